Context: an optimization exercise on an open-source flow, tuned for small area. The choices shown serve that exercise and are no tape-out recipe.
RTL that was checked went through simulation tests only; none was proved equivalent to the original.
The runs stand in the order in which they began. Some may have run side by side, so a run need not build on the results above it, and the first need not be the original design.
The series may have gaps, and a smaller design here may also do less where the tests do not look.
For runs 1, 4 and 6, only the layout was checked, not whether the RTL still works.
Power and IR drop assume default switching activity.

`flow/config.mk`:
```
export PLATFORM = sky130hd
export DESIGN_NAME = armreduced
export DESIGN_NICKNAME = armreduced
export VERILOG_FILES = /design/flow/design.v
export SDC_FILE = /design/flow/constraint.sdc
export NUM_CORES = 4
export LEC_CHECK = 0
export CAP_MARGIN = 20
export CORE_MARGIN = 2
export CORE_UTILIZATION = 45
export SLEW_MARGIN = 20
```
`flow/constraint.sdc`:
```
create_clock -name core_clock -period 10.0 [get_ports {clk}]
set_input_delay 2.0000 -clock core_clock [delete_from_list [all_inputs] [get_ports {clk}]]
set_output_delay 2.0000 -clock core_clock [all_outputs]
set_load 0.01 [all_outputs]
```
`flow/design.v`:
```
 module signextmux(
	 input [23:0] in,
	 input [1:0] select,
	 output reg[31:0] extVal);
	integer i;
	always @ (*) begin
	case(select)
	0 : begin
		extVal[7:0]=in[7:0];
		for(i=8;i<32;i=i+1) extVal[i]=in[7];
		end
	1 : begin
		extVal[11:0]=in[11:0];
		for(i=12;i<32;i=i+1) extVal[i]='b0;
		end
	2 : begin
		extVal[1:0]=2'b00;
		extVal[25:2]=in[23:0];
		for(i=26;i<32;i=i+1) extVal[i]=in[23];
		end
	default : extVal='h00000000;
	endcase
	end
endmodule
module register_1bit(
	input regin,
	input clk,
	input write,
	input reset,
	output reg regout);
	always @ (posedge clk,posedge reset)
	if(reset) begin
		regout<=0;
	end
	else if(write) begin
		regout<=regin;
	end
endmodule
module register(
	input[31:0] regin,
	input clk,
	input write,
	input reset,
	output reg[31:0] regout);
	always @ (posedge clk)
	if(reset)
		regout<='h0000;
	else if(write)
		regout<=regin;
endmodule
module decoder_4to16(
	input[3:0] in,
	output reg[15:0] out);
	always @ (*)
	case(in)
	0 : out='h0001;
	1 : out='h0002;
	2 : out='h0004;
	3 : out='h0008;
	4 : out='h0010;
	5 : out='h0020;
	6 : out='h0040;
	7 : out='h0080;
	8 : out='h0100;
	9 : out='h0200;
   10 : out='h0400;
   11 : out='h0800;
   12 : out='h1000;
   13 : out='h2000;
   14 : out='h4000;
   15 : out='h8000;
    endcase
endmodule
module registerfile(
	input[3:0] reg1,
	input[3:0] reg2,
	input[3:0] regdst,
	input[31:0] regsrc,
	input[31:0] newPc,
	input PCsv,
	input clk,
	input reset,
	input we,
	output[31:0] out1,
	output[31:0] out2,
	output[31:0] pc);
	wire[15:0] write;
	wire[31:0] registers [15:0];
	decoder_4to16 selecter(.in (regdst), .out (write));
	register register0 (.regin (regsrc), .write (write[0]&we), .clk (clk), .reset (reset), .regout (registers[0]));
	register register1 (.regin (regsrc), .write (write[1]&we), .clk (clk), .reset (reset), .regout (registers[1]));
	register register2 (.regin (regsrc), .write (write[2]&we), .clk (clk), .reset (reset), .regout (registers[2]));
	register register3 (.regin (regsrc), .write (write[3]&we), .clk (clk), .reset (reset), .regout (registers[3]));
	register register4 (.regin (regsrc), .write (write[4]&we), .clk (clk), .reset (reset), .regout (registers[4]));
	register register5 (.regin (regsrc), .write (write[5]&we), .clk (clk), .reset (reset), .regout (registers[5]));
	register register6 (.regin (regsrc), .write (write[6]&we), .clk (clk), .reset (reset), .regout (registers[6]));
	register register7 (.regin (regsrc), .write (write[7]&we), .clk (clk), .reset (reset), .regout (registers[7]));
	register register8 (.regin (regsrc), .write (write[8]&we), .clk (clk), .reset (reset), .regout (registers[8]));
	register register9 (.regin (regsrc), .write (write[9]&we), .clk (clk), .reset (reset), .regout (registers[9]));
	register register10 (.regin (regsrc), .write (write[10]&we), .clk (clk), .reset (reset), .regout (registers[10]));
	register register11 (.regin (regsrc), .write (write[11]&we), .clk (clk), .reset (reset), .regout (registers[11]));
	register register12 (.regin (regsrc), .write (write[12]&we), .clk (clk), .reset (reset), .regout (registers[12]));
	register register13 (.regin (regsrc), .write (write[13]&we), .clk (clk), .reset (reset), .regout (registers[13]));
	register register14 (.regin (registers[15]), .write (PCsv), .clk (clk), .reset (reset), .regout (registers[14]));
	register register15 (.regin (newPc), .write ('b1), .clk (clk), .reset (reset), .regout (registers[15]));
	assign out1=registers[reg1];
	assign out2=registers[reg2];
	assign pc=registers[15];
endmodule
module armreduced(
	input clk,
	input reset,
	output[31:0] pc,
	input[31:0] inst,
	input nIRQ,
	output [3:0] be,
	output[31:0] memaddr,
	output memwrite,
	output memread,
	output[31:0] writedata,
	input[31:0] readdata);
	wire [31:0] pc_reg, pc_next, pc_plus4, pc_branch;
	wire IRwrite,PCsave,regwrite,NZCVwrite;
	wire [1:0] regdst,regsrc,ALUsrcA,immsrc,ALUsrcB;
	wire [2:0] ALUop;
	wire [3:0] instop;
	wire regBdst;
	wire[31:0] imm;
	wire [3:0] ALUflags;
	wire [31:0] ALUresult,readA,readB;
	wire [3:0] RFdst [2:0];
	wire [31:0] RFsrc [3:0];
	wire [31:0] ALUnum1 [2:0];
	wire [31:0] ALUnum2 [3:0];
	wire [3:0] regBread [1:0];
	assign be = 4'b1111;
	wire[31:0] instructions;  
	wire[31:0] A,B;  
	wire[31:0] ALUout, B_MEM;  
	wire[31:0] ALUout_WB, B_WB, mdr;  
	reg n,v;
	wire z,c;
	reg setbubble;
	assign instructions = (setbubble == 1'b0) ? inst : 32'b00000000000000000000000000000000;
	register A_Register(.regin (readA), .write ('b1), .clk (clk), .reset (reset), .regout (A));
	register B_Register(.regin (readB), .write ('b1), .clk (clk), .reset (reset), .regout (B));
	register ALUoutRegister(.regin (ALUresult), .write ('b1), .clk (clk), .reset (reset), .regout (ALUout));
	register B_MEM_Register(.regin (B), .write ('b1), .clk (clk), .reset (reset), .regout (B_MEM));
	register MDR(.regin (readdata), .write ('b1), .clk (clk), .reset (reset), .regout (mdr));
	register B_WB_Register(.regin (B_MEM), .write ('b1), .clk (clk), .reset (reset), .regout (B_WB));
	register ALUout_WB_Register(.regin (ALUout), .write ('b1), .clk (clk), .reset (reset), .regout (ALUout_WB));
	register_1bit Z(.regin (ALUflags[2]), .reset (reset), .clk (clk), .write (NZCVwrite), .regout (z));
	register_1bit C(.regin (ALUflags[1]), .reset (reset), .clk (clk), .write (NZCVwrite), .regout (c));
	assign RFdst[0]=instructions[15:12];
	assign RFdst[1]=4'b1111;
	assign RFdst[2]=4'b1110;
	assign RFsrc[0]=mdr;
	assign RFsrc[1]=ALUout_WB;
	assign RFsrc[2]=ALUout;
	assign RFsrc[3]=B_WB;
	assign regBread[0]=instructions[3:0];
	assign regBread[1]=instructions[15:12];
	assign ALUnum1[0]=pc;
	assign ALUnum1[1]=A;
	assign ALUnum1[2]='h00000000;
	assign ALUnum2[0]='h00000004;
	assign ALUnum2[1]='h00000008;
	assign ALUnum2[2]=imm;
	assign ALUnum2[3]=B<<instructions[11:7];
	assign writedata=B_MEM;
	assign memaddr=ALUout;
	signalunit SignalControl(
		.clk (clk),
		.reset (reset),
		.flags (instructions[31:20]),
		.zero (z),
		.Mwrite (memwrite),
		.IRwrite (IRwrite),
		.PCsave (PCsave),
		.Mread (memread),
		.regwrite (regwrite),
		.regdst (regdst),
		.regsrc (regsrc),
		.ALUsrcA (ALUsrcA),
		.ALUsrcB (ALUsrcB),
		.ALUop (instop),
		.NZCVwrite (NZCVwrite),
		.immsrc (immsrc),
		.regbdst (regBdst));  
	registerfile RegisterFile(
		.reg1 (instructions[19:16]),
		.reg2 (regBread[regBdst]),
		.regdst (RFdst[regdst]),
		.regsrc (RFsrc[regsrc]),
		.newPc (pc_next),
		.PCsv (PCsave),
		.clk (clk),
		.reset (reset),
		.we (regwrite),
		.out1 (readA),
		.out2 (readB),
		.pc (pc_reg));
	signextmux Immidiate(instructions[23:0],immsrc,imm);
	ALUopdecoder ALUopDecoder(
		.instop (instop),
		.aluop (ALUop));
	ALU32bit ALU(
		.inpa (ALUnum1[ALUsrcA]),
		.inpb (ALUnum2[ALUsrcB]),
		.cin (c),
		.aluop (ALUop),
		.result (ALUresult),
		.negative (ALUflags[3]),
		.zero (ALUflags[2]),
		.cout (ALUflags[1]),
		.overflow (ALUflags[0]));
	assign pc = pc_reg;
	assign pc_plus4 = pc_reg + 32'd4;
    assign pc_branch = ALUresult;
    assign pc_next = (setbubble == 1'b0) ? pc_plus4 : pc_branch;
	always @(posedge clk or posedge reset) begin
		if (reset) begin
			setbubble <= 0;
		end else begin
			if (IRwrite == 0) begin
				setbubble <= 1;
			end else if (setbubble > 0) begin
				setbubble <= setbubble - 1;
			end
		end
	end
endmodule
module ArithUnit
(input[31:0] inpa,	input[31:0] inpb, input cin, input addsub, input carryop,	output[31:0] outp, output cout, output overflow);
	wire [32:0] temp;
  assign temp = addsub ? inpa+inpb+(carryop ? cin : 0) : inpa-inpb-(carryop? (cin ? 0 : 1) : 0);
  assign cout = temp[32];
  assign outp = temp[31:0];
  assign overflow = (inpa[31]^outp[31])&(inpb[31]^outp[31]);
endmodule
module ALUopdecoder(
 input[3:0] instop,
 output reg[2:0] aluop);
	always @ (*)
		case(instop)
		0 : aluop='b011;
		1 : aluop='b111;
		2 : aluop='b000;
		4 : aluop='b001;
		5 : aluop='b101;
		6 : aluop='b100;
		10 : aluop='b000;
		12 : aluop='b010;
		13 : aluop='b001;
		default : aluop='b000;
		endcase
endmodule 
module LogicUnit
(input[31:0] inpa, input[31:0] inpb, input andor, input xorop, output[31:0] outp);
  assign outp = xorop ? inpa^inpb : andor ? inpa&inpb : inpa|inpb;
endmodule
module ALU32bit
(input[31:0] inpa,	input[31:0] inpb,	input cin, input[2:0] aluop,	output[31:0] result, output negative, output zero, output cout, output overflow);
  wire[31:0] resultl;
  wire[31:0] resulta;
  wire carrya, overflowa;
  wire carryl = cin;
  wire overflowl = overflow; 
  wire al = aluop[1];  
  LogicUnit logicop(inpa,	inpb,	aluop[0], aluop[2],	resultl);
  ArithUnit arithop(inpa,	inpb,	cin, aluop[0], aluop[2],	resulta, carrya, overflowa);
  assign result = al ? resultl : resulta;
  assign negative = result[31];
  assign zero = (result=='h00000000) ? 'b1 : 'b0; 
  assign cout = al ? carryl : carrya;
  assign overflow = al ? overflowl : overflowa;
endmodule
module signalcontrol(
	input[11:0] flags,
	input zero,
  output reg [4:0] s1,  
	output reg [8:0] s2,  
	output reg [1:0] s3,  
	output reg [4:0] s4);  
 always @ (*) begin
  if(flags==12'b000000000000) begin  
    s1=5'b10000;
    s2=9'b000000000;
    s3=2'b00;
    s4=5'b00000;
  end
  else if((flags[11]&flags[10]&flags[9])||(flags[8]^zero)) begin
    if(flags[7]) begin  
      if(~flags[4]) begin  
        s1=5'b00100;
      end
      else begin  
        s1=5'b01100;
      end
      s2=9'b001001000;
      s3=2'b00;
      s4=5'b00000;
    end
    else if(flags[6]) begin  
      s1={4'b1001, (flags[0]==1 ? 1'b0 : 1'b1)};
      s2={2'b01,(flags[5]==1 ? 2'b11 : 2'b10),(flags[3]==1 ? 4'b0100 : 4'b0010),1'b0};
      if(~flags[0]) begin  
        s3=2'b10;
        s4=5'b00000;
      end
      else begin  
        s3=2'b01;
        s4=5'b10000;
      end 
    end
    else  
    case(flags[4:1])
      10 : begin  
        s1=5'b10000;
        s2={2'b01, (flags[5]==1 ? 2'b10 : 2'b11), 5'b00101};
        s3=2'b00;
        s4=5'b00000;
      end
      13 : begin  
        s1=5'b10000;
        s2={2'b10, (flags[5]==1 ? 2'b10 : 2'b11), 4'b0100 ,flags[0]};
        s3=2'b00;
        s4=5'b10001;
      end
      default : begin  
        s1=5'b10000;
        s2={2'b01, (flags[5]==1 ? 2'b10 : 2'b11), flags[4:0]};
        s3=2'b00;
        s4=5'b10001;
      end
    endcase
  end
  else begin  
    s1=5'b10000;
    s2=9'b000000000;
    s3=2'b00;
    s4=5'b00000;
  end
 end
endmodule 
module oneStep(
	input clk,
	input reset,
	input [11:0] new_flag,
	output reg[11:0] step1,
  output reg[11:0] step2,
  output reg[11:0] step3,
  output reg[11:0] step4);
  wire [11:0] stepB[3:0];
  assign stepB[3] = step3;
  assign stepB[2] = step2;
  assign stepB[1] = step1;
  assign stepB[0] = new_flag;
	always @ (posedge clk, posedge reset) begin
    if(reset) begin
      step1<=12'b000000000000;
      step2<=12'b000000000000;
      step3<=12'b000000000000;
      step4<=12'b000000000000;
    end
    else begin
      step4=stepB[3];
      step3=stepB[2];
      step2=stepB[1];
      step1=stepB[0];
    end
  end
endmodule
module signalunit
	(input clk,
	 input reset,
	 input[11:0] flags,
	 input zero,
	 output Mwrite,
	 output IRwrite,
   output PCsave,
	 output Mread,
	 output regwrite,
	 output[1:0] regdst,
	 output[1:0] regsrc,
	 output[1:0] ALUsrcA,
	 output[1:0] ALUsrcB,
	 output[3:0] ALUop,
	 output NZCVwrite,
	 output [1:0] immsrc,
	 output regbdst);
  wire [4:0] s_if;
  wire [8:0] s_alu;
  wire [1:0] s_mem;
  wire [4:0] s_wb;
  wire [11:0] stage1,stage2,stage3,stage4;
  oneStep Next_step(.clk (clk), .reset (reset), .new_flag (flags), .step1 (stage1), .step2(stage2), .step3(stage3), .step4(stage4));
  signalcontrol bring_if(.flags (stage1), .zero (zero), .s1 (s_if), .s2 (), .s3 (),.s4 ());
  signalcontrol bring_alu(.flags (stage2), .zero (zero), .s1 (), .s2 (s_alu), .s3 (),.s4 ()); 
  signalcontrol bring_mem(.flags (stage3), .zero (zero), .s1 (), .s2 (), .s3 (s_mem),.s4 ()); 
  signalcontrol bring_wb(.flags (stage4), .zero (zero), .s1 (), .s2 (), .s3 (),.s4 (s_wb)); 
  assign IRwrite=s_if[4];
  assign PCsave=s_if[3];
  assign immsrc=s_if[2:1];
  assign regbdst=s_if[0];
  assign ALUsrcA=s_alu[8:7];
  assign ALUsrcB=s_alu[6:5];
  assign ALUop=s_alu[4:1];
  assign NZCVwrite=s_alu[0];
  assign Mwrite=s_mem[1];
  assign Mread=s_mem[0];
  assign regwrite=s_wb[4];
  assign regdst=s_wb[3:2];
  assign regsrc=s_wb[1:0];
endmodule
```
`flow/run.sh`:
```
#!/bin/bash
# synth_recipe.tcl (not shown) runs the flow's synth.tcl, then flattens the netlist and writes it again
# the make line also repeats each setting of config.mk as NAME=value (left out here)
make -C /OpenROAD-flow-scripts/flow DESIGN_CONFIG=/design/flow/config.mk WORK_HOME=/design/flow/orfs CLKGATE_MAP_FILE= SYNTH_SCRIPT=/design/flow/synth_recipe.tcl finish
```
==> metrics.md, run 1 <==
| Metric | Value |
|---|---|
| Peak VDD IR | `0.123 mV` |
| Setup TNS Final | `0 ps` |
| Clock buffer depth | `3` |
| Synth cell types | `95` |
| WS Path Type | `input port to register` |
| CP startpoint kind | `input port` |
| Remaining Overflow, GRT | `0` |
| Global-route wire length before repair | `approximately 240000 um` |
| Post-synthesis adder-cell area fraction | `under 10%` |
| Gpl congestion | `0.991` |
| CTS sink count | `755` |
| Hold crit path type | `register to register` |
| DP Area | `between 40000 and 50000 um^2` |
| Average size of a mapped cell | `~8.5 um^2` |
| Fin nets | `between 4000 and 5000` |
| Share of layout cells above drive strength 1 | `8.07%` |
| DR iter-0 viols | `5557` |
| Die area | `89300 um^2` |
| Post-layout instance area | `~44000 um^2` |
| Routed met2 length | `71300 um` |
| Pre-CTS setup slack | `roughly 1100 ps` |
| Mapped Cells | `around 4600` |
| Synthesized cell area | `~40000 um^2` |
| Hold Vio Cnt, Final | `0` |
| Die Y | `between 200 and 300 um` |
| Leakage | `between 15 and 20 nW` |
| Post-CTS Setup Repair Bufs | `0` |
| Synth Area in XOR/XNOR | `1.59%` |
| CTS tree | `done` |
| RSZ-0062 raised after global routing | `false` |
| Worst EP required | `around 11000 ps` |
| P&R area growth vs syn | `13.8%` |
| Cts bufs inserted | `just over 80` |
| WL final | `approximately 170000 um` |
| Met1 WL | `between 60000 and 70000 um` |
| Post-synth EDFFs | `0` |
| Resized cells post-CTS | `0` |
| Met3 Wirelength | `about 20000 um` |
| Worst slew margin | `17.7%` |
| Status | `no timing/DRC/antenna violations` |
| Worst setup margin | `roughly 1700 ps` |
| Number of port buffers | `roughly 160` |
| Worst Skew | `about 26 ps` |
| Max Slew Vio Count | `0` |
| Fin Hold WS | `~350 ps` |
| Clk latency of the worst-skew pair | `approximately 660 ps` |
| Dominant synthesized flop cell | `dfxtp_1` |
| Warnings from Yosys | `9` |
| Slew @ Worst Pin | `roughly 1200 ps` |
| Initial antenna violation count | `6` |
| Row Count | `about 110` |
| Sequential element share of the synthesized area | `between 30% and 40%` |
| Residual DRC | `0` |
| Die X | `299 um` |
| Remaining antenna violation count after routing | `0` |
| Initial Utilization | `45.2%` |
| DR WL/cell | `approximately 29 um` |
| Largest family of logic cells by synthesized area | `compound AO/OA/AOI/OAI gates` |
| Worst setup EP type | `register` |
| Clock-pin transition on the worst setup and hold timing paths | `60 ps` |
| Post-CTS Hold Buffers | `0` |
| Compound-Gate Fraction of Synth Area | `between 20% and 30%` |
| Ports | `about 170` |
| Core box area | `between 80000 and 90000 um^2` |
| Max-cap violations | `0` |
| Final period util | `83.3%` |
| Clock H-tree levels | `3` |
| CP Data Arrival Time | `roughly 8900 ps` |
| Final period demand of the worst path | `around 8300 ps` |
| Achievable Freq | `approximately 120 MHz` |
| CP Max Fanout | `19` |
| Post-DP HPWL | `between 100000 and 150000 um` |
| Final-report setup violation count | `0` |
| Total track usage | `a little over a third` |
| Asr flop ratio synth | `roughly 6.8%` |
| Number of global-route vias before repair | `34900` |
| Total vias in the final route | `about 38000` |
| Pre-antenna DRT Iters | `7` |
| Clk root buf | `clkbuf_16` |
| Vias per inst | `6.56` |
| Highest routed layer | `met4` |
| P per Cell Area | `between 150 and 200 nW/um^2` |
| Post-synthesis mux area share | `4.19%` |
| Post-synthesis simple-gate area fraction | `between 10% and 20%` |
| Seq cells post-synth | `about 760` |
| Maximum number of pins on one net before global-route repair | `about 200` |
stage by stage:
stage,instances,total power [W],util [%]
after floorplan,4595,0.00444,-
after detailed placement,5597,0.00513,48.3
after CTS,5741,0.00822,51.4
after global placement,5596,0.00513,48.3
after global routing,5741,0.00852,51.4
final,5742,0.00826,51.5
final timing paths:
path | slack [ps] | depth (start not counted) | start | endpoint
worst max-delay path | 1670 | 23 | inst[8] | Z.regout
worst min-delay path | 350 | 0 | SignalControl.Next_step.step1[2] | SignalControl.Next_step.step2[2]
worst max register to register | 2260 | 23 | SignalControl.Next_step.step2[2] | Z.regout
worst min register to register | 350 | 0 | SignalControl.Next_step.step1[2] | SignalControl.Next_step.step2[2]
max in group asynchronous | 6820 | 3 | reset | SignalControl.Next_step.step1[3]
min in group asynchronous | 1890 | 2 | reset | SignalControl.Next_step.step1[0]
synth_stat cells, types with 9 or more instances:
library cell | count | area, um^2
a211oi_1 | 503 | 3780
a21o_1 | 25 | 188
a21oi_1 | 181 | 906
a221o_1 | 23 | 230
a221oi_1 | 96 | 841
a222oi_1 | 42 | 420
a22o_1 | 75 | 657
a22oi_1 | 207 | 1550
a31oi_1 | 37 | 231
and2_1 | 21 | 131
and3_1 | 45 | 282
buf_1 | 24 | 90.1
buf_2 | 17 | 85.1
clkbuf_1 | 382 | 1430
dfrtp_1 | 51 | 1280
dfxtp_1 | 704 | 14100
ha_1 | 128 | 1600
inv_1 | 130 | 488
mux2i_1 | 159 | 1590
nand2_1 | 234 | 878
nand2b_1 | 19 | 119
nand3_1 | 83 | 415
nand3b_1 | 11 | 82.6
nand4_1 | 57 | 357
nor2_1 | 694 | 2610
nor2b_1 | 129 | 807
nor3_1 | 43 | 215
nor4_1 | 9 | 56.3
o211ai_1 | 28 | 210
o21a_1 | 19 | 143
o21ai_0 | 108 | 541
o221a_2 | 31 | 349
o22a_1 | 12 | 105
o22ai_1 | 13 | 81.3
or3_1 | 12 | 75.1
xnor2_1 | 42 | 368
xor2_1 | 29 | 254
where the power goes:
part	total (W)	switching, W	internal (W)
clock	0.00311	0.00127	0.00184
sequential	0.00328	0.000146	0.00314
combinational	0.00186	0.00120	0.000657
total	0.00826	0.00262	0.00563
layer usage:
metal,vias to the layer above,GRT usage [%]
li1,16800,-
met1,17900,48.8
met2,2415,54.4
met3,545,10.2
met4,0,16.8
met5,-,0
worst max-delay path: stages:
cell             delay [ps]
clkdlybuf4s50_1         570
nor2b_4                 620
buf_4                   420
nor2b_1                  80
nor2_1                   90
a21oi_1                 100
mux2i_1                 300
nor2_1                   60
o21ai_0                 430
inv_1                   130
ha_1                    490
ha_1                    390
a211oi_1                310
o21bai_1                150
a22o_1                  290
or3_1                   530
a31oi_1                 240
xnor2_1                 120
a2111oi_2               660
and4bb_1                280
nand4_1                 110
nor4_1                  400
a21o_1                  120
layout by cell type (no fill, tap or decap), types with 39 or more instances in the layout:
| master | synthesis | final |
|---|---|---|
| nand3_1 | 83 | 81 |
| nand2_1 | 234 | 233 |
| clkdlybuf4s50_1 | 0 | 161 |
| a22o_1 | 75 | 75 |
| clkbuf_16 | 0 | 85 |
| a22oi_1 | 207 | 207 |
| dfxtp_1 | 704 | 704 |
| a211oi_1 | 503 | 503 |
| xnor2_1 | 42 | 42 |
| ha_1 | 128 | 128 |
| inv_1 | 130 | 129 |
| a21oi_1 | 181 | 180 |
| a222oi_1 | 42 | 42 |
| buf_4 | 7 | 120 |
| a221oi_1 | 96 | 96 |
| o21ai_0 | 108 | 108 |
| nor2b_1 | 129 | 127 |
| and3_1 | 45 | 44 |
| nor3_1 | 43 | 39 |
| dfrtp_1 | 51 | 50 |
| nor2_1 | 694 | 658 |
| mux2i_1 | 159 | 151 |
| nand4_1 | 57 | 57 |
logic make-up (layout without fill, tap and decap cells):
| group | Yosys count | count (layout) |
|---|---|---|
| AO/OA/AOI/OAI | 1502 | 1502 |
| other | 1 | 5 |
| multiplexers | 163 | 163 |
| buffers and inverters | 569 | 560 |
| flip-flops | 755 | 755 |
| adder cells (fa/ha/maj) | 132 | 132 |
| XOR/XNOR | 71 | 71 |
| AND/OR/NAND/NOR | 1399 | 1399 |
layout make-up:
cell class | instances | area, um^2
Antenna cell | 1 | 2.50
Clock buffer | 121 | 2440
Clock inverter | 23 | 282
Fill cell | 8266 | 42000
Inverter | 132 | 498
Multi-Input combinational cell | 3271 | 21900
Sequential cell | 755 | 15400
Tap cell | 1155 | 1450
Timing Repair Buffer | 284 | 2560
==> run 2, diff against run 1 <==
==> flow/design.v (replaced) <==
module armreduced(
	input clk,
	input reset,
	output[31:0] pc,
	input[31:0] inst,
	input nIRQ,
	output [3:0] be,
	output[31:0] memaddr,
	output memwrite,
	output memread,
	output[31:0] writedata,
	input[31:0] readdata);
	assign be = 4'b1111;
	reg [31:0] r15;             
	reg [31:0] r14;             
	reg [32*14-1:0] rf;         
	reg [31:0] A, B;            
	reg [31:0] ALUout;          
	reg [31:0] B_MEM;           
	reg [31:0] WBdata;          
	reg z, c, setbubble;
	reg [9:0] st1, st2;         
	reg [3:0] st3;              
	reg [2:0] st4;              
	assign pc = r15;
	assign memaddr = ALUout;
	assign writedata = B_MEM;
	wire [31:0] ins = setbubble ? 32'd0 : inst;
	wire [11:0] F = ins[31:20];
	wire [1:0] cF = (F == 12'd0) ? 2'b00 : (&F[11:9]) ? 2'b11 : (F[8] ? 2'b10 : 2'b01);
	function pass_of(input [1:0] cc, input zz);
		pass_of = (cc[1] & cc[0]) | (cc[0] & zz) | (cc[1] & ~zz);
	endfunction
	wire p1 = pass_of(st1[9:8], z);
	wire s1_br = p1 & st1[7];
	wire s1_ls = p1 & ~st1[7] & st1[6];
	wire IRwrite = ~s1_br;
	wire PCsave = s1_br & st1[4];
	wire regbdst = s1_ls & ~st1[0];
	reg [31:0] imm;
	always @(*) begin
		if (s1_br)
			imm = {{6{ins[23]}}, ins[23:0], 2'b00};
		else if (s1_ls)
			imm = {20'd0, ins[11:0]};
		else
			imm = {{24{ins[7]}}, ins[7:0]};
	end
	wire [3:0] ra = ins[19:16];
	wire [3:0] rb = regbdst ? ins[15:12] : ins[3:0];
	function [31:0] rd(input [3:0] idx, input [32*14-1:0] f, input [31:0] x14, input [31:0] x15);
		integer k;
		begin
			rd = 32'd0;
			for (k = 0; k < 14; k = k + 1)
				rd = rd | ({32{idx == k}} & f[32*k +: 32]);
			rd = rd | ({32{idx == 4'd14}} & x14) | ({32{idx == 4'd15}} & x15);
		end
	endfunction
	wire [31:0] readA = rd(ra, rf, r14, r15);
	wire [31:0] readB = rd(rb, rf, r14, r15);
	wire p2 = pass_of(st2[9:8], z);
	wire [3:0] op = st2[4:1];
	wire isB = st2[7];
	wire isLS = ~st2[7] & st2[6];
	wire isDP = ~st2[7] & ~st2[6];
	wire isMOV = isDP & (op == 4'd13);
	wire useImm = isB | (isLS & ~st2[5]) | (isDP & st2[5]);
	wire [31:0] shifted = B << ins[11:7];
	wire [31:0] opA = isB ? r15 : isMOV ? 32'd0 : A;
	wire [31:0] opB = useImm ? imm : shifted;
	reg lg, sub, usec;       
	reg [1:0] lop;           
	always @(*) begin
		lg = 1'b0; sub = 1'b1; usec = 1'b0; lop = 2'd0;
		if (isB) begin
			sub = 1'b0;
		end else if (isLS) begin
			sub = ~st2[3];
		end else begin
			case (op)
			4'd0: begin lg = 1'b1; lop = 2'd0; end
			4'd1: begin lg = 1'b1; lop = 2'd1; end
			4'd12: begin lg = 1'b1; lop = 2'd2; end
			4'd4, 4'd13: sub = 1'b0;
			4'd5: begin sub = 1'b0; usec = 1'b1; end
			4'd6: begin sub = 1'b1; usec = 1'b1; end
			default: sub = 1'b1;
			endcase
		end
	end
	wire [31:0] bx = sub ? ~opB : opB;
	wire cin = usec ? c : sub;
	wire [32:0] sum = {1'b0, opA} + {1'b0, bx} + {32'd0, cin};
	wire [31:0] lres = (lop == 2'd0) ? (opA & opB) : (lop == 2'd1) ? (opA ^ opB) : (opA | opB);
	wire [31:0] res = lg ? lres : sum[31:0];
	wire [31:0] ALUresult = p2 ? res : {29'd0, r15[2], 2'b00};
	wire nzcv = p2 & isDP & ((op == 4'd10) | st2[0]);
	wire cnew = lg ? c : (sum[32] ^ sub);
	wire p3 = pass_of(st3[3:2], z);
	assign memwrite = p3 & (st3[1:0] == 2'b01);
	assign memread = p3 & (st3[1:0] == 2'b10);
	wire p4 = pass_of(st4[2:1], z);
	wire regwrite = p4 & st4[0];
	wire [3:0] rdst = ins[15:12];
	wire [31:0] wd = WBdata;    
	wire [1:0] tnext = isB ? 2'b00 : isLS ? (st2[0] ? 2'b10 : 2'b01) : ((op == 4'd10) ? 2'b00 : 2'b11);
	always @(posedge clk or posedge reset) begin
		if (reset) begin
			r15 <= 32'd0;
			B <= 32'd0;
			WBdata <= 32'd0;
			z <= 1'b0;
			c <= 1'b0;
			setbubble <= 1'b0;
			st1 <= 10'd0;
			st2 <= 10'd0;
			st3 <= 4'd0;
			st4 <= 3'd0;
		end else begin
			r15 <= setbubble ? ALUresult : r15 + 32'd4;
			B <= readB;
			WBdata <= (st3[1:0] == 2'b10) ? readdata : ALUout;
			if (nzcv) begin
				z <= (res == 32'd0);
				c <= cnew;
			end
			setbubble <= ~IRwrite;
			st1 <= {cF, F[7:0]};
			st2 <= st1;
			st3 <= {st2[9:8], tnext};
			st4 <= {st3[3:2], st3[1]};
		end
	end
	always @(posedge clk) begin
		A <= readA;
		ALUout <= ALUresult;
		B_MEM <= B;
		if (reset | PCsave)
			r14 <= r15;
	end
	genvar g;
	generate
		for (g = 0; g < 14; g = g + 1) begin : regs
			always @(posedge clk)
				if (reset | (regwrite & (rdst == g)))
					rf[32*g +: 32] <= wd;
		end
	endgenerate
endmodule
==> run 2 against run 1 <==
Still clean on timing, DRC and antenna. Synthesized cell count fell by 40%. Synthesized area fell by 14%. Non-clock buffer count fell by 35. Maximum frequency increased by 5.0%. Worst hold slack got worse by 0.90 ps. Clock power is 3% lower. Clock skew shrank 1.2 ps. Sequential share of layout area up 15 points. Worst setup slack gained 400 ps. Final cell count fell by 31%. Final area shrank 11%. Register-to-register slack improved by 1100 ps.
==> metrics.md, run 2 <==
| Metric | Value |
|---|---|
| Status | `no timing/DRC/antenna violations` |
| Total vias in the final route | `27900 (-26%)` |
| Peak VDD IR | `0.168 mV (+36%)` |
| Post-synth EDFFs | `480 (+480)` |
| Initial antenna violation count | `8 (+2)` |
| Seq cells post-synth | `702 (-7.0%)` |
| Slew @ Worst Pin | `1350 ps (+136 ps)` |
| Hold Vio Cnt, Final | `0 (unchanged)` |
| DR iter-0 viols | `4898 (-12%)` |
| Post-synthesis simple-gate area fraction | `8.47% (-7.9 points)` |
| Commonest cells after routing, fill and taps aside | `480 x edfxtp_1, 210 x a22o_1, 210 x a221oi_1, 175 x nand2_1, 163 x clkdlybuf4s50_1` |
| Post-layout instance area | `39600 um^2 (-11%)` |
| Commonest non-fill, non-tap cell in the layout | `edfxtp_1` |
| Fin Hold WS | `346 ps (-0.896 ps)` |
| Achievable Freq | `126 MHz (+5.0%)` |
| Clk root buf | `clkbuf_16` |
| Remaining Overflow, GRT | `0 (unchanged)` |
| Synth Area in XOR/XNOR | `2.05% (+0.46 points)` |
| Clock H-tree levels | `3 (unchanged)` |
| Post-DP HPWL | `86200 um (-17%)` |
| Vias per inst | `7.08 (+7.9%)` |
| Remaining antenna violation count after routing | `0 (unchanged)` |
| RSZ-0062 raised after global routing | `false` |
| Compound-Gate Fraction of Synth Area | `20.2% (-8.4 points)` |
| Warnings from Yosys | `1 (-8)` |
| Synthesized cell area | `33800 um^2 (-14%)` |
| Maximum number of pins on one net before global-route repair | `94 (-53%)` |
| Main area contributors after synthesis | `edfxtp_1 43%, dfrtp_1 9.3%, dfxtp_1 5.7%` |
| Row Count | `100 (-7.4%)` |
| Synth top area share | `42.7% (+6.7 points)` |
| CP startpoint kind | `input port` |
| Cts bufs inserted | `77 (-7.2%)` |
| Core box area | `74300 um^2 (-14%)` |
| Synth cell types | `80 (-16%)` |
| Ports | `169 (unchanged)` |
| P per Cell Area | `303 nW/um^2 (+63%)` |
| Number of global-route vias before repair | `26800 (-23%)` |
| Die X | `278 um (-7.0%)` |
| Hold crit path type | `register to register` |
| Setup TNS Final | `0 ps (unchanged)` |
| Pre-antenna DRT Iters | `7 (unchanged)` |
| Worst Skew | `24.9 ps (-1.15 ps)` |
| Max-cap violations | `0 (unchanged)` |
| Fin nets | `3070 (-35%)` |
| Count leader, synth | `edfxtp_1` |
| Mapped Cells | `2765 (-40%)` |
| CP Max Fanout | `32 (+13)` |
| Post-CTS Hold Buffers | `0 (unchanged)` |
| Asr flop ratio synth | `17.9% (+11 points)` |
| Total Power | `0.0120 W (+45%)` |
| Top post-synthesis cells by count | `480 x edfxtp_1, 210 x a221oi_1, 210 x a22o_1` |
| Average size of a mapped cell | `12.2 um^2 (+43%)` |
| Dominant synthesized flop cell | `edfxtp_1` |
| Worst setup EP type | `register` |
| Gpl congestion | `0.952 (-3.9%)` |
| Post-synthesis adder-cell area fraction | `3.68% (-0.62 points)` |
| Pre-CTS setup slack | `1630 ps (+506 ps)` |
| Clk latency of the worst-skew pair | `640 ps (-20 ps)` |
| Post-synth top area cell | `edfxtp_1` |
| P&R area growth vs syn | `17.3%` |
| Clock-pin transition on the worst setup and hold timing paths | `60 ps (about the same)` |
| Largest family of logic cells by synthesized area | `compound AO/OA/AOI/OAI gates` |
| WL final | `139000 um (-18%)` |
| Worst setup margin | `2060 ps (+396 ps)` |
| FF-to-FF path depth | `19 (-17%)` |
| Most flop-heavy register | `rf` |
| Number of flip-flops in the largest register | `between 400 and 500` |
| Worst slew margin | `9.26% (-8.4 points)` |
| Share of layout cells above drive strength 1 | `11.1% (+3.0 points)` |
| Die Y | `278 um (-7.0%)` |
| Global-route wire length before repair | `194000 um (-20%)` |
| Resized cells post-CTS | `0 (unchanged)` |
| Initial Utilization | `45.4% (+0.21 points)` |
| Residual DRC | `0 (unchanged)` |
| Worst EP required | `10560 ps (-30 ps)` |
| CTS sink count | `702 (-7.0%)` |
| WHS Path Cells | `0 (unchanged)` |
| Post-CTS Setup Repair Bufs | `0 (unchanged)` |
| CTS tree | `done` |
| DR WL/cell | `35.2 um (+20%)` |
| CP Data Arrival Time | `8500 ps (-420 ps)` |
| Sequential element share of the synthesized area | `57.7% (+18 points)` |
| Post-synthesis mux area share | `4.59% (+0.40 points)` |
| Total track usage | `35.2% (-1.3 points)` |
| Max Slew Vio Count | `0 (unchanged)` |
| WS Path Type | `input port to register` |
| Final-report setup violation count | `0 (unchanged)` |
| Number of port buffers | `163 (unchanged)` |
| Final period demand of the worst path | `7940 ps (-396 ps)` |
| DP Area | `36900 um^2 (-12%)` |
| Final period util | `79.4% (-4.0 points)` |
| Clock buffer depth | `3 (unchanged)` |
| Die area | `77200 um^2 (-13%)` |
| Leakage | `14.9 nW (-6.3%)` |
run 2: changes by cell type after synthesis, sizes merged, moves of 49 or more:
cell and delta:
dfxtp -608, nor2 -568, edfxtp +480, a211oi -461, clkbuf -249, a22o +135, a221oi +115, a22oi -115
nor2b -107, a21oi -94, dfrtp +75, nand2 -58, mux2i -56, nand3 -49
run 2: power by group:
group / switching [W] / internal (W)
Sequential: 0.000894 / 0.00418
Combinational: 0.00240 / 0.00148
Clock: 0.00122 / 0.00181
run 2: through the flow:
stage          cells  utilization [%]
4_1_cts         3937             53.2
5_1_grt         3938             53.3
3_5_place_dp    3794             49.6
3_3_place_gp    3794             49.6
2_1_floorplan   2768                -
6_report        3939             53.3
run 2: cell families after synthesis:
group	Yosys count
DFF	702
AOI/OAI and AO/OA	884
adders and majority gates	98
other	1
muxes	149
buffers and inverters	275
xor gates and xnor gates	79
and+or+nand+nor	577
run 2: final timing paths:
check | start | to | slack (ps)
worst max register to register | setbubble | z | 3310
worst max-delay path | inst[8] | z | 2060
min in group asynchronous | reset | B[11] | 1770
max in group asynchronous | reset | r15[4] | 6590
worst min-delay path | st1[3] | st2[3] | 350
worst min register to register | st1[3] | st2[3] | 350
run 2: critical path, stage by stage:
cell and delay, ps:
clkdlybuf4s50_1 490, nor2b_4 880, mux2i_1 260, mux2i_1 310, mux2i_1 190, nand2_1 100, a31oi_1 150, o21ai_0 830
xor2_1 150, ha_1 470, nand4_1 230, a2111oi_2 480, nand2b_1 130, o22ai_1 340, nor3_1 90, or4_1 570
o21ai_0 240, o2111a_1 210, nand4_1 220, nand2_1 130
run 2: layer usage:
layer  GRT usage, %  routed length (um)  vias up
met5              0                   7        -
met1           46.2               51400    13800
met3           9.88               18300      499
met4           20.9                9550        2
met2           52.0               59600     2322
li1               -                   -    11300
run 2: area by class of cell:
type | instances | area, um^2
diodes | 1 | 2.50
clock buffers | 104 | 2150
clock inverters | 39 | 561
fillers | 6368 | 34700
inverters | 84 | 320
multi-input cells | 1791 | 13600
flip-flops and latches | 702 | 19500
well taps | 969 | 1210
repair buffers | 249 | 2300
==> run 3, diff against run 2 <==
==> flow/flow/run.sh (new file) <==
#!/bin/bash
# Standard layout (standard.sh, unchanged synthesis) with smaller port
# buffers and a clock tree without dummy loads.
export BUFFER_PORTS_ARGS="-buffer_cell sky130_fd_sc_hd__buf_1"
export CTS_ARGS="-sink_clustering_enable -repair_clock_nets -dont_use_dummy_load"
bash standard.sh > standard.log 2>&1
==> flow/standard.sh (new file) <==
#!/bin/bash
# synth_recipe.tcl (not shown) runs the flow's synth.tcl, then flattens the netlist and writes it again
# the make line also repeats each setting of config.mk as NAME=value (left out here)
make -C /OpenROAD-flow-scripts/flow DESIGN_CONFIG=/design/flow/config.mk WORK_HOME=/design/flow/orfs CLKGATE_MAP_FILE= SYNTH_SCRIPT=/design/flow/synth_recipe.tcl "${@:-finish}"
--- a/flow/config.mk
+++ b/flow/config.mk
@@ -7,5 +7,5 @@
 export LEC_CHECK = 0
 export CAP_MARGIN = 20
 export CORE_MARGIN = 2
-export CORE_UTILIZATION = 45
+export CORE_UTILIZATION = 65
 export SLEW_MARGIN = 20
removed: flow/run.sh
==> run 3 against run 2 <==
Still clean. Worst setup slack improved by 490 ps. Final cell count decreased by 9.0%. Via count increased by 1.3%.
==> metrics.md, run 3 <==
| Metric | Value |
|---|---|
| Cts bufs inserted | `71 (-7.8%)` |
| Fin Hold WS | `351 ps (+4.50 ps)` |
| Post-synth EDFFs | `480 (unchanged)` |
| Count leader, synth | `edfxtp_1` |
| Share of layout cells above drive strength 1 | `9.33% (-1.7 points)` |
| CP startpoint kind | `input port` |
| CP endpoint | `z` |
| Die area | `53800 um^2 (-30%)` |
| WL final | `130000 um (-6.1%)` |
| Commonest cells after routing, fill and taps aside | `480 x edfxtp_1, 210 x a22o_1, 210 x a221oi_1, 175 x nand2_1, 162 x buf_1` |
| RSZ-0062 raised after global routing | `false` |
| Synthesized cell area | `33800 um^2 (unchanged)` |
| Clock H-tree levels | `3 (unchanged)` |
| Remaining Overflow, GRT | `0 (unchanged)` |
| Core box area | `51300 um^2 (-31%)` |
| Post-DP HPWL | `80300 um (-6.8%)` |
| Highest routed layer | `met5` |
| Post-synth top area cell | `edfxtp_1` |
| CP Max Fanout | `13 (-59%)` |
| CP Data Arrival Time | `7950 ps (-550 ps)` |
| WS Path Type | `input port to register` |
| Clk latency of the worst-skew pair | `630 ps (about the same)` |
| Met1 WL | `42600 um (-17%)` |
| Maximum number of pins on one net before global-route repair | `86 (-8.5%)` |
| Routed met2 length | `54600 um (-8.3%)` |
| Status | `no timing/DRC/antenna violations` |
| Synth cell types | `80 (unchanged)` |
| Sequential element share of the synthesized area | `57.7% (unchanged)` |
| Resized cells post-CTS | `0 (unchanged)` |
| Clock-pin transition on the worst setup and hold timing paths | `60 ps (about the same)` |
| Max Slew Vio Count | `0 (unchanged)` |
| Hold Vio Cnt, Final | `0 (unchanged)` |
| Top post-synthesis cells by count | `480 x edfxtp_1, 210 x a221oi_1, 210 x a22o_1` |
| Worst Skew | `66.3 ps (+41.4 ps)` |
| Residual DRC | `0 (unchanged)` |
| Met3 Wirelength | `21900 um (+20%)` |
| Remaining antenna violation count after routing | `0 (unchanged)` |
| Number of flip-flops in the largest register | `448 (unchanged)` |
| Setup TNS Final | `0 ps (unchanged)` |
| Peak VDD IR | `0.285 mV (+70%)` |
| R2R Setup Slk | `3300 ps (about the same)` |
| Worst slew margin | `18.8% (+9.5 points)` |
| Worst setup EP type | `register` |
| Pre-antenna DRT Iters | `10 (+3)` |
| Global-route wire length before repair | `183000 um (-5.6%)` |
| Total track usage | `48.0% (+13 points)` |
| Total vias in the final route | `28200 (+1.3%)` |
| CTS tree | `done` |
| Number of port buffers | `163 (unchanged)` |
| Synth top area share | `42.7% (unchanged)` |
| Die Y | `232 um (-17%)` |
| Initial antenna violation count | `18 (+10)` |
| Most flop-heavy register | `rf` |
| Total Power | `0.0111 W (-7.4%)` |
| Mapped Cells | `2765 (unchanged)` |
| Asr flop ratio synth | `17.9% (unchanged)` |
| Achievable Freq | `134 MHz (+6.6%)` |
| Warnings from Yosys | `1 (unchanged)` |
| Main area contributors after synthesis | `edfxtp_1 43%, dfrtp_1 9.3%, dfxtp_1 5.7%` |
| Final period util | `74.4% (-4.9 points)` |
| P per Cell Area | `298 nW/um^2 (-1.4%)` |
| Fin nets | `3060 (-0.33%)` |
| Crit path launch | `inst[7]` |
| CTS sink count | `702 (unchanged)` |
| Row Count | `83 (-17%)` |
| FF-to-FF path depth | `19 (unchanged)` |
| Post-CTS Setup Repair Bufs | `0 (unchanged)` |
| FILL cells | `3515 (-45%)` |
| Hold crit path type | `register to register` |
| Slew @ Worst Pin | `1220 ps (-132 ps)` |
| Max-cap violations | `0 (unchanged)` |
| Worst r2r src | `setbubble` |
| Post-CTS Hold Buffers | `0 (unchanged)` |
| P&R area growth vs syn | `10.2%` |
| Die X | `232 um (-17%)` |
| Clk root buf | `clkbuf_16` |
| Area occupied by multi-input gates | `13500 um^2 (-0.54%)` |
| Seq cells post-synth | `702 (unchanged)` |
| RR Endpoint | `z` |
| Storage element area | `19500 um^2 (about the same)` |
| Dominant synthesized flop cell | `edfxtp_1` |
| Initial Utilization | `65.8% (+20 points)` |
| Number of global-route vias before repair | `26700 (-0.66%)` |
| Gpl congestion | `0.990 (+4.0%)` |
| Final-report setup violation count | `0 (unchanged)` |
| Ports | `169 (unchanged)` |
| Worst EP required | `10510 ps (-50 ps)` |
| Vias per inst | `7.88 (+11%)` |
| Final period demand of the worst path | `7440 ps (-491 ps)` |
| Average size of a mapped cell | `12.2 um^2 (unchanged)` |
| DR iter-0 viols | `5293 (+8.1%)` |
| DR WL/cell | `36.4 um (+3.1%)` |
| Leakage | `13.9 nW (-6.1%)` |
| Clock buffer depth | `3 (unchanged)` |
| Commonest non-fill, non-tap cell in the layout | `edfxtp_1` |
-- run 3: cell counts after synthesis --
Identical to the previous run, type by type.
-- run 3: metrics by stage --
stage               cells  util, %  setup WS [ps]  cell area (um^2)
finish               3585     72.5           2560             37200
global route         3574     72.5           2160             37200
CTS                  3573     72.4           2730             37200
detailed placement   3502     69.0           2180             35400
global placement     3502     69.0           2200             35400
floorplan            2768        -           3130             33800
-- run 3: report_power, final --
part / internal [W] / leakage, nW / switching (W) / total, W
registers: 0.00419 / 7.25 / 0.000833 / 0.00502
logic: 0.00127 / 5.82 / 0.00256 / 0.00382
clock network: 0.00124 / 0.875 / 0.00102 / 0.00226
total: 0.00670 / 13.9 / 0.00440 / 0.0111
-- run 3: critical path, cell delays in order --
cell and delay [ps]:
buf_1 200, nor2b_1 960, mux2_2 480, nor2_1 100, a31oi_1 90, mux2i_1 290
mux2i_1 160, a22oi_1 580, xnor2_1 140, ha_1 480, nand4_1 240, a2111oi_2 450
nand2b_1 150, o22ai_1 300, nor3_1 90, or4_1 540, o21ai_0 170, o2111a_1 210
nand4_1 200, nand2_1 120
-- run 3: layout make-up --
cell class                 count  area share [%]
antenna                       12          0.0807
clock buffer                  71            4.78
inverter                      84           0.861
multi-input combinational   1791            36.3
sequential                   702            52.4
tap                          680            2.29
timing repair buffer         245            3.30
-- run 3: how the worst min path moves through the flow --
stage          cells past startpoint    from      to  slack [ps]
6_report                           0  st1[5]  st2[5]         350
5_1_grt                            0  st1[5]  st2[5]         360
4_1_cts                            0  st1[5]  st2[5]         350
3_5_place_dp                       0  st1[2]  st2[2]         340
3_3_place_gp                       0  st1[1]  st2[1]         340
2_1_floorplan                      0  st1[1]  st2[1]         330
-- run 3: kinds of logic after synthesis --
logic type | Yosys count | share of synthesized area, %
simple gates | 577 | 8.47
other cells | 1 | 0.0111
flops | 702 | 57.7
compound gates | 884 | 20.2
mux | 149 | 4.59
xor+xnor | 79 | 2.05
buf+inv | 275 | 3.31
fa+ha+maj | 98 | 3.68
-- run 3: metal layers --
layer  up-vias  global-route usage [%]
met5         -                    2.11
met1     13400                    59.1
met3       796                    20.8
met4        18                    30.6
met2      2828                    69.3
li1      11200                       -
==> run 4, diff against run 3 <==
--- a/flow/design.v
+++ b/flow/design.v
@@ -11,8 +11,8 @@
 	output[31:0] writedata,
 	input[31:0] readdata);
 	assign be = 4'b1111;
-	reg [31:0] r15;             
-	reg [31:0] r14;             
+	reg [31:2] r15;             
+	reg [31:2] r14;             
 	reg [32*14-1:0] rf;         
 	reg [31:0] A, B;            
 	reg [31:0] ALUout;          
@@ -22,7 +22,9 @@
 	reg [9:0] st1, st2;         
 	reg [3:0] st3;              
 	reg [2:0] st4;              
-	assign pc = r15;
+	assign pc = {r15, 2'b00};
+	wire [31:0] pcv = {r15, 2'b00};
+	wire [31:0] lrv = {r14, 2'b00};
 	assign memaddr = ALUout;
 	assign writedata = B_MEM;
 	wire [31:0] ins = setbubble ? 32'd0 : inst;
@@ -46,20 +48,25 @@
 		else
 			imm = {{24{ins[7]}}, ins[7:0]};
 	end
+	wire p2 = pass_of(st2[9:8], z);
+	genvar q;
+	wire [31:2] pc4;
+	wire [32:2] ic;
+	assign ic[2] = 1'b1;
+	generate
+		for (q = 2; q < 32; q = q + 1) begin : inc
+			assign pc4[q] = r15[q] ^ ic[q];
+			assign ic[q+1] = r15[q] & ic[q];
+		end
+	endgenerate
+	wire [31:2] pc_next = setbubble ? (p2 ? r15 : {29'd0, r15[2]}) : pc4;
 	wire [3:0] ra = ins[19:16];
 	wire [3:0] rb = regbdst ? ins[15:12] : ins[3:0];
-	function [31:0] rd(input [3:0] idx, input [32*14-1:0] f, input [31:0] x14, input [31:0] x15);
-		integer k;
-		begin
-			rd = 32'd0;
-			for (k = 0; k < 14; k = k + 1)
-				rd = rd | ({32{idx == k}} & f[32*k +: 32]);
-			rd = rd | ({32{idx == 4'd14}} & x14) | ({32{idx == 4'd15}} & x15);
-		end
-	endfunction
-	wire [31:0] readA = rd(ra, rf, r14, r15);
-	wire [31:0] readB = rd(rb, rf, r14, r15);
-	wire p2 = pass_of(st2[9:8], z);
+	wire [31:0] readA, readB;
+	wire st1_br = st1[7];
+	wire st1_mov = ~st1[7] & ~st1[6] & (st1[4:1] == 4'd13);
+	rfreadA_cells port_a (.idx(ra), .regs({pcv, lrv, rf}), .alt({pc_next, 2'b00}), .use_alt(st1_br), .kill(st1_mov), .out(readA));
+	rfread_cells port_b (.idx(rb), .regs({pcv, lrv, rf}), .out(readB));
 	wire [3:0] op = st2[4:1];
 	wire isB = st2[7];
 	wire isLS = ~st2[7] & st2[6];
@@ -67,7 +74,7 @@
 	wire isMOV = isDP & (op == 4'd13);
 	wire useImm = isB | (isLS & ~st2[5]) | (isDP & st2[5]);
 	wire [31:0] shifted = B << ins[11:7];
-	wire [31:0] opA = isB ? r15 : isMOV ? 32'd0 : A;
+	wire [31:0] opA = A;
 	wire [31:0] opB = useImm ? imm : shifted;
 	reg lg, sub, usec;       
 	reg [1:0] lop;           
@@ -79,9 +86,9 @@
 			sub = ~st2[3];
 		end else begin
 			case (op)
-			4'd0: begin lg = 1'b1; lop = 2'd0; end
-			4'd1: begin lg = 1'b1; lop = 2'd1; end
-			4'd12: begin lg = 1'b1; lop = 2'd2; end
+			4'd0: begin lg = 1'b1; sub = 1'b0; lop = 2'd0; end
+			4'd1: begin lg = 1'b1; sub = 1'b0; lop = 2'd1; end
+			4'd12: begin lg = 1'b1; sub = 1'b0; lop = 2'd2; end
 			4'd4, 4'd13: sub = 1'b0;
 			4'd5: begin sub = 1'b0; usec = 1'b1; end
 			4'd6: begin sub = 1'b1; usec = 1'b1; end
@@ -91,9 +98,21 @@
 	end
 	wire [31:0] bx = sub ? ~opB : opB;
 	wire cin = usec ? c : sub;
-	wire [32:0] sum = {1'b0, opA} + {1'b0, bx} + {32'd0, cin};
-	wire [31:0] lres = (lop == 2'd0) ? (opA & opB) : (lop == 2'd1) ? (opA ^ opB) : (opA | opB);
-	wire [31:0] res = lg ? lres : sum[31:0];
+	wire kp = ~(lg & (lop == 2'd0));
+	wire kg = lg & (lop != 2'd1);
+	wire kc = ~lg;
+	wire [32:0] cy;
+	wire [31:0] res;
+	assign cy[0] = cin;
+	generate
+		for (q = 0; q < 32; q = q + 1) begin : rca
+			wire pp = opA[q] ^ bx[q];
+			wire gg = opA[q] & bx[q];
+			assign res[q] = (pp & kp) ^ (gg & kg) ^ (cy[q] & kc);
+			assign cy[q+1] = gg | (cy[q] & pp);
+		end
+	endgenerate
+	wire [32:0] sum = {cy[32], 32'd0};
 	wire [31:0] ALUresult = p2 ? res : {29'd0, r15[2], 2'b00};
 	wire nzcv = p2 & isDP & ((op == 4'd10) | st2[0]);
 	wire cnew = lg ? c : (sum[32] ^ sub);
@@ -107,7 +126,7 @@
 	wire [1:0] tnext = isB ? 2'b00 : isLS ? (st2[0] ? 2'b10 : 2'b01) : ((op == 4'd10) ? 2'b00 : 2'b11);
 	always @(posedge clk or posedge reset) begin
 		if (reset) begin
-			r15 <= 32'd0;
+			r15 <= 30'd0;
 			B <= 32'd0;
 			WBdata <= 32'd0;
 			z <= 1'b0;
@@ -118,7 +137,7 @@
 			st3 <= 4'd0;
 			st4 <= 3'd0;
 		end else begin
-			r15 <= setbubble ? ALUresult : r15 + 32'd4;
+			r15 <= pc_next;
 			B <= readB;
 			WBdata <= (st3[1:0] == 2'b10) ? readdata : ALUout;
 			if (nzcv) begin
@@ -139,12 +158,115 @@
 		if (reset | PCsave)
 			r14 <= r15;
 	end
+	wire [13:0] en_lo, en_hi;
+	rfwen_cells wen (.dst(rdst), .we(regwrite), .rst(reset), .en_lo(en_lo), .en_hi(en_hi));
 	genvar g;
 	generate
 		for (g = 0; g < 14; g = g + 1) begin : regs
-			always @(posedge clk)
-				if (reset | (regwrite & (rdst == g)))
-					rf[32*g +: 32] <= wd;
-		end
-	endgenerate
-endmodule
+			always @(posedge clk) begin
+				if (en_lo[g])
+					rf[32*g +: 16] <= wd[15:0];
+				if (en_hi[g])
+					rf[32*g+16 +: 16] <= wd[31:16];
+			end
+		end
+	endgenerate
+endmodule
+module rfread(input [3:0] idx, input [32*16-1:0] regs, output [31:0] out);
+	reg [31:0] o;
+	integer k;
+	always @(*) begin
+		o = 32'd0;
+		for (k = 0; k < 16; k = k + 1)
+			o = o | ({32{idx == k}} & regs[32*k +: 32]);
+	end
+	assign out = o;
+endmodule
+module rfwen(input [3:0] dst, input we, input rst, output [13:0] en_lo, output [13:0] en_hi);
+	genvar g;
+	generate
+		for (g = 0; g < 14; g = g + 1) begin : e
+			assign en_lo[g] = rst | (we & (dst == g));
+		end
+	endgenerate
+	assign en_hi = en_lo;
+endmodule
+module rfreadA(input [3:0] idx, input [32*16-1:0] regs, input [31:0] alt, input use_alt, input kill, output [31:0] out);
+	reg [31:0] o;
+	integer k;
+	always @(*) begin
+		o = 32'd0;
+		for (k = 0; k < 16; k = k + 1)
+			o = o | ({32{idx == k}} & regs[32*k +: 32]);
+		if (use_alt)
+			o = alt;
+		else if (kill)
+			o = 32'd0;
+	end
+	assign out = o;
+endmodule
+// Hand-mapped 16:1 x 32 read port: one-hot selects, a222oi AND-OR tree.
+module rfread_cells(input [3:0] idx, input [32*16-1:0] regs, output [31:0] out);
+	wire [15:0] s;
+	wire [3:0] lo = 4'b0001 << idx[1:0];
+	wire [3:0] hi = 4'b0001 << idx[3:2];
+	genvar i, b;
+	generate
+		// each select drives 32 gates: use a strong and2 as its driver
+		for (i = 0; i < 16; i = i + 1) begin : dec
+			sky130_fd_sc_hd__and2_4 sd (.X(s[i]), .A(lo[i % 4]), .B(hi[i / 4]));
+		end
+		for (b = 0; b < 32; b = b + 1) begin : bit_
+			wire t0, t1, t2, t3, t4, t5, u0, u1;
+			sky130_fd_sc_hd__a222oi_1 g0 (.Y(t0), .A1(s[0]), .A2(regs[32*0+b]), .B1(s[1]), .B2(regs[32*1+b]), .C1(s[2]), .C2(regs[32*2+b]));
+			sky130_fd_sc_hd__a222oi_1 g1 (.Y(t1), .A1(s[3]), .A2(regs[32*3+b]), .B1(s[4]), .B2(regs[32*4+b]), .C1(s[5]), .C2(regs[32*5+b]));
+			sky130_fd_sc_hd__a222oi_1 g2 (.Y(t2), .A1(s[6]), .A2(regs[32*6+b]), .B1(s[7]), .B2(regs[32*7+b]), .C1(s[8]), .C2(regs[32*8+b]));
+			sky130_fd_sc_hd__a222oi_1 g3 (.Y(t3), .A1(s[9]), .A2(regs[32*9+b]), .B1(s[10]), .B2(regs[32*10+b]), .C1(s[11]), .C2(regs[32*11+b]));
+			sky130_fd_sc_hd__a222oi_1 g4 (.Y(t4), .A1(s[12]), .A2(regs[32*12+b]), .B1(s[13]), .B2(regs[32*13+b]), .C1(s[14]), .C2(regs[32*14+b]));
+			sky130_fd_sc_hd__nand2_1 g5 (.Y(t5), .A(s[15]), .B(regs[32*15+b]));
+			sky130_fd_sc_hd__nand3_1 g6 (.Y(u0), .A(t0), .B(t1), .C(t2));
+			sky130_fd_sc_hd__nand3_1 g7 (.Y(u1), .A(t3), .B(t4), .C(t5));
+			sky130_fd_sc_hd__or2_1 g8 (.X(out[b]), .A(u0), .B(u1));
+		end
+	endgenerate
+endmodule
+// Hand-mapped port A: 16 register slots plus an alternative input.
+// out = use_alt ? alt : kill ? 0 : regs[idx]   (one-hot a222oi AND-OR tree)
+module rfreadA_cells(input [3:0] idx, input [32*16-1:0] regs, input [31:0] alt, input use_alt, input kill, output [31:0] out);
+	wire [15:0] s;
+	wire sa;
+	wire [3:0] lo = 4'b0001 << idx[1:0];
+	wire [3:0] hi = {4{~use_alt & ~kill}} & (4'b0001 << idx[3:2]);
+	genvar i, b;
+	generate
+		// each select drives 32 gates: use a strong driver
+		for (i = 0; i < 16; i = i + 1) begin : dec
+			sky130_fd_sc_hd__and2_4 sd (.X(s[i]), .A(lo[i % 4]), .B(hi[i / 4]));
+		end
+		sky130_fd_sc_hd__buf_4 sad (.X(sa), .A(use_alt));
+		for (b = 0; b < 32; b = b + 1) begin : bit_
+			wire t0, t1, t2, t3, t4, t5, u0, u1;
+			sky130_fd_sc_hd__a222oi_1 g0 (.Y(t0), .A1(s[0]), .A2(regs[32*0+b]), .B1(s[1]), .B2(regs[32*1+b]), .C1(s[2]), .C2(regs[32*2+b]));
+			sky130_fd_sc_hd__a222oi_1 g1 (.Y(t1), .A1(s[3]), .A2(regs[32*3+b]), .B1(s[4]), .B2(regs[32*4+b]), .C1(s[5]), .C2(regs[32*5+b]));
+			sky130_fd_sc_hd__a222oi_1 g2 (.Y(t2), .A1(s[6]), .A2(regs[32*6+b]), .B1(s[7]), .B2(regs[32*7+b]), .C1(s[8]), .C2(regs[32*8+b]));
+			sky130_fd_sc_hd__a222oi_1 g3 (.Y(t3), .A1(s[9]), .A2(regs[32*9+b]), .B1(s[10]), .B2(regs[32*10+b]), .C1(s[11]), .C2(regs[32*11+b]));
+			sky130_fd_sc_hd__a222oi_1 g4 (.Y(t4), .A1(s[12]), .A2(regs[32*12+b]), .B1(s[13]), .B2(regs[32*13+b]), .C1(s[14]), .C2(regs[32*14+b]));
+			sky130_fd_sc_hd__a22oi_1 g5 (.Y(t5), .A1(s[15]), .A2(regs[32*15+b]), .B1(sa), .B2(alt[b]));
+			sky130_fd_sc_hd__nand3_1 g6 (.Y(u0), .A(t0), .B(t1), .C(t2));
+			sky130_fd_sc_hd__nand3_1 g7 (.Y(u1), .A(t3), .B(t4), .C(t5));
+			sky130_fd_sc_hd__or2_1 g8 (.X(out[b]), .A(u0), .B(u1));
+		end
+	endgenerate
+endmodule
+// Hand-mapped register-file write enables: one a21o_2 per register half.
+module rfwen_cells(input [3:0] dst, input we, input rst, output [13:0] en_lo, output [13:0] en_hi);
+	wire [3:0] lo = {4{we}} & (4'b0001 << dst[1:0]);
+	wire [3:0] hi = 4'b0001 << dst[3:2];
+	genvar g;
+	generate
+		for (g = 0; g < 14; g = g + 1) begin : e
+			sky130_fd_sc_hd__a21o_2 dl (.X(en_lo[g]), .A1(lo[g % 4]), .A2(hi[g / 4]), .B1(rst));
+			sky130_fd_sc_hd__a21o_2 dh (.X(en_hi[g]), .A1(lo[g % 4]), .A2(hi[g / 4]), .B1(rst));
+		end
+	endgenerate
+endmodule
==> flow/flow/run.sh (replaced) <==
#!/bin/bash
# Layout flow: the standard ORFS flow (standard.sh, standard synthesis
# script) with these changes:
#  - the instances of rfread and rfreadA (register-file read ports) and rfwen
#    (register-file write enables) are swapped for hand-mapped versions of
#    the same function (flow/*_cells.v) before synthesis; no register
#    changes;
#  - buf_1 port buffers;
#  - a clock tree of clkbuf_4/clkbuf_8 without dummy loads.
# Each tool's output goes to a log file in this folder.
set -euo pipefail
swap() {  # module, expected instance count
	local n
	n=$(grep -c "^[[:space:]]*$1 [a-z_]* (" design.v || true)
	if [[ "$n" != "$2" ]]; then echo "expected $2 $1 instances, found $n" >&2; exit 1; fi
	sed -i "s/^\([[:space:]]*\)$1 \([a-z_]*\) (/\1$1_cells \2 (/" design.v
	cat "flow/$1_cells.v" >> design.v
}
swap rfread 1
swap rfreadA 1
swap rfwen 1
export BUFFER_PORTS_ARGS="-buffer_cell sky130_fd_sc_hd__buf_1"
export CTS_ARGS="-sink_clustering_enable -repair_clock_nets -dont_use_dummy_load -buf_list {sky130_fd_sc_hd__clkbuf_4 sky130_fd_sc_hd__clkbuf_8} -sink_clustering_size 16 -sink_clustering_max_diameter 50"
bash standard.sh > standard.log 2>&1
==> flow/flow/rfreadA_cells.v (new file) <==
// Hand-mapped port A: 16 register slots plus an alternative input.
// out = use_alt ? alt : kill ? 0 : regs[idx]   (one-hot a222oi AND-OR tree)
module rfreadA_cells(input [3:0] idx, input [32*16-1:0] regs, input [31:0] alt, input use_alt, input kill, output [31:0] out);
	wire [15:0] s;
	wire sa;
	wire [3:0] lo = 4'b0001 << idx[1:0];
	wire [3:0] hi = {4{~use_alt & ~kill}} & (4'b0001 << idx[3:2]);
	genvar i, b;
	generate
		// each select drives 32 gates: use a strong driver
		for (i = 0; i < 16; i = i + 1) begin : dec
			sky130_fd_sc_hd__and2_4 sd (.X(s[i]), .A(lo[i % 4]), .B(hi[i / 4]));
		end
		sky130_fd_sc_hd__buf_4 sad (.X(sa), .A(use_alt));
		for (b = 0; b < 32; b = b + 1) begin : bit_
			wire t0, t1, t2, t3, t4, t5, u0, u1;
			sky130_fd_sc_hd__a222oi_1 g0 (.Y(t0), .A1(s[0]), .A2(regs[32*0+b]), .B1(s[1]), .B2(regs[32*1+b]), .C1(s[2]), .C2(regs[32*2+b]));
			sky130_fd_sc_hd__a222oi_1 g1 (.Y(t1), .A1(s[3]), .A2(regs[32*3+b]), .B1(s[4]), .B2(regs[32*4+b]), .C1(s[5]), .C2(regs[32*5+b]));
			sky130_fd_sc_hd__a222oi_1 g2 (.Y(t2), .A1(s[6]), .A2(regs[32*6+b]), .B1(s[7]), .B2(regs[32*7+b]), .C1(s[8]), .C2(regs[32*8+b]));
			sky130_fd_sc_hd__a222oi_1 g3 (.Y(t3), .A1(s[9]), .A2(regs[32*9+b]), .B1(s[10]), .B2(regs[32*10+b]), .C1(s[11]), .C2(regs[32*11+b]));
			sky130_fd_sc_hd__a222oi_1 g4 (.Y(t4), .A1(s[12]), .A2(regs[32*12+b]), .B1(s[13]), .B2(regs[32*13+b]), .C1(s[14]), .C2(regs[32*14+b]));
			sky130_fd_sc_hd__a22oi_1 g5 (.Y(t5), .A1(s[15]), .A2(regs[32*15+b]), .B1(sa), .B2(alt[b]));
			sky130_fd_sc_hd__nand3_1 g6 (.Y(u0), .A(t0), .B(t1), .C(t2));
			sky130_fd_sc_hd__nand3_1 g7 (.Y(u1), .A(t3), .B(t4), .C(t5));
			sky130_fd_sc_hd__or2_1 g8 (.X(out[b]), .A(u0), .B(u1));
		end
	endgenerate
endmodule
==> flow/flow/rfread_cells.v (new file) <==
// Hand-mapped 16:1 x 32 read port: one-hot selects, a222oi AND-OR tree.
module rfread_cells(input [3:0] idx, input [32*16-1:0] regs, output [31:0] out);
	wire [15:0] s;
	wire [3:0] lo = 4'b0001 << idx[1:0];
	wire [3:0] hi = 4'b0001 << idx[3:2];
	genvar i, b;
	generate
		// each select drives 32 gates: use a strong and2 as its driver
		for (i = 0; i < 16; i = i + 1) begin : dec
			sky130_fd_sc_hd__and2_4 sd (.X(s[i]), .A(lo[i % 4]), .B(hi[i / 4]));
		end
		for (b = 0; b < 32; b = b + 1) begin : bit_
			wire t0, t1, t2, t3, t4, t5, u0, u1;
			sky130_fd_sc_hd__a222oi_1 g0 (.Y(t0), .A1(s[0]), .A2(regs[32*0+b]), .B1(s[1]), .B2(regs[32*1+b]), .C1(s[2]), .C2(regs[32*2+b]));
			sky130_fd_sc_hd__a222oi_1 g1 (.Y(t1), .A1(s[3]), .A2(regs[32*3+b]), .B1(s[4]), .B2(regs[32*4+b]), .C1(s[5]), .C2(regs[32*5+b]));
			sky130_fd_sc_hd__a222oi_1 g2 (.Y(t2), .A1(s[6]), .A2(regs[32*6+b]), .B1(s[7]), .B2(regs[32*7+b]), .C1(s[8]), .C2(regs[32*8+b]));
			sky130_fd_sc_hd__a222oi_1 g3 (.Y(t3), .A1(s[9]), .A2(regs[32*9+b]), .B1(s[10]), .B2(regs[32*10+b]), .C1(s[11]), .C2(regs[32*11+b]));
			sky130_fd_sc_hd__a222oi_1 g4 (.Y(t4), .A1(s[12]), .A2(regs[32*12+b]), .B1(s[13]), .B2(regs[32*13+b]), .C1(s[14]), .C2(regs[32*14+b]));
			sky130_fd_sc_hd__nand2_1 g5 (.Y(t5), .A(s[15]), .B(regs[32*15+b]));
			sky130_fd_sc_hd__nand3_1 g6 (.Y(u0), .A(t0), .B(t1), .C(t2));
			sky130_fd_sc_hd__nand3_1 g7 (.Y(u1), .A(t3), .B(t4), .C(t5));
			sky130_fd_sc_hd__or2_1 g8 (.X(out[b]), .A(u0), .B(u1));
		end
	endgenerate
endmodule
==> flow/flow/rfwen_cells.v (new file) <==
// Hand-mapped register-file write enables: one a21o_2 per register half.
module rfwen_cells(input [3:0] dst, input we, input rst, output [13:0] en_lo, output [13:0] en_hi);
	wire [3:0] lo = {4{we}} & (4'b0001 << dst[1:0]);
	wire [3:0] hi = 4'b0001 << dst[3:2];
	genvar g;
	generate
		for (g = 0; g < 14; g = g + 1) begin : e
			sky130_fd_sc_hd__a21o_2 dl (.X(en_lo[g]), .A1(lo[g % 4]), .A2(hi[g / 4]), .B1(rst));
			sky130_fd_sc_hd__a21o_2 dh (.X(en_hi[g]), .A1(lo[g % 4]), .A2(hi[g / 4]), .B1(rst));
		end
	endgenerate
endmodule
--- a/flow/config.mk
+++ b/flow/config.mk
@@ -7,5 +7,6 @@
 export LEC_CHECK = 0
 export CAP_MARGIN = 20
 export CORE_MARGIN = 2
-export CORE_UTILIZATION = 65
+export CORE_UTILIZATION = 55
+export GPL_TIMING_DRIVEN = 0
 export SLEW_MARGIN = 20
==> run 4 against run 3 <==
Sequential share of layout area is 4.5 points higher. Combinational power fell by 28%. Via count down 15%. Largest cell class unchanged.
==> metrics.md, run 4 <==
| Metric | Value |
|---|---|
| P&R area growth vs syn | `8.32%` |
| Remaining Overflow, GRT | `0 (unchanged)` |
| Worst slew margin | `20.2% (+1.5 points)` |
| Post-synth EDFFs | `478 (-0.42%)` |
| Asr flop ratio synth | `17.8% (-0.18 points)` |
| Main area contributors after synthesis | `edfxtp_1 46%, a222oi_1 10%, dfrtp_1 9.9%` |
| Global-route wire length before repair | `158000 um (-14%)` |
| Worst setup EP type | `register` |
| Share of layout cells above drive strength 1 | `9.09% (-0.25 points)` |
| Die Y | `243 um (+4.8%)` |
| Worst EP required | `10550 ps (+40 ps)` |
| Number of global-route vias before repair | `22900 (-14%)` |
| Max Slew Vio Count | `0 (unchanged)` |
| Sequential element share of the synthesized area | `61.6% (+3.9 points)` |
| Post-CTS Setup Repair Bufs | `0 (unchanged)` |
| Worst Skew | `108 ps (+41.3 ps)` |
| Slew @ Worst Pin | `1170 ps (-49.1 ps)` |
| Clock-pin transition on the worst setup and hold timing paths | `70 ps (about the same)` |
| Met1 Use GR | `52.2% (-6.9 points)` |
| Fin Hold WS | `338 ps (-12.6 ps)` |
| Total vias in the final route | `23900 (-15%)` |
| CP Max Fanout | `10 (-3)` |
| Fin nets | `2704 (-12%)` |
| Post-Layout Cell Count | `3333 (-7.0%)` |
| Clock buffer depth | `3 (unchanged)` |
| Die X | `243 um (+4.8%)` |
| CTS tree | `done` |
| Resized cells post-CTS | `0 (unchanged)` |
| Final period util | `85.6% (+11 points)` |
| GR peak layer | `met2` |
| Number of port buffers | `161 (-1.2%)` |
| Initial antenna violation count | `16 (-2)` |
| Core box area | `56500 um^2 (+10%)` |
| Top post-synthesis cells by count | `478 x edfxtp_1, 320 x a222oi_1, 175 x nand2_1` |
| Final-report setup violation count | `0 (unchanged)` |
| Grt met3 use | `10.3% (-11 points)` |
| Final period demand of the worst path | `8560 ps (+1120 ps)` |
| Crit path launch | `inst[8]` |
| FF-to-FF path depth | `21 (+2)` |
| Maximum number of pins on one net before global-route repair | `77 (-10%)` |
| DR iter-0 viols | `4849 (-8.4%)` |
| Status | `no timing/DRC/antenna violations` |
| Mapped Cells | `2330 (-16%)` |
| Commonest non-fill, non-tap cell in the layout | `edfxtp_1` |
| Leakage | `12.9 nW (-7.2%)` |
| Number of flip-flops in the largest register | `448 (unchanged)` |
| Count leader, synth | `edfxtp_1` |
| RR Endpoint | `z` |
| RSZ-0062 raised after global routing | `false` |
| Worst setup margin | `1440 ps (-1120 ps)` |
| Cts bufs inserted | `68 (-4.2%)` |
| CP startpoint kind | `input port` |
| Hold Vio Cnt, Final | `0 (unchanged)` |
| Worst r2r src | `setbubble` |
| Post-synth top area cell | `edfxtp_1` |
| P per Cell Area | `264 nW/um^2 (-12%)` |
| CP endpoint | `z` |
| Post-CTS Hold Buffers | `0 (unchanged)` |
| Dominant synthesized flop cell | `edfxtp_1` |
| Clk root buf | `clkbuf_8` |
| Total Power | `0.00899 W (-19%)` |
| Synth cell types | `82 (+2.5%)` |
| Warnings from Yosys | `1 (unchanged)` |
| Pre-antenna DRT Iters | `14 (+4)` |
| Most flop-heavy register | `rf` |
| Seq cells post-synth | `698 (-0.57%)` |
| CP peak stage delay | `710 ps (-250 ps)` |
| Vias per inst | `7.18 (-8.9%)` |
| Synthesized cell area | `31400 um^2 (-6.9%)` |
| CTS sink count | `698 (-0.57%)` |
| Crit path cell chain | `buf_1 > nor2b_1 > clkbuf_1 > buf_1 > mux2i_1 > mux2i_1 > a21oi_1 > o22ai_1 > xor2_1 > ha_1 > and3_1 > nor4_1 > nand2_1 > o211ai_1 > a2111oi_0 > a311oi_1 > nand2_1 > or4_1 > nor4_1 > nand4bb_1 > o31ai_2` |
| Clk latency of the worst-skew pair | `690 ps (+60 ps)` |
| Synth top area share | `45.7% (+3.0 points)` |
| WS Path Type | `input port to register` |
| Post-DP HPWL | `72900 um (-9.2%)` |
| Ports | `169 (unchanged)` |
| Initial Utilization | `55.7% (-10 points)` |
| Average size of a mapped cell | `13.5 um^2 (+11%)` |
| DR WL/cell | `33.3 um (-8.4%)` |
| Achievable Freq | `117 MHz (-13%)` |
| Clock H-tree levels | `3 (unchanged)` |
| Setup TNS Final | `0 ps (unchanged)` |
| Pre-CTS setup slack | `941 ps (-1240 ps)` |
| Grt met2 use | `56.9% (-12 points)` |
| Remaining antenna violation count after routing | `0 (unchanged)` |
| Max-cap violations | `0 (unchanged)` |
| Worst path slowest cell | `a311oi_1` |
| Row Count | `87 (+4.8%)` |
| Gpl congestion | `0.974 (-1.7%)` |
| Peak VDD IR | `0.152 mV (-47%)` |
| WL final | `111000 um (-15%)` |
| CP Data Arrival Time | `9110 ps (+1160 ps)` |
| Total track usage | `37.0% (-11 points)` |
| Commonest cells after routing, fill and taps aside | `478 x edfxtp_1, 320 x a222oi_1, 174 x nand2_1, 170 x buf_1, 146 x nand3_1` |
| Placed cells | `3263 (-6.8%)` |
| Residual DRC | `0 (unchanged)` |
| Die area | `59100 um^2 (+9.9%)` |
| Hold crit path type | `register to register` |
| R2R Setup Slk | `2180 ps (-1120 ps)` |
==> run 4: cell count changes in the layout (fill, tap and decap cells not counted), sizes merged, moves of 69 or more <==
cell    before  now
inv         84   15
nand3       34  146
a222oi      15  320
nand4       75    2
a221oi     212    0
a22o       210    0
==> run 4: layout make-up <==
type                       count  area [um^2]
clock buffer                  68          936
tap                          756          946
multi-input combinational   1532        11500
timing repair buffer         163          647
fill                        4444        22400
buffer                        99          563
inverter                      15         63.8
antenna                        2         5.00
sequential                   698        19400
==> run 4: cells by family (layout without fill, tap and decap cells) <==
| kind of cell | count (synthesis) | in the layout | share of synthesized area [%] |
|---|---|---|---|
| flops | 698 | 698 | 61.6 |
| fa+ha+maj | 60 | 60 | 2.39 |
| buf+inv | 114 | 345 | 1.97 |
| xor+xnor | 101 | 101 | 2.81 |
| simple gates | 590 | 590 | 9.44 |
| mux | 133 | 133 | 4.39 |
| other cells | 2 | 18 | 0.0239 |
| compound gates | 632 | 632 | 17.4 |
==> run 4: worst min path at each step <==
stage | start | to | slack, ps | depth (start not counted)
6_report | st3[3] | st4[2] | 340 | 0
5_1_grt | st3[3] | st4[2] | 340 | 0
4_1_cts | st3[3] | st4[2] | 340 | 0
3_5_place_dp | st1[5] | st2[5] | 350 | 0
3_3_place_gp | st1[5] | st2[5] | 340 | 0
2_1_floorplan | st1[5] | st2[5] | 330 | 0
==> run 4: per-layer routing <==
metal | share of wire [%] | vias to the layer above
met5 | 0.044 | -
met4 | 2.8 | 8
met3 | 13 | 197
met2 | 45 | 1711
met1 | 39 | 11900
li1 | - | 10100
==> run 4: stage by stage <==
| stage | area, um^2 | utilization [%] |
|---|---|---|
| floorplan | 31500 | - |
| global placement | 33000 | 58.5 |
| detailed placement | 33100 | 58.6 |
| CTS | 34000 | 60.3 |
| global route | 34100 | 60.3 |
| finish | 34100 | 60.3 |
==> run 4: power breakdown <==
part / leakage, nW / total, W / internal (W) / switching (W)
registers: 7.25 / 0.00472 / 0.00404 / 0.000685
logic: 5.21 / 0.00275 / 0.000982 / 0.00177
clock network: 0.489 / 0.00151 / 0.000607 / 0.000908
total: 12.9 / 0.00899 / 0.00563 / 0.00336
==> run 4: critical path: cells and delay by family <==
kind,cells,cell delay [ps]
mux,2,500
xor+xnor,1,170
compound gates,6,2450
buf+inv,3,1020
simple gates,8,2530
fa+ha+maj,1,430
==> run 5, diff against run 4 <==
--- a/flow/design.v
+++ b/flow/design.v
@@ -48,25 +48,12 @@
 		else
 			imm = {{24{ins[7]}}, ins[7:0]};
 	end
-	wire p2 = pass_of(st2[9:8], z);
-	genvar q;
-	wire [31:2] pc4;
-	wire [32:2] ic;
-	assign ic[2] = 1'b1;
-	generate
-		for (q = 2; q < 32; q = q + 1) begin : inc
-			assign pc4[q] = r15[q] ^ ic[q];
-			assign ic[q+1] = r15[q] & ic[q];
-		end
-	endgenerate
-	wire [31:2] pc_next = setbubble ? (p2 ? r15 : {29'd0, r15[2]}) : pc4;
 	wire [3:0] ra = ins[19:16];
 	wire [3:0] rb = regbdst ? ins[15:12] : ins[3:0];
 	wire [31:0] readA, readB;
-	wire st1_br = st1[7];
-	wire st1_mov = ~st1[7] & ~st1[6] & (st1[4:1] == 4'd13);
-	rfreadA_cells port_a (.idx(ra), .regs({pcv, lrv, rf}), .alt({pc_next, 2'b00}), .use_alt(st1_br), .kill(st1_mov), .out(readA));
+	rfread_cells port_a (.idx(ra), .regs({pcv, lrv, rf}), .out(readA));
 	rfread_cells port_b (.idx(rb), .regs({pcv, lrv, rf}), .out(readB));
+	wire p2 = pass_of(st2[9:8], z);
 	wire [3:0] op = st2[4:1];
 	wire isB = st2[7];
 	wire isLS = ~st2[7] & st2[6];
@@ -74,7 +61,7 @@
 	wire isMOV = isDP & (op == 4'd13);
 	wire useImm = isB | (isLS & ~st2[5]) | (isDP & st2[5]);
 	wire [31:0] shifted = B << ins[11:7];
-	wire [31:0] opA = A;
+	wire [31:0] opA = isB ? pcv : isMOV ? 32'd0 : A;
 	wire [31:0] opB = useImm ? imm : shifted;
 	reg lg, sub, usec;       
 	reg [1:0] lop;           
@@ -104,6 +91,7 @@
 	wire [32:0] cy;
 	wire [31:0] res;
 	assign cy[0] = cin;
+	genvar q;
 	generate
 		for (q = 0; q < 32; q = q + 1) begin : rca
 			wire pp = opA[q] ^ bx[q];
@@ -116,6 +104,15 @@
 	wire [31:0] ALUresult = p2 ? res : {29'd0, r15[2], 2'b00};
 	wire nzcv = p2 & isDP & ((op == 4'd10) | st2[0]);
 	wire cnew = lg ? c : (sum[32] ^ sub);
+	wire [31:2] pc4;
+	wire [32:2] ic;
+	assign ic[2] = 1'b1;
+	generate
+		for (q = 2; q < 32; q = q + 1) begin : inc
+			assign pc4[q] = r15[q] ^ ic[q];
+			assign ic[q+1] = r15[q] & ic[q];
+		end
+	endgenerate
 	wire p3 = pass_of(st3[3:2], z);
 	assign memwrite = p3 & (st3[1:0] == 2'b01);
 	assign memread = p3 & (st3[1:0] == 2'b10);
@@ -137,7 +134,7 @@
 			st3 <= 4'd0;
 			st4 <= 3'd0;
 		end else begin
-			r15 <= pc_next;
+			r15 <= setbubble ? (p2 ? r15 : {29'd0, r15[2]}) : pc4;
 			B <= readB;
 			WBdata <= (st3[1:0] == 2'b10) ? readdata : ALUout;
 			if (nzcv) begin
@@ -191,20 +188,6 @@
 	endgenerate
 	assign en_hi = en_lo;
 endmodule
-module rfreadA(input [3:0] idx, input [32*16-1:0] regs, input [31:0] alt, input use_alt, input kill, output [31:0] out);
-	reg [31:0] o;
-	integer k;
-	always @(*) begin
-		o = 32'd0;
-		for (k = 0; k < 16; k = k + 1)
-			o = o | ({32{idx == k}} & regs[32*k +: 32]);
-		if (use_alt)
-			o = alt;
-		else if (kill)
-			o = 32'd0;
-	end
-	assign out = o;
-endmodule
 // Hand-mapped 16:1 x 32 read port: one-hot selects, a222oi AND-OR tree.
 module rfread_cells(input [3:0] idx, input [32*16-1:0] regs, output [31:0] out);
 	wire [15:0] s;
@@ -230,34 +213,6 @@
 		end
 	endgenerate
 endmodule
-// Hand-mapped port A: 16 register slots plus an alternative input.
-// out = use_alt ? alt : kill ? 0 : regs[idx]   (one-hot a222oi AND-OR tree)
-module rfreadA_cells(input [3:0] idx, input [32*16-1:0] regs, input [31:0] alt, input use_alt, input kill, output [31:0] out);
-	wire [15:0] s;
-	wire sa;
-	wire [3:0] lo = 4'b0001 << idx[1:0];
-	wire [3:0] hi = {4{~use_alt & ~kill}} & (4'b0001 << idx[3:2]);
-	genvar i, b;
-	generate
-		// each select drives 32 gates: use a strong driver
-		for (i = 0; i < 16; i = i + 1) begin : dec
-			sky130_fd_sc_hd__and2_4 sd (.X(s[i]), .A(lo[i % 4]), .B(hi[i / 4]));
-		end
-		sky130_fd_sc_hd__buf_4 sad (.X(sa), .A(use_alt));
-		for (b = 0; b < 32; b = b + 1) begin : bit_
-			wire t0, t1, t2, t3, t4, t5, u0, u1;
-			sky130_fd_sc_hd__a222oi_1 g0 (.Y(t0), .A1(s[0]), .A2(regs[32*0+b]), .B1(s[1]), .B2(regs[32*1+b]), .C1(s[2]), .C2(regs[32*2+b]));
-			sky130_fd_sc_hd__a222oi_1 g1 (.Y(t1), .A1(s[3]), .A2(regs[32*3+b]), .B1(s[4]), .B2(regs[32*4+b]), .C1(s[5]), .C2(regs[32*5+b]));
-			sky130_fd_sc_hd__a222oi_1 g2 (.Y(t2), .A1(s[6]), .A2(regs[32*6+b]), .B1(s[7]), .B2(regs[32*7+b]), .C1(s[8]), .C2(regs[32*8+b]));
-			sky130_fd_sc_hd__a222oi_1 g3 (.Y(t3), .A1(s[9]), .A2(regs[32*9+b]), .B1(s[10]), .B2(regs[32*10+b]), .C1(s[11]), .C2(regs[32*11+b]));
-			sky130_fd_sc_hd__a222oi_1 g4 (.Y(t4), .A1(s[12]), .A2(regs[32*12+b]), .B1(s[13]), .B2(regs[32*13+b]), .C1(s[14]), .C2(regs[32*14+b]));
-			sky130_fd_sc_hd__a22oi_1 g5 (.Y(t5), .A1(s[15]), .A2(regs[32*15+b]), .B1(sa), .B2(alt[b]));
-			sky130_fd_sc_hd__nand3_1 g6 (.Y(u0), .A(t0), .B(t1), .C(t2));
-			sky130_fd_sc_hd__nand3_1 g7 (.Y(u1), .A(t3), .B(t4), .C(t5));
-			sky130_fd_sc_hd__or2_1 g8 (.X(out[b]), .A(u0), .B(u1));
-		end
-	endgenerate
-endmodule
 // Hand-mapped register-file write enables: one a21o_2 per register half.
 module rfwen_cells(input [3:0] dst, input we, input rst, output [13:0] en_lo, output [13:0] en_hi);
 	wire [3:0] lo = {4{we}} & (4'b0001 << dst[1:0]);
--- a/flow/flow/run.sh
+++ b/flow/flow/run.sh
@@ -1,7 +1,7 @@
 #!/bin/bash
 # Layout flow: the standard ORFS flow (standard.sh, standard synthesis
 # script) with these changes:
-#  - the instances of rfread and rfreadA (register-file read ports) and rfwen
+#  - the instances of rfread (register-file read ports) and rfwen
 #    (register-file write enables) are swapped for hand-mapped versions of
 #    the same function (flow/*_cells.v) before synthesis; no register
 #    changes;
@@ -16,8 +16,7 @@
 	sed -i "s/^\([[:space:]]*\)$1 \([a-z_]*\) (/\1$1_cells \2 (/" design.v
 	cat "flow/$1_cells.v" >> design.v
 }
-swap rfread 1
-swap rfreadA 1
+swap rfread 2
 swap rfwen 1
 export BUFFER_PORTS_ARGS="-buffer_cell sky130_fd_sc_hd__buf_1"
 export CTS_ARGS="-sink_clustering_enable -repair_clock_nets -dont_use_dummy_load -buf_list {sky130_fd_sc_hd__clkbuf_4 sky130_fd_sc_hd__clkbuf_8} -sink_clustering_size 16 -sink_clustering_max_diameter 50"
--- a/flow/config.mk
+++ b/flow/config.mk
@@ -7,6 +7,6 @@
 export LEC_CHECK = 0
 export CAP_MARGIN = 20
 export CORE_MARGIN = 2
-export CORE_UTILIZATION = 55
+export CORE_UTILIZATION = 65
 export GPL_TIMING_DRIVEN = 0
 export SLEW_MARGIN = 20
removed: flow/flow/rfreadA_cells.v
==> run 5 against run 4 <==
Critical path depth increased by 3. Clock skew increased by 54 ps. Maximum frequency increased by 12%. Global-route usage increased by 6.8 points. Sequential power about the same. Final area increased by 2.0%. Routed wire length increased by 1.9%. Utilization increased by 11 points. Die area decreased by 13%. Synthesized area increased by 2.8%. First-iteration DRC count increased by 39%. Synthesized cell count increased by 8.6%.
==> metrics.md, run 5 <==
| Metric | Value |
|---|---|
| P&R area growth vs syn | `7.46%` |
| Clock-pin transition on the worst setup and hold timing paths | `70 ps (about the same)` |
| Hold_sp | `st1[1]` |
| RSZ-0062 raised after global routing | `false` |
| Pre-antenna DRT Iters | `13 (-1)` |
| Synth top area share | `44.4% (-1.2 points)` |
| Post-CTS Hold Buffers | `0 (unchanged)` |
| Total Power | `0.00907 W (+0.88%)` |
| Post-synth top area cell | `edfxtp_1` |
| Sequential element share of the synthesized area | `60.0% (-1.7 points)` |
| Worst r2r src | `r15[2]` |
| Post-synth EDFFs | `478 (unchanged)` |
| WS Path Type | `input port to register` |
| Leakage | `13.2 nW (+1.7%)` |
| Die Y | `227 um (-6.6%)` |
| Top post-synthesis cells by count | `478 x edfxtp_1, 320 x a222oi_1, 191 x nand2_1` |
| Resized cells post-CTS | `0 (unchanged)` |
| Crit path max-delay family | `compound AO/OA/AOI/OAI gates` |
| Vias per inst | `7.66 (+6.7%)` |
| Final period demand of the worst path | `7640 ps (-919 ps)` |
| Achievable Freq | `131 MHz (+12%)` |
| Remaining Overflow, GRT | `0 (unchanged)` |
| Fin nets | `2896 (+7.1%)` |
| Crit path cell chain | `buf_1 > nor2b_1 > clkbuf_1 > buf_2 > mux2i_1 > mux2i_1 > a21oi_1 > nand2_1 > nand2_1 > o22ai_1 > a21oi_1 > xnor2_1 > ha_1 > clkbuf_1 > a21o_1 > a21oi_1 > o21ai_0 > a41o_1 > a32oi_1 > a2111oi_0 > nor4b_1 > and4_1 > nand4_1 > o22ai_2` |
| Most flop-heavy register | `rf` |
| Number of global-route vias before repair | `24800 (+8.4%)` |
| Number of port buffers | `161 (unchanged)` |
| Total track usage | `43.8% (+6.8 points)` |
| Slew @ Worst Pin | `1090 ps (-71.8 ps)` |
| Mapped Cells | `2530 (+8.6%)` |
| CP Max Fanout | `10 (unchanged)` |
| CP peak stage delay | `550 ps (-160 ps)` |
| Maximum number of pins on one net before global-route repair | `72 (-6.5%)` |
| P_sw | `0.00350 W (+4.0%)` |
| Asr flop ratio synth | `17.8% (unchanged)` |
| Core box area | `49100 um^2 (-13%)` |
| Clock share of power | `15.5% (-1.3 points)` |
| Dominant synthesized flop cell | `edfxtp_1` |
| Post-Layout Cell Count | `3438 (+3.2%)` |
| Crit path launch | `inst[8]` |
| Fin util | `70.8% (+11 points)` |
| Gpl congestion | `1.01 (+3.7%)` |
| Commonest cells after routing, fill and taps aside | `478 x edfxtp_1, 320 x a222oi_1, 190 x nand2_1, 173 x nand3_1, 168 x buf_1` |
| Remaining antenna violation count after routing | `0 (unchanged)` |
| CP startpoint kind | `input port` |
| Cell mode on critical path | `a21oi_1` |
| Main area contributors after synthesis | `edfxtp_1 44%, a222oi_1 9.9%, dfrtp_1 9.6%` |
| Synthesized cell area | `32300 um^2 (+2.8%)` |
| Synth cell types | `97 (+18%)` |
| CTS sink count | `698 (unchanged)` |
| Initial antenna violation count | `11 (-5)` |
| Worst EP required | `10550 ps (about the same)` |
| Sequential share of power | `52.1% (-0.4 points)` |
| DP Area | `33900 um^2 (+2.3%)` |
| Number of flip-flops in the largest register | `448 (unchanged)` |
| Commonest non-fill, non-tap cell in the layout | `edfxtp_1` |
| Clock H-tree levels | `2 (-1)` |
| Global-route wire length before repair | `163000 um (+3.1%)` |
| Clk latency of the worst-skew pair | `770 ps (+80 ps)` |
| P per Cell Area | `261 nW/um^2 (-1.1%)` |
| Share of layout cells above drive strength 1 | `9.25% (+0.16 points)` |
| Post-DP HPWL | `77600 um (+6.4%)` |
| Row Count | `81 (-6.9%)` |
| Max Slew Vio Count | `0 (unchanged)` |
| Die area | `51500 um^2 (-13%)` |
| Cts bufs inserted | `60 (-12%)` |
| Peak VDD IR | `0.161 mV (+6.4%)` |
| Count leader, synth | `edfxtp_1` |
| Switching Share | `38.6% (+1.2 points)` |
| Hold Vio Cnt, Final | `0 (unchanged)` |
| Post-CTS Setup Repair Bufs | `0 (unchanged)` |
| Warnings from Yosys | `1 (unchanged)` |
| Final-report setup violation count | `0 (unchanged)` |
| Residual DRC | `0 (unchanged)` |
| Die X | `227 um (-6.6%)` |
| CP Data Arrival Time | `8190 ps (-920 ps)` |
| Clk root buf | `clkbuf_8` |
| Worst path slowest cell | `nor4b_1` |
| Initial Utilization | `65.9% (+10 points)` |
| Status | `no timing/DRC/antenna violations` |
| Critical path buffers and inverters | `4 (+1)` |
| CTS tree | `done` |
| DR WL/cell | `32.9 um (-1.2%)` |
| Ports | `169 (unchanged)` |
| Hold crit path type | `register to register` |
| Clock buffer depth | `3 (unchanged)` |
| Comb power frac | `32.3% (+1.7 points)` |
| Worst Skew | `161 ps (+53.6 ps)` |
| Worst slew margin | `26.5% (+6.2 points)` |
| WL final | `113000 um (+1.9%)` |
| DR iter-0 viols | `6762 (+39%)` |
| Worst setup EP type | `register` |
| Final period util | `76.4% (-9.2 points)` |
| Average size of a mapped cell | `12.8 um^2 (-5.3%)` |
| Internal | `0.00557 W (-0.99%)` |
| Max-cap violations | `0 (unchanged)` |
| Post-layout instance area | `34700 um^2 (+2.0%)` |
| Total vias in the final route | `26300 (+10%)` |
| Placed cells | `3371 (+3.3%)` |
| Seq cells post-synth | `698 (unchanged)` |
run 5: changes by cell type after synthesis, sizes merged, moves of 16 or more:
cell     previous run  this run
a21oi              58       114
a22o                0        30
a22oi              39         9
inv                15        48
nand2             175       191
nand3             146       173
o21ai              34        66
o22ai              19        44
o2bb2ai            28         1
xnor2              48        31
xor2               53        23
run 5: layer usage:
metal	track usage [%]	part of all wire, %	vias to the layer above
met5	0	0.031	-
met4	17.5	5.4	6
met3	13.2	15	469
met2	68.0	45	2461
met1	58.4	35	12600
li1	-	-	10800
run 5: logic make-up (layout without fill, tap and decap cells):
family	count (synthesis)	in the layout	synth area share, %
AOI/OAI and AO/OA	744	744	18.9
DFF	698	698	60.0
and+or+nand+nor	681	681	10.9
buffers and inverters	171	396	2.52
muxes	120	120	3.85
adders and majority gates	60	60	2.32
xor gates and xnor gates	54	54	1.49
other	2	21	0.0232
run 5: power groups by stage:
stage	Clock (W)	Combinational, W	Sequential [W]
floorplan	0	0.00185	0.00447
global placement	0	0.00275	0.00466
detailed placement	0	0.00280	0.00475
CTS	0.00140	0.00282	0.00469
global route	0.00150	0.00311	0.00479
finish	0.00141	0.00293	0.00473
run 5: final cells by class:
| class | instances | area, um^2 |
|---|---|---|
| diodes | 7 | 17.5 |
| plain buffers | 123 | 633 |
| clock buffers | 60 | 826 |
| fillers | 3418 | 14300 |
| inverters | 48 | 188 |
| multi-input cells | 1673 | 12200 |
| flip-flops and latches | 698 | 19400 |
| well taps | 664 | 831 |
| repair buffers | 165 | 672 |
run 5: metrics by stage:
stage               hold slack, ps  TNS, ps  worst slack [ps]
detailed placement             337        0              2020
global placement               334    -8770              -299
floorplan                      331        0              3150
global route                   366        0              2230
CTS                            357        0              2680
finish                         354        0              2360
run 5: path summary, 6_finish.rpt:
kind / slack [ps] / cells after the start / end
max: 2360 / 24 / z
min: 350 / 0 / st2[1]
max reg2reg: 3100 / 30 / r15[30]
min reg2reg: 350 / 0 / st2[1]
max in group asynchronous: 7620 / 3 / WBdata[3]
min in group asynchronous: 1500 / 2 / WBdata[16]
run 5: worst reg2reg max path: cells and delay by family (launching register included):
family / cells / cell delay, ps
compound gates: 1 / 60
flops: 1 / 580
fa+ha+maj: 28 / 6070
buf+inv: 1 / 50
==> run 6, diff against run 5 <==
--- a/flow/design.v
+++ b/flow/design.v
@@ -19,9 +19,14 @@
 	reg [31:0] B_MEM;           
 	reg [31:0] WBdata;          
 	reg z, c, setbubble;
-	reg [9:0] st1, st2;         
-	reg [3:0] st3;              
-	reg [2:0] st4;              
+	reg [1:0] c1, c2, c3, c4;   
+	reg [7:0] f1, f2;           
+	reg [1:0] t3;               
+	reg w4;                     
+	wire [9:0] st1 = {c1, f1};
+	wire [9:0] st2 = {c2, f2};
+	wire [3:0] st3 = {c3, t3};
+	wire [2:0] st4 = {c4, w4};
 	assign pc = {r15, 2'b00};
 	wire [31:0] pcv = {r15, 2'b00};
 	wire [31:0] lrv = {r14, 2'b00};
@@ -48,12 +53,25 @@
 		else
 			imm = {{24{ins[7]}}, ins[7:0]};
 	end
+	wire p2 = pass_of(st2[9:8], z);
+	genvar q;
+	wire [31:2] pc4;
+	wire [32:2] ic;
+	assign ic[2] = 1'b1;
+	generate
+		for (q = 2; q < 32; q = q + 1) begin : inc
+			assign pc4[q] = r15[q] ^ ic[q];
+			assign ic[q+1] = r15[q] & ic[q];
+		end
+	endgenerate
+	wire [31:2] pc_next = setbubble ? (p2 ? r15 : {29'd0, r15[2]}) : pc4;
 	wire [3:0] ra = ins[19:16];
 	wire [3:0] rb = regbdst ? ins[15:12] : ins[3:0];
 	wire [31:0] readA, readB;
-	rfread_cells port_a (.idx(ra), .regs({pcv, lrv, rf}), .out(readA));
+	wire st1_br = st1[7];
+	wire st1_mov = ~st1[7] & ~st1[6] & (st1[4:1] == 4'd13);
+	rfreadA_cells port_a (.idx(ra), .regs({pcv, lrv, rf}), .alt({pc_next, 2'b00}), .use_alt(st1_br), .kill(st1_mov), .out(readA));
 	rfread_cells port_b (.idx(rb), .regs({pcv, lrv, rf}), .out(readB));
-	wire p2 = pass_of(st2[9:8], z);
 	wire [3:0] op = st2[4:1];
 	wire isB = st2[7];
 	wire isLS = ~st2[7] & st2[6];
@@ -61,7 +79,7 @@
 	wire isMOV = isDP & (op == 4'd13);
 	wire useImm = isB | (isLS & ~st2[5]) | (isDP & st2[5]);
 	wire [31:0] shifted = B << ins[11:7];
-	wire [31:0] opA = isB ? pcv : isMOV ? 32'd0 : A;
+	wire [31:0] opA = A;
 	wire [31:0] opB = useImm ? imm : shifted;
 	reg lg, sub, usec;       
 	reg [1:0] lop;           
@@ -83,36 +101,17 @@
 			endcase
 		end
 	end
-	wire [31:0] bx = sub ? ~opB : opB;
 	wire cin = usec ? c : sub;
-	wire kp = ~(lg & (lop == 2'd0));
-	wire kg = lg & (lop != 2'd1);
+	wire kp = p2 & ~(lg & (lop == 2'd0));
+	wire kg = p2 & lg & (lop != 2'd1);
 	wire kc = ~lg;
-	wire [32:0] cy;
 	wire [31:0] res;
-	assign cy[0] = cin;
-	genvar q;
-	generate
-		for (q = 0; q < 32; q = q + 1) begin : rca
-			wire pp = opA[q] ^ bx[q];
-			wire gg = opA[q] & bx[q];
-			assign res[q] = (pp & kp) ^ (gg & kg) ^ (cy[q] & kc);
-			assign cy[q+1] = gg | (cy[q] & pp);
-		end
-	endgenerate
-	wire [32:0] sum = {cy[32], 32'd0};
-	wire [31:0] ALUresult = p2 ? res : {29'd0, r15[2], 2'b00};
+	wire cout, zero;
+	alu32_cells alu (.a(opA), .b(opB), .sub(sub), .cin(cin), .kc(kc), .kp(kp), .kg(kg), .pcb(~p2 & r15[2]),
+		.res(res), .cout(cout), .zero(zero));
+	wire [31:0] ALUresult = res;
 	wire nzcv = p2 & isDP & ((op == 4'd10) | st2[0]);
-	wire cnew = lg ? c : (sum[32] ^ sub);
-	wire [31:2] pc4;
-	wire [32:2] ic;
-	assign ic[2] = 1'b1;
-	generate
-		for (q = 2; q < 32; q = q + 1) begin : inc
-			assign pc4[q] = r15[q] ^ ic[q];
-			assign ic[q+1] = r15[q] & ic[q];
-		end
-	endgenerate
+	wire cnew = lg ? c : (cout ^ sub);
 	wire p3 = pass_of(st3[3:2], z);
 	assign memwrite = p3 & (st3[1:0] == 2'b01);
 	assign memread = p3 & (st3[1:0] == 2'b10);
@@ -129,26 +128,30 @@
 			z <= 1'b0;
 			c <= 1'b0;
 			setbubble <= 1'b0;
-			st1 <= 10'd0;
-			st2 <= 10'd0;
-			st3 <= 4'd0;
-			st4 <= 3'd0;
+			c1 <= 2'd0;
+			c2 <= 2'd0;
+			c3 <= 2'd0;
+			c4 <= 2'd0;
 		end else begin
-			r15 <= setbubble ? (p2 ? r15 : {29'd0, r15[2]}) : pc4;
+			r15 <= pc_next;
 			B <= readB;
 			WBdata <= (st3[1:0] == 2'b10) ? readdata : ALUout;
 			if (nzcv) begin
-				z <= (res == 32'd0);
+				z <= zero;
 				c <= cnew;
 			end
 			setbubble <= ~IRwrite;
-			st1 <= {cF, F[7:0]};
-			st2 <= st1;
-			st3 <= {st2[9:8], tnext};
-			st4 <= {st3[3:2], st3[1]};
+			c1 <= cF;
+			c2 <= c1;
+			c3 <= c2;
+			c4 <= c3;
 		end
 	end
 	always @(posedge clk) begin
+		f1 <= F[7:0];
+		f2 <= f1;
+		t3 <= tnext;
+		w4 <= t3[1];
 		A <= readA;
 		ALUout <= ALUresult;
 		B_MEM <= B;
@@ -188,6 +191,38 @@
 	endgenerate
 	assign en_hi = en_lo;
 endmodule
+module rfreadA(input [3:0] idx, input [32*16-1:0] regs, input [31:0] alt, input use_alt, input kill, output [31:0] out);
+	reg [31:0] o;
+	integer k;
+	always @(*) begin
+		o = 32'd0;
+		for (k = 0; k < 16; k = k + 1)
+			o = o | ({32{idx == k}} & regs[32*k +: 32]);
+		if (use_alt)
+			o = alt;
+		else if (kill)
+			o = 32'd0;
+	end
+	assign out = o;
+endmodule
+module alu32(input [31:0] a, input [31:0] b, input sub, input cin, input kc, input kp, input kg, input pcb,
+		output [31:0] res, output cout, output zero);
+	wire [31:0] bx = b ^ {32{sub}};
+	wire [31:0] p = a ^ bx;
+	wire [31:0] g = a & bx;
+	wire [32:0] cy;
+	assign cy[0] = cin;
+	genvar i;
+	generate
+		for (i = 0; i < 32; i = i + 1) begin : c
+			assign cy[i+1] = (g[i] & kc) | (p[i] & cy[i]);
+		end
+	endgenerate
+	wire [31:0] sum = p ^ cy[31:0];
+	assign res = (sum & {32{kp}}) | (g & {32{kg}}) | {29'd0, pcb, 2'b00};
+	assign cout = cy[32];
+	assign zero = (res == 32'd0);
+endmodule
 // Hand-mapped 16:1 x 32 read port: one-hot selects, a222oi AND-OR tree.
 module rfread_cells(input [3:0] idx, input [32*16-1:0] regs, output [31:0] out);
 	wire [15:0] s;
@@ -200,16 +235,42 @@
 			sky130_fd_sc_hd__and2_4 sd (.X(s[i]), .A(lo[i % 4]), .B(hi[i / 4]));
 		end
 		for (b = 0; b < 32; b = b + 1) begin : bit_
-			wire t0, t1, t2, t3, t4, t5, u0, u1;
+			wire t0, t1, t2, t3, t4, t5, u0;
 			sky130_fd_sc_hd__a222oi_1 g0 (.Y(t0), .A1(s[0]), .A2(regs[32*0+b]), .B1(s[1]), .B2(regs[32*1+b]), .C1(s[2]), .C2(regs[32*2+b]));
 			sky130_fd_sc_hd__a222oi_1 g1 (.Y(t1), .A1(s[3]), .A2(regs[32*3+b]), .B1(s[4]), .B2(regs[32*4+b]), .C1(s[5]), .C2(regs[32*5+b]));
 			sky130_fd_sc_hd__a222oi_1 g2 (.Y(t2), .A1(s[6]), .A2(regs[32*6+b]), .B1(s[7]), .B2(regs[32*7+b]), .C1(s[8]), .C2(regs[32*8+b]));
 			sky130_fd_sc_hd__a222oi_1 g3 (.Y(t3), .A1(s[9]), .A2(regs[32*9+b]), .B1(s[10]), .B2(regs[32*10+b]), .C1(s[11]), .C2(regs[32*11+b]));
 			sky130_fd_sc_hd__a222oi_1 g4 (.Y(t4), .A1(s[12]), .A2(regs[32*12+b]), .B1(s[13]), .B2(regs[32*13+b]), .C1(s[14]), .C2(regs[32*14+b]));
 			sky130_fd_sc_hd__nand2_1 g5 (.Y(t5), .A(s[15]), .B(regs[32*15+b]));
-			sky130_fd_sc_hd__nand3_1 g6 (.Y(u0), .A(t0), .B(t1), .C(t2));
-			sky130_fd_sc_hd__nand3_1 g7 (.Y(u1), .A(t3), .B(t4), .C(t5));
-			sky130_fd_sc_hd__or2_1 g8 (.X(out[b]), .A(u0), .B(u1));
+			sky130_fd_sc_hd__and3_1 g6 (.X(u0), .A(t0), .B(t1), .C(t2));
+			sky130_fd_sc_hd__nand4_1 g7 (.Y(out[b]), .A(u0), .B(t3), .C(t4), .D(t5));
+		end
+	endgenerate
+endmodule
+// Hand-mapped port A: 16 register slots plus an alternative input.
+// out = use_alt ? alt : kill ? 0 : regs[idx]   (one-hot a222oi AND-OR tree)
+module rfreadA_cells(input [3:0] idx, input [32*16-1:0] regs, input [31:0] alt, input use_alt, input kill, output [31:0] out);
+	wire [15:0] s;
+	wire sa;
+	wire [3:0] lo = 4'b0001 << idx[1:0];
+	wire [3:0] hi = {4{~use_alt & ~kill}} & (4'b0001 << idx[3:2]);
+	genvar i, b;
+	generate
+		// each select drives 32 gates: use a strong driver
+		for (i = 0; i < 16; i = i + 1) begin : dec
+			sky130_fd_sc_hd__and2_4 sd (.X(s[i]), .A(lo[i % 4]), .B(hi[i / 4]));
+		end
+		sky130_fd_sc_hd__buf_4 sad (.X(sa), .A(use_alt));
+		for (b = 0; b < 32; b = b + 1) begin : bit_
+			wire t0, t1, t2, t3, t4, t5, u0;
+			sky130_fd_sc_hd__a222oi_1 g0 (.Y(t0), .A1(s[0]), .A2(regs[32*0+b]), .B1(s[1]), .B2(regs[32*1+b]), .C1(s[2]), .C2(regs[32*2+b]));
+			sky130_fd_sc_hd__a222oi_1 g1 (.Y(t1), .A1(s[3]), .A2(regs[32*3+b]), .B1(s[4]), .B2(regs[32*4+b]), .C1(s[5]), .C2(regs[32*5+b]));
+			sky130_fd_sc_hd__a222oi_1 g2 (.Y(t2), .A1(s[6]), .A2(regs[32*6+b]), .B1(s[7]), .B2(regs[32*7+b]), .C1(s[8]), .C2(regs[32*8+b]));
+			sky130_fd_sc_hd__a222oi_1 g3 (.Y(t3), .A1(s[9]), .A2(regs[32*9+b]), .B1(s[10]), .B2(regs[32*10+b]), .C1(s[11]), .C2(regs[32*11+b]));
+			sky130_fd_sc_hd__a222oi_1 g4 (.Y(t4), .A1(s[12]), .A2(regs[32*12+b]), .B1(s[13]), .B2(regs[32*13+b]), .C1(s[14]), .C2(regs[32*14+b]));
+			sky130_fd_sc_hd__a22oi_1 g5 (.Y(t5), .A1(s[15]), .A2(regs[32*15+b]), .B1(sa), .B2(alt[b]));
+			sky130_fd_sc_hd__and3_1 g6 (.X(u0), .A(t0), .B(t1), .C(t2));
+			sky130_fd_sc_hd__nand4_1 g7 (.Y(out[b]), .A(u0), .B(t3), .C(t4), .D(t5));
 		end
 	endgenerate
 endmodule
@@ -225,3 +286,59 @@
 		end
 	endgenerate
 endmodule
+// Hand-mapped ALU datapath (same function as module alu32 in ARMCPU.v).
+// Ripple carry chain alternating a21oi (even bits, true carry in) and
+// o21ai (odd bits, inverted carry in).
+module alu32_cells(input [31:0] a, input [31:0] b, input sub, input cin, input kc, input kp, input kg, input pcb,
+		output [31:0] res, output cout, output zero);
+	wire subb, kpb, kgn, kcb, kcn;
+	sky130_fd_sc_hd__buf_4 d_sub (.X(subb), .A(sub));
+	sky130_fd_sc_hd__buf_4 d_kp (.X(kpb), .A(kp));
+	sky130_fd_sc_hd__inv_4 d_kg (.Y(kgn), .A(kg));
+	sky130_fd_sc_hd__buf_2 d_kc (.X(kcb), .A(kc));
+	sky130_fd_sc_hd__inv_2 d_kcn (.Y(kcn), .A(kc));
+	wire [32:0] cy;   // true carry at even positions, inverted at odd ones
+	wire [31:0] r;
+	assign cy[0] = cin;
+	genvar i;
+	generate
+		for (i = 0; i < 32; i = i + 1) begin : bit_
+			wire bx, gn, s;
+			sky130_fd_sc_hd__xor2_1 u_bx (.X(bx), .A(b[i]), .B(subb));
+			sky130_fd_sc_hd__nand2_1 u_gn (.Y(gn), .A(a[i]), .B(bx));
+			if (i % 2 == 0) begin : ev
+				wire p, gm;
+				sky130_fd_sc_hd__xor2_1 u_p (.X(p), .A(a[i]), .B(bx));
+				sky130_fd_sc_hd__nor2_1 u_gm (.Y(gm), .A(gn), .B(kcn));
+				sky130_fd_sc_hd__a21oi_1 u_c (.Y(cy[i+1]), .A1(p), .A2(cy[i]), .B1(gm));
+				sky130_fd_sc_hd__xor2_1 u_s (.X(s), .A(p), .B(cy[i]));
+			end else begin : od
+				wire pn, gmn;
+				sky130_fd_sc_hd__xnor2_1 u_p (.Y(pn), .A(a[i]), .B(bx));
+				sky130_fd_sc_hd__nand3_1 u_gm (.Y(gmn), .A(a[i]), .B(bx), .C(kcb));
+				sky130_fd_sc_hd__o21ai_1 u_c (.Y(cy[i+1]), .A1(pn), .A2(cy[i]), .B1(gmn));
+				sky130_fd_sc_hd__xor2_1 u_s (.X(s), .A(pn), .B(cy[i]));
+			end
+			if (i == 2) begin : b2
+				wire r0;
+				sky130_fd_sc_hd__a2bb2o_1 u_r (.X(r0), .A1_N(gn), .A2_N(kgn), .B1(s), .B2(kpb));
+				sky130_fd_sc_hd__or2_1 u_o (.X(r[i]), .A(r0), .B(pcb));
+			end else begin : bn
+				sky130_fd_sc_hd__a2bb2o_1 u_r (.X(r[i]), .A1_N(gn), .A2_N(kgn), .B1(s), .B2(kpb));
+			end
+		end
+	endgenerate
+	assign res = r;
+	assign cout = cy[32];
+	// zero = ~|r
+	wire [7:0] z4;
+	wire [1:0] z16;
+	generate
+		for (i = 0; i < 8; i = i + 1) begin : zq
+			sky130_fd_sc_hd__nor4_1 u_z (.Y(z4[i]), .A(r[4*i]), .B(r[4*i+1]), .C(r[4*i+2]), .D(r[4*i+3]));
+		end
+	endgenerate
+	sky130_fd_sc_hd__nand4_1 u_z0 (.Y(z16[0]), .A(z4[0]), .B(z4[1]), .C(z4[2]), .D(z4[3]));
+	sky130_fd_sc_hd__nand4_1 u_z1 (.Y(z16[1]), .A(z4[4]), .B(z4[5]), .C(z4[6]), .D(z4[7]));
+	sky130_fd_sc_hd__nor2_1 u_z2 (.Y(zero), .A(z16[0]), .B(z16[1]));
+endmodule
--- a/flow/flow/run.sh
+++ b/flow/flow/run.sh
@@ -1,8 +1,8 @@
 #!/bin/bash
 # Layout flow: the standard ORFS flow (standard.sh, standard synthesis
 # script) with these changes:
-#  - the instances of rfread (register-file read ports) and rfwen
-#    (register-file write enables) are swapped for hand-mapped versions of
+#  - the instances of rfread and rfreadA (register-file read ports), rfwen
+#    (register-file write enables) and alu32 (ALU datapath) are swapped for hand-mapped versions of
 #    the same function (flow/*_cells.v) before synthesis; no register
 #    changes;
 #  - buf_1 port buffers;
@@ -16,8 +16,10 @@
 	sed -i "s/^\([[:space:]]*\)$1 \([a-z_]*\) (/\1$1_cells \2 (/" design.v
 	cat "flow/$1_cells.v" >> design.v
 }
-swap rfread 2
+swap rfread 1
+swap rfreadA 1
 swap rfwen 1
+swap alu32 1
 export BUFFER_PORTS_ARGS="-buffer_cell sky130_fd_sc_hd__buf_1"
 export CTS_ARGS="-sink_clustering_enable -repair_clock_nets -dont_use_dummy_load -buf_list {sky130_fd_sc_hd__clkbuf_4 sky130_fd_sc_hd__clkbuf_8} -sink_clustering_size 16 -sink_clustering_max_diameter 50"
 bash standard.sh > standard.log 2>&1
==> flow/flow/alu32_cells.v (new file) <==
// Hand-mapped ALU datapath (same function as module alu32 in ARMCPU.v).
// Ripple carry chain alternating a21oi (even bits, true carry in) and
// o21ai (odd bits, inverted carry in).
module alu32_cells(input [31:0] a, input [31:0] b, input sub, input cin, input kc, input kp, input kg, input pcb,
		output [31:0] res, output cout, output zero);
	wire subb, kpb, kgn, kcb, kcn;
	sky130_fd_sc_hd__buf_4 d_sub (.X(subb), .A(sub));
	sky130_fd_sc_hd__buf_4 d_kp (.X(kpb), .A(kp));
	sky130_fd_sc_hd__inv_4 d_kg (.Y(kgn), .A(kg));
	sky130_fd_sc_hd__buf_2 d_kc (.X(kcb), .A(kc));
	sky130_fd_sc_hd__inv_2 d_kcn (.Y(kcn), .A(kc));
	wire [32:0] cy;   // true carry at even positions, inverted at odd ones
	wire [31:0] r;
	assign cy[0] = cin;
	genvar i;
	generate
		for (i = 0; i < 32; i = i + 1) begin : bit_
			wire bx, gn, s;
			sky130_fd_sc_hd__xor2_1 u_bx (.X(bx), .A(b[i]), .B(subb));
			sky130_fd_sc_hd__nand2_1 u_gn (.Y(gn), .A(a[i]), .B(bx));
			if (i % 2 == 0) begin : ev
				wire p, gm;
				sky130_fd_sc_hd__xor2_1 u_p (.X(p), .A(a[i]), .B(bx));
				sky130_fd_sc_hd__nor2_1 u_gm (.Y(gm), .A(gn), .B(kcn));
				sky130_fd_sc_hd__a21oi_1 u_c (.Y(cy[i+1]), .A1(p), .A2(cy[i]), .B1(gm));
				sky130_fd_sc_hd__xor2_1 u_s (.X(s), .A(p), .B(cy[i]));
			end else begin : od
				wire pn, gmn;
				sky130_fd_sc_hd__xnor2_1 u_p (.Y(pn), .A(a[i]), .B(bx));
				sky130_fd_sc_hd__nand3_1 u_gm (.Y(gmn), .A(a[i]), .B(bx), .C(kcb));
				sky130_fd_sc_hd__o21ai_1 u_c (.Y(cy[i+1]), .A1(pn), .A2(cy[i]), .B1(gmn));
				sky130_fd_sc_hd__xor2_1 u_s (.X(s), .A(pn), .B(cy[i]));
			end
			if (i == 2) begin : b2
				wire r0;
				sky130_fd_sc_hd__a2bb2o_1 u_r (.X(r0), .A1_N(gn), .A2_N(kgn), .B1(s), .B2(kpb));
				sky130_fd_sc_hd__or2_1 u_o (.X(r[i]), .A(r0), .B(pcb));
			end else begin : bn
				sky130_fd_sc_hd__a2bb2o_1 u_r (.X(r[i]), .A1_N(gn), .A2_N(kgn), .B1(s), .B2(kpb));
			end
		end
	endgenerate
	assign res = r;
	assign cout = cy[32];
	// zero = ~|r
	wire [7:0] z4;
	wire [1:0] z16;
	generate
		for (i = 0; i < 8; i = i + 1) begin : zq
			sky130_fd_sc_hd__nor4_1 u_z (.Y(z4[i]), .A(r[4*i]), .B(r[4*i+1]), .C(r[4*i+2]), .D(r[4*i+3]));
		end
	endgenerate
	sky130_fd_sc_hd__nand4_1 u_z0 (.Y(z16[0]), .A(z4[0]), .B(z4[1]), .C(z4[2]), .D(z4[3]));
	sky130_fd_sc_hd__nand4_1 u_z1 (.Y(z16[1]), .A(z4[4]), .B(z4[5]), .C(z4[6]), .D(z4[7]));
	sky130_fd_sc_hd__nor2_1 u_z2 (.Y(zero), .A(z16[0]), .B(z16[1]));
endmodule
==> flow/flow/rfreadA_cells.v (new file) <==
// Hand-mapped port A: 16 register slots plus an alternative input.
// out = use_alt ? alt : kill ? 0 : regs[idx]   (one-hot a222oi AND-OR tree)
module rfreadA_cells(input [3:0] idx, input [32*16-1:0] regs, input [31:0] alt, input use_alt, input kill, output [31:0] out);
	wire [15:0] s;
	wire sa;
	wire [3:0] lo = 4'b0001 << idx[1:0];
	wire [3:0] hi = {4{~use_alt & ~kill}} & (4'b0001 << idx[3:2]);
	genvar i, b;
	generate
		// each select drives 32 gates: use a strong driver
		for (i = 0; i < 16; i = i + 1) begin : dec
			sky130_fd_sc_hd__and2_4 sd (.X(s[i]), .A(lo[i % 4]), .B(hi[i / 4]));
		end
		sky130_fd_sc_hd__buf_4 sad (.X(sa), .A(use_alt));
		for (b = 0; b < 32; b = b + 1) begin : bit_
			wire t0, t1, t2, t3, t4, t5, u0;
			sky130_fd_sc_hd__a222oi_1 g0 (.Y(t0), .A1(s[0]), .A2(regs[32*0+b]), .B1(s[1]), .B2(regs[32*1+b]), .C1(s[2]), .C2(regs[32*2+b]));
			sky130_fd_sc_hd__a222oi_1 g1 (.Y(t1), .A1(s[3]), .A2(regs[32*3+b]), .B1(s[4]), .B2(regs[32*4+b]), .C1(s[5]), .C2(regs[32*5+b]));
			sky130_fd_sc_hd__a222oi_1 g2 (.Y(t2), .A1(s[6]), .A2(regs[32*6+b]), .B1(s[7]), .B2(regs[32*7+b]), .C1(s[8]), .C2(regs[32*8+b]));
			sky130_fd_sc_hd__a222oi_1 g3 (.Y(t3), .A1(s[9]), .A2(regs[32*9+b]), .B1(s[10]), .B2(regs[32*10+b]), .C1(s[11]), .C2(regs[32*11+b]));
			sky130_fd_sc_hd__a222oi_1 g4 (.Y(t4), .A1(s[12]), .A2(regs[32*12+b]), .B1(s[13]), .B2(regs[32*13+b]), .C1(s[14]), .C2(regs[32*14+b]));
			sky130_fd_sc_hd__a22oi_1 g5 (.Y(t5), .A1(s[15]), .A2(regs[32*15+b]), .B1(sa), .B2(alt[b]));
			sky130_fd_sc_hd__and3_1 g6 (.X(u0), .A(t0), .B(t1), .C(t2));
			sky130_fd_sc_hd__nand4_1 g7 (.Y(out[b]), .A(u0), .B(t3), .C(t4), .D(t5));
		end
	endgenerate
endmodule
--- a/flow/flow/rfread_cells.v
+++ b/flow/flow/rfread_cells.v
@@ -10,16 +10,15 @@
 			sky130_fd_sc_hd__and2_4 sd (.X(s[i]), .A(lo[i % 4]), .B(hi[i / 4]));
 		end
 		for (b = 0; b < 32; b = b + 1) begin : bit_
-			wire t0, t1, t2, t3, t4, t5, u0, u1;
+			wire t0, t1, t2, t3, t4, t5, u0;
 			sky130_fd_sc_hd__a222oi_1 g0 (.Y(t0), .A1(s[0]), .A2(regs[32*0+b]), .B1(s[1]), .B2(regs[32*1+b]), .C1(s[2]), .C2(regs[32*2+b]));
 			sky130_fd_sc_hd__a222oi_1 g1 (.Y(t1), .A1(s[3]), .A2(regs[32*3+b]), .B1(s[4]), .B2(regs[32*4+b]), .C1(s[5]), .C2(regs[32*5+b]));
 			sky130_fd_sc_hd__a222oi_1 g2 (.Y(t2), .A1(s[6]), .A2(regs[32*6+b]), .B1(s[7]), .B2(regs[32*7+b]), .C1(s[8]), .C2(regs[32*8+b]));
 			sky130_fd_sc_hd__a222oi_1 g3 (.Y(t3), .A1(s[9]), .A2(regs[32*9+b]), .B1(s[10]), .B2(regs[32*10+b]), .C1(s[11]), .C2(regs[32*11+b]));
 			sky130_fd_sc_hd__a222oi_1 g4 (.Y(t4), .A1(s[12]), .A2(regs[32*12+b]), .B1(s[13]), .B2(regs[32*13+b]), .C1(s[14]), .C2(regs[32*14+b]));
 			sky130_fd_sc_hd__nand2_1 g5 (.Y(t5), .A(s[15]), .B(regs[32*15+b]));
-			sky130_fd_sc_hd__nand3_1 g6 (.Y(u0), .A(t0), .B(t1), .C(t2));
-			sky130_fd_sc_hd__nand3_1 g7 (.Y(u1), .A(t3), .B(t4), .C(t5));
-			sky130_fd_sc_hd__or2_1 g8 (.X(out[b]), .A(u0), .B(u1));
+			sky130_fd_sc_hd__and3_1 g6 (.X(u0), .A(t0), .B(t1), .C(t2));
+			sky130_fd_sc_hd__nand4_1 g7 (.Y(out[b]), .A(u0), .B(t3), .C(t4), .D(t5));
 		end
 	endgenerate
 endmodule
--- a/flow/config.mk
+++ b/flow/config.mk
@@ -7,6 +7,6 @@
 export LEC_CHECK = 0
 export CAP_MARGIN = 20
 export CORE_MARGIN = 2
-export CORE_UTILIZATION = 65
+export CORE_UTILIZATION = 55
 export GPL_TIMING_DRIVEN = 0
 export SLEW_MARGIN = 20
==> run 6 against run 5 <==
Final area is 3.5% lower. Final cell count is 9.2% lower. Highest routed layer unchanged. Utilization is 10 points lower.
==> metrics.md, run 6 <==
| Metric | Value |
|---|---|
| Status | `no timing/DRC/antenna violations` |
| Max Slew Vio Count | `0 (unchanged)` |
| DR WL/cell | `36.0 um (+9.4%)` |
| Vias per inst | `7.52 (-1.8%)` |
| Remaining antenna violation count after routing | `0 (unchanged)` |
| Hold Vio Cnt, Final | `0 (unchanged)` |
| Main area contributors after synthesis | `edfxtp_1 47%, a222oi_1 10%, dfrtp_1 8.6%` |
| CP Data Arrival Time | `10290 ps (+2100 ps)` |
| WHS Path Cells | `0 (unchanged)` |
| Pre-CTS setup slack | `-1940 ps (-3960 ps)` |
| Final period util | `96.9% (+20 points)` |
| Hold_sp | `f1[5]` |
| RR Endpoint | `z` |
| CTS sink count | `698 (unchanged)` |
| Mapped Cells | `2125 (-16%)` |
| Count leader, synth | `edfxtp_1` |
| Total Power | `0.00866 W (-4.6%)` |
| Met1 Use GR | `53.3% (-5.1 points)` |
| Die Y | `240 um (+5.9%)` |
| Warnings from Yosys | `1 (unchanged)` |
| Clk root buf | `clkbuf_8` |
| Max-cap violations | `0 (unchanged)` |
| GR peak layer | `met2` |
| Global-route wire length before repair | `156000 um (-4.1%)` |
| WL final | `112000 um (-0.65%)` |
| Worst path slowest cell | `a221oi_1` |
| Fin Hold WS | `339 ps (-14.8 ps)` |
| Commonest non-fill, non-tap cell in the layout | `edfxtp_1` |
| Post-synthesis mux area share | `4.08% (+0.23 points)` |
| Worst setup margin | `315 ps (-2040 ps)` |
| Asr flop ratio synth | `15.0% (-2.7 points)` |
| Fin nets | `2469 (-15%)` |
| CP startpoint kind | `input port` |
| Post-synth EDFFs | `478 (unchanged)` |
| Average size of a mapped cell | `14.5 um^2 (+13%)` |
| Synth top area share | `46.7% (+2.3 points)` |
| FF-to-FF path depth | `46 (+53%)` |
| Final period demand of the worst path | `9690 ps (+2040 ps)` |
| Hold crit path type | `register to register` |
| Clock buffer depth | `3 (unchanged)` |
| Number of port buffers | `158 (-1.9%)` |
| Final-report setup violation count | `0 (unchanged)` |
| Crit path launch | `inst[7]` |
| Worst slew margin | `20.6% (-5.8 points)` |
| Cell mode on critical path | `a21oi_2` |
| Sequential element share of the synthesized area | `62.8% (+2.8 points)` |
| Largest family of logic cells by synthesized area | `compound AO/OA/AOI/OAI gates` |
| Peak VDD IR | `0.163 mV (+0.82%)` |
| DR iter-0 viols | `5231 (-23%)` |
| Synthesized cell area | `30700 um^2 (-5.0%)` |
| DP Area | `32400 um^2 (-4.5%)` |
| CP peak stage delay | `870 ps (+320 ps)` |
| Number of global-route vias before repair | `22100 (-11%)` |
| Clock H-tree levels | `3 (+1)` |
| Slew @ Worst Pin | `1190 ps (+96.0 ps)` |
| Cts bufs inserted | `70 (+17%)` |
| Number of flip-flops in the largest register | `448 (unchanged)` |
| Achievable Freq | `103 MHz (-21%)` |
| CTS tree | `done` |
| Worst EP required | `10610 ps (+60 ps)` |
| CP Max Fanout | `10 (unchanged)` |
| Residual DRC | `0 (unchanged)` |
| Initial antenna violation count | `8 (-3)` |
| Worst setup EP type | `register` |
| Gpl congestion | `1.04 (+2.8%)` |
| Dominant synthesized flop cell | `edfxtp_1` |
| Synth cell types | `91 (-6.2%)` |
| Crit path max-delay family | `compound AO/OA/AOI/OAI gates` |
| Seq cells post-synth | `698 (unchanged)` |
| Clk latency of the worst-skew pair | `690 ps (-80 ps)` |
| Initial Utilization | `55.6% (-10 points)` |
| Most flop-heavy register | `rf` |
| P&R area growth vs syn | `9.09%` |
| Share of layout cells above drive strength 1 | `13.7% (+4.4 points)` |
| Remaining Overflow, GRT | `0 (unchanged)` |
| Grt met2 use | `58.3% (-9.7 points)` |
| Post-synthesis simple-gate area fraction | `8.49% (-2.4 points)` |
| Hold EP | `f2[5]` |
| Compound-Gate Fraction of Synth Area | `18.2% (-0.73 points)` |
| Post-layout instance area | `33500 um^2 (-3.5%)` |
| Critical path buffers and inverters | `3 (-1)` |
| P per Cell Area | `258 nW/um^2 (-1.1%)` |
| Grt met3 use | `11.4% (-1.7 points)` |
| Synth Area in XOR/XNOR | `2.97% (+1.5 points)` |
| Die X | `240 um (+5.9%)` |
| Leakage | `12.1 nW (-8.3%)` |
| Commonest cells after routing, fill and taps aside | `478 x edfxtp_1, 322 x a222oi_1, 161 x buf_1, 131 x nand2_1, 115 x dfxtp_1` |
| Total track usage | `38.5% (-5.3 points)` |
| Post-DP HPWL | `73100 um (-5.8%)` |
| Total vias in the final route | `23500 (-11%)` |
| Clock-pin transition on the worst setup and hold timing paths | `80 ps (about the same)` |
| Top post-synthesis cells by count | `478 x edfxtp_1, 322 x a222oi_1, 132 x nand2_1` |
| Core box area | `55200 um^2 (+13%)` |
| Row Count | `86 (+6.2%)` |
| FILL cells | `4283 (+25%)` |
| Ports | `169 (unchanged)` |
| WS Path Type | `input port to register` |
| Post-synth top area cell | `edfxtp_1` |
| Post-Layout Cell Count | `3123 (-9.2%)` |
| Worst r2r src | `setbubble` |
| Worst Skew | `60.8 ps (-100 ps)` |
| Pre-antenna DRT Iters | `14 (+1)` |
| Placed cells | `3047 (-9.6%)` |
| Die area | `57800 um^2 (+12%)` |
| Post-synthesis adder-cell area fraction | `1.14% (-1.2 points)` |
| Maximum number of pins on one net before global-route repair | `61 (-15%)` |
| R2R Setup Slk | `940 ps (-2160 ps)` |
| Post-CTS Hold Buffers | `0 (unchanged)` |
run 6: cell types whose count changed after synthesis, moves of 56 or more:
cell	delta
xor2_1	+60
mux2i_1	-61
and3_1	+56
or2_1	-63
nand3_1	-143
a21oi_1	-68
nand2_1	-59
run 6: logic make-up after synthesis:
kind of cell,Yosys count
fa+ha+maj,28
compound gates,628
buf+inv,108
flops,698
mux,89
xor+xnor,102
other cells,2
simple gates,470
run 6: worst max path at each step:
stage,endpoint,cells after the start
floorplan,z,43
global placement,z,44
detailed placement,z,44
CTS,z,45
global route,z,45
finish,z,43
run 6: per-layer routing:
layer | part of all wire, % | vias up
met2 | 44 | 1898
met5 | 0.038 | -
met1 | 37 | 11700
li1 | - | 9592
met4 | 3.7 | 6
met3 | 15 | 273
run 6: repair_timing:
action                     in CTS  in global routing
pin swaps                       2                  2
setup buffers                   2                  1
gates resized for setup        20                 18
setup endpoints to repair       5                  4
run 6: through the flow:
step                setup TNS, ps  util (%)
finish                          0      60.7
floorplan                       0         -
detailed placement          -8000      58.6
global placement            -6750      58.5
global route                -57.1      60.7
CTS                             0      60.5
run 6: cell type report:
class                   instances  area [um^2]  share of cell area, %
repair buffers                163          666                   1.99
plain buffers                  91          651                   1.94
flip-flops and latches        698        19300                   57.5
well taps                     748          936                   2.79
inverters                      17         71.3                  0.213
multi-input cells            1333        10900                   32.6
diodes                          3         7.51                 0.0224
clock buffers                  70          963                   2.88
run 6: power breakdown:
part | leakage [nW] | internal (W) | switching, W
Clock | 0.503 | 0.000624 | 0.000918
Combinational | 4.38 | 0.000821 | 0.00146
Sequential | 7.18 | 0.00405 | 0.000775
run 6: worst register-to-register path, delay by kind of cell (launching register included):
kind,cells,cell delay (ps)
muxes,1,190
and+or+nand+nor,5,970
buffers and inverters,4,990
xor gates and xnor gates,3,650
DFF,1,440
AOI/OAI and AO/OA,33,5780
==> run 7, diff against run 6 <==
--- a/flow/design.v
+++ b/flow/design.v
@@ -18,7 +18,9 @@
 	reg [31:0] ALUout;          
 	reg [31:0] B_MEM;           
 	reg [31:0] WBdata;          
-	reg z, c, setbubble;
+	reg c, setbubble;
+	reg zlive, zs;
+	wire z = zlive ? (ALUout == 32'd0) : zs;
 	reg [1:0] c1, c2, c3, c4;   
 	reg [7:0] f1, f2;           
 	reg [1:0] t3;               
@@ -78,7 +80,8 @@
 	wire isDP = ~st2[7] & ~st2[6];
 	wire isMOV = isDP & (op == 4'd13);
 	wire useImm = isB | (isLS & ~st2[5]) | (isDP & st2[5]);
-	wire [31:0] shifted = B << ins[11:7];
+	wire [31:0] shifted;
+	shl_cells shifter (.d(B), .sh(ins[11:7]), .out(shifted));
 	wire [31:0] opA = A;
 	wire [31:0] opB = useImm ? imm : shifted;
 	reg lg, sub, usec;       
@@ -106,9 +109,9 @@
 	wire kg = p2 & lg & (lop != 2'd1);
 	wire kc = ~lg;
 	wire [31:0] res;
-	wire cout, zero;
+	wire cout;
 	alu32_cells alu (.a(opA), .b(opB), .sub(sub), .cin(cin), .kc(kc), .kp(kp), .kg(kg), .pcb(~p2 & r15[2]),
-		.res(res), .cout(cout), .zero(zero));
+		.res(res), .cout(cout));
 	wire [31:0] ALUresult = res;
 	wire nzcv = p2 & isDP & ((op == 4'd10) | st2[0]);
 	wire cnew = lg ? c : (cout ^ sub);
@@ -125,7 +128,8 @@
 			r15 <= 30'd0;
 			B <= 32'd0;
 			WBdata <= 32'd0;
-			z <= 1'b0;
+			zlive <= 1'b0;
+			zs <= 1'b0;
 			c <= 1'b0;
 			setbubble <= 1'b0;
 			c1 <= 2'd0;
@@ -136,10 +140,10 @@
 			r15 <= pc_next;
 			B <= readB;
 			WBdata <= (st3[1:0] == 2'b10) ? readdata : ALUout;
-			if (nzcv) begin
-				z <= zero;
+			zlive <= nzcv;
+			zs <= z;
+			if (nzcv)
 				c <= cnew;
-			end
 			setbubble <= ~IRwrite;
 			c1 <= cF;
 			c2 <= c1;
@@ -206,7 +210,7 @@
 	assign out = o;
 endmodule
 module alu32(input [31:0] a, input [31:0] b, input sub, input cin, input kc, input kp, input kg, input pcb,
-		output [31:0] res, output cout, output zero);
+		output [31:0] res, output cout);
 	wire [31:0] bx = b ^ {32{sub}};
 	wire [31:0] p = a ^ bx;
 	wire [31:0] g = a & bx;
@@ -221,7 +225,9 @@
 	wire [31:0] sum = p ^ cy[31:0];
 	assign res = (sum & {32{kp}}) | (g & {32{kg}}) | {29'd0, pcb, 2'b00};
 	assign cout = cy[32];
-	assign zero = (res == 32'd0);
+endmodule
+module shl(input [31:0] d, input [4:0] sh, output [31:0] out);
+	assign out = d << sh;
 endmodule
 // Hand-mapped 16:1 x 32 read port: one-hot selects, a222oi AND-OR tree.
 module rfread_cells(input [3:0] idx, input [32*16-1:0] regs, output [31:0] out);
@@ -287,19 +293,22 @@
 	endgenerate
 endmodule
 // Hand-mapped ALU datapath (same function as module alu32 in ARMCPU.v).
-// Ripple carry chain alternating a21oi (even bits, true carry in) and
-// o21ai (odd bits, inverted carry in).
+// Carries ripple inside 4-bit blocks, alternating a21oi (even bits, true
+// carry in) and o21ai (odd bits, inverted carry in); each block's carry in
+// comes from a block-level generate/propagate chain.
 module alu32_cells(input [31:0] a, input [31:0] b, input sub, input cin, input kc, input kp, input kg, input pcb,
-		output [31:0] res, output cout, output zero);
+		output [31:0] res, output cout);
 	wire subb, kpb, kgn, kcb, kcn;
 	sky130_fd_sc_hd__buf_4 d_sub (.X(subb), .A(sub));
 	sky130_fd_sc_hd__buf_4 d_kp (.X(kpb), .A(kp));
 	sky130_fd_sc_hd__inv_4 d_kg (.Y(kgn), .A(kg));
 	sky130_fd_sc_hd__buf_2 d_kc (.X(kcb), .A(kc));
 	sky130_fd_sc_hd__inv_2 d_kcn (.Y(kcn), .A(kc));
-	wire [32:0] cy;   // true carry at even positions, inverted at odd ones
+	wire [31:0] cy;   // true carry at even positions, inverted at odd ones
 	wire [31:0] r;
-	assign cy[0] = cin;
+	wire [31:0] P, GM; // propagate, masked generate (true polarity)
+	wire [8:0] C;      // block carries
+	assign C[0] = cin;
 	genvar i;
 	generate
 		for (i = 0; i < 32; i = i + 1) begin : bit_
@@ -310,13 +319,19 @@
 				wire p, gm;
 				sky130_fd_sc_hd__xor2_1 u_p (.X(p), .A(a[i]), .B(bx));
 				sky130_fd_sc_hd__nor2_1 u_gm (.Y(gm), .A(gn), .B(kcn));
+				assign P[i] = p;
+				assign GM[i] = gm;
 				sky130_fd_sc_hd__a21oi_1 u_c (.Y(cy[i+1]), .A1(p), .A2(cy[i]), .B1(gm));
 				sky130_fd_sc_hd__xor2_1 u_s (.X(s), .A(p), .B(cy[i]));
 			end else begin : od
 				wire pn, gmn;
 				sky130_fd_sc_hd__xnor2_1 u_p (.Y(pn), .A(a[i]), .B(bx));
 				sky130_fd_sc_hd__nand3_1 u_gm (.Y(gmn), .A(a[i]), .B(bx), .C(kcb));
-				sky130_fd_sc_hd__o21ai_1 u_c (.Y(cy[i+1]), .A1(pn), .A2(cy[i]), .B1(gmn));
+				assign P[i] = ~pn;
+				assign GM[i] = ~gmn;
+				if (i % 4 == 1) begin : rc
+					sky130_fd_sc_hd__o21ai_1 u_c (.Y(cy[i+1]), .A1(pn), .A2(cy[i]), .B1(gmn));
+				end
 				sky130_fd_sc_hd__xor2_1 u_s (.X(s), .A(pn), .B(cy[i]));
 			end
 			if (i == 2) begin : b2
@@ -328,17 +343,48 @@
 			end
 		end
 	endgenerate
+	generate
+		for (i = 0; i < 8; i = i + 1) begin : blk
+			wire G = GM[4*i+3] | (P[4*i+3] & (GM[4*i+2] | (P[4*i+2] & (GM[4*i+1] | (P[4*i+1] & GM[4*i])))));
+			wire PP = &P[4*i+3:4*i];
+			assign C[i+1] = G | (PP & C[i]);
+			assign cy[4*i] = C[i];
+		end
+	endgenerate
 	assign res = r;
-	assign cout = cy[32];
-	// zero = ~|r
-	wire [7:0] z4;
-	wire [1:0] z16;
+	assign cout = C[8];
+endmodule
+// Hand-mapped 32-bit left shifter (zero fill): five mux2i levels, each
+// inverting; the inverted result of level 5 is inverted back at the end.
+module shl_cells(input [31:0] d, input [4:0] sh, output [31:0] out);
+	wire [4:0] s;
+	genvar k;
+	generate
+		for (k = 0; k < 5; k = k + 1) begin : sd
+			sky130_fd_sc_hd__buf_2 u_s (.X(s[k]), .A(sh[k]));
+		end
+	endgenerate
+	wire [31:0] l0 = d;
+	wire [31:0] l1n, l2, l3n, l4, l5n;
+	genvar i;
 	generate
-		for (i = 0; i < 8; i = i + 1) begin : zq
-			sky130_fd_sc_hd__nor4_1 u_z (.Y(z4[i]), .A(r[4*i]), .B(r[4*i+1]), .C(r[4*i+2]), .D(r[4*i+3]));
+		for (i = 0; i < 32; i = i + 1) begin : b
+			// level 1: shift by 1, output inverted
+			if (i >= 1) sky130_fd_sc_hd__mux2i_1 m1 (.Y(l1n[i]), .A0(l0[i]), .A1(l0[i-1]), .S(s[0]));
+			else        sky130_fd_sc_hd__nand2b_1 m1 (.Y(l1n[i]), .A_N(s[0]), .B(l0[i]));
+			// level 2: shift by 2, inverted input -> true output
+			if (i >= 2) sky130_fd_sc_hd__mux2i_1 m2 (.Y(l2[i]), .A0(l1n[i]), .A1(l1n[i-2]), .S(s[1]));
+			else        sky130_fd_sc_hd__nor2_1 m2 (.Y(l2[i]), .A(l1n[i]), .B(s[1]));
+			// level 3: shift by 4, output inverted
+			if (i >= 4) sky130_fd_sc_hd__mux2i_1 m3 (.Y(l3n[i]), .A0(l2[i]), .A1(l2[i-4]), .S(s[2]));
+			else        sky130_fd_sc_hd__nand2b_1 m3 (.Y(l3n[i]), .A_N(s[2]), .B(l2[i]));
+			// level 4: shift by 8, true output
+			if (i >= 8) sky130_fd_sc_hd__mux2i_1 m4 (.Y(l4[i]), .A0(l3n[i]), .A1(l3n[i-8]), .S(s[3]));
+			else        sky130_fd_sc_hd__nor2_1 m4 (.Y(l4[i]), .A(l3n[i]), .B(s[3]));
+			// level 5: shift by 16, output inverted
+			if (i >= 16) sky130_fd_sc_hd__mux2i_1 m5 (.Y(l5n[i]), .A0(l4[i]), .A1(l4[i-16]), .S(s[4]));
+			else         sky130_fd_sc_hd__nand2b_1 m5 (.Y(l5n[i]), .A_N(s[4]), .B(l4[i]));
 		end
 	endgenerate
-	sky130_fd_sc_hd__nand4_1 u_z0 (.Y(z16[0]), .A(z4[0]), .B(z4[1]), .C(z4[2]), .D(z4[3]));
-	sky130_fd_sc_hd__nand4_1 u_z1 (.Y(z16[1]), .A(z4[4]), .B(z4[5]), .C(z4[6]), .D(z4[7]));
-	sky130_fd_sc_hd__nor2_1 u_z2 (.Y(zero), .A(z16[0]), .B(z16[1]));
+	assign out = ~l5n;
 endmodule
==> flow/flow/run.sh (replaced) <==
#!/bin/bash
# Layout flow: the standard ORFS flow (standard.sh, standard synthesis
# script) with these changes:
#  - the instances of rfread and rfreadA (register-file read ports), rfwen
#    (register-file write enables), alu32 (ALU datapath) and shl (shifter)
#    are swapped for hand-mapped versions of
#    the same function (flow/*_cells.v) before synthesis; no register
#    changes;
#  - buf_1 port buffers;
#  - a clock tree of clkbuf_16 with large clusters, without dummy loads.
# Each tool's output goes to a log file in this folder.
set -euo pipefail
swap() {  # module, expected instance count
	local n
	n=$(grep -c "^[[:space:]]*$1 [a-z_]* (" design.v || true)
	if [[ "$n" != "$2" ]]; then echo "expected $2 $1 instances, found $n" >&2; exit 1; fi
	sed -i "s/^\([[:space:]]*\)$1 \([a-z_]*\) (/\1$1_cells \2 (/" design.v
	cat "flow/$1_cells.v" >> design.v
}
swap rfread 1
swap rfreadA 1
swap rfwen 1
swap alu32 1
swap shl 1
export BUFFER_PORTS_ARGS="-buffer_cell sky130_fd_sc_hd__buf_1"
export CTS_ARGS="-sink_clustering_enable -repair_clock_nets -dont_use_dummy_load -buf_list {sky130_fd_sc_hd__clkbuf_16} -sink_clustering_size 32 -sink_clustering_max_diameter 80"
bash standard.sh > standard.log 2>&1
==> flow/flow/alu32_cells.v (replaced) <==
// Hand-mapped ALU datapath (same function as module alu32 in ARMCPU.v).
// Carries ripple inside 4-bit blocks, alternating a21oi (even bits, true
// carry in) and o21ai (odd bits, inverted carry in); each block's carry in
// comes from a block-level generate/propagate chain.
module alu32_cells(input [31:0] a, input [31:0] b, input sub, input cin, input kc, input kp, input kg, input pcb,
		output [31:0] res, output cout);
	wire subb, kpb, kgn, kcb, kcn;
	sky130_fd_sc_hd__buf_4 d_sub (.X(subb), .A(sub));
	sky130_fd_sc_hd__buf_4 d_kp (.X(kpb), .A(kp));
	sky130_fd_sc_hd__inv_4 d_kg (.Y(kgn), .A(kg));
	sky130_fd_sc_hd__buf_2 d_kc (.X(kcb), .A(kc));
	sky130_fd_sc_hd__inv_2 d_kcn (.Y(kcn), .A(kc));
	wire [31:0] cy;   // true carry at even positions, inverted at odd ones
	wire [31:0] r;
	wire [31:0] P, GM; // propagate, masked generate (true polarity)
	wire [8:0] C;      // block carries
	assign C[0] = cin;
	genvar i;
	generate
		for (i = 0; i < 32; i = i + 1) begin : bit_
			wire bx, gn, s;
			sky130_fd_sc_hd__xor2_1 u_bx (.X(bx), .A(b[i]), .B(subb));
			sky130_fd_sc_hd__nand2_1 u_gn (.Y(gn), .A(a[i]), .B(bx));
			if (i % 2 == 0) begin : ev
				wire p, gm;
				sky130_fd_sc_hd__xor2_1 u_p (.X(p), .A(a[i]), .B(bx));
				sky130_fd_sc_hd__nor2_1 u_gm (.Y(gm), .A(gn), .B(kcn));
				assign P[i] = p;
				assign GM[i] = gm;
				sky130_fd_sc_hd__a21oi_1 u_c (.Y(cy[i+1]), .A1(p), .A2(cy[i]), .B1(gm));
				sky130_fd_sc_hd__xor2_1 u_s (.X(s), .A(p), .B(cy[i]));
			end else begin : od
				wire pn, gmn;
				sky130_fd_sc_hd__xnor2_1 u_p (.Y(pn), .A(a[i]), .B(bx));
				sky130_fd_sc_hd__nand3_1 u_gm (.Y(gmn), .A(a[i]), .B(bx), .C(kcb));
				assign P[i] = ~pn;
				assign GM[i] = ~gmn;
				if (i % 4 == 1) begin : rc
					sky130_fd_sc_hd__o21ai_1 u_c (.Y(cy[i+1]), .A1(pn), .A2(cy[i]), .B1(gmn));
				end
				sky130_fd_sc_hd__xor2_1 u_s (.X(s), .A(pn), .B(cy[i]));
			end
			if (i == 2) begin : b2
				wire r0;
				sky130_fd_sc_hd__a2bb2o_1 u_r (.X(r0), .A1_N(gn), .A2_N(kgn), .B1(s), .B2(kpb));
				sky130_fd_sc_hd__or2_1 u_o (.X(r[i]), .A(r0), .B(pcb));
			end else begin : bn
				sky130_fd_sc_hd__a2bb2o_1 u_r (.X(r[i]), .A1_N(gn), .A2_N(kgn), .B1(s), .B2(kpb));
			end
		end
	endgenerate
	generate
		for (i = 0; i < 8; i = i + 1) begin : blk
			wire G = GM[4*i+3] | (P[4*i+3] & (GM[4*i+2] | (P[4*i+2] & (GM[4*i+1] | (P[4*i+1] & GM[4*i])))));
			wire PP = &P[4*i+3:4*i];
			assign C[i+1] = G | (PP & C[i]);
			assign cy[4*i] = C[i];
		end
	endgenerate
	assign res = r;
	assign cout = C[8];
endmodule
==> flow/flow/shl_cells.v (new file) <==
// Hand-mapped 32-bit left shifter (zero fill): five mux2i levels, each
// inverting; the inverted result of level 5 is inverted back at the end.
module shl_cells(input [31:0] d, input [4:0] sh, output [31:0] out);
	wire [4:0] s;
	genvar k;
	generate
		for (k = 0; k < 5; k = k + 1) begin : sd
			sky130_fd_sc_hd__buf_2 u_s (.X(s[k]), .A(sh[k]));
		end
	endgenerate
	wire [31:0] l0 = d;
	wire [31:0] l1n, l2, l3n, l4, l5n;
	genvar i;
	generate
		for (i = 0; i < 32; i = i + 1) begin : b
			// level 1: shift by 1, output inverted
			if (i >= 1) sky130_fd_sc_hd__mux2i_1 m1 (.Y(l1n[i]), .A0(l0[i]), .A1(l0[i-1]), .S(s[0]));
			else        sky130_fd_sc_hd__nand2b_1 m1 (.Y(l1n[i]), .A_N(s[0]), .B(l0[i]));
			// level 2: shift by 2, inverted input -> true output
			if (i >= 2) sky130_fd_sc_hd__mux2i_1 m2 (.Y(l2[i]), .A0(l1n[i]), .A1(l1n[i-2]), .S(s[1]));
			else        sky130_fd_sc_hd__nor2_1 m2 (.Y(l2[i]), .A(l1n[i]), .B(s[1]));
			// level 3: shift by 4, output inverted
			if (i >= 4) sky130_fd_sc_hd__mux2i_1 m3 (.Y(l3n[i]), .A0(l2[i]), .A1(l2[i-4]), .S(s[2]));
			else        sky130_fd_sc_hd__nand2b_1 m3 (.Y(l3n[i]), .A_N(s[2]), .B(l2[i]));
			// level 4: shift by 8, true output
			if (i >= 8) sky130_fd_sc_hd__mux2i_1 m4 (.Y(l4[i]), .A0(l3n[i]), .A1(l3n[i-8]), .S(s[3]));
			else        sky130_fd_sc_hd__nor2_1 m4 (.Y(l4[i]), .A(l3n[i]), .B(s[3]));
			// level 5: shift by 16, output inverted
			if (i >= 16) sky130_fd_sc_hd__mux2i_1 m5 (.Y(l5n[i]), .A0(l4[i]), .A1(l4[i-16]), .S(s[4]));
			else         sky130_fd_sc_hd__nand2b_1 m5 (.Y(l5n[i]), .A_N(s[4]), .B(l4[i]));
		end
	endgenerate
	assign out = ~l5n;
endmodule
==> run 7 against run 6 <==
Still clean on timing, DRC and antenna. Utilization down 0.52 points. Synthesized area fell by 0.59%. Via count is 4.2% lower. Sequential share of layout area increased by 0.80 points. Synthesized cell count is 1.5% higher. Count of clock-buffer cells in the layout is 35 lower. Clock power about the same. Clock skew up 8.0 ps. Largest cell class unchanged. Highest routed layer unchanged.
==> metrics.md, run 7 <==
| Metric | Value |
|---|---|
| Status | `no timing/DRC/antenna violations` |
| Most flop-heavy register | `rf` |
| Leakage | `12.0 nW (-0.35%)` |
| Count leader, synth | `edfxtp_1` |
| Mapped Cells | `2156 (+1.5%)` |
| Seq cells post-synth | `699 (+0.14%)` |
| Row Count | `86 (unchanged)` |
| Synthesized cell area | `30500 um^2 (-0.59%)` |
| Clock buffer depth | `3 (unchanged)` |
| Worst EP required | `10470 ps (-140 ps)` |
| Final-report setup violation count | `0 (unchanged)` |
| P&R area growth vs syn | `8.37%` |
| FILL cells | `4397 (+2.7%)` |
| Resized cells post-CTS | `0 (-100%)` |
| Final period util | `75.1% (-22 points)` |
| Max-cap violations | `0 (unchanged)` |
| WL final | `104000 um (-7.4%)` |
| Asr flop ratio synth | `15.2% (+0.12 points)` |
| Number of global-route vias before repair | `21100 (-4.6%)` |
| Synth cell types | `66 (-27%)` |
| CTS tree | `done` |
| Max Slew Vio Count | `0 (unchanged)` |
| Fin util | `60.2% (-0.52 points)` |
| Worst slew margin | `28.1% (+7.5 points)` |
| Clock-pin transition on the worst setup and hold timing paths | `90 ps (about the same)` |
| Synth top area share | `47.0% (+0.28 points)` |
| Post-layout instance area | `33100 um^2 (-1.2%)` |
| Fin nets | `2466 (-0.12%)` |
| Hold Vio Cnt, Final | `0 (unchanged)` |
| Number of flip-flops in the largest register | `448 (unchanged)` |
| DR WL/cell | `33.4 um (-7.3%)` |
| Top post-synthesis cells by count | `478 x edfxtp_1, 322 x a222oi_1, 139 x mux2i_1` |
| Sequential element share of the synthesized area | `63.2% (+0.45 points)` |
| Maximum number of pins on one net before global-route repair | `75 (+23%)` |
| Die X | `240 um (-0.29%)` |
| Clk root buf | `clkbuf_16` |
| Global-route wire length before repair | `147000 um (-6.3%)` |
| Met1 WL | `41000 um (-2.2%)` |
| Slew @ Worst Pin | `1070 ps (-122 ps)` |
| Share of layout cells above drive strength 1 | `8.48% (-5.2 points)` |
| Residual DRC | `0 (unchanged)` |
| Die Y | `240 um (-0.29%)` |
| Vias per inst | `7.22 (-4.1%)` |
| Core box area | `55000 um^2 (-0.39%)` |
| Main area contributors after synthesis | `edfxtp_1 47%, a222oi_1 11%, dfrtp_1 8.7%` |
| P per Cell Area | `239 nW/um^2 (-7.4%)` |
| Total track usage | `35.7% (-2.8 points)` |
| Gpl congestion | `0.945 (-8.9%)` |
| Achievable Freq | `133 MHz (+29%)` |
| Total vias in the final route | `22500 (-4.2%)` |
| CP startpoint kind | `input port` |
| Pre-antenna DRT Iters | `10 (-4)` |
| Clock H-tree levels | `2 (-1)` |
| Commonest cells after routing, fill and taps aside | `478 x edfxtp_1, 322 x a222oi_1, 163 x buf_1, 138 x mux2i_1` |
| Final period demand of the worst path | `7510 ps (-2170 ps)` |
| Ports | `169 (unchanged)` |
| CP Data Arrival Time | `7990 ps (-2300 ps)` |
| Average size of a mapped cell | `14.2 um^2 (-2.0%)` |
| RSZ-0062 raised after global routing | `false` |
| Initial antenna violation count | `5 (-3)` |
| Highest routed layer | `met5` |
| Worst Skew | `68.8 ps (+8.00 ps)` |
| Met3 Wirelength | `13300 um (-19%)` |
| Cts bufs inserted | `35 (-50%)` |
| DR iter-0 viols | `4641 (-11%)` |
| Dominant synthesized flop cell | `edfxtp_1` |
| Hold_sp | `f1[5]` |
| CP Max Fanout | `32 (+22)` |
| Crit path launch | `inst[7]` |
| DP Area | `32200 um^2 (-0.49%)` |
| Initial Utilization | `55.5% (-0.11 points)` |
| Die area | `57400 um^2 (-0.58%)` |
| Setup TNS Final | `0 ps (unchanged)` |
| Post-CTS Hold Buffers | `0 (unchanged)` |
| Peak VDD IR | `0.159 mV (-2.3%)` |
| Remaining antenna violation count after routing | `0 (unchanged)` |
| Post-synth EDFFs | `478 (unchanged)` |
| Commonest non-fill, non-tap cell in the layout | `edfxtp_1` |
| Clk latency of the worst-skew pair | `610 ps (-80 ps)` |
| WS Path Type | `input port to register` |
| Worst r2r src | `r15[2]` |
| Worst setup EP type | `register` |
| CTS sink count | `699 (+0.14%)` |
| Warnings from Yosys | `1 (unchanged)` |
| Hold crit path type | `register to register` |
| Post-CTS Setup Repair Bufs | `0 (-2)` |
| Post-synth top area cell | `edfxtp_1` |
| Post-DP HPWL | `67400 um (-7.8%)` |
| Number of port buffers | `161 (+1.9%)` |
| Routed met2 length | `47100 um (-5.5%)` |
| Remaining Overflow, GRT | `0 (unchanged)` |
run 7: cell types whose count changed in the layout (fill, tap and decap cells not counted), sizes merged, moves of 10 or more:
cell,change
mux2i,+115
inv,+35
clkbuf,-33
o2bb2ai,-30
nand2b,+24
mux4,-22
o22ai,+22
nand2,-17
buf,-16
a21oi,-12
a22oi,+10
run 7: cell families (layout without fill, tap and decap cells):
kind of cell | Yosys count | in the layout | synth area share, %
other cells | 2 | 17 | 0.0246
simple gates | 466 | 466 | 8.61
compound gates | 561 | 561 | 16.2
fa+ha+maj | 28 | 28 | 1.15
buf+inv | 127 | 326 | 2.14
xor+xnor | 100 | 100 | 2.87
flops | 699 | 699 | 63.2
mux | 173 | 173 | 5.81
run 7: power by group:
group / switching [W] / internal (W) / leakage (nW)
combinational: 0.00105 / 0.000607 / 4.40
sequential: 0.000719 / 0.00403 / 7.19
clock: 0.000879 / 0.000630 / 0.431
run 7: metrics by stage:
stage | hold WS [ps] | worst slack, ps | std cells | total power (W)
2_1_floorplan | 310 | 3640 | 2170 | 0.00552
3_3_place_gp | 319 | 291 | 3079 | 0.00632
3_5_place_dp | 321 | 1940 | 3081 | 0.00640
4_1_cts | 337 | 2520 | 3116 | 0.00787
5_1_grt | 341 | 2160 | 3117 | 0.00822
6_report | 332 | 2490 | 3118 | 0.00792
run 7: final timing paths:
check	to	slack [ps]	cells past startpoint
worst max-delay path	ALUout[31]	2490	22
worst min-delay path	f2[5]	330	0
worst max register to register	A[31]	2700	32
worst min register to register	f2[5]	330	0
max in group asynchronous	setbubble	7420	3
min in group asynchronous	r15[30]	1810	2
run 7: layer usage:
metal / up-vias / GRT usage (%)
li1: 9447 / -
met1: 11300 / 51.9
met2: 1625 / 55.1
met3: 157 / 7.47
met4: 4 / 8.66
met5: - / 0
run 7: area by class of cell:
type | count | area, um^2 | area share, %
Antenna cell | 1 | 2.50 | 0.00756
Buffer | 76 | 460 | 1.39
Clock buffer | 35 | 876 | 2.65
Inverter | 51 | 199 | 0.601
Multi-Input combinational cell | 1344 | 10600 | 32.2
Sequential cell | 699 | 19300 | 58.3
Tap cell | 748 | 936 | 2.83
Timing Repair Buffer | 164 | 666 | 2.01
run 7: worst max-delay path: stages:
cell and delay (ps):
buf_1 160, nor2b_1 230, buf_2 780, mux2i_1 350
mux2i_1 280, mux2i_1 130, mux2i_1 310, nand2b_1 100
a22oi_1 300, xor2_1 300, xnor2_1 180, nor4bb_1 900
inv_1 90, o221ai_1 500, a22oi_1 130, nand2_1 140
a31o_2 230, a21oi_1 110, o21ai_1 220, a21oi_1 110
xor2_1 160, a2bb2o_1 270
==> run 8, diff against run 7 <==
--- a/flow/flow/run.sh
+++ b/flow/flow/run.sh
@@ -7,7 +7,7 @@
 #    the same function (flow/*_cells.v) before synthesis; no register
 #    changes;
 #  - buf_1 port buffers;
-#  - a clock tree of clkbuf_16 with large clusters, without dummy loads.
+#  - a clock tree of clkbuf_4/clkbuf_8 without dummy loads.
 # Each tool's output goes to a log file in this folder.
 set -euo pipefail
 swap() {  # module, expected instance count
@@ -23,5 +23,5 @@
 swap alu32 1
 swap shl 1
 export BUFFER_PORTS_ARGS="-buffer_cell sky130_fd_sc_hd__buf_1"
-export CTS_ARGS="-sink_clustering_enable -repair_clock_nets -dont_use_dummy_load -buf_list {sky130_fd_sc_hd__clkbuf_16} -sink_clustering_size 32 -sink_clustering_max_diameter 80"
+export CTS_ARGS="-sink_clustering_enable -repair_clock_nets -dont_use_dummy_load -buf_list {sky130_fd_sc_hd__clkbuf_4 sky130_fd_sc_hd__clkbuf_8} -sink_clustering_size 16 -sink_clustering_max_diameter 50"
 bash standard.sh > standard.log 2>&1
==> run 8 against run 7 <==
Still clean on timing, DRC and antenna. Worst setup slack lost 39 ps. Sequential cell count is the same. Combinational power is essentially flat. Non-clock buffer count shrank 1. Sequential power is essentially flat. Routed wire length grew 0.41%. Clock skew grew 15 ps. Die area is the same. Synthesized area is the same. Final cell count grew 1.1%. Critical path type unchanged. Largest cell class unchanged. Largest power group unchanged. Highest routed layer unchanged.
==> metrics.md, run 8 <==
| Metric | Value |
|---|---|
| Warnings from Yosys | `1 (unchanged)` |
| WS Path Type | `input port to register` |
| Fin Hold WS | `328 ps (-4.26 ps)` |
| Pre-antenna DRT Iters | `12 (+2)` |
| Clock-pin transition on the worst setup and hold timing paths | `70 ps (-20 ps)` |
| Vias per inst | `7.16 (-0.78%)` |
| CP Data Arrival Time | `8080 ps (+90 ps)` |
| Hold crit path type | `register to register` |
| Post-synthesis mux area share | `5.81% (unchanged)` |
| Post-CTS Hold Buffers | `0 (unchanged)` |
| Dominant synthesized flop cell | `edfxtp_1` |
| Synth Area in XOR/XNOR | `2.87% (unchanged)` |
| RSZ-0062 raised after global routing | `false` |
| Setup TNS Final | `0 ps (unchanged)` |
| Synth cell types | `66 (unchanged)` |
| Final period util | `75.5% (+0.39 points)` |
| Seq cells post-synth | `699 (unchanged)` |
| Core box area | `55000 um^2 (unchanged)` |
| N_diodes | `0 (-1)` |
| Commonest non-fill, non-tap cell in the layout | `edfxtp_1` |
| Synth top area share | `47.0% (unchanged)` |
| Number of global-route vias before repair | `21300 (+1.3%)` |
| Largest family of logic cells by synthesized area | `compound AO/OA/AOI/OAI gates` |
| Status | `no timing/DRC/antenna violations` |
| Post-synthesis adder-cell area fraction | `1.15% (unchanged)` |
| Worst setup EP type | `register` |
| Max-cap violations | `0 (unchanged)` |
| Final period demand of the worst path | `7550 ps (+38.8 ps)` |
| Initial Utilization | `55.5% (unchanged)` |
| CTS sink count | `699 (unchanged)` |
| Gpl congestion | `0.945 (unchanged)` |
| Hold Vio Cnt, Final | `0 (unchanged)` |
| Compound-Gate Fraction of Synth Area | `16.2% (unchanged)` |
| Peak VDD IR | `0.160 mV (+0.86%)` |
| Slew @ Worst Pin | `1130 ps (+65.0 ps)` |
| Row Count | `86 (unchanged)` |
| Worst slew margin | `23.8% (-4.4 points)` |
| WL final | `104000 um (+0.41%)` |
| Final-report setup violation count | `0 (unchanged)` |
| Asr flop ratio synth | `15.2% (unchanged)` |
| Sequential element share of the synthesized area | `63.2% (unchanged)` |
| Post-synth top area cell | `edfxtp_1` |
| Leakage | `12.1 nW (+0.62%)` |
| Main area contributors after synthesis | `edfxtp_1 47%, a222oi_1 11%, dfrtp_1 8.7%` |
| Worst EP required | `10530 ps (+60 ps)` |
| Die X | `240 um (unchanged)` |
| Count leader, synth | `edfxtp_1` |
| Remaining antenna violation count after routing | `0 (unchanged)` |
| CP Max Fanout | `32 (unchanged)` |
| Clk latency of the worst-skew pair | `670 ps (+60 ps)` |
| Total track usage | `35.9% (+0.19 points)` |
| Cts bufs inserted | `71 (+100%)` |
| Post-DP HPWL | `67400 um (unchanged)` |
| Maximum number of pins on one net before global-route repair | `75 (unchanged)` |
| Synthesized cell area | `30500 um^2 (unchanged)` |
| CP startpoint kind | `input port` |
| Fin util | `60.4% (+0.17 points)` |
| Clock H-tree levels | `3 (+1)` |
| P&R area growth vs syn | `8.68%` |
| Remaining Overflow, GRT | `0 (unchanged)` |
| Ports | `169 (unchanged)` |
| Die Y | `240 um (unchanged)` |
| P per Cell Area | `240 nW/um^2 (+0.14%)` |
| Clk root buf | `clkbuf_8` |
| Clock buffer depth | `3 (unchanged)` |
| DR WL/cell | `33.1 um (-0.67%)` |
| Residual DRC | `0 (unchanged)` |
| DR iter-0 viols | `4466 (-3.8%)` |
| Achievable Freq | `132 MHz (-0.51%)` |
| Average size of a mapped cell | `14.2 um^2 (unchanged)` |
| Top post-synthesis cells by count | `478 x edfxtp_1, 322 x a222oi_1, 139 x mux2i_1` |
| Post-synth EDFFs | `478 (unchanged)` |
| Total vias in the final route | `22600 (+0.30%)` |
| Resized cells post-CTS | `0 (unchanged)` |
| Die area | `57400 um^2 (unchanged)` |
| Most flop-heavy register | `rf` |
| Number of port buffers | `161 (unchanged)` |
| Post-synthesis simple-gate area fraction | `8.61% (unchanged)` |
| Global-route wire length before repair | `147000 um (+0.35%)` |
| CTS tree | `done` |
| Share of layout cells above drive strength 1 | `9.82% (+1.3 points)` |
| Fin nets | `2501 (+1.4%)` |
| Number of flip-flops in the largest register | `448 (unchanged)` |
| Mapped Cells | `2156 (unchanged)` |
| Initial antenna violation count | `4 (-1)` |
| Commonest cells after routing, fill and taps aside | `478 x edfxtp_1, 322 x a222oi_1, 163 x buf_1, 138 x mux2i_1` |
| Worst Skew | `84.3 ps (+15.5 ps)` |
| Max Slew Vio Count | `0 (unchanged)` |
| Post-CTS Setup Repair Bufs | `0 (unchanged)` |
## run 8: power by group
group	total [W]	switching (W)	internal [W]
logic	0.00166	0.00105	0.000605
clock network	0.00154	0.000911	0.000633
registers	0.00475	0.000719	0.00403
## run 8: worst paths after layout
kind | startpoint | endpoint | slack (ps) | depth (start not counted)
max in group asynchronous | reset | B[0] | 7500 | 3
setup reg to reg | ALUout[2] | ALUout[31] | 2670 | 22
min in group asynchronous | reset | WBdata[16] | 1740 | 2
hold / removal | f1[5] | f2[5] | 330 | 0
setup / recovery | inst[7] | ALUout[31] | 2450 | 22
hold reg to reg | f1[5] | f2[5] | 330 | 0
## run 8: per-layer routing
metal	wire (um)	global-route usage (%)	vias to the layer above
met4	2970	9.62	4
li1	-	-	9498
met1	41200	51.8	11300
met3	13600	8.56	189
met5	27	0	-
met2	46700	54.6	1597
## run 8: through the flow
stage / setup slack, ps / power [W] / std cells / cell area [um^2]
global route: 2220 / 0.00827 / 3152 / 33200
floorplan: 3640 / 0.00552 / 2170 / 30600
global placement: 291 / 0.00632 / 3079 / 32100
CTS: 2600 / 0.00792 / 3152 / 33200
finish: 2450 / 0.00795 / 3152 / 33200
detailed placement: 1940 / 0.00640 / 3081 / 32200
## run 8: logic make-up after synthesis
family | Yosys count
AO/OA/AOI/OAI | 561
flip-flops | 699
XOR/XNOR | 100
buffers and inverters | 127
AND/OR/NAND/NOR | 466
adder cells (fa/ha/maj) | 28
multiplexers | 173
other | 2
## run 8: layout make-up
cell class                 count  area, um^2
buffer                        76         460
clock buffer                  71         977
fill                        4425       21800
inverter                      51         199
multi-input combinational   1344       10600
sequential                   699       19300
tap                          748         936
timing repair buffer         163         661
## run 8: worst max-delay path, stage by stage
cell,delay [ps]
buf_1,150
nor2b_1,240
buf_2,790
mux2i_1,350
mux2i_1,290
mux2i_1,130
mux2i_1,310
nand2b_1,100
a22oi_1,300
xor2_1,290
xnor2_1,180
nor4bb_1,940
inv_1,90
o221ai_1,500
a22oi_1,130
nand2_1,150
a31o_2,230
a21oi_1,110
o21ai_1,220
a21oi_1,110
xor2_1,160
a2bb2o_1,270
==> run 9, diff against run 8 <==
--- a/flow/design.v
+++ b/flow/design.v
@@ -238,7 +238,7 @@
 	generate
 		// each select drives 32 gates: use a strong and2 as its driver
 		for (i = 0; i < 16; i = i + 1) begin : dec
-			sky130_fd_sc_hd__and2_4 sd (.X(s[i]), .A(lo[i % 4]), .B(hi[i / 4]));
+			sky130_fd_sc_hd__and2_2 sd (.X(s[i]), .A(lo[i % 4]), .B(hi[i / 4]));
 		end
 		for (b = 0; b < 32; b = b + 1) begin : bit_
 			wire t0, t1, t2, t3, t4, t5, u0;
@@ -264,7 +264,7 @@
 	generate
 		// each select drives 32 gates: use a strong driver
 		for (i = 0; i < 16; i = i + 1) begin : dec
-			sky130_fd_sc_hd__and2_4 sd (.X(s[i]), .A(lo[i % 4]), .B(hi[i / 4]));
+			sky130_fd_sc_hd__and2_2 sd (.X(s[i]), .A(lo[i % 4]), .B(hi[i / 4]));
 		end
 		sky130_fd_sc_hd__buf_4 sad (.X(sa), .A(use_alt));
 		for (b = 0; b < 32; b = b + 1) begin : bit_
@@ -280,15 +280,15 @@
 		end
 	endgenerate
 endmodule
-// Hand-mapped register-file write enables: one a21o_2 per register half.
+// Hand-mapped register-file write enables: one a21o_1 per register half.
 module rfwen_cells(input [3:0] dst, input we, input rst, output [13:0] en_lo, output [13:0] en_hi);
 	wire [3:0] lo = {4{we}} & (4'b0001 << dst[1:0]);
 	wire [3:0] hi = 4'b0001 << dst[3:2];
 	genvar g;
 	generate
 		for (g = 0; g < 14; g = g + 1) begin : e
-			sky130_fd_sc_hd__a21o_2 dl (.X(en_lo[g]), .A1(lo[g % 4]), .A2(hi[g / 4]), .B1(rst));
-			sky130_fd_sc_hd__a21o_2 dh (.X(en_hi[g]), .A1(lo[g % 4]), .A2(hi[g / 4]), .B1(rst));
+			sky130_fd_sc_hd__a21o_1 dl (.X(en_lo[g]), .A1(lo[g % 4]), .A2(hi[g / 4]), .B1(rst));
+			sky130_fd_sc_hd__a21o_1 dh (.X(en_hi[g]), .A1(lo[g % 4]), .A2(hi[g / 4]), .B1(rst));
 		end
 	endgenerate
 endmodule
--- a/flow/flow/run.sh
+++ b/flow/flow/run.sh
@@ -7,7 +7,7 @@
 #    the same function (flow/*_cells.v) before synthesis; no register
 #    changes;
 #  - buf_1 port buffers;
-#  - a clock tree of clkbuf_4/clkbuf_8 without dummy loads.
+#  - a clock tree of clkbuf_16 with large clusters, without dummy loads.
 # Each tool's output goes to a log file in this folder.
 set -euo pipefail
 swap() {  # module, expected instance count
@@ -23,5 +23,5 @@
 swap alu32 1
 swap shl 1
 export BUFFER_PORTS_ARGS="-buffer_cell sky130_fd_sc_hd__buf_1"
-export CTS_ARGS="-sink_clustering_enable -repair_clock_nets -dont_use_dummy_load -buf_list {sky130_fd_sc_hd__clkbuf_4 sky130_fd_sc_hd__clkbuf_8} -sink_clustering_size 16 -sink_clustering_max_diameter 50"
+export CTS_ARGS="-sink_clustering_enable -repair_clock_nets -dont_use_dummy_load -buf_list {sky130_fd_sc_hd__clkbuf_16} -sink_clustering_size 32 -sink_clustering_max_diameter 80"
 bash standard.sh > standard.log 2>&1
--- a/flow/flow/rfreadA_cells.v
+++ b/flow/flow/rfreadA_cells.v
@@ -9,7 +9,7 @@
 	generate
 		// each select drives 32 gates: use a strong driver
 		for (i = 0; i < 16; i = i + 1) begin : dec
-			sky130_fd_sc_hd__and2_4 sd (.X(s[i]), .A(lo[i % 4]), .B(hi[i / 4]));
+			sky130_fd_sc_hd__and2_2 sd (.X(s[i]), .A(lo[i % 4]), .B(hi[i / 4]));
 		end
 		sky130_fd_sc_hd__buf_4 sad (.X(sa), .A(use_alt));
 		for (b = 0; b < 32; b = b + 1) begin : bit_
--- a/flow/flow/rfread_cells.v
+++ b/flow/flow/rfread_cells.v
@@ -7,7 +7,7 @@
 	generate
 		// each select drives 32 gates: use a strong and2 as its driver
 		for (i = 0; i < 16; i = i + 1) begin : dec
-			sky130_fd_sc_hd__and2_4 sd (.X(s[i]), .A(lo[i % 4]), .B(hi[i / 4]));
+			sky130_fd_sc_hd__and2_2 sd (.X(s[i]), .A(lo[i % 4]), .B(hi[i / 4]));
 		end
 		for (b = 0; b < 32; b = b + 1) begin : bit_
 			wire t0, t1, t2, t3, t4, t5, u0;
==> flow/flow/rfwen_cells.v (replaced) <==
// Hand-mapped register-file write enables: one a21o_1 per register half.
module rfwen_cells(input [3:0] dst, input we, input rst, output [13:0] en_lo, output [13:0] en_hi);
	wire [3:0] lo = {4{we}} & (4'b0001 << dst[1:0]);
	wire [3:0] hi = 4'b0001 << dst[3:2];
	genvar g;
	generate
		for (g = 0; g < 14; g = g + 1) begin : e
			sky130_fd_sc_hd__a21o_1 dl (.X(en_lo[g]), .A1(lo[g % 4]), .A2(hi[g / 4]), .B1(rst));
			sky130_fd_sc_hd__a21o_1 dh (.X(en_hi[g]), .A1(lo[g % 4]), .A2(hi[g / 4]), .B1(rst));
		end
	endgenerate
endmodule
--- a/flow/config.mk
+++ b/flow/config.mk
@@ -7,6 +7,6 @@
 export LEC_CHECK = 0
 export CAP_MARGIN = 20
 export CORE_MARGIN = 2
-export CORE_UTILIZATION = 55
+export CORE_UTILIZATION = 60
 export GPL_TIMING_DRIVEN = 0
 export SLEW_MARGIN = 20
==> run 9 against run 8 <==
Synthesized area down 0.25%. Highest routed layer unchanged. Global-route usage up 1.7 points. Synthesized cell count unchanged. Largest power group unchanged. Sequential power about the same. Sequential cell count unchanged.
==> metrics.md, run 9 <==
| Metric | Value |
|---|---|
| Average size of a mapped cell | `14.1 um^2 (-0.25%)` |
| Core box area | `50200 um^2 (-8.8%)` |
| Hold Vio Cnt, Final | `0 (unchanged)` |
| Comb power frac | `21.0% (+0.2 points)` |
| Crit path cell chain | `buf_1 > nor2b_1 > buf_2 > mux2i_1 > mux2i_1 > mux2i_1 > mux2i_1 > nand2b_1 > a22oi_1 > xor2_1 > xor2_1 > nor4bb_1 > inv_1 > o221ai_1 > a22oi_1 > nand2_1 > a31o_2 > a21oi_1 > o21ai_1 > a21oi_1 > xor2_1 > a2bb2o_1` |
| Hold crit path type | `register to register` |
| CP startpoint kind | `input port` |
| FILL cells | `3745 (-15%)` |
| Internal | `0.00524 W (-0.48%)` |
| Remaining Overflow, GRT | `0 (unchanged)` |
| DR iter-0 viols | `5051 (+13%)` |
| Worst path slowest cell | `nor4bb_1` |
| CP Max Fanout | `32 (unchanged)` |
| P&R area growth vs syn | `7.91%` |
| Total vias in the final route | `22600 (+0.34%)` |
| WL final | `101000 um (-3.2%)` |
| CP peak stage delay | `890 ps (-50 ps)` |
| Synth top area share | `47.1% (+0.12 points)` |
| DR WL/cell | `33.3 um (+0.38%)` |
| Worst Skew | `82.1 ps (-2.18 ps)` |
| Maximum number of pins on one net before global-route repair | `56 (-25%)` |
| Synthesized cell area | `30500 um^2 (-0.25%)` |
| Post-synth EDFFs | `478 (unchanged)` |
| P_sw | `0.00263 W (-1.8%)` |
| RSZ-0062 raised after global routing | `false` |
| DP Area | `32000 um^2 (-0.58%)` |
| Worst setup margin | `2260 ps (-192 ps)` |
| Global-route wire length before repair | `144000 um (-2.1%)` |
| Sequential element share of the synthesized area | `63.4% (+0.16 points)` |
| Fin nets | `2463 (-1.5%)` |
| Die Y | `229 um (-4.3%)` |
| Pre-antenna DRT Iters | `14 (+2)` |
| Worst slew margin | `25.5% (+1.7 points)` |
| Number of port buffers | `161 (unchanged)` |
| Count leader, synth | `edfxtp_1` |
| Setup TNS Final | `0 ps (unchanged)` |
| Worst EP required | `10480 ps (-50 ps)` |
| Die area | `52600 um^2 (-8.4%)` |
| Residual DRC | `0 (unchanged)` |
| Final period demand of the worst path | `7740 ps (+192 ps)` |
| Leakage | `12.0 nW (-0.75%)` |
| Vias per inst | `7.45 (+4.1%)` |
| Worst setup EP type | `register` |
| Switching Share | `33.4% (-0.30 points)` |
| Commonest non-fill, non-tap cell in the layout | `edfxtp_1` |
| Post-DP HPWL | `65800 um (-2.3%)` |
| Initial antenna violation count | `4 (unchanged)` |
| Post-CTS Setup Repair Bufs | `0 (unchanged)` |
| Peak VDD IR | `0.226 mV (+41%)` |
| Sequential share of power | `60.2% (+0.4 points)` |
| Slew @ Worst Pin | `1110 ps (-25.9 ps)` |
| Number of flip-flops in the largest register | `448 (unchanged)` |
| Post-layout instance area | `32900 um^2 (-0.95%)` |
| Main area contributors after synthesis | `edfxtp_1 47%, a222oi_1 11%, dfrtp_1 8.7%` |
| Number of global-route vias before repair | `21200 (-0.71%)` |
| Final period util | `77.4% (+1.9 points)` |
| Max Slew Vio Count | `0 (unchanged)` |
| Mapped Cells | `2156 (unchanged)` |
| Critical path buffers and inverters | `3 (unchanged)` |
| Max-cap violations | `0 (unchanged)` |
| Most flop-heavy register | `rf` |
| Clock H-tree levels | `2 (-1)` |
| Worst r2r src | `r15[2]` |
| Share of layout cells above drive strength 1 | `7.19% (-2.6 points)` |
| Clock share of power | `18.8% (-0.6 points)` |
| Gpl congestion | `0.981 (+3.8%)` |
| Hold_sp | `f1[0]` |
| Initial Utilization | `60.7% (+5.2 points)` |
| CP Data Arrival Time | `8220 ps (+140 ps)` |
| Crit path max-delay family | `compound AO/OA/AOI/OAI gates` |
| Remaining antenna violation count after routing | `0 (unchanged)` |
| P per Cell Area | `240 nW/um^2 (about the same)` |
| Clock-pin transition on the worst setup and hold timing paths | `100 ps (+30 ps)` |
| Cell mode on critical path | `mux2i_1` |
| Post-CTS Hold Buffers | `0 (unchanged)` |
| Fin Hold WS | `332 ps (+3.70 ps)` |
| Row Count | `82 (-4.7%)` |
| Dominant synthesized flop cell | `edfxtp_1` |
| Clock buffer depth | `3 (unchanged)` |
| Status | `no timing/DRC/antenna violations` |
| Resized cells post-CTS | `0 (unchanged)` |
| Achievable Freq | `129 MHz (-2.5%)` |
| Cts bufs inserted | `34 (-52%)` |
| Seq cells post-synth | `699 (unchanged)` |
| Clk root buf | `clkbuf_16` |
| Total track usage | `37.6% (+1.7 points)` |
| Commonest cells after routing, fill and taps aside | `478 x edfxtp_1, 322 x a222oi_1, 163 x buf_1, 138 x mux2i_1` |
| CTS sink count | `699 (unchanged)` |
| Die X | `229 um (-4.3%)` |
| Ports | `169 (unchanged)` |
| WS Path Type | `input port to register` |
| Final-report setup violation count | `0 (unchanged)` |
| CTS tree | `done` |
| Warnings from Yosys | `1 (unchanged)` |
| Total Power | `0.00788 W (-0.93%)` |
| Pre-CTS setup slack | `1730 ps (-201 ps)` |
| Synth cell types | `65 (-1.5%)` |
| Crit path launch | `inst[7]` |
| Post-synth top area cell | `edfxtp_1` |
| Asr flop ratio synth | `15.2% (unchanged)` |
| Clk latency of the worst-skew pair | `620 ps (-50 ps)` |
| Top post-synthesis cells by count | `478 x edfxtp_1, 322 x a222oi_1, 139 x mux2i_1` |
-- run 9: cell count changes in the layout (fill, tap and decap cells not counted), sizes merged --
cell and delta:
buf -1, clkbuf -37, diode +1
-- run 9: final timing paths --
kind	to	slack [ps]	cells past startpoint
worst max-delay path	ALUout[31]	2260	22
worst min-delay path	f2[0]	330	0
worst max register to register	A[31]	2710	32
worst min register to register	f2[0]	330	0
max in group asynchronous	WBdata[20]	7400	3
min in group asynchronous	r15[11]	1850	2
-- run 9: cell type report --
cell class              instances  area (um^2)  area share [%]
diodes                          1         2.50         0.00761
plain buffers                  76          460            1.40
clock buffers                  34          851            2.59
inverters                      51          199           0.605
multi-input cells            1344        10600            32.2
flip-flops and latches        699        19300            58.7
well taps                     672          841            2.56
repair buffers                162          633            1.93
-- run 9: worst register-to-register path: cells and delay by family (launching register included) --
kind,cells,cell delay [ps]
fa+ha+maj,28,5950
flops,1,520
compound gates,2,340
xor+xnor,1,200
simple gates,1,140
-- run 9: power groups by stage --
stage                     combinational [W]  sequential [W]  clock [W]
after floorplan                     0.00101         0.00451          0
after global placement              0.00158         0.00471          0
after detailed placement            0.00160         0.00478          0
after CTS                           0.00161         0.00472    0.00148
after global routing                0.00176         0.00482    0.00158
final                               0.00165         0.00474    0.00148
-- run 9: per-layer routing --
metal	track usage (%)	wire length (um)	vias up
met5	0	27	-
met4	8.77	2990	4
met3	8.75	14900	210
met2	58.4	45600	1793
met1	54.4	37500	11200
li1	-	-	9441
-- run 9: cells by family (layout without fill, tap and decap cells) --
kind of cell / after synthesis / count (layout) / synth area share, %
muxes: 173 / 173 / 5.82
buffers and inverters: 127 / 323 / 2.15
other: 2 / 17 / 0.0247
and+or+nand+nor: 466 / 466 / 8.50
adders and majority gates: 28 / 28 / 1.15
xor gates and xnor gates: 100 / 100 / 2.88
DFF: 699 / 699 / 63.4
AOI/OAI and AO/OA: 561 / 561 / 16.1
-- run 9: stage by stage --
stage	util (%)	std cells
finish	65.5	3039
global route	65.5	3038
CTS	65.5	3038
detailed placement	63.8	3004
global placement	63.7	3003
floorplan	-	2170
==> run 10, diff against run 9 <==
--- a/flow/config.mk
+++ b/flow/config.mk
@@ -5,6 +5,7 @@
 export SDC_FILE = /design/flow/constraint.sdc
 export NUM_CORES = 4
 export LEC_CHECK = 0
+export ABC_AREA = 1
 export CAP_MARGIN = 20
 export CORE_MARGIN = 2
 export CORE_UTILIZATION = 60
==> run 10 against run 9 <==
Still clean on timing, DRC and antenna. Worst setup slack improved by 370 ps. Maximum frequency up 5.0%. Sequential power rose by 3%. Synthesized cell count grew 3.6%. Combinational power increased by 6%. Synthesized area shrank 0.48%. Utilization about the same. Final area is 0.45% lower. Largest cell class unchanged. Largest power group unchanged.
==> metrics.md, run 10 <==
| Metric | Value |
|---|---|
| Status | `no timing/DRC/antenna violations` |
| Achievable Freq | `136 MHz (+5.0%)` |
| Commonest non-fill, non-tap cell in the layout | `edfxtp_1` |
| P&R area growth vs syn | `7.94% (about the same)` |
| Commonest cells after routing, fill and taps aside | `478 x edfxtp_1, 320 x a222oi_1, 233 x nand2_1, 164 x buf_1, 130 x mux2i_1` |
| Final-report setup violation count | `0 (unchanged)` |
| Average size of a mapped cell | `13.6 um^2 (-3.9%)` |
| Max-cap violations | `0 (unchanged)` |
| Fin nets | `2541 (+3.2%)` |
| Remaining Overflow, GRT | `0 (unchanged)` |
| Residual DRC | `0 (unchanged)` |
| Synth cell types | `47 (-28%)` |
| Clk root buf | `clkbuf_16` |
| Worst setup EP type | `register` |
| Post-synth EDFFs | `478 (unchanged)` |
| Setup TNS Final | `0 ps (unchanged)` |
| CP Max Fanout | `7 (-78%)` |
| Fin util | `65.5% (about the same)` |
| Most flop-heavy register | `rf` |
| Clock H-tree levels | `2 (unchanged)` |
| Ports | `169 (unchanged)` |
| Main area contributors after synthesis | `edfxtp_1 47%, a222oi_1 11%, dfrtp_1 8.8%` |
| Core box area | `50000 um^2 (-0.41%)` |
| Row Count | `82 (unchanged)` |
| Worst EP required | `10430 ps (-50 ps)` |
| Gpl congestion | `1.04 (+6.5%)` |
| Top post-synthesis cells by count | `478 x edfxtp_1, 320 x a222oi_1, 234 x nand2_1` |
| Vias per inst | `7.26 (-2.6%)` |
| Cell mode on critical path | `ha_1` |
| Warnings from Yosys | `1 (unchanged)` |
| CTS tree | `done` |
| Post-CTS Setup Repair Bufs | `0 (unchanged)` |
| Number of port buffers | `161 (unchanged)` |
| WS Path Type | `register to register` |
| Dominant synthesized flop cell | `edfxtp_1` |
| Mapped Cells | `2233 (+3.6%)` |
| Max Slew Vio Count | `0 (unchanged)` |
| Maximum number of pins on one net before global-route repair | `68 (+21%)` |
| CP startpoint kind | `register` |
| Total vias in the final route | `22600 (-0.053%)` |
| Post-synth top area cell | `edfxtp_1` |
| Slew @ Worst Pin | `1050 ps (-61.8 ps)` |
| Sequential element share of the synthesized area | `63.7% (+0.31 points)` |
| Total track usage | `36.9% (-0.71 points)` |
| Synthesized cell area | `30300 um^2 (-0.48%)` |
| RSZ-0062 raised after global routing | `false` |
| Clock-pin transition on the worst setup and hold timing paths | `110 ps (about the same)` |
| Global-route wire length before repair | `141000 um (-1.7%)` |
| Initial antenna violation count | `5 (+1)` |
| Asr flop ratio synth | `15.2% (unchanged)` |
| Worst path slowest cell | `dfrtp_1` |
| Number of flip-flops in the largest register | `448 (unchanged)` |
| DR iter-0 viols | `5154 (+2.0%)` |
| Remaining antenna violation count after routing | `0 (unchanged)` |
| Leakage | `12.3 nW (+2.4%)` |
| Peak VDD IR | `0.180 mV (-20%)` |
| Initial Utilization | `60.7% (about the same)` |
| Synth top area share | `47.4% (+0.23 points)` |
| Die Y | `229 um (-0.24%)` |
| Hold Vio Cnt, Final | `0 (unchanged)` |
| Count leader, synth | `edfxtp_1` |
| DP Area | `31900 um^2 (-0.46%)` |
| Worst slew margin | `29.7% (+4.2 points)` |
| Clk latency of the worst-skew pair | `610 ps (about the same)` |
| Final period util | `73.7% (-3.7 points)` |
| P per Cell Area | `247 nW/um^2 (+3.0%)` |
| Cts bufs inserted | `34 (unchanged)` |
| Post-layout instance area | `32700 um^2 (-0.45%)` |
| CP Data Arrival Time | `7810 ps (-410 ps)` |
| Post-CTS Hold Buffers | `0 (unchanged)` |
| Worst Skew | `91.4 ps (+9.29 ps)` |
| Seq cells post-synth | `699 (unchanged)` |
| CP peak stage delay | `520 ps (-370 ps)` |
| Clock buffer depth | `3 (unchanged)` |
| DR WL/cell | `31.8 um (-4.5%)` |
| WL final | `99000 um (-2.0%)` |
| Hold crit path type | `register to register` |
| Die area | `52300 um^2 (-0.47%)` |
| Fin Hold WS | `335 ps (+3.18 ps)` |
| Resized cells post-CTS | `0 (unchanged)` |
| Pre-antenna DRT Iters | `13 (-1)` |
| Share of layout cells above drive strength 1 | `6.83% (-0.35 points)` |
| Die X | `229 um (-0.24%)` |
| CTS sink count | `699 (unchanged)` |
| Number of global-route vias before repair | `21200 (-0.10%)` |
| Post-DP HPWL | `64200 um (-2.4%)` |
| Final period demand of the worst path | `7370 ps (-371 ps)` |
| Total Power | `0.00807 W (+2.5%)` |
==> run 10: cell types whose count changed in the layout (fill, tap and decap cells not counted), sizes merged, moves of 14 or more <==
cell | previous run | this run
nor2 | 53 | 75
o21ai | 37 | 86
a22oi | 46 | 32
nand2 | 116 | 234
nor2b | 24 | 0
o22ai | 36 | 5
==> run 10: per-stage QoR <==
step	std cells	setup slack (ps)
2_1_floorplan	2247	3520
3_3_place_gp	3080	646
3_5_place_dp	3082	2240
4_1_cts	3116	2600
5_1_grt	3116	2140
6_report	3117	2630
==> run 10: worst max-delay path, delay by kind of cell, from the launching register on <==
| family | cells | cell delay (ps) |
|---|---|---|
| AOI/OAI and AO/OA | 2 | 330 |
| xor gates and xnor gates | 1 | 160 |
| and+or+nand+nor | 2 | 230 |
| adders and majority gates | 28 | 5910 |
| DFF | 1 | 520 |
| buffers and inverters | 1 | 70 |
==> run 10: final timing paths <==
| kind | from | to | slack (ps) | cells after the start |
|---|---|---|---|---|
| setup / recovery | r15[2] | A[31] | 2630 | 34 |
| hold / removal | f1[1] | f2[1] | 340 | 0 |
| setup reg to reg | r15[2] | A[31] | 2630 | 34 |
| hold reg to reg | f1[1] | f2[1] | 340 | 0 |
| max in group asynchronous | reset | WBdata[30] | 7470 | 3 |
| min in group asynchronous | reset | WBdata[16] | 1740 | 2 |
==> run 10: layout make-up <==
| cell class | instances | area (um^2) |
|---|---|---|
| sequential | 699 | 19300 |
| buffer | 72 | 435 |
| tap | 672 | 841 |
| multi-input combinational | 1413 | 10400 |
| fill | 3822 | 17200 |
| antenna | 1 | 2.50 |
| inverter | 63 | 244 |
| clock buffer | 34 | 851 |
| timing repair buffer | 163 | 653 |
==> run 10: cell families (layout without fill, tap and decap cells) <==
family | Yosys count | count (layout) | synth area share [%]
flip-flops | 699 | 699 | 63.7
multiplexers | 162 | 162 | 5.48
AO/OA/AOI/OAI | 550 | 550 | 15.6
XOR/XNOR | 98 | 98 | 2.83
AND/OR/NAND/NOR | 559 | 559 | 8.97
buffers and inverters | 135 | 332 | 2.22
other | 2 | 17 | 0.0248
adder cells (fa/ha/maj) | 28 | 28 | 1.16
==> run 10: routing by layer <==
metal	global-route usage (%)	share of wire, %	vias to the layer above
met4	9.62	3.0	8
met5	0	0.051	-
met3	10.2	14	197
met2	55.2	44	1719
met1	53.8	38	11100
li1	-	-	9571
==> run 10: power breakdown <==
| part | switching (W) | internal [W] | total (W) |
|---|---|---|---|
| combinational | 0.00113 | 0.000615 | 0.00175 |
| clock | 0.000856 | 0.000613 | 0.00147 |
| sequential | 0.000751 | 0.00411 | 0.00486 |
| total | 0.00274 | 0.00534 | 0.00807 |
==> run 11, diff against run 10 <==
--- a/flow/flow/run.sh
+++ b/flow/flow/run.sh
@@ -23,5 +23,5 @@
 swap alu32 1
 swap shl 1
 export BUFFER_PORTS_ARGS="-buffer_cell sky130_fd_sc_hd__buf_1"
-export CTS_ARGS="-sink_clustering_enable -repair_clock_nets -dont_use_dummy_load -buf_list {sky130_fd_sc_hd__clkbuf_16} -sink_clustering_size 32 -sink_clustering_max_diameter 80"
+export CTS_ARGS="-sink_clustering_enable -repair_clock_nets -dont_use_dummy_load -buf_list {sky130_fd_sc_hd__clkbuf_16} -sink_clustering_size 24 -sink_clustering_max_diameter 70"
 bash standard.sh > standard.log 2>&1
==> run 11 against run 10 <==
Still clean on timing, DRC and antenna. Worst setup slack worse by 20 ps. Routed wire length is 0.37% higher. Combinational power hardly changed. Power is 1.6% higher. Non-clock buffer count stayed put. First-iteration DRC count is 4.0% lower. Synthesized area stayed put. Register-to-register slack worse by 20 ps. Global-route usage is 0.11 points higher. Highest routed layer unchanged.
==> metrics.md, run 11 <==
| Metric | Value |
|---|---|
| Status | `no timing/DRC/antenna violations` |
| Clk root buf | `clkbuf_16` |
| Vias per inst | `7.27 (+0.11%)` |
| Number of flip-flops in the largest register | `448 (unchanged)` |
| Slew @ Worst Pin | `1040 ps (-9.08 ps)` |
| Hold crit path type | `register to register` |
| Resized cells post-CTS | `0 (unchanged)` |
| Clk latency of the worst-skew pair | `610 ps (about the same)` |
| Residual DRC | `0 (unchanged)` |
| Average size of a mapped cell | `13.6 um^2 (unchanged)` |
| Most flop-heavy register | `rf` |
| Ports | `169 (unchanged)` |
| WS Path Type | `register to register` |
| Initial antenna violation count | `4 (-1)` |
| Final period demand of the worst path | `7390 ps (+19.9 ps)` |
| RSZ-0062 raised after global routing | `false` |
| Post-synth EDFFs | `478 (unchanged)` |
| CP startpoint kind | `register` |
| Worst EP required | `10430 ps (about the same)` |
| CP peak stage delay | `530 ps (about the same)` |
| Worst setup margin | `2610 ps (-19.9 ps)` |
| Commonest non-fill, non-tap cell in the layout | `edfxtp_1` |
| CTS tree | `done` |
| Worst Skew | `90.1 ps (-1.29 ps)` |
| Total Power | `0.00821 W (+1.6%)` |
| P per Cell Area | `250 nW/um^2 (+1.2%)` |
| Post-CTS Setup Repair Bufs | `0 (unchanged)` |
| Die X | `229 um (unchanged)` |
| Top post-synthesis cells by count | `478 x edfxtp_1, 320 x a222oi_1, 234 x nand2_1` |
| Cts bufs inserted | `40 (+18%)` |
| Post-synthesis simple-gate area fraction | `8.97% (unchanged)` |
| Synthesized cell area | `30300 um^2 (unchanged)` |
| Remaining Overflow, GRT | `0 (unchanged)` |
| Seq cells post-synth | `699 (unchanged)` |
| WL final | `99400 um (+0.37%)` |
| Sequential element share of the synthesized area | `63.7% (unchanged)` |
| Total vias in the final route | `22700 (+0.40%)` |
| Clock buffer depth | `3 (unchanged)` |
| Achievable Freq | `135 MHz (-0.27%)` |
| Area occupied by multi-input gates | `10400 um^2 (unchanged)` |
| Global-route wire length before repair | `142000 um (+0.34%)` |
| Max-cap violations | `0 (unchanged)` |
| Synth top area share | `47.4% (unchanged)` |
| Hold Vio Cnt, Final | `0 (unchanged)` |
| Mapped Cells | `2233 (unchanged)` |
| Count leader, synth | `edfxtp_1` |
| Worst setup EP type | `register` |
| Peak VDD IR | `0.202 mV (+12%)` |
| Initial Utilization | `60.7% (unchanged)` |
| Largest family of logic cells by synthesized area | `compound AO/OA/AOI/OAI gates` |
| P&R area growth vs syn | `8.46%` |
| Post-DP HPWL | `64200 um (unchanged)` |
| Setup TNS Final | `0 ps (unchanged)` |
| FILL cells | `3799 (-0.60%)` |
| Synth cell types | `47 (unchanged)` |
| Final-report setup violation count | `0 (unchanged)` |
| DR iter-0 viols | `4949 (-4.0%)` |
| Cell mode on critical path | `ha_1` |
| Core box area | `50000 um^2 (unchanged)` |
| Worst path slowest cell | `dfrtp_1` |
| Pre-antenna DRT Iters | `13 (unchanged)` |
| CTS sink count | `699 (unchanged)` |
| Fin nets | `2547 (+0.24%)` |
| Placed cells | `3082 (unchanged)` |
| Number of global-route vias before repair | `21200 (+0.26%)` |
| Warnings from Yosys | `1 (unchanged)` |
| FF-to-FF path depth | `34 (unchanged)` |
| Share of layout cells above drive strength 1 | `7.06% (+0.23 points)` |
| Post-Layout Cell Count | `3126 (+0.29%)` |
| Clock-pin transition on the worst setup and hold timing paths | `90 ps (-20 ps)` |
| Maximum number of pins on one net before global-route repair | `68 (unchanged)` |
| Final period util | `73.9% (+0.20 points)` |
| Pre-CTS setup slack | `2240 ps (unchanged)` |
| DR WL/cell | `31.8 um (about the same)` |
| Post-synthesis adder-cell area fraction | `1.16% (unchanged)` |
| Clock H-tree levels | `2 (unchanged)` |
| Post-CTS Hold Buffers | `0 (unchanged)` |
| Post-synthesis mux area share | `5.48% (unchanged)` |
| Main area contributors after synthesis | `edfxtp_1 47%, a222oi_1 11%, dfrtp_1 8.8%` |
| WHS Path Cells | `0 (unchanged)` |
| Compound-Gate Fraction of Synth Area | `15.6% (unchanged)` |
| Die Y | `229 um (unchanged)` |
| Post-synth top area cell | `edfxtp_1` |
| Die area | `52300 um^2 (unchanged)` |
| Leakage | `12.4 nW (+0.60%)` |
| Remaining antenna violation count after routing | `0 (unchanged)` |
| Max Slew Vio Count | `0 (unchanged)` |
| Worst slew margin | `30.3% (+0.61 points)` |
| Dominant synthesized flop cell | `edfxtp_1` |
| CP Max Fanout | `7 (unchanged)` |
| Storage element area | `19300 um^2 (unchanged)` |
| Synth Area in XOR/XNOR | `2.83% (unchanged)` |
| Asr flop ratio synth | `15.2% (unchanged)` |
| Number of port buffers | `161 (unchanged)` |
| Row Count | `82 (unchanged)` |
| Total track usage | `37.0% (+0.11 points)` |
| Commonest cells after routing, fill and taps aside | `478 x edfxtp_1, 320 x a222oi_1, 233 x nand2_1, 164 x buf_1, 130 x mux2i_1` |
| CP Data Arrival Time | `7820 ps (about the same)` |
| Gpl congestion | `1.04 (unchanged)` |
run 11: cell types whose count changed in the layout (fill, tap and decap cells not counted), sizes merged:
cell,previous run,this run
clkbuf,54,60
diode,1,4
run 11: stage by stage:
step,hold slack (ps),utilization (%),instance area (um^2)
2_1_floorplan,310,-,30400
3_3_place_gp,315,63.7,31800
3_5_place_dp,321,63.8,31900
4_1_cts,319,65.8,32900
5_1_grt,324,65.8,32900
6_report,318,65.8,32900
run 11: cell type report:
cell class              count  share of cell area, %
flip-flops and latches    699                   58.7
multi-input cells        1413                   31.6
clock buffers              40                   3.04
well taps                 672                   2.56
repair buffers            163                   1.99
plain buffers              72                   1.32
inverters                  63                  0.742
diodes                      4                 0.0304
run 11: final timing paths:
check,from,to,slack (ps)
max,r15[2],A[31],2610
max reg2reg,r15[2],A[31],2610
min in group asynchronous,reset,WBdata[16],1770
min reg2reg,f1[5],f2[5],320
max in group asynchronous,reset,WBdata[30],7480
min,f1[5],f2[5],320
run 11: worst max-delay path: cells and delay by family, from the launching register on:
kind                     cells  cell delay (ps)
AO/OA/AOI/OAI                2              320
AND/OR/NAND/NOR              2              210
XOR/XNOR                     1              160
flip-flops                   1              530
buffers and inverters        1               70
adder cells (fa/ha/maj)     28             5920
run 11: kinds of logic (layout without fill, tap and decap cells):
family,count (synthesis),in the layout
buffers and inverters,135,338
other,2,20
muxes,162,162
adders and majority gates,28,28
AOI/OAI and AO/OA,550,550
DFF,699,699
xor gates and xnor gates,98,98
and+or+nand+nor,559,559
run 11: power by group:
| part | switching, W | total, W | internal (W) |
|---|---|---|---|
| Sequential | 0.000755 | 0.00487 | 0.00411 |
| Clock | 0.000882 | 0.00160 | 0.000713 |
| Combinational | 0.00113 | 0.00174 | 0.000615 |
run 11: per-layer routing:
layer | vias up | track usage, % | share of wire [%]
met4 | 8 | 8.85 | 2.6
met2 | 1742 | 55.9 | 44
met1 | 11200 | 53.8 | 38
met5 | - | 0 | 0.077
li1 | 9576 | - | -
met3 | 169 | 10.3 | 15
==> run 12, diff against run 11 <==
--- a/flow/flow/run.sh
+++ b/flow/flow/run.sh
@@ -23,5 +23,5 @@
 swap alu32 1
 swap shl 1
 export BUFFER_PORTS_ARGS="-buffer_cell sky130_fd_sc_hd__buf_1"
-export CTS_ARGS="-sink_clustering_enable -repair_clock_nets -dont_use_dummy_load -buf_list {sky130_fd_sc_hd__clkbuf_16} -sink_clustering_size 24 -sink_clustering_max_diameter 70"
+export CTS_ARGS="-sink_clustering_enable -repair_clock_nets -dont_use_dummy_load -buf_list {sky130_fd_sc_hd__clkbuf_16} -sink_clustering_size 32 -sink_clustering_max_diameter 80"
 bash standard.sh > standard.log 2>&1
--- a/flow/config.mk
+++ b/flow/config.mk
@@ -8,6 +8,6 @@
 export ABC_AREA = 1
 export CAP_MARGIN = 20
 export CORE_MARGIN = 2
-export CORE_UTILIZATION = 60
+export CORE_UTILIZATION = 70
 export GPL_TIMING_DRIVEN = 0
 export SLEW_MARGIN = 20
==> run 12 against run 11 <==
Synthesized cell count unchanged. Utilization rose by 10 points. Highest routed layer unchanged. Clock power down 15%. Sequential share of layout area grew 0.66 points. Sequential power is essentially flat. Sequential cell count unchanged.
==> metrics.md, run 12 <==
| Metric | Value |
|---|---|
| GR peak layer | `met2` |
| Max Slew Vio Count | `0 (unchanged)` |
| Main area contributors after synthesis | `edfxtp_1 47%, a222oi_1 11%, dfrtp_1 8.8%` |
| Post-synth top area cell | `edfxtp_1` |
| Synth top area share | `47.4% (unchanged)` |
| Remaining antenna violation count after routing | `0 (unchanged)` |
| Grt met2 use | `64.2% (+8.3 points)` |
| Asr flop ratio synth | `15.2% (unchanged)` |
| Final-report setup violation count | `0 (unchanged)` |
| CP Max Fanout | `7 (unchanged)` |
| Worst slew margin | `30.0% (-0.31 points)` |
| Status | `no timing/DRC/antenna violations` |
| CP peak stage delay | `490 ps (-40 ps)` |
| Critical path buffers and inverters | `1 (unchanged)` |
| Die Y | `212 um (-7.3%)` |
| Post-synthesis adder-cell area fraction | `1.16% (unchanged)` |
| P per Cell Area | `245 nW/um^2 (-1.7%)` |
| Compound-Gate Fraction of Synth Area | `15.6% (unchanged)` |
| RSZ-0062 raised after global routing | `false` |
| Synth Area in XOR/XNOR | `2.83% (unchanged)` |
| Final period demand of the worst path | `7440 ps (+47.6 ps)` |
| WL final | `96600 um (-2.8%)` |
| Synth cell types | `47 (unchanged)` |
| Vias per inst | `7.64 (+5.0%)` |
| CP Data Arrival Time | `7920 ps (+100 ps)` |
| Number of global-route vias before repair | `21200 (+0.17%)` |
| Clock H-tree levels | `1 (-1)` |
| Residual DRC | `0 (unchanged)` |
| Maximum number of pins on one net before global-route repair | `77 (+13%)` |
| Die area | `45000 um^2 (-14%)` |
| Most flop-heavy register | `rf` |
| Initial Utilization | `70.7% (+10 points)` |
| Pre-antenna DRT Iters | `17 (+4)` |
| Post-CTS Hold Buffers | `0 (unchanged)` |
| CTS sink count | `699 (unchanged)` |
| Ports | `169 (unchanged)` |
| Peak VDD IR | `0.276 mV (+36%)` |
| Grt met3 use | `13.7% (+3.4 points)` |
| Clock-pin transition on the worst setup and hold timing paths | `110 ps (+20 ps)` |
| CTS tree | `done` |
| R2R Setup Slk | `2560 ps (-50 ps)` |
| Max-cap violations | `0 (unchanged)` |
| Gpl congestion | `1.01 (-3.6%)` |
| Synthesized cell area | `30300 um^2 (unchanged)` |
| Warnings from Yosys | `1 (unchanged)` |
| Fin nets | `2537 (-0.39%)` |
| Initial antenna violation count | `4 (unchanged)` |
| Hold crit path type | `register to register` |
| Leakage | `12.2 nW (-1.0%)` |
| Hold Vio Cnt, Final | `0 (unchanged)` |
| Global-route wire length before repair | `138000 um (-2.8%)` |
| Share of layout cells above drive strength 1 | `6.68% (-0.38 points)` |
| Commonest cells after routing, fill and taps aside | `478 x edfxtp_1, 320 x a222oi_1, 233 x nand2_1, 164 x buf_1, 130 x mux2i_1` |
| Number of port buffers | `161 (unchanged)` |
| Slew @ Worst Pin | `1040 ps (+4.55 ps)` |
| Seq cells post-synth | `699 (unchanged)` |
| Post-CTS Setup Repair Bufs | `0 (unchanged)` |
| Clock buffer depth | `3 (unchanged)` |
| Clk latency of the worst-skew pair | `660 ps (+50 ps)` |
| Total vias in the final route | `23100 (+1.7%)` |
| Met1 Use GR | `60.2% (+6.4 points)` |
| Commonest non-fill, non-tap cell in the layout | `edfxtp_1` |
| Total Power | `0.00798 W (-2.8%)` |
| Final period util | `74.4% (+0.48 points)` |
| Cts bufs inserted | `30 (-25%)` |
| Setup TNS Final | `0 ps (unchanged)` |
| WS Path Type | `register to register` |
| DR iter-0 viols | `6066 (+23%)` |
| Clk root buf | `clkbuf_16` |
| Row Count | `76 (-7.3%)` |
| Count leader, synth | `edfxtp_1` |
| Largest family of logic cells by synthesized area | `compound AO/OA/AOI/OAI gates` |
| Sequential element share of the synthesized area | `63.7% (unchanged)` |
| Dominant synthesized flop cell | `edfxtp_1` |
| Number of flip-flops in the largest register | `448 (unchanged)` |
| Core box area | `42900 um^2 (-14%)` |
| Post-synthesis mux area share | `5.48% (unchanged)` |
| CP startpoint kind | `register` |
| P&R area growth vs syn | `7.25%` |
| DR WL/cell | `31.9 um (+0.42%)` |
| Mapped Cells | `2233 (unchanged)` |
| Post-synthesis simple-gate area fraction | `8.97% (unchanged)` |
| Resized cells post-CTS | `0 (unchanged)` |
| Post-DP HPWL | `62100 um (-3.2%)` |
| Worst EP required | `10480 ps (+50 ps)` |
| Crit path max-delay family | `adder cells` |
| Post-synth EDFFs | `478 (unchanged)` |
| Die X | `212 um (-7.3%)` |
| FILL cells | `2777 (-27%)` |
| Cell mode on critical path | `ha_1` |
| Top post-synthesis cells by count | `478 x edfxtp_1, 320 x a222oi_1, 234 x nand2_1` |
| Remaining Overflow, GRT | `0 (unchanged)` |
| Achievable Freq | `134 MHz (-0.64%)` |
| Worst Skew | `79.3 ps (-10.9 ps)` |
| Worst path slowest cell | `dfrtp_1` |
| Average size of a mapped cell | `13.6 um^2 (unchanged)` |
| Total track usage | `42.3% (+5.3 points)` |
| Worst setup EP type | `register` |
## run 12: changes by cell type in the layout (fill, tap and decap cells not counted), sizes merged
cell,previous run,this run
clkbuf,60,50
diode,4,1
## run 12: final cells by class
| cell class | count | area (um^2) | area share [%] |
|---|---|---|---|
| flip-flops and latches | 699 | 19300 | 59.4 |
| multi-input cells | 1413 | 10400 | 31.9 |
| clock buffers | 30 | 751 | 2.31 |
| well taps | 585 | 732 | 2.25 |
| repair buffers | 163 | 653 | 2.01 |
| plain buffers | 72 | 435 | 1.34 |
| inverters | 63 | 244 | 0.750 |
| diodes | 1 | 2.50 | 0.00770 |
## run 12: cells by family after synthesis
group	count (synthesis)
compound gates	550
xor+xnor	98
fa+ha+maj	28
buf+inv	135
flops	699
mux	162
other cells	2
simple gates	559
## run 12: layer usage
layer  share of wire, %  wire length (um)
met1                 35             33700
met2                 44             42300
met5              0.051                49
met4                3.6              3470
met3                 18             17100
## run 12: metrics by stage
stage	cell area [um^2]	hold slack [ps]	utilization [%]	setup slack, ps	std cells
2_1_floorplan	30400	310	-	3520	2247
3_3_place_gp	31700	318	73.9	648	2993
3_5_place_dp	31800	329	74.1	2380	2995
4_1_cts	32500	341	75.8	2620	3025
5_1_grt	32500	356	75.8	2270	3025
6_report	32500	348	75.8	2560	3026
## run 12: path summary, 6_finish.rpt
path,from,to,cells past startpoint
min,f1[6],f2[6],0
min in group asynchronous,reset,WBdata[16],2
min reg2reg,f1[6],f2[6],0
max reg2reg,r15[2],A[31],34
max in group asynchronous,reset,setbubble,3
max,r15[2],A[31],34
## run 12: power by group
group	switching [W]	internal [W]
registers	0.000754	0.00411
logic	0.00114	0.000615
clock network	0.000827	0.000535
total	0.00272	0.00526

==> afterwards: timing with drivers on the ports <==
No port has a modelled driver above. Below, the same layouts with a new extraction and two added sets of constraints. Step 1 (the two cells are an assumption about what drives the block):
set clk [get_ports {clk}]
set_driving_cell -lib_cell sky130_fd_sc_hd__clkbuf_16 $clk
set_driving_cell -lib_cell sky130_fd_sc_hd__buf_2 [delete_from_list [all_inputs] $clk]
Step 2 also shifts input and output timing later by t, the mid clock arrival at the registers, as if the neighbouring blocks saw the same clock. Three values: ideal, step 1, step 2; two values: the first two.
run	t (ns)	slack for setup (ns)	worst slew at a driven data input, ns
run 1	0.710	1.668 / 1.702 / 0.992	0.14
run 2	0.700	2.064 / 2.106 / 1.406	0.05
run 3	0.663	2.556 / 2.597 / 1.934	0.11
run 4	0.691	1.440 / 1.459 / 0.769	0.09
run 5	0.744	2.359 / 2.317 / 1.573	0.10
run 6	0.724	0.315 / 0.347 / -0.377	0.14
run 7	0.639	2.486 / 2.530 / 1.891	0.07
run 8	0.693	2.448 / 2.485 / 1.793	0.07
run 9	0.638	2.256 / 2.282 / 1.644	0.07
run 10	0.625	2.627 / 2.627 / 2.067	0.09
run 11	0.630	2.607 / 2.607 / 2.086	0.09
run 12	0.677	2.559 / 2.559 / 2.241	0.06
Met with ideal ports but missed after step 2: setup timing in run 6. For run 5, which loses most, drivers alone change the setup slack by -0.042 ns; drivers and shift together by -0.786 ns.
